What follows belongs to an exercise in optimizing a design on an open flow for small area; a production flow would make more cautious choices.
At most, simulation tests tie the RTL to the original design; equivalence was not proved.
The runs stand in the order in which they began. Some may have run side by side, so a run need not build on the results above it, and the first need not be the original design.
Not every run is shown, and edits may drop behaviour that the tests do not exercise.
For run 1, only the layout was checked, not whether the RTL still works.
No driver is modelled on the clock port, so clocking that relies on it looks cheaper here than on a real chip.
Power figures rest on the tool's default switching activity, not on a simulated workload.

## design/flow/run.sh

```bash
#!/bin/bash
# synth_recipe.tcl (not shown) runs the flow's synth.tcl, then flattens the netlist and writes it again
# the make line also repeats each setting of config.mk as NAME=value (left out here)
make -C /OpenROAD-flow-scripts/flow DESIGN_CONFIG=/design/flow/config.mk WORK_HOME=/design/flow/orfs CLKGATE_MAP_FILE= SYNTH_SCRIPT=/design/flow/synth_recipe.tcl finish
```

## design/flow/constraint.sdc

```tcl
create_clock -name core_clock -period 8.0 [get_ports {i_Clk}]
set_input_delay 1.6000 -clock core_clock [delete_from_list [all_inputs] [get_ports {i_Clk}]]
set_output_delay 1.6000 -clock core_clock [all_outputs]
set_load 0.01 [all_outputs]
```

## design/flow/config.mk

```make
export PLATFORM = sky130hd
export DESIGN_NAME = Paddle_Top
export DESIGN_NICKNAME = Paddle_Top
export VERILOG_FILES = /design/flow/design.v
export SDC_FILE = /design/flow/constraint.sdc
export NUM_CORES = 4
export LEC_CHECK = 0
export ABC_AREA = 1
export CAP_MARGIN = 20
export CORE_MARGIN = 2
export CORE_UTILIZATION = 40
export CTS_BUF_LIST = sky130_fd_sc_hd__clkbuf_8
export CTS_CLUSTER_DIAMETER = 100
export CTS_CLUSTER_SIZE = 20
export PLACE_DENSITY = 0.6
export SLEW_MARGIN = 20
```

## design/flow/design.v

```verilog
module Paddle_Top
(input i_Clk,
input i_Rst,
input i_Switch_1,
input i_Switch_2,
input i_Switch_3,
input i_Switch_4,
input i_UART_RX,
output o_UART_TX,
output o_Segment1_A,
output o_Segment1_B,
output o_Segment1_C,
output o_Segment1_D,
output o_Segment1_E,
output o_Segment1_F,
output o_Segment1_G,
output o_Segment2_A,
output o_Segment2_B,
output o_Segment2_C,
output o_Segment2_D,
output o_Segment2_E,
output o_Segment2_F,
output o_Segment2_G,
output o_VGA_HSync,
output o_VGA_VSync,
output o_VGA_Red_0,
output o_VGA_Red_1,
output o_VGA_Red_2,
output o_VGA_Green_0,
output o_VGA_Green_1,
output o_VGA_Green_2,
output o_VGA_Blue_0,
output o_VGA_Blue_1,
output o_VGA_Blue_2);
    localparam [14:0] B_END = 1, B_MASK = 32767;
    localparam [14:0] B_KR = 31360, B_KWO = 29952, B_KS = 31330, B_KW = 29892;
    localparam [10:0] P_END = 913, P_MASK = 1499, P_W0 = 451;
    localparam [7:0] R_END = 72, R_MASK = 237, R_S0 = 84, R_SH = 142;
    localparam [7:0] T_END = 72, T_MASK = 237, T_S0 = 84, T_L = 213;
    reg [9:0] r_H;
    reg [9:0] r_V;
    wire w_H_end = r_H[9] & r_H[8] & (&r_H[4:0]);    
    wire w_V_end = r_V[9] & r_V[3] & r_V[2];         
    always @(posedge i_Clk) begin
        if (i_Rst) begin
            r_H <= 10'd799;
            r_V <= 10'd524;
        end else begin
            r_H <= w_H_end ? 10'd0 : r_H + 10'd1;
            r_V <= (w_H_end & w_V_end) ? 10'd0 : r_V + {9'd0, w_H_end};
        end
    end
    assign o_VGA_HSync = ~(r_H[9] & ~r_H[8] & r_H[7] & (r_H[6:4] != 3'd0) & (r_H[6:4] != 3'd7));
    assign o_VGA_VSync = ~(&r_V[8:5] & ~r_V[4] & r_V[3] & ~r_V[2] & r_V[1]);
    reg [3:0] r_rn;
    reg [7:0] r_ru;
    reg r_rbit;
    reg [7:0] r_Byte;        
    wire w_rev = ((r_ru ^ R_END) & R_MASK) == 8'd0;
    wire [7:0] w_ru_step = {r_ru[6:0], r_ru[7] ^ (r_ru[3] | r_ru[4])};
    wire w_RX_DV = w_rev & (r_rn == 4'd15);
    always @(posedge i_Clk) begin
        if (i_Rst)
            r_rn <= 4'd0;
        else case (r_rn)
            4'd0: r_rn <= i_UART_RX ? 4'd0 : 4'd1;
            4'd1: if (w_rev) r_rn <= i_UART_RX ? 4'd0 : 4'd2;
            4'd2: if (w_rev) r_rn <= 4'd8;
            4'd3: r_rn <= 4'd0;
            4'd15: if (w_rev) r_rn <= 4'd3;
            default: if (w_rev) r_rn <= r_rn + 4'd1;
        endcase
        if (r_rn == 4'd0)
            r_ru <= R_SH;
        else if (w_rev)
            r_ru <= R_S0;
        else
            r_ru <= w_ru_step;
        if (w_rev)
            r_rbit <= i_UART_RX;
        if (i_Rst)
            r_Byte <= 8'd0;
        else if (r_rn[3])
            r_Byte[r_rn[2:0]] <= r_rbit;
    end
    wire w_Ready = (r_Byte == 8'h0d);
    wire w_Quit = (r_Byte == 8'h71);
    reg r_Quit;
    always @(posedge i_Clk)
        r_Quit <= w_Quit;
    wire w_Reset = w_Quit & ~r_Quit;
    reg [3:0] r_tm;
    reg [7:0] r_tu;
    reg r_TX;
    wire w_tev = ((r_tu ^ T_END) & T_MASK) == 8'd0;
    wire [7:0] w_tu_step = {r_tu[6:0], r_tu[7] ^ (r_tu[3] | r_tu[4])};
    always @(posedge i_Clk) begin
        if (i_Rst) begin
            r_tm <= 4'd0;
            r_TX <= 1'b1;
        end else case (r_tm)
            4'd0: if (w_RX_DV) r_tm <= 4'd1;
            4'd1: begin r_tm <= 4'd8; r_TX <= 1'b0; end
            4'd2: if (w_tev) begin r_tm <= 4'd3; r_TX <= 1'b1; end
            4'd3: if (w_tev) r_tm <= 4'd0;
            4'd15: if (w_tev) begin r_tm <= 4'd2; r_TX <= r_Byte[7]; end
            default: if (w_tev) begin r_tm <= r_tm + 4'd1; r_TX <= r_Byte[r_tm[2:0]]; end
        endcase
        if (r_tm == 4'd0)
            r_tu <= T_L;
        else if (w_tev)
            r_tu <= T_S0;
        else
            r_tu <= w_tu_step;
    end
    assign o_UART_TX = r_TX;
    localparam [127:0] SEG_TAB = 128'h474f3d4e1f777b7f705f5b33796d307e;
    wire [6:0] w_Seg1 = ~SEG_TAB[{r_Byte[7:4], 3'b000} +: 7];
    wire [6:0] w_Seg2 = ~SEG_TAB[{r_Byte[3:0], 3'b000} +: 7];
    assign {o_Segment1_A, o_Segment1_B, o_Segment1_C, o_Segment1_D,
            o_Segment1_E, o_Segment1_F, o_Segment1_G} = w_Seg1;
    assign {o_Segment2_A, o_Segment2_B, o_Segment2_C, o_Segment2_D,
            o_Segment2_E, o_Segment2_F, o_Segment2_G} = w_Seg2;
    localparam G_RESET = 3'd0;    
    localparam G_RESP  = 3'd1;    
    localparam G_START = 3'd2;    
    localparam G_OUT   = 3'd3;    
    localparam G_MOVE  = 3'd4;    
    localparam G_WAIT  = 3'd5;    
    localparam G_MOVEO = 3'd6;    
    localparam G_WAITO = 3'd7;    
    reg [2:0] r_G;
    reg r_Done;                   
    reg [14:0] r_BC;
    wire w_bev = ((r_BC ^ B_END) & B_MASK) == 15'd0;
    wire [14:0] w_BC_step = {r_BC[13:0], r_BC[14] ^ r_BC[13]};
    wire w_Play = r_G[2] | (r_G[1] & r_G[0]);
    reg [5:0] r_BH;
    reg [4:0] r_BV;
    reg [1:0] r_Dir;
    reg [4:0] r_PL, r_PR;
    wire w_Out = (~r_BH[0] & ~r_BH[1] & r_BH[2] & ~r_BH[3] & ~r_BH[4]) |
                 (r_BH[0] & r_BH[1] & r_BH[5]);
    wire w_AtL = ~r_BH[1] & r_BH[2] & ~r_BH[3] & ~r_BH[4];               
    wire w_AtR = r_BH[1] & r_BH[5];                                       
    wire w_AtT = ~r_BH[0] & ~r_BH[1] & r_BH[2] & ~r_BH[3] & ~r_BV[2];     
    wire w_AtB = r_BH[0] & ~r_BH[3] & r_BH[4] & r_BV[2];                  
    wire w_FrontL = ~r_PL[4] & r_PL[3] & (r_PL[2:0] != 3'd0);             
    wire w_CornL = r_Dir[1] ? (r_PL == 5'd16) : (r_PL == 5'd8);
    wire w_FrontR = ~r_PR[4] & r_PR[3] & (r_PR[2:0] != 3'd7);             
    wire w_CornR = r_Dir[1] ? (r_PR == 5'd15) : (r_PR == 5'd7);
    wire w_FlipH = (w_AtL & (w_FrontL | w_CornL)) | (w_AtR & (w_FrontR | w_CornR));
    wire w_FlipV = w_AtT | w_AtB | (w_AtL & w_CornL) | (w_AtR & w_CornR);
    wire [1:0] w_NDir = r_Dir ^ {w_FlipV, w_FlipH};
    always @(posedge i_Clk) begin
        if (i_Rst | w_Reset)
            r_G <= G_RESET;
        else case (r_G)
            G_RESET: r_G <= w_Ready ? G_START : (r_Done ? G_RESP : G_RESET);
            G_RESP:  r_G <= w_Ready ? G_START : G_RESP;
            G_START: if (w_bev) r_G <= G_MOVE;
            G_OUT:   if (r_Done) r_G <= G_START;
            G_MOVE:  r_G <= w_Out ? G_WAITO : G_WAIT;
            G_WAIT:  if (w_bev) r_G <= G_MOVE;
            G_MOVEO: r_G <= G_OUT;
            default: if (w_bev) r_G <= G_MOVEO;
        endcase
        if (!i_Rst) begin
            if (!w_Play)
                r_Done <= 1'b0;
            else if (r_G == G_OUT && w_bev)
                r_Done <= 1'b1;
        end
        if (r_G == G_RESET || r_G == G_RESP || (r_G == G_OUT && w_bev))
            r_BC <= B_KR;
        else if (r_G == G_START && w_bev)
            r_BC <= B_KS;
        else if (r_G == G_WAIT && w_bev)
            r_BC <= B_KW;
        else if (r_G == G_WAITO && w_bev)
            r_BC <= B_KWO;
        else
            r_BC <= w_BC_step;
        if (!w_Play) begin
            r_BH <= 6'd6;
            r_BV <= 5'd14;
            r_Dir <= 2'b01;
        end else if (r_G == G_MOVE && !w_Out) begin
            r_Dir <= w_NDir;
            r_BH <= w_NDir[0] ? r_BH + 6'd1 : r_BH - 6'd1;
            r_BV <= w_NDir[1] ? r_BV + 5'd1 : r_BV - 5'd1;
        end
    end
    wire w_PInit = !w_Play || (r_G == G_OUT && r_Done);
    reg [1:0] r_LS, r_RS;         
    reg r_LUp, r_RUp;
    reg [10:0] r_LC, r_RC;
    wire w_Lev = ((r_LC ^ P_END) & P_MASK) == 11'd0;
    wire w_Rev = ((r_RC ^ P_END) & P_MASK) == 11'd0;
    always @(posedge i_Clk) begin
        if (i_Rst) r_LUp <= 1'b0;
        else if (i_Switch_1) r_LUp <= 1'b1;
        else if (i_Switch_2) r_LUp <= 1'b0;
        if (i_Rst) r_RUp <= 1'b0;
        else if (i_Switch_3) r_RUp <= 1'b1;
        else if (i_Switch_4) r_RUp <= 1'b0;
        if (!w_Play) r_LS <= 2'd0;
        else case (r_LS)
            2'd0: r_LS <= (i_Switch_1 ^ i_Switch_2) ? 2'd1 : 2'd0;
            2'd1: if (w_Lev) r_LS <= r_LUp ? 2'd2 : 2'd3;
            default: r_LS <= 2'd0;
        endcase
        if (!w_Play) r_RS <= 2'd0;
        else case (r_RS)
            2'd0: r_RS <= (i_Switch_3 ^ i_Switch_4) ? 2'd1 : 2'd0;
            2'd1: if (w_Rev) r_RS <= r_RUp ? 2'd2 : 2'd3;
            default: r_RS <= 2'd0;
        endcase
        r_LC <= (r_LS == 2'd1) ? {r_LC[9:0], r_LC[10] ^ r_LC[8]} : P_W0;
        r_RC <= (r_RS == 2'd1) ? {r_RC[9:0], r_RC[10] ^ r_RC[8]} : P_W0;
        if (w_PInit) r_PL <= 5'd11;
        else if (r_LS == 2'd2 && r_PL != 5'd0) r_PL <= r_PL - 5'd1;
        else if (r_LS == 2'd3 && r_PL != 5'd23) r_PL <= r_PL + 5'd1;
        if (w_PInit) r_PR <= 5'd11;
        else if (r_RS == 2'd2 && r_PR != 5'd0) r_PR <= r_PR - 5'd1;
        else if (r_RS == 2'd3 && r_PR != 5'd23) r_PR <= r_PR + 5'd1;
    end
    wire w_HSubLast = &r_H[3:0];
    wire w_BallPix = (r_G[2] | r_G[1]) &
                     (r_H[9:4] == r_BH) & ~w_HSubLast &
                     (r_V[9:4] == {1'b0, r_BV}) & (r_V[3:0] != 4'd0);
    wire w_PadCol = (r_H[8:4] == 5'd3) | ((r_H[8:4] == 5'd4) & ~w_HSubLast);
    wire [4:0] w_PadRow = r_H[9] ? r_PR : r_PL;
    wire [6:0] w_K = {1'b0, r_V[9:4]} - {2'b00, w_PadRow};
    wire w_PadPix = (r_G != G_RESET) & w_PadCol & (w_K[6:3] == 4'd0) & (w_K[2:0] != 3'd7) &
                    ~((w_K[2:0] == 3'd0) & (r_V[3:0] == 4'd0));
    reg r_Draw;
    always @(posedge i_Clk)
        r_Draw <= w_BallPix | w_PadPix;
    assign o_VGA_Red_0 = r_Draw;
    assign o_VGA_Red_1 = r_Draw;
    assign o_VGA_Red_2 = r_Draw;
    assign o_VGA_Green_0 = r_Draw;
    assign o_VGA_Green_1 = r_Draw;
    assign o_VGA_Green_2 = r_Draw;
    assign o_VGA_Blue_0 = r_Draw;
    assign o_VGA_Blue_1 = r_Draw;
    assign o_VGA_Blue_2 = r_Draw;
endmodule
```

==> flow_summary.yaml, run 1 <==
global_routing:
  grt_pass1_wl_um: 26400
  grt_usage: 0.178
  antenna_found_initial: 0
  grt_overflow: 0
  grt_pass1_vias: 5534
  grt_max_degree: 19
power_and_ir_drop:
  ir_drop_v: 0.000141
  p_total_mw: 1.75
  p_per_area_nw_per_um2: 226
  p_leak_nw: 3.36
critical_path:
  rrSetupSlack_ns: 5.10
  crit_path_start_kind: "flip-flop"
  cp.required_ns: 6.40
  cp_cell_sequence: "clkinv_1 > nor3_1 > inv_1 > o21ai_0 > clkdlybuf4s50_1"
  path_class: "flip-flop to output port"
  path_max_fanout: 9
  endpoint_kind: "output port"
  crit_path_max_incr_delay_ns: 0.56
  crit_family: "buffers and inverters"
  worst_r2r_endpoint: "r_V[6]$_SDFF_PP0_"
  cp.depth: 5
  r2r-start: "r_H[0]$_SDFF_PP1_"
  cp_slowest_cell: "clkdlybuf4s50_1"
  startpoint: "r_Byte[3]$_SDFFE_PP0P_"
  worstSetupEndpoint: "o_Segment2_F"
  reg2reg_depth: 15
  worst-path-buf-inv: 3
  critPathArrivalTime_ns: 2.23
timing:
  worst_pin_slew_ns: 0.632
  hold_ws_ns: 0.412
  max_freq_mhz: 261
  drv_slew: 0
  finalCritPeriodShare: 0.479
  fin_tns_setup_ns: 0
  finalClockSkew_ns: 0.00964
  slew_headroom: 0.575
  finalCriticalPeriod_ns: 3.83
  hold_viol: 0
  rsz0062_at_grt: "false"
  setup_viol: 0
  setup_slack_ns: 4.17
final_layout:
  finalInstanceArea_sq_um: 7740
  instances_no_fill: 1202
  syn2layout_area_growth_pct: 12.7
  seq_area_sq_um: 2540
  fill_cells: 1729
  multi_input_area_sq_um: 3620
  final_cell_mix: "inv_1 (147), nand2_1 (142), dfxtp_1 (124), nor2_1 (98), o21ai_0 (67)"
  final_common_cell: "inv_1"
  antenna_cells: 0
  utilization: 0.463
  fin_nets: 1024
  drive_gt1_frac: 0.0855
yosys:
  synth_flop_cell: "dfxtp_1"
  ys_seq_area_frac: 0.370
  synth.avg_cell_area_sq_um: 7.32
  synthesis.area_sq_um: 6870
  synth-edff-count: 2
  syn_inst: 938
  synth_nets: 992
  ys_async_sr_fraction: 0
  synthDistinctLibCells: 54
  yosysWarnings: 1
  synth-seq-cells: 126
drt:
  viasPerCell: 4.92
  wl_per_cell_um: 12.4
  vias: 5917
  ant_nets: 0
  drt_iter0_drc: 378
  drc: 0
  wirelength_um: 14900
  dr.pass1.iters: 5
floorplan:
  coreArea_sq_um: 16700
  dieWidth_um: 135
  fp.dieH_um: 135
  dieArea_sq_um: 18200
  rows: 47
  start_util: 0.411
  ioPinCount: 33
clock_tree:
  clock_latency_ns: 0.44
  cts.path.max_buffers: 2
  cts_inserted_buffers: 17
  hold_buffers: 0
  post_cts_resized: 0
  clk_pin_slew_worst_paths_ns: 0.08
  cts_setup_buffers: 0
  cts_sinks: 126
  htree_num_levels: 4
  cts_tree: "yes"
  clockRootBuffer: "clkbuf_8"
place:
  placed_area_sq_um: 7360
  io_buffers: 32
  dp.cells: 1171
  post-place-ws_ns: 4.64
  gp_congestion: 0.867
  hpwl_um: 11300
run_status:
  status: "complete, no violations"
job:
  max_cap_viol_count: 0
min_path:
  min_path_type: "flip-flop to flip-flop"
## cells in the mapped netlist (all sizes together), types with 2 or more instances
library cell / count / area [sq um]
a211oi: 6 / 45.0
a21oi: 62 / 310
a221oi: 2 / 17.5
a31oi: 7 / 43.8
a41oi: 2 / 17.5
buf: 10 / 76.3
clkbuf: 11 / 41.3
clkinv: 4 / 15.0
dfxtp: 124 / 2480
edfxtp: 2 / 60.1
fa: 4 / 80.1
ha: 43 / 538
inv: 153 / 574
nand2: 150 / 593
nand3: 58 / 320
nand3b: 2 / 18.8
nand4: 16 / 100
nor2: 104 / 405
nor3: 24 / 125
nor4: 9 / 62.6
o2111ai: 2 / 17.5
o211ai: 8 / 60.1
o21a: 2 / 15.0
o21ai: 75 / 387
o22ai: 5 / 31.3
o311ai: 3 / 33.8
o31ai: 2 / 15.0
or2: 18 / 113
xnor2: 5 / 43.8
xor2: 16 / 148
## worst min-delay path by stage
stage	startpoint	to	slack, ns	cells after the start
after detailed placement	r_tu[1]$_SDFF_PP0_	r_tu[2]$_SDFF_PP1_	0.40	1
after global placement	r_tu[1]$_SDFF_PP0_	r_tu[2]$_SDFF_PP1_	0.39	1
final	r_tu[1]$_SDFF_PP0_	r_tu[2]$_SDFF_PP1_	0.41	1
after CTS	r_tu[1]$_SDFF_PP0_	r_tu[2]$_SDFF_PP1_	0.42	1
after floorplan	r_LC[5]$_SDFF_PN0_	r_LC[6]$_SDFF_PN1_	0.39	1
after global routing	r_tu[1]$_SDFF_PP0_	r_tu[2]$_SDFF_PP1_	0.42	1
## where the power goes
group | total (mW) | switching [mW] | internal (mW)
logic | 0.423 | 0.264 | 0.159
registers | 0.787 | 0.0776 | 0.709
clock network | 0.536 | 0.276 | 0.260
total | 1.75 | 0.618 | 1.13
## registers in the layout, indices dropped and copies added (netlist names), 5 cells and up
name	flops
r_BC	15
r_BH	6
r_BV	5
r_Byte	8
r_H	10
r_LC	11
r_PL	5
r_PR	5
r_RC	11
r_V	10
r_ru	8
r_tu	8
## layer usage
metal / global-route usage / wire [um]
met2: 0.268 / 6410
met4: 0.0440 / 155
met5: 0 / 0
met3: 0.0424 / 625
met1: 0.256 / 7750
## kinds of logic after synthesis
group,after synthesis,share of synthesized area
muxes,1,0.00146
adders and majority gates,47,0.0900
buffers and inverters,178,0.103
DFF,126,0.370
AOI/OAI and AO/OA,182,0.152
xor gates and xnor gates,21,0.0279
and+or+nand+nor,383,0.256
## final cells by class
| class | instances | share of cell area |
|---|---|---|
| multi-input combinational | 634 | 0.467 |
| timing repair buffer | 34 | 0.0433 |
| clock buffer | 18 | 0.0320 |
| inverter | 157 | 0.0762 |
| tap | 220 | 0.0356 |
| clock inverter | 13 | 0.0170 |
| sequential | 126 | 0.329 |
==> run 2: changes to the inputs <==
--- a/design/flow/design.v
+++ b/design/flow/design.v
@@ -38,4 +38,71 @@
     localparam [7:0] R_END = 72, R_MASK = 237, R_S0 = 84, R_SH = 142;
     localparam [7:0] T_END = 72, T_MASK = 237, T_S0 = 84, T_L = 213;
+    function [9:0] inc10;
+        input [9:0] x;
+        input ci;
+        integer i;
+        reg c;
+        begin
+            c = ci;
+            for (i = 0; i < 10; i = i + 1) begin
+                inc10[i] = x[i] ^ c;
+                c = c & x[i];
+            end
+        end
+    endfunction
+    function [5:0] step6;      
+        input [5:0] x;
+        input up;
+        integer i;
+        reg c;
+        begin
+            c = 1'b1;
+            for (i = 0; i < 6; i = i + 1) begin
+                step6[i] = x[i] ^ c;
+                c = c & (x[i] ~^ up);
+            end
+        end
+    endfunction
+    function [4:0] step5;
+        input [4:0] x;
+        input up;
+        integer i;
+        reg c;
+        begin
+            c = 1'b1;
+            for (i = 0; i < 5; i = i + 1) begin
+                step5[i] = x[i] ^ c;
+                c = c & (x[i] ~^ up);
+            end
+        end
+    endfunction
+    function [3:0] inc4;
+        input [3:0] x;
+        integer i;
+        reg c;
+        begin
+            c = 1'b1;
+            for (i = 0; i < 4; i = i + 1) begin
+                inc4[i] = x[i] ^ c;
+                c = c & x[i];
+            end
+        end
+    endfunction
+    function [6:0] sub6;       
+        input [5:0] a;
+        input [4:0] b;
+        integer i;
+        reg c;
+        reg [5:0] nb;
+        begin
+            c = 1'b1;
+            nb = ~{1'b0, b};
+            for (i = 0; i < 6; i = i + 1) begin
+                sub6[i] = a[i] ^ nb[i] ^ c;
+                c = (a[i] & nb[i]) | (c & (a[i] ^ nb[i]));
+            end
+            sub6[6] = ~c;
+        end
+    endfunction
     reg [9:0] r_H;
     reg [9:0] r_V;
@@ -47,6 +114,6 @@
             r_V <= 10'd524;
         end else begin
-            r_H <= w_H_end ? 10'd0 : r_H + 10'd1;
-            r_V <= (w_H_end & w_V_end) ? 10'd0 : r_V + {9'd0, w_H_end};
+            r_H <= w_H_end ? 10'd0 : inc10(r_H, 1'b1);
+            r_V <= (w_H_end & w_V_end) ? 10'd0 : inc10(r_V, w_H_end);
         end
     end
@@ -69,5 +136,5 @@
             4'd3: r_rn <= 4'd0;
             4'd15: if (w_rev) r_rn <= 4'd3;
-            default: if (w_rev) r_rn <= r_rn + 4'd1;
+            default: if (w_rev) r_rn <= inc4(r_rn);
         endcase
         if (r_rn == 4'd0)
@@ -105,5 +172,5 @@
             4'd3: if (w_tev) r_tm <= 4'd0;
             4'd15: if (w_tev) begin r_tm <= 4'd2; r_TX <= r_Byte[7]; end
-            default: if (w_tev) begin r_tm <= r_tm + 4'd1; r_TX <= r_Byte[r_tm[2:0]]; end
+            default: if (w_tev) begin r_tm <= inc4(r_tm); r_TX <= r_Byte[r_tm[2:0]]; end
         endcase
         if (r_tm == 4'd0)
@@ -188,6 +255,6 @@
         end else if (r_G == G_MOVE && !w_Out) begin
             r_Dir <= w_NDir;
-            r_BH <= w_NDir[0] ? r_BH + 6'd1 : r_BH - 6'd1;
-            r_BV <= w_NDir[1] ? r_BV + 5'd1 : r_BV - 5'd1;
+            r_BH <= step6(r_BH, w_NDir[0]);
+            r_BV <= step5(r_BV, w_NDir[1]);
         end
     end
@@ -220,9 +287,9 @@
         r_RC <= (r_RS == 2'd1) ? {r_RC[9:0], r_RC[10] ^ r_RC[8]} : P_W0;
         if (w_PInit) r_PL <= 5'd11;
-        else if (r_LS == 2'd2 && r_PL != 5'd0) r_PL <= r_PL - 5'd1;
-        else if (r_LS == 2'd3 && r_PL != 5'd23) r_PL <= r_PL + 5'd1;
+        else if ((r_LS == 2'd2 && r_PL != 5'd0) || (r_LS == 2'd3 && r_PL != 5'd23))
+            r_PL <= step5(r_PL, r_LS[0]);
         if (w_PInit) r_PR <= 5'd11;
-        else if (r_RS == 2'd2 && r_PR != 5'd0) r_PR <= r_PR - 5'd1;
-        else if (r_RS == 2'd3 && r_PR != 5'd23) r_PR <= r_PR + 5'd1;
+        else if ((r_RS == 2'd2 && r_PR != 5'd0) || (r_RS == 2'd3 && r_PR != 5'd23))
+            r_PR <= step5(r_PR, r_RS[0]);
     end
     wire w_HSubLast = &r_H[3:0];
@@ -232,5 +299,5 @@
     wire w_PadCol = (r_H[8:4] == 5'd3) | ((r_H[8:4] == 5'd4) & ~w_HSubLast);
     wire [4:0] w_PadRow = r_H[9] ? r_PR : r_PL;
-    wire [6:0] w_K = {1'b0, r_V[9:4]} - {2'b00, w_PadRow};
+    wire [6:0] w_K = sub6(r_V[9:4], w_PadRow);
     wire w_PadPix = (r_G != G_RESET) & w_PadCol & (w_K[6:3] == 4'd0) & (w_K[2:0] != 3'd7) &
                     ~((w_K[2:0] == 3'd0) & (r_V[3:0] == 4'd0));
==> design/flow/config.mk (replaced) <==
export PLATFORM = sky130hd
export DESIGN_NAME = Paddle_Top
export DESIGN_NICKNAME = Paddle_Top
export VERILOG_FILES = /design/flow/design.v
export SDC_FILE = /design/flow/constraint.sdc
export NUM_CORES = 4
export LEC_CHECK = 0
export CAP_MARGIN = 20
export CORE_MARGIN = 2
export CORE_UTILIZATION = 40
export CTS_BUF_LIST = sky130_fd_sc_hd__clkbuf_4
export PLACE_DENSITY = 0.6
export SLEW_MARGIN = 20
==> run 2 against run 1 <==
Net effect: still clean on timing, DRC and antenna; cell area decreased by 4.5%; worst setup slack worse by 0.31 ns; core utilization shrank 1.6 points; maximum frequency shrank 7.4%; clock skew is 0.0077 ns higher; first-iteration DRC count shrank 8.2%; sequential power decreased by 2%; count of clock-buffer cells in the layout is 2 higher; final cell count down 18%.
==> flow_summary.yaml, run 2 <==
final_layout:
  syn2layout_area_growth_pct: 9.80
  final_common_cell: "dfxtp_1"
  fin_nets: 813
  largest_reg_flops: 15
  reg.largest.list: "r_BC: 15 flops, r_LC: 11 flops, r_RC: 11 flops"
  drive_gt1_frac: 0.0818
  final_cell_mix: "dfxtp_1 (124), nand2_1 (68), nor2_1 (56), ha_1 (45), clkdlybuf4s50_1 (32)"
  regMostFlops: "r_BC"
yosys:
  synth_area_leaders: "dfxtp_1 (37%), ha_1 (8.4%), nand2_1 (3.8%)"
  synth-seq-cells: 126
  synth_flop_cell: "dfxtp_1"
  synth-edff-count: 2
  synthesis.area_sq_um: 6730
  synthMostInstantiatedCell: "dfxtp_1"
  ys_seq_area_frac: 0.378
  netlist_top_cells_count: "dfxtp_1 (124), nand2_1 (68), nor2_1 (56)"
  synthDistinctLibCells: 78
  synth.avg_cell_area_sq_um: 8.92
  yosys.area.top_type_share: 0.369
  yosys.area.top_type: "dfxtp_1"
  synth_nets: 810
  syn_inst: 754
  ys_async_sr_fraction: 0
  yosysWarnings: 1
clock_tree:
  post_cts_resized: 0
  cts_sinks: 126
  cts_inserted_buffers: 17
  cts_setup_buffers: 0
  htree_num_levels: 4
  clk_pin_slew_worst_paths_ns: 0.11
  hold_buffers: 0
  clockRootBuffer: "clkbuf_4"
  cts.path.max_buffers: 2
  clock_latency_ns: 0.55
  cts_tree: "yes"
critical_path:
  endpoint_kind: "output port"
  critPathArrivalTime_ns: 2.54
  cp_cell_sequence: "inv_1 > ha_1 > nor2b_1 > or3b_2 > o21ai_0 > clkdlybuf4s50_1"
  worst-path-buf-inv: 2
  path_class: "flip-flop to output port"
  path_max_fanout: 7
  cp.required_ns: 6.40
  cp_slowest_cell: "clkdlybuf4s50_1"
  crit_path_start_kind: "flip-flop"
  crit_family: "buffers and inverters"
  crit_path_max_incr_delay_ns: 0.56
drt:
  ant_nets: 0
  drt_iter0_drc: 347
  wl_per_cell_um: 13.5
  vias: 5171
  dr.pass1.iters: 5
  wirelength_um: 13400
  drc: 0
  viasPerCell: 5.22
place:
  io_buffers: 32
  hpwl_um: 9870
  gp_congestion: 0.780
floorplan:
  dieArea_sq_um: 17900
  dieWidth_um: 134
  ioPinCount: 33
  rows: 47
  fp.dieH_um: 134
  coreArea_sq_um: 16500
  start_util: 0.407
min_path:
  min_path_type: "flip-flop to flip-flop"
power_and_ir_drop:
  p_int_mw: 1.07
  power.switching_mw: 0.483
  comb_power_share: 0.211
  p_leak_nw: 2.87
  clkPwrFrac: 0.295
  ir_drop_v: 0.000128
  seq_power_share: 0.494
  p_sw_frac: 0.311
  p_per_area_nw_per_um2: 210
timing:
  max_freq_mhz: 242
  fin_tns_setup_ns: 0
  slew_headroom: 0.440
  setup_viol: 0
  finalCritPeriodShare: 0.517
  worst_pin_slew_ns: 0.837
  drv_slew: 0
  rsz0062_at_grt: "false"
  finalCriticalPeriod_ns: 4.14
  hold_ws_ns: 0.417
  hold_viol: 0
  finalClockSkew_ns: 0.0174
global_routing:
  grt_max_degree: 23
  grt_pass1_wl_um: 23400
  grt_pass1_vias: 4862
  grt_usage: 0.161
  grt_overflow: 0
  antenna_found_initial: 1
run_status:
  status: "complete, no violations"
job:
  max_cap_viol_count: 0
==> run 2: final timing paths <==
check	from	end	slack, ns	cells after the start
worst min-delay path	r_tu[1]$_SDFF_PP0_	r_tu[2]$_SDFF_PP1_	0.42	1
worst max-delay path	r_Byte[1]$_SDFFE_PP0P_	o_Segment2_A	3.86	6
worst min register to register	r_tu[1]$_SDFF_PP0_	r_tu[2]$_SDFF_PP1_	0.42	1
worst max register to register	r_H[9]$_SDFF_PP1_	r_Draw$_DFF_P_	4.32	13
==> run 2: worst reg2reg max path: stages (launching register included) <==
cell and delay (ns):
dfxtp_1 0.59, mux2_2 0.40, ha_1 0.18, inv_1 0.06
fa_1 0.15, inv_1 0.05, fa_1 0.39, fa_1 0.39
fa_1 0.50, nand2_1 0.05, a2111oi_0 0.35, o311ai_0 0.22
nor3_1 0.21, a41o_1 0.11
==> run 2: cell families after synthesis <==
| kind of cell | after synthesis | share of synthesized area |
|---|---|---|
| buf+inv | 81 | 0.0536 |
| flops | 126 | 0.378 |
| xor+xnor | 34 | 0.0443 |
| compound gates | 119 | 0.115 |
| simple gates | 312 | 0.256 |
| fa+ha+maj | 49 | 0.0956 |
| mux | 33 | 0.0575 |
==> run 2: final cells by class <==
class | count | area (sq um)
fillers | 1576 | 9140
inverters | 32 | 120
clock inverters | 12 | 144
repair buffers | 33 | 328
flip-flops and latches | 126 | 2540
multi-input cells | 547 | 3820
well taps | 220 | 275
diodes | 1 | 2.50
clock buffers | 20 | 150
==> run 2: stage by stage <==
step / instances / total power, mW / worst slack (ns) / utilization / instance area, sq um
5_1_grt: 991 / 1.67 / 3.69 / 0.447 / 7390
3_5_place_dp: 958 / 1.11 / 4.28 / 0.429 / 7090
3_3_place_gp: 958 / 1.10 / 4.38 / 0.429 / 7090
4_1_cts: 990 / 1.57 / 3.80 / 0.447 / 7380
6_report: 991 / 1.55 / 3.86 / 0.447 / 7390
2_1_floorplan: 754 / 1.03 / 4.52 / - / 6730
==> run 2: power by group through the flow <==
stage | Clock (mW) | Sequential, mW | Combinational (mW)
after CTS | 0.472 | 0.770 | 0.331
after detailed placement | 0 | 0.784 | 0.329
final | 0.458 | 0.768 | 0.328
after global placement | 0 | 0.780 | 0.317
after floorplan | 0 | 0.756 | 0.273
after global routing | 0.503 | 0.782 | 0.385
==> run 2: per-layer routing <==
metal | up-vias | track usage | part of all wire
met2 | 77 | 0.256 | 0.46
li1 | 2651 | - | -
met5 | - | 0 | 0
met3 | 12 | 0.0396 | 0.030
met4 | 0 | 0.0597 | 0.014
met1 | 2431 | 0.213 | 0.49
--- run 3: outline of the changes from run 2 ---
design/flow/design.v: 316 -> 4284 lines; modules unchanged: 0
  Paddle_Top: edited, 316 -> 4284 lines, shown in part
==> module Paddle_Top as of run 3, first 66 of 4284 lines <==
module Paddle_Top(i_Clk, i_Rst, i_Switch_1, i_Switch_2, i_Switch_3, i_Switch_4, i_UART_RX, o_UART_TX, o_Segment1_A, o_Segment1_B, o_Segment1_C, o_Segment1_D, o_Segment1_E, o_Segment1_F, o_Segment1_G, o_Segment2_A, o_Segment2_B, o_Segment2_C, o_Segment2_D, o_Segment2_E, o_Segment2_F
, o_Segment2_G, o_VGA_HSync, o_VGA_VSync, o_VGA_Red_0, o_VGA_Red_1, o_VGA_Red_2, o_VGA_Green_0, o_VGA_Green_1, o_VGA_Green_2, o_VGA_Blue_0, o_VGA_Blue_1, o_VGA_Blue_2);
  input i_Clk;
  wire i_Clk;
  input i_Rst;
  wire i_Rst;
  input i_Switch_1;
  wire i_Switch_1;
  input i_Switch_2;
  wire i_Switch_2;
  input i_Switch_3;
  wire i_Switch_3;
  input i_Switch_4;
  wire i_Switch_4;
  input i_UART_RX;
  wire i_UART_RX;
  output o_UART_TX;
  reg o_UART_TX;
  output o_Segment1_A;
  wire o_Segment1_A;
  output o_Segment1_B;
  wire o_Segment1_B;
  output o_Segment1_C;
  wire o_Segment1_C;
  output o_Segment1_D;
  wire o_Segment1_D;
  output o_Segment1_E;
  wire o_Segment1_E;
  output o_Segment1_F;
  wire o_Segment1_F;
  output o_Segment1_G;
  wire o_Segment1_G;
  output o_Segment2_A;
  wire o_Segment2_A;
  output o_Segment2_B;
  wire o_Segment2_B;
  output o_Segment2_C;
  wire o_Segment2_C;
  output o_Segment2_D;
  wire o_Segment2_D;
  output o_Segment2_E;
  wire o_Segment2_E;
  output o_Segment2_F;
  wire o_Segment2_F;
  output o_Segment2_G;
  wire o_Segment2_G;
  output o_VGA_HSync;
  wire o_VGA_HSync;
  output o_VGA_VSync;
  wire o_VGA_VSync;
  output o_VGA_Red_0;
  wire o_VGA_Red_0;
  output o_VGA_Red_1;
  wire o_VGA_Red_1;
  output o_VGA_Red_2;
  wire o_VGA_Red_2;
  output o_VGA_Green_0;
  wire o_VGA_Green_0;
  output o_VGA_Green_1;
  wire o_VGA_Green_1;
  output o_VGA_Green_2;
  wire o_VGA_Green_2;
  output o_VGA_Blue_0;
  reg o_VGA_Blue_0;
  output o_VGA_Blue_1;
  wire o_VGA_Blue_1;
--- a/design/flow/config.mk
+++ b/design/flow/config.mk
@@ -6,4 +6,5 @@
 export NUM_CORES = 4
 export LEC_CHECK = 0
+export ABC_AREA = 1
 export CAP_MARGIN = 20
 export CORE_MARGIN = 2
==> run 3 against run 2 <==
Net effect: still clean on timing, DRC and antenna; worst hold slack worse by 0.0086 ns; global-route usage is 0.25 points higher; clock skew is 0.0035 ns lower; sequential share of layout area is 4.0 points higher; core utilization is 0.85 points higher; first-iteration DRC count is 25% lower; maximum frequency is 2.9% higher; critical endpoint is now o_Segment1_C; largest power group unchanged; highest routed layer unchanged.
==> flow_summary.yaml, run 3 <==
timing:
  finalCriticalPeriod_ns: 4.02
  setup_viol: 0
  slew_headroom: 0.513
  fin_tns_setup_ns: 0
  max_freq_mhz: 249
  finalCritPeriodShare: 0.502
  finalClockSkew_ns: 0.0139
  rsz0062_at_grt: "false"
  hold_viol: 0
  drv_slew: 0
  worst_pin_slew_ns: 0.726
yosys:
  synthDistinctLibCells: 47
  ys_async_sr_fraction: 0
  synth-seq-cells: 126
  synth_nets: 837
  synth_flop_cell: "dfxtp_1"
  synth.avg_cell_area_sq_um: 7.23
  ys_seq_area_frac: 0.430
  yosys.area.top_type_share: 0.425
  synthMostInstantiatedCell: "nand2_1"
  synth-edff-count: 1
  netlist_top_cells_count: "nand2_1 (149), dfxtp_1 (125), inv_1 (121)"
  synth_area_leaders: "dfxtp_1 (42%), nand2_1 (9.5%), inv_1 (7.7%)"
  yosysWarnings: 1
  synthesis.area_sq_um: 5890
  yosys.area.top_type: "dfxtp_1"
  syn_inst: 814
drt:
  drc: 0
  met3_length_um: 458
  drt_iter0_drc: 261
  wl_met2_um: 5520
  wl_per_cell_um: 11.8
  vias: 5038
  met1_length_um: 6210
  ant_nets: 0
  viasPerCell: 4.82
  wirelength_um: 12300
  dr.pass1.iters: 5
  top_layer: "met4"
global_routing:
  antenna_found_initial: 1
  grt_pass1_wl_um: 21200
  grt_max_degree: 29
  grt_pass1_vias: 4596
  grt_usage: 0.164
  grt_overflow: 0
final_layout:
  regMostFlops: "r_BC"
  reg.largest.list: "r_BC: 15 flops, r_LC: 11 flops, r_RC: 11 flops"
  instances_no_fill: 1045
  finalInstanceArea_sq_um: 6600
  final_cell_mix: "nand2_1 (149), dfxtp_1 (125), inv_1 (121), nor2_1 (104)"
  largest_reg_flops: 15
  fin_nets: 871
  drive_gt1_frac: 0.0721
  fill_cells: 1471
  syn2layout_area_growth_pct: 12.0
  final_common_cell: "nand2_1"
clock_tree:
  clk_pin_slew_worst_paths_ns: 0.10
  cts_inserted_buffers: 17
  cts_tree: "yes"
  post_cts_resized: 0
  cts.path.max_buffers: 2
  cts_setup_buffers: 0
  clockRootBuffer: "clkbuf_4"
  hold_buffers: 0
  htree_num_levels: 4
  clock_latency_ns: 0.51
  cts_sinks: 126
place:
  io_buffers: 32
  gp_congestion: 0.827
  placed_area_sq_um: 6340
  hpwl_um: 9050
  dp.cells: 1013
run_status:
  status: "complete, no violations"
critical_path:
  path_max_fanout: 8
  endpoint_kind: "output port"
  cp.required_ns: 6.40
  crit_path_start_kind: "flip-flop"
  rrSetupSlack_ns: 5.40
  path_class: "flip-flop to output port"
  critPathArrivalTime_ns: 2.42
floorplan:
  rows: 44
  dieWidth_um: 125
  start_util: 0.407
  ioPinCount: 33
  coreArea_sq_um: 14500
  dieArea_sq_um: 15700
  fp.dieH_um: 125
min_path:
  min_path_type: "flip-flop to flip-flop"
power_and_ir_drop:
  p_leak_nw: 2.97
  p_per_area_nw_per_um2: 178
  p_total_mw: 1.18
  ir_drop_v: 0.000104
job:
  max_cap_viol_count: 0
-- run 3: changes by cell type after synthesis, sizes merged, moves of 13 or more --
cell,delta
and3,-16
mux2i,-24
o21ai,+22
xor2,-13
nand2b,-22
nand3,+34
nand2,+84
inv,+98
nor2,+53
xnor2,-14
and2,-26
clkbuf,-25
ha,-29
a21oi,+15
-- run 3: cell type report --
class | count | area (sq um) | share of cell area
diodes | 1 | 2.50 | 0.000379
clock buffers | 20 | 150 | 0.0228
clock inverters | 11 | 100 | 0.0152
inverters | 132 | 497 | 0.0753
multi-input cells | 539 | 2760 | 0.419
flip-flops and latches | 126 | 2530 | 0.384
well taps | 184 | 230 | 0.0349
repair buffers | 32 | 320 | 0.0486
-- run 3: path summary, 6_finish.rpt --
check,start,to,cells past startpoint
worst max-delay path,r_Byte[4]$_DFF_P_,o_Segment1_C,7
worst min-delay path,r_H[0]$_DFF_P_,r_H[0]$_DFF_P_,1
worst max register to register,r_BH[1]$_DFF_P_,r_BH[5]$_DFF_P_,15
worst min register to register,r_H[0]$_DFF_P_,r_H[0]$_DFF_P_,1
-- run 3: cell families (layout without fill, tap and decap cells) --
kind of cell,after synthesis,count (layout),share of synthesized area
other,0,1,0
xor gates and xnor gates,7,7,0.0104
adders and majority gates,16,16,0.0340
and+or+nand+nor,377,377,0.290
buffers and inverters,149,195,0.101
AOI/OAI and AO/OA,139,139,0.135
DFF,126,126,0.430
-- run 3: stage by stage --
stage | utilization | setup WS [ns] | hold slack (ns)
finish | 0.456 | 3.98 | 0.408
global route | 0.456 | 3.81 | 0.428
CTS | 0.455 | 3.93 | 0.412
detailed placement | 0.438 | 4.52 | 0.387
global placement | 0.438 | 4.54 | 0.380
floorplan | - | 5.10 | 0.371
-- run 3: critical path, cell delays in order, from the launching register on --
cell and delay [ns]:
dfxtp_1 0.49, inv_1 0.13, ha_1 0.30, or2_1 0.23
nand2_1 0.10, o22ai_1 0.07, o21a_1 0.12, clkdlybuf4s50_1 0.47
-- run 3: where the power goes --
| part | leakage [nW] | switching [mW] | internal (mW) |
|---|---|---|---|
| Clock | 0.138 | 0.221 | 0.187 |
| Combinational | 1.81 | 0.0535 | 0.0359 |
| Sequential | 1.02 | 0.0257 | 0.653 |
-- run 3: layer usage --
| metal | vias up | track usage |
|---|---|---|
| met5 | - | 0 |
| met4 | 0 | 0.0608 |
| met3 | 8 | 0.0496 |
| met2 | 80 | 0.250 |
| met1 | 2236 | 0.219 |
| li1 | 2714 | - |
==> run 4: changes to the inputs <==
--- a/design/flow/config.mk
+++ b/design/flow/config.mk
@@ -9,6 +9,6 @@
 export CAP_MARGIN = 20
 export CORE_MARGIN = 2
-export CORE_UTILIZATION = 40
+export CORE_UTILIZATION = 65
 export CTS_BUF_LIST = sky130_fd_sc_hd__clkbuf_4
-export PLACE_DENSITY = 0.6
+export PLACE_DENSITY = 0.85
 export SLEW_MARGIN = 20
==> run 4 against run 3 <==
Net effect: still clean; routed wire length increased by 2.6%; sequential share of layout area increased by 0.43 points; clock skew increased by 0.0040 ns; first-iteration DRC count increased by 10%; flip-flop and latch count unchanged; core utilization increased by 29 points; power increased by 2.0%; clock power increased by 5.4%; synthesized cell count unchanged; global-route usage increased by 9.9 points; via count increased by 5.7%; area after synthesis unchanged; largest power group unchanged.
==> flow_summary.yaml, run 4 <==
place:
  hpwl_um: 9390
  dp.cells: 937
  gp_congestion: 0.993
  placed_area_sq_um: 6250
  io_buffers: 32
  post-place-ws_ns: 4.51
final_layout:
  largest_reg_flops: 15
  final_cell_mix: "nand2_1 (149), dfxtp_1 (125), inv_1 (121), nor2_1 (104)"
  instances_no_fill: 969
  finalInstanceArea_sq_um: 6520
  syn2layout_area_growth_pct: 10.8
  antenna_cells: 0
  regMostFlops: "r_BC"
  fill_cells: 685
  fin_nets: 871
  final_common_cell: "nand2_1"
  drive_gt1_frac: 0.0778
  reg.largest.list: "r_BC: 15 flops, r_LC: 11 flops, r_RC: 11 flops"
drt:
  wirelength_um: 12700
  wl_per_cell_um: 13.1
  viasPerCell: 5.50
  drt_iter0_drc: 288
  drc: 0
  dr.pass1.iters: 5
  ant_nets: 0
  vias: 5327
global_routing:
  grt_pass1_wl_um: 21200
  grt_usage: 0.263
  antenna_found_initial: 0
  grt_max_degree: 29
  grt_pass1_vias: 5000
  grt_overflow: 0
clock_tree:
  cts_sinks: 126
  htree_num_levels: 4
  post_cts_resized: 0
  clockRootBuffer: "clkbuf_4"
  cts_tree: "yes"
  clk_pin_slew_worst_paths_ns: 0.12
  cts_inserted_buffers: 17
  clock_latency_ns: 0.51
  hold_buffers: 0
  cts.path.max_buffers: 2
  cts_setup_buffers: 0
yosys:
  synth-seq-cells: 126
  synth_flop_cell: "dfxtp_1"
  yosys.area.top_type_share: 0.425
  yosysWarnings: 1
  netlist_top_cells_count: "nand2_1 (149), dfxtp_1 (125), inv_1 (121)"
  ys_async_sr_fraction: 0
  synth_area_leaders: "dfxtp_1 (42%), nand2_1 (9.5%), inv_1 (7.7%)"
  synth.avg_cell_area_sq_um: 7.23
  synthMostInstantiatedCell: "nand2_1"
  synth-edff-count: 1
  synth_nets: 837
  ys_seq_area_frac: 0.430
  yosys.area.top_type: "dfxtp_1"
  synthesis.area_sq_um: 5890
  syn_inst: 814
  synthDistinctLibCells: 47
timing:
  rsz0062_at_grt: "false"
  drv_slew: 0
  worst_pin_slew_ns: 0.695
  finalCriticalPeriod_ns: 4.08
  finalClockSkew_ns: 0.0179
  hold_viol: 0
  max_freq_mhz: 245
  finalCritPeriodShare: 0.510
  setup_viol: 0
  setup_slack_ns: 3.92
  fin_tns_setup_ns: 0
  hold_ws_ns: 0.409
  slew_headroom: 0.533
power_and_ir_drop:
  p_sw_frac: 0.272
  p_int_mw: 0.873
  power.switching_mw: 0.326
  seq_power_share: 0.567
  clkPwrFrac: 0.358
  p_per_area_nw_per_um2: 184
  comb_power_share: 0.075
  p_leak_nw: 2.98
  ir_drop_v: 0.000121
job:
  max_cap_viol_count: 0
floorplan:
  fp.dieH_um: 99.2
  start_util: 0.672
  rows: 34
  coreArea_sq_um: 8760
  dieArea_sq_um: 9840
  dieWidth_um: 99.2
  ioPinCount: 33
critical_path:
  worst_r2r_endpoint: "r_BH[5]$_DFF_P_"
  r2r-start: "r_BH[1]$_DFF_P_"
  worstSetupEndpoint: "o_Segment1_C"
  critPathArrivalTime_ns: 2.48
  startpoint: "r_Byte[4]$_DFF_P_"
  path_class: "flip-flop to output port"
  rrSetupSlack_ns: 5.48
  reg2reg_depth: 15
  crit_path_start_kind: "flip-flop"
  endpoint_kind: "output port"
  cp.required_ns: 6.40
  path_max_fanout: 8
min_path:
  min_path_type: "flip-flop to flip-flop"
run_status:
  status: "complete, no violations"
-- run 4: changes by cell type in the layout (fill, tap and decap cells not counted) --
cell / delta
clkbuf_4: -3
clkinv_2: +2
clkinv_1: -4
clkinv_4: +3
inv_6: +2
diode_2: -1
clkinvlp_4: +1
-- run 4: power groups by stage --
| stage | sequential [mW] | combinational, mW | clock, mW |
|---|---|---|---|
| after floorplan | 0.685 | 0.0720 | 0 |
| after global placement | 0.692 | 0.0843 | 0 |
| after detailed placement | 0.694 | 0.0885 | 0 |
| after CTS | 0.680 | 0.0899 | 0.435 |
| after global routing | 0.685 | 0.104 | 0.464 |
| final | 0.680 | 0.0895 | 0.430 |
-- run 4: kinds of logic after synthesis --
group	count (synthesis)	share of synthesized area
AOI/OAI and AO/OA	139	0.135
xor gates and xnor gates	7	0.0104
adders and majority gates	16	0.0340
buffers and inverters	149	0.101
DFF	126	0.430
and+or+nand+nor	377	0.290
-- run 4: stage by stage --
| step | power [mW] | util |
|---|---|---|
| 3_5_place_dp | 0.782 | 0.713 |
| 5_1_grt | 1.25 | 0.744 |
| 6_report | 1.20 | 0.744 |
| 2_1_floorplan | 0.757 | - |
| 3_3_place_gp | 0.776 | 0.713 |
| 4_1_cts | 1.20 | 0.744 |
-- run 4: worst max-delay path, stage by stage (launching register included) --
cell and delay, ns:
dfxtp_1 0.50, inv_1 0.12, ha_1 0.31, or2_1 0.25, nand2_1 0.12, o22ai_1 0.08, o21a_1 0.12, clkdlybuf4s50_1 0.47
-- run 4: routing by layer --
| layer | GRT usage | vias to the layer above | wire length, um |
|---|---|---|---|
| met5 | 0 | - | 0 |
| met2 | 0.455 | 152 | 6260 |
| met3 | 0.0583 | 30 | 600 |
| met1 | 0.312 | 2428 | 5560 |
| met4 | 0.118 | 0 | 238 |
| li1 | - | 2717 | - |
-- run 4: worst min-delay path by stage --
stage | from | to | slack (ns) | cells past startpoint
CTS | r_H[0]$_DFF_P_ | r_H[0]$_DFF_P_ | 0.41 | 1
detailed placement | r_H[0]$_DFF_P_ | r_H[0]$_DFF_P_ | 0.38 | 1
floorplan | r_H[0]$_DFF_P_ | r_H[0]$_DFF_P_ | 0.37 | 1
global placement | r_H[0]$_DFF_P_ | r_H[0]$_DFF_P_ | 0.38 | 1
global route | r_H[0]$_DFF_P_ | r_H[0]$_DFF_P_ | 0.42 | 1
finish | r_H[0]$_DFF_P_ | r_H[0]$_DFF_P_ | 0.41 | 1
-- run 4: layout make-up --
type	instances	area [sq um]	area share
Clock buffer	17	128	0.0196
Sequential cell	126	2530	0.388
Clock inverter	15	146	0.0224
Tap cell	108	135	0.0207
Inverter	132	497	0.0762
Timing Repair Buffer	32	320	0.0491
Multi-Input combinational cell	539	2760	0.424
==> run 5: changes to the inputs <==
==> design/flow/flow/run.sh (new file) <==
#!/bin/bash
# Own layout flow: the standard flow (standard.sh), with two changes:
#  - ports are buffered with the smallest buffer (sky130_fd_sc_hd__buf_1);
#  - clock tree synthesis uses clkbuf_4 buffers and inserts no dummy loads.
# Every tool's full output goes to the ORFS logs under orfs/logs/ and the
# make output to flow_make.log in this folder.
set -euo pipefail
export BUFFER_PORTS_ARGS="-buffer_cell sky130_fd_sc_hd__buf_1"
export CTS_ARGS="-sink_clustering_enable -repair_clock_nets -buf_list sky130_fd_sc_hd__clkbuf_4 -dont_use_dummy_load"
bash standard.sh finish > flow_make.log 2>&1
==> design/flow/standard.sh (new file) <==
#!/bin/bash
# synth_recipe.tcl (not shown) runs the flow's synth.tcl, then flattens the netlist and writes it again
# the make line also repeats each setting of config.mk as NAME=value (left out here)
make -C /OpenROAD-flow-scripts/flow DESIGN_CONFIG=/design/flow/config.mk WORK_HOME=/design/flow/orfs CLKGATE_MAP_FILE= SYNTH_SCRIPT=/design/flow/synth_recipe.tcl "${@:-finish}"
--- a/design/flow/config.mk
+++ b/design/flow/config.mk
@@ -9,6 +9,6 @@
 export CAP_MARGIN = 20
 export CORE_MARGIN = 2
-export CORE_UTILIZATION = 65
+export CORE_UTILIZATION = 40
 export CTS_BUF_LIST = sky130_fd_sc_hd__clkbuf_4
-export PLACE_DENSITY = 0.85
+export PLACE_DENSITY = 0.6
 export SLEW_MARGIN = 20
removed: design/flow/run.sh
==> run 5 against run 4 <==
Net effect: non-clock buffer count unchanged; register-to-register slack improved by 0.03 ns; critical path depth unchanged; critical path type unchanged; critical endpoint unchanged; largest cell class unchanged; highest routed layer unchanged.
==> flow_summary.yaml, run 5 <==
drt:
  ant_nets: 0
  wirelength_um: 12200
  drc: 0
  dr.pass1.iters: 5
  viasPerCell: 4.93
  wl_per_cell_um: 11.9
  vias: 5079
  drt_iter0_drc: 239
yosys:
  synth_flop_cell: "dfxtp_1"
  yosys.area.top_type: "dfxtp_1"
  synthMostInstantiatedCell: "nand2_1"
  synth-adder-area-share: 0.0340
  ys_async_sr_fraction: 0
  synth-seq-cells: 126
  synth-xor-area-share: 0.0104
  synth_top_family_by_area: "simple AND/OR/NAND/NOR gates"
  yosys.area_share.simple: 0.290
  synthesis.area_sq_um: 5890
  synth_compound_area_frac: 0.135
  ys_seq_area_frac: 0.430
  syn_inst: 814
  synthDistinctLibCells: 47
  synthMuxAreaShare: 0
  yosysWarnings: 1
  yosys.area.top_type_share: 0.425
  synth.avg_cell_area_sq_um: 7.23
  synth_nets: 837
  netlist_top_cells_count: "nand2_1 (149), dfxtp_1 (125), inv_1 (121)"
  synth-edff-count: 1
  synth_area_leaders: "dfxtp_1 (42%), nand2_1 (9.5%), inv_1 (7.7%)"
min_path:
  min_path_type: "flip-flop to flip-flop"
clock_tree:
  clock_latency_ns: 0.52
  clk_pin_slew_worst_paths_ns: 0.09
  cts_inserted_buffers: 17
  htree_num_levels: 4
  post_cts_resized: 0
  cts_tree: "yes"
  cts_setup_buffers: 0
  hold_buffers: 0
  cts.path.max_buffers: 2
  clockRootBuffer: "clkbuf_4"
  cts_sinks: 126
critical_path:
  cp_slowest_cell: "dfxtp_1"
  worst_r2r_endpoint: "r_BH[5]$_DFF_P_"
  crit_path_start_kind: "flip-flop"
  critPathArrivalTime_ns: 2.05
  path_max_fanout: 8
  cp.depth: 7
  cp.required_ns: 6.40
  crit_family: "flip-flops"
  reg2reg_depth: 15
  endpoint_kind: "output port"
  crit_path_max_incr_delay_ns: 0.49
  worstSetupEndpoint: "o_Segment1_C"
  rrSetupSlack_ns: 5.51
  cp_cell_sequence: "inv_1 > ha_1 > or2_1 > nand2_1 > o22ai_1 > o21a_1 > buf_1"
  path_class: "flip-flop to output port"
  r2r-start: "r_BH[1]$_DFF_P_"
  startpoint: "r_Byte[4]$_DFF_P_"
  worst-path-buf-inv: 2
final_layout:
  largest_reg_flops: 15
  drive_gt1_frac: 0.0638
  fill_cells: 1518
  finalInstanceArea_sq_um: 6270
  final_common_cell: "nand2_1"
  final_cell_mix: "nand2_1 (149), dfxtp_1 (125), inv_1 (121), nor2_1 (104)"
  reg.largest.list: "r_BC: 15 flops, r_LC: 11 flops, r_RC: 11 flops"
  regMostFlops: "r_BC"
  fin_nets: 871
  syn2layout_area_growth_pct: 6.54
floorplan:
  ioPinCount: 33
  start_util: 0.407
  dieWidth_um: 125
  coreArea_sq_um: 14500
  fp.dieH_um: 125
  rows: 44
  dieArea_sq_um: 15700
timing:
  drv_slew: 0
  slew_headroom: 0.516
  finalCriticalPeriod_ns: 3.65
  hold_viol: 0
  finalCritPeriodShare: 0.456
  finalClockSkew_ns: 0.0284
  rsz0062_at_grt: "false"
  max_freq_mhz: 274
  setup_viol: 0
  worst_pin_slew_ns: 0.721
  fin_tns_setup_ns: 0
run_status:
  status: "complete, no violations"
place:
  hpwl_um: 9210
  io_buffers: 32
  gp_congestion: 0.833
  placed_area_sq_um: 6140
global_routing:
  grt_overflow: 0
  grt_max_degree: 29
  grt_pass1_wl_um: 21500
  antenna_found_initial: 1
  grt_pass1_vias: 4673
  grt_usage: 0.166
power_and_ir_drop:
  p_leak_nw: 2.84
  p_sw_frac: 0.257
  p_int_mw: 0.784
  seq_power_share: 0.644
  clkPwrFrac: 0.274
  comb_power_share: 0.082
  power.switching_mw: 0.272
  ir_drop_v: 0.000149
  p_per_area_nw_per_um2: 168
job:
  max_cap_viol_count: 0
run 5: kinds of logic after synthesis:
logic type / after synthesis
buffers and inverters: 149
xor gates and xnor gates: 7
AOI/OAI and AO/OA: 139
adders and majority gates: 16
DFF: 126
and+or+nand+nor: 377
run 5: worst min-delay path by stage:
stage          slack, ns               end       startpoint  cells past startpoint
6_report            0.41  r_LC[10]$_DFF_P_  r_LC[9]$_DFF_P_                      2
5_1_grt             0.42  r_LC[10]$_DFF_P_  r_LC[9]$_DFF_P_                      2
4_1_cts             0.41  r_LC[10]$_DFF_P_  r_LC[9]$_DFF_P_                      2
3_5_place_dp        0.39    r_H[0]$_DFF_P_   r_H[0]$_DFF_P_                      1
3_3_place_gp        0.38    r_H[0]$_DFF_P_   r_H[0]$_DFF_P_                      1
2_1_floorplan       0.37    r_H[0]$_DFF_P_   r_H[0]$_DFF_P_                      1
run 5: tightest hold or removal path, cell delays in order (launching register included):
cell     delay [ns]
dfxtp_1        0.31
inv_1          0.04
nor2_1         0.03
run 5: layout make-up:
cell class | count | area [sq um] | share of cell area
Antenna cell | 1 | 2.50 | 0.000399
Clock buffer | 17 | 128 | 0.0203
Inverter | 132 | 497 | 0.0792
Multi-Input combinational cell | 539 | 2760 | 0.441
Sequential cell | 126 | 2530 | 0.404
Tap cell | 184 | 230 | 0.0367
Timing Repair Buffer | 32 | 120 | 0.0191
run 5: metrics by stage:
step,hold WS (ns),util,cells,power (mW),setup slack (ns)
after global placement,0.385,0.424,1013,0.781,4.91
after detailed placement,0.394,0.424,1013,0.781,4.87
after global routing,0.420,0.433,1031,1.12,4.15
after floorplan,0.371,-,814,0.757,5.10
after CTS,0.410,0.433,1030,1.07,4.29
final,0.410,0.433,1031,1.06,4.35
run 5: power by group through the flow:
stage | registers [mW] | clock network [mW] | logic [mW]
2_1_floorplan | 0.685 | 0 | 0.0720
3_3_place_gp | 0.694 | 0 | 0.0866
3_5_place_dp | 0.694 | 0 | 0.0874
4_1_cts | 0.679 | 0.307 | 0.0881
5_1_grt | 0.683 | 0.332 | 0.102
6_report | 0.680 | 0.289 | 0.0867
run 5: routing by layer:
metal	track usage	vias to the layer above	part of all wire
li1	-	2704	-
met1	0.224	2261	0.50
met2	0.257	95	0.43
met3	0.0458	19	0.039
met4	0.0562	0	0.022
met5	0	-	0
==> run 6: changes to the inputs <==
==> design/flow/flow/run.sh (replaced) <==
#!/bin/bash
# Own layout flow: the standard flow (standard.sh) with three changes:
#  - after the standard synthesis, its combinational logic is mapped again
#    for area (flow/remap.ys); registers keep their cells and names;
#  - ports are buffered with the smallest buffer (sky130_fd_sc_hd__buf_1);
#  - clock tree synthesis uses clkbuf_4 buffers and inserts no dummy loads.
# Tool output: ORFS logs under orfs/logs/, make output in flow_synth.log and
# flow_make.log, the re-mapping in remap.log.
set -euo pipefail
R=orfs/results/$FLOW_PLATFORM/Paddle_Top/base
LIB=$FLOW_HOME/platforms/sky130hd/lib/sky130_fd_sc_hd__tt_025C_1v80.lib
DONTUSE="-dont_use *probe* -dont_use *lpflow*"
bash standard.sh synth > flow_synth.log 2>&1
cp $R/1_2_yosys.v $R/1_2_yosys_standard.v
sed -e "s#@LIB@#$LIB#g" -e "s#@IN@#$R/1_2_yosys_standard.v#" -e "s#@OUT@#$R/1_2_yosys_remap.v#" \
    -e "s#@TOP@#$FLOW_TOP#" -e "s#@DONTUSE@#$DONTUSE -dont_use *clkbuf* -dont_use *clkinv* -dont_use *dly*#" \
    flow/remap.ys > remap_run.ys
yosys -l remap.log remap_run.ys > /dev/null
cp $R/1_2_yosys_remap.v $R/1_2_yosys.v
export BUFFER_PORTS_ARGS="-buffer_cell sky130_fd_sc_hd__buf_1"
export CTS_ARGS="-sink_clustering_enable -repair_clock_nets -buf_list sky130_fd_sc_hd__clkbuf_4 -dont_use_dummy_load"
bash standard.sh finish > flow_make.log 2>&1
==> design/flow/flow/remap.ys (new file) <==
# Re-map the combinational logic of the standard synthesis for area.
# Registers (dfxtp/edfxtp) and tie cells are kept as they are, with their
# names; every other cell is replaced by its function and mapped again by
# ABC with an area-only script (no buffering or upsizing), then the
# standard synthesis's closing steps are repeated.
read_liberty -ignore_miss_func @LIB@
read_verilog @IN@
hierarchy -top @TOP@
blackbox sky130_fd_sc_hd__dfxtp_1 sky130_fd_sc_hd__edfxtp_1 sky130_fd_sc_hd__conb_1
flatten
rename -hide w:*.*
opt_clean -purge
abc -liberty @LIB@ @DONTUSE@ -script "+strash;dch;map -a;topo"
opt_clean -purge
read_liberty -lib -ignore_redef @LIB@
hilomap -singleton -hicell sky130_fd_sc_hd__conb_1 HI -locell sky130_fd_sc_hd__conb_1 LO
insbuf -buf sky130_fd_sc_hd__buf_4 A X
opt_clean -purge
tee -o remap_stat.txt stat -liberty @LIB@
check -assert
write_verilog -noattr -nohex -nodec @OUT@
==> run 6 against run 5 <==
Net effect: area after synthesis is 5.1% lower; flip-flop and latch count stayed put; first-iteration DRC count is 80% higher; maximum frequency is 0.13% higher; core utilization is 0.39 points higher; final cell count is 1.6% lower; still clean; combinational power is 9.7% lower; critical path type unchanged.
==> flow_summary.yaml, run 6 <==
global_routing:
  grt_max_degree: 30
  grt_pass1_wl_um: 21100
  grt_overflow: 0
  grt_pass1_vias: 4565
  grt_usage: 0.178
  antenna_found_initial: 1
timing:
  fin_tns_setup_ns: 0
  max_freq_mhz: 274
  setup_viol: 0
  finalCritPeriodShare: 0.456
  finalCriticalPeriod_ns: 3.65
  finalClockSkew_ns: 0.0273
  hold_viol: 0
  rsz0062_at_grt: "false"
  slew_headroom: 0.546
  setup_slack_ns: 4.35
  hold_ws_ns: 0.407
  worst_pin_slew_ns: 0.678
  drv_slew: 0
final_layout:
  final_cell_mix: "inv_1 (151), nor2_1 (143), dfxtp_1 (125), nand2_1 (85), o21ai_0 (77)"
  fill_cells: 1514
  fin_nets: 843
  final_common_cell: "inv_1"
  reg.largest.list: "r_BC: 15 flops, r_LC: 11 flops, r_RC: 11 flops"
  utilization: 0.437
  largest_reg_flops: 15
  drive_gt1_frac: 0.0384
  finalInstanceArea_sq_um: 6020
  instances_no_fill: 1015
  syn2layout_area_growth_pct: 7.70
  regMostFlops: "r_BC"
yosys:
  synth_nets: 798
  synthesis.area_sq_um: 5590
  syn_inst: 791
  synth.avg_cell_area_sq_um: 7.07
  yosysWarnings: 1
drt:
  ant_nets: 0
  drc: 0
  drt_iter0_drc: 430
  viasPerCell: 4.93
  wl_per_cell_um: 12.1
  wirelength_um: 12300
  dr.pass1.iters: 5
  vias: 5003
power_and_ir_drop:
  ir_drop_v: 0.0000777
  p_total_mw: 1.04
  p_per_area_nw_per_um2: 174
  p_leak_nw: 2.59
clock_tree:
  cts_tree: "yes"
  cts_sinks: 126
  hold_buffers: 0
  cts_inserted_buffers: 17
  clk_pin_slew_worst_paths_ns: 0.10
  clockRootBuffer: "clkbuf_4"
  cts_setup_buffers: 0
  htree_num_levels: 4
  cts.path.max_buffers: 2
  clock_latency_ns: 0.53
  post_cts_resized: 0
run_status:
  status: "complete, no violations"
place:
  placed_area_sq_um: 5890
  hpwl_um: 9140
  post-place-ws_ns: 4.90
  dp.cells: 997
  gp_congestion: 0.813
  io_buffers: 32
critical_path:
  endpoint_kind: "output port"
  crit_path_start_kind: "flip-flop"
  crit_top_cell: "inv_1"
  cp_slowest_cell: "dfxtp_1"
  crit_path_max_incr_delay_ns: 0.48
  reg2reg_depth: 18
  path_class: "flip-flop to output port"
  rrSetupSlack_ns: 5.32
  cp.required_ns: 6.40
  path_max_fanout: 8
  worst_r2r_endpoint: "r_V[9]$_DFF_P_"
  startpoint: "r_Byte[4]$_DFF_P_"
  r2r-start: "r_H[0]$_DFF_P_"
  critPathArrivalTime_ns: 2.05
  cp_cell_sequence: "inv_1 > nor2_1 > inv_1 > nor3_1 > a21oi_1 > inv_1 > nor2_1 > o22a_2 > buf_1"
job:
  max_cap_viol_count: 0
min_path:
  whs_path_depth: 2
  whs_endpoint: "r_RC[4]$_DFF_P_"
  min_from: "r_RC[3]$_DFF_P_"
  min_path_type: "flip-flop to flip-flop"
floorplan:
  start_util: 0.406
  dieArea_sq_um: 14900
  ioPinCount: 33
  dieWidth_um: 122
  rows: 43
  coreArea_sq_um: 13800
  fp.dieH_um: 122
run 6: how the worst max path moves through the flow:
| stage | endpoint | slack, ns | depth (start not counted) |
|---|---|---|---|
| after global placement | o_Segment1_C | 4.94 | 9 |
| after floorplan | o_Segment1_C | 5.21 | 8 |
| after CTS | o_Segment1_C | 4.30 | 9 |
| after detailed placement | o_Segment1_C | 4.90 | 9 |
| final | o_Segment1_C | 4.35 | 9 |
| after global routing | o_Segment1_C | 4.17 | 9 |
run 6: per-layer routing:
layer / global-route usage / part of all wire / vias up
met5: 0 / 0 / -
met1: 0.242 / 0.51 / 2213
met3: 0.0474 / 0.040 / 14
li1: - / - / 2672
met2: 0.275 / 0.44 / 104
met4: 0.0603 / 0.011 / 0
run 6: report_power, final:
part / leakage (nW) / total (mW) / switching (mW) / internal [mW]
clock network: 0.0782 / 0.295 / 0.198 / 0.0969
registers: 1.02 / 0.671 / 0.0198 / 0.651
logic: 1.49 / 0.0783 / 0.0498 / 0.0286
total: 2.59 / 1.04 / 0.268 / 0.777
run 6: critical path: cells and delay by family, from the launching register on:
kind	cells	cell delay, ns
DFF	1	0.48
and+or+nand+nor	3	0.42
buffers and inverters	4	0.38
AOI/OAI and AO/OA	2	0.26
run 6: area by class of cell:
type / count / area, sq um / share of cell area
multi-input combinational: 506 / 2430 / 0.404
sequential: 126 / 2530 / 0.421
timing repair buffer: 34 / 135 / 0.0224
clock buffer: 17 / 128 / 0.0212
tap: 180 / 225 / 0.0374
inverter: 151 / 567 / 0.0941
antenna: 1 / 2.50 / 0.000416
==> run 7: changes to the inputs <==
--- a/design/flow/flow/run.sh
+++ b/design/flow/flow/run.sh
@@ -19,4 +19,4 @@
 cp $R/1_2_yosys_remap.v $R/1_2_yosys.v
 export BUFFER_PORTS_ARGS="-buffer_cell sky130_fd_sc_hd__buf_1"
-export CTS_ARGS="-sink_clustering_enable -repair_clock_nets -buf_list sky130_fd_sc_hd__clkbuf_4 -dont_use_dummy_load"
+export CTS_ARGS="-sink_clustering_enable -repair_clock_nets -buf_list sky130_fd_sc_hd__clkbuf_8 -sink_clustering_size 25 -sink_clustering_max_diameter 150 -dont_use_dummy_load"
 bash standard.sh finish > flow_make.log 2>&1
==> run 7 against run 6 <==
Net effect: critical endpoint unchanged; flip-flop and latch count did not move; routed wire length about the same; combinational power about the same; register-to-register slack improved by 0.03 ns; sequential share of layout area shrank 0.71 points; synthesized cell count unchanged.
==> flow_summary.yaml, run 7 <==
run_status:
  status: "complete, no violations"
global_routing:
  grt_pass1_wl_um: 21100
  busiest_layer: "met2"
  grt_usage: 0.179
  grt_pass1_vias: 4530
  grt_overflow: 0
  antenna_found_initial: 0
  grt_max_degree: 30
  met1_usage: 0.242
  gr-usage-met2: 0.277
  grt_use_met3: 0.0418
final_layout:
  largest_reg_flops: 15
  seq_area_sq_um: 2530
  multi_input_area_sq_um: 2430
  final_cell_mix: "inv_1 (151), nor2_1 (143), dfxtp_1 (125), nand2_1 (85), o21ai_0 (77)"
  regMostFlops: "r_BC"
  reg.largest.list: "r_BC: 15 flops, r_LC: 11 flops, r_RC: 11 flops"
  fin_nets: 843
  syn2layout_area_growth_pct: 9.56
  instances_no_fill: 1014
  drive_gt1_frac: 0.0384
  fill_cells: 1497
  final_common_cell: "inv_1"
  antenna_cells: 0
job:
  max_cap_viol_count: 0
timing:
  hold_viol: 0
  drv_slew: 0
  max_freq_mhz: 281
  worst_pin_slew_ns: 0.697
  finalCritPeriodShare: 0.444
  finalCriticalPeriod_ns: 3.55
  rsz0062_at_grt: "false"
  slew_headroom: 0.534
  fin_tns_setup_ns: 0
  setup_viol: 0
  hold_ws_ns: 0.405
  finalClockSkew_ns: 0.0181
yosys:
  syn_inst: 791
  synth.avg_cell_area_sq_um: 7.07
  synth_nets: 798
  yosysWarnings: 1
  synthesis.area_sq_um: 5590
place:
  gp_congestion: 0.813
  hpwl_um: 9140
  dp.cells: 997
  io_buffers: 32
min_path:
  whs_path_depth: 2
  whs_endpoint: "r_tu[2]$_DFF_P_"
  min_path_type: "flip-flop to flip-flop"
  min_from: "r_tu[1]$_DFF_P_"
critical_path:
  startpoint: "r_Byte[4]$_DFF_P_"
  crit_path_max_incr_delay_ns: 0.47
  path_max_fanout: 8
  cp_slowest_cell: "dfxtp_1"
  crit_path_start_kind: "flip-flop"
  rrSetupSlack_ns: 5.35
  r2r-start: "r_H[0]$_DFF_P_"
  cp_cell_sequence: "inv_1 > nor2_1 > inv_1 > nor3_1 > a21oi_1 > inv_1 > nor2_1 > o22a_2 > buf_1"
  critPathArrivalTime_ns: 1.95
  endpoint_kind: "output port"
  worst-path-buf-inv: 4
  path_class: "flip-flop to output port"
  worst_r2r_endpoint: "r_V[9]$_DFF_P_"
  cp.required_ns: 6.40
  reg2reg_depth: 18
  crit_family: "flip-flops"
  crit_top_cell: "inv_1"
floorplan:
  dieWidth_um: 122
  ioPinCount: 33
  rows: 43
  coreArea_sq_um: 13800
  start_util: 0.406
  dieArea_sq_um: 14900
  fp.dieH_um: 122
drt:
  wirelength_um: 12300
  wl_per_cell_um: 12.1
  vias: 5015
  dr.pass1.iters: 5
  drc: 0
  viasPerCell: 4.95
  ant_nets: 0
  drt_iter0_drc: 348
clock_tree:
  post_cts_resized: 0
  htree_num_levels: 4
  cts.path.max_buffers: 2
  cts_inserted_buffers: 17
  cts_setup_buffers: 0
  clk_pin_slew_worst_paths_ns: 0.06
  cts_sinks: 126
  hold_buffers: 0
  clock_latency_ns: 0.44
  clockRootBuffer: "clkbuf_8"
  cts_tree: "yes"
power_and_ir_drop:
  p_per_area_nw_per_um2: 187
  p_leak_nw: 2.64
  ir_drop_v: 0.0000940
## run 7: per-stage QoR
step | utilization | power [mW] | area, sq um | setup slack [ns]
floorplan | - | 0.739 | 5590 | 5.21
global placement | 0.428 | 0.764 | 5890 | 4.94
detailed placement | 0.428 | 0.764 | 5890 | 4.90
CTS | 0.445 | 1.17 | 6120 | 4.40
global route | 0.445 | 1.21 | 6120 | 4.29
finish | 0.445 | 1.15 | 6120 | 4.45
## run 7: area by class of cell
class                      count  share of cell area
sequential                   126               0.413
tap                          180              0.0368
timing repair buffer          34              0.0221
clock buffer                  17              0.0382
inverter                     151              0.0925
multi-input combinational    506               0.397
## run 7: where the power goes
group	leakage, nW	switching [mW]	internal, mW
clock	0.122	0.210	0.186
sequential	1.02	0.0198	0.652
combinational	1.49	0.0497	0.0286
total	2.64	0.279	0.867
## run 7: worst register-to-register path, cell delays in order, from the launching register on
cell and delay (ns):
dfxtp_1 0.35, nand2_1 0.05, inv_1 0.08, nand2_1 0.05
inv_1 0.09, nand2_1 0.10, nor2_1 0.21, inv_1 0.09
nor3_1 0.24, nand2_1 0.11, nor2_1 0.17, nand2_1 0.09
nor2_1 0.20, nand2_1 0.10, nor2_1 0.17, nand2_1 0.11
nor3_1 0.22, o21ai_0 0.12, nand2_1 0.06
## run 7: worst max path at each step
stage,end,slack (ns),cells after the start
3_5_place_dp,o_Segment1_C,4.90,9
5_1_grt,o_Segment1_C,4.29,9
2_1_floorplan,o_Segment1_C,5.21,8
3_3_place_gp,o_Segment1_C,4.94,9
4_1_cts,o_Segment1_C,4.40,9
6_report,o_Segment1_C,4.45,9
## run 7: layer usage
| layer | wire [um] | vias to the layer above |
|---|---|---|
| met5 | 0 | - |
| met4 | 218 | 0 |
| met1 | 6100 | 2226 |
| met2 | 5420 | 109 |
| li1 | - | 2663 |
| met3 | 560 | 17 |
==> run 8: changes to the inputs <==
--- a/design/flow/flow/run.sh
+++ b/design/flow/flow/run.sh
@@ -19,4 +19,4 @@
 cp $R/1_2_yosys_remap.v $R/1_2_yosys.v
 export BUFFER_PORTS_ARGS="-buffer_cell sky130_fd_sc_hd__buf_1"
-export CTS_ARGS="-sink_clustering_enable -repair_clock_nets -buf_list sky130_fd_sc_hd__clkbuf_8 -sink_clustering_size 25 -sink_clustering_max_diameter 150 -dont_use_dummy_load"
+export CTS_ARGS="-sink_clustering_enable -repair_clock_nets -buf_list sky130_fd_sc_hd__clkbuf_4 -dont_use_dummy_load"
 bash standard.sh finish > flow_make.log 2>&1
--- a/design/flow/config.mk
+++ b/design/flow/config.mk
@@ -9,6 +9,5 @@
 export CAP_MARGIN = 20
 export CORE_MARGIN = 2
-export CORE_UTILIZATION = 40
-export CTS_BUF_LIST = sky130_fd_sc_hd__clkbuf_4
-export PLACE_DENSITY = 0.6
+export CORE_UTILIZATION = 60
+export PLACE_DENSITY = 0.8
 export SLEW_MARGIN = 20
==> run 8 against run 7 <==
Net effect: flip-flop and latch count did not move; cell area down 3.3%; worst setup slack got worse by 0.061 ns; still clean; highest routed layer unchanged; clock power fell by 28%; sequential power hardly changed; maximum frequency decreased by 1.7%; first-iteration DRC count shrank 32%; clock skew up 0.024 ns; critical path type unchanged.
==> flow_summary.yaml, run 8 <==
clock_tree:
  clk_pin_slew_worst_paths_ns: 0.09
  clock_latency_ns: 0.48
  clockRootBuffer: "clkbuf_4"
  post_cts_resized: 0
  cts.path.max_buffers: 2
  cts_sinks: 126
  cts_setup_buffers: 0
  cts_inserted_buffers: 17
  hold_buffers: 0
  htree_num_levels: 4
  cts_tree: "yes"
drt:
  wirelength_um: 12200
  viasPerCell: 5.59
  ant_nets: 0
  drc: 0
  wl_per_cell_um: 12.9
  drt_iter0_drc: 236
  vias: 5280
  dr.pass1.iters: 5
floorplan:
  dieWidth_um: 101
  fp.dieH_um: 101
  dieArea_sq_um: 10100
  ioPinCount: 33
  rows: 35
  start_util: 0.611
  coreArea_sq_um: 9150
global_routing:
  grt_max_degree: 30
  grt_overflow: 0
  antenna_found_initial: 0
  grt_pass1_wl_um: 20500
  grt_pass1_vias: 4757
  grt_usage: 0.250
final_layout:
  final_cell_mix: "inv_1 (151), nor2_1 (143), dfxtp_1 (125), nand2_1 (85), o21ai_0 (77)"
  reg.largest.list: "r_BC: 15 flops, r_LC: 11 flops, r_RC: 11 flops"
  fill_cells: 813
  utilization: 0.647
  regMostFlops: "r_BC"
  antenna_cells: 0
  largest_reg_flops: 15
  syn2layout_area_growth_pct: 5.98
  fin_nets: 842
  finalInstanceArea_sq_um: 5920
  drive_gt1_frac: 0.0372
  final_common_cell: "inv_1"
yosys:
  synth.avg_cell_area_sq_um: 7.07
  synthesis.area_sq_um: 5590
  syn_inst: 791
  synth_nets: 798
  yosysWarnings: 1
critical_path:
  worst-path-buf-inv: 4
  path_class: "flip-flop to output port"
  crit_path_max_incr_delay_ns: 0.47
  cp_cell_sequence: "inv_1 > nor2_1 > inv_1 > nor3_1 > a21oi_1 > inv_1 > nor2_1 > o22a_2 > buf_1"
  rrSetupSlack_ns: 4.96
  crit_top_cell: "inv_1"
  crit_path_start_kind: "flip-flop"
  endpoint_kind: "output port"
  reg2reg_depth: 18
  worst_r2r_endpoint: "r_V[9]$_DFF_P_"
  r2r-start: "r_H[0]$_DFF_P_"
  cp_slowest_cell: "dfxtp_1"
  cp.required_ns: 6.40
  path_max_fanout: 8
  critPathArrivalTime_ns: 2.02
  crit_family: "flip-flops"
timing:
  finalCritPeriodShare: 0.452
  rsz0062_at_grt: "false"
  hold_viol: 0
  worst_pin_slew_ns: 0.845
  max_freq_mhz: 277
  setup_viol: 0
  slew_headroom: 0.436
  finalClockSkew_ns: 0.0423
  drv_slew: 0
  fin_tns_setup_ns: 0
  hold_ws_ns: 0.406
  finalCriticalPeriod_ns: 3.62
min_path:
  whs_path_depth: 1
  min_from: "r_H[0]$_DFF_P_"
  whs_endpoint: "r_H[0]$_DFF_P_"
  min_path_type: "flip-flop to flip-flop"
place:
  io_buffers: 32
  placed_area_sq_um: 5800
  hpwl_um: 9260
  gp_congestion: 0.918
power_and_ir_drop:
  p_leak_nw: 2.59
  p_sw_frac: 0.250
  seq_power_share: 0.650
  p_per_area_nw_per_um2: 175
  ir_drop_v: 0.000145
  power.switching_mw: 0.258
  comb_power_share: 0.076
  clkPwrFrac: 0.274
  p_int_mw: 0.776
  p_total_mw: 1.03
run_status:
  status: "complete, no violations"
job:
  max_cap_viol_count: 0
## run 8: worst max path at each step
stage,end,depth (start not counted),startpoint,slack (ns)
floorplan,o_Segment1_C,8,r_Byte[4]$_DFF_P_,5.21
global placement,r_rn[1]$_DFF_P_,8,i_Rst,4.85
detailed placement,r_rn[1]$_DFF_P_,8,i_Rst,4.73
CTS,o_Segment1_C,9,r_Byte[4]$_DFF_P_,4.37
global route,o_Segment1_C,9,r_Byte[4]$_DFF_P_,4.19
finish,o_Segment1_C,9,r_Byte[4]$_DFF_P_,4.38
## run 8: final cells by class
type	instances	area, sq um	share of cell area
inverter	151	567	0.0957
multi-input combinational	506	2430	0.410
clock buffer	17	128	0.0215
timing repair buffer	33	128	0.0215
sequential	126	2530	0.427
tap	111	139	0.0234
## run 8: worst reg2reg max path, delay by kind of cell (launching register included)
family | cells | cell delay, ns
DFF | 1 | 0.35
and+or+nand+nor | 14 | 2.23
AOI/OAI and AO/OA | 1 | 0.16
buffers and inverters | 3 | 0.24
## run 8: layer usage
| metal | GRT usage | up-vias | share of wire |
|---|---|---|---|
| li1 | - | 2670 | - |
| met4 | 0.0811 | 0 | 0.015 |
| met5 | 0 | - | 0 |
| met1 | 0.301 | 2414 | 0.44 |
| met2 | 0.442 | 175 | 0.50 |
| met3 | 0.0569 | 21 | 0.050 |
## run 8: stage by stage
step,instances,worst slack (ns)
after global routing,944,4.19
after detailed placement,927,4.73
after CTS,944,4.37
after global placement,927,4.85
final,944,4.38
after floorplan,791,5.21
## run 8: power by group through the flow
stage	clock [mW]	sequential, mW	combinational, mW
2_1_floorplan	0	0.680	0.0590
3_3_place_gp	0	0.684	0.0736
3_5_place_dp	0	0.686	0.0772
4_1_cts	0.291	0.671	0.0781
5_1_grt	0.317	0.675	0.0897
6_report	0.284	0.672	0.0783
==> run 9: changes to the inputs <==
--- a/design/flow/config.mk
+++ b/design/flow/config.mk
@@ -9,5 +9,5 @@
 export CAP_MARGIN = 20
 export CORE_MARGIN = 2
-export CORE_UTILIZATION = 60
-export PLACE_DENSITY = 0.8
+export CORE_UTILIZATION = 40
+export PLACE_DENSITY = 0.6
 export SLEW_MARGIN = 20
==> run 9 against run 8 <==
Net effect: final cell count is 7.5% higher; die area is 48% higher; power is 1.0% higher; highest routed layer unchanged; area after synthesis stayed put; sequential power hardly changed; clock skew is 0.015 ns lower; register-to-register slack better by 0.36 ns; via count is 5.2% lower; largest cell class unchanged; count of clock-buffer cells in the layout stayed put; worst hold slack better by 0.0014 ns; combinational power hardly changed.
==> flow_summary.yaml, run 9 <==
run_status:
  status: "complete, no violations"
final_layout:
  reg.largest.list: "r_BC: 15 flops, r_LC: 11 flops, r_RC: 11 flops"
  drive_gt1_frac: 0.0384
  largest_reg_flops: 15
  multi_input_area_sq_um: 2430
  seq_area_sq_um: 2530
  regMostFlops: "r_BC"
  syn2layout_area_growth_pct: 7.70
  final_common_cell: "inv_1"
  fin_nets: 843
  fill_cells: 1514
  final_cell_mix: "inv_1 (151), nor2_1 (143), dfxtp_1 (125), nand2_1 (85), o21ai_0 (77)"
global_routing:
  grt_overflow: 0
  grt_pass1_vias: 4565
  grt_usage: 0.178
  antenna_found_initial: 1
  grt_max_degree: 30
  grt_pass1_wl_um: 21100
drt:
  dr.pass1.iters: 5
  wirelength_um: 12300
  ant_nets: 0
  wl_per_cell_um: 12.1
  drt_iter0_drc: 430
  drc: 0
  viasPerCell: 4.93
  vias: 5003
floorplan:
  rows: 43
  dieArea_sq_um: 14900
  fp.dieH_um: 122
  start_util: 0.406
  ioPinCount: 33
  coreArea_sq_um: 13800
  dieWidth_um: 122
clock_tree:
  hold_buffers: 0
  post_cts_resized: 0
  cts.path.max_buffers: 2
  cts_tree: "yes"
  cts_sinks: 126
  clk_pin_slew_worst_paths_ns: 0.10
  clockRootBuffer: "clkbuf_4"
  cts_inserted_buffers: 17
  clock_latency_ns: 0.53
  htree_num_levels: 4
  cts_setup_buffers: 0
place:
  hpwl_um: 9140
  io_buffers: 32
  gp_congestion: 0.813
critical_path:
  startpoint: "r_Byte[4]$_DFF_P_"
  rrSetupSlack_ns: 5.32
  reg2reg_depth: 18
  crit_path_start_kind: "flip-flop"
  path_max_fanout: 8
  path_class: "flip-flop to output port"
  worstSetupEndpoint: "o_Segment1_C"
  r2r-start: "r_H[0]$_DFF_P_"
  cp.required_ns: 6.40
  worst_r2r_endpoint: "r_V[9]$_DFF_P_"
  endpoint_kind: "output port"
  critPathArrivalTime_ns: 2.05
timing:
  hold_viol: 0
  hold_ws_ns: 0.407
  setup_viol: 0
  slew_headroom: 0.546
  worst_pin_slew_ns: 0.678
  finalCriticalPeriod_ns: 3.65
  rsz0062_at_grt: "false"
  drv_slew: 0
  finalCritPeriodShare: 0.456
  max_freq_mhz: 274
  fin_tns_setup_ns: 0
  finalClockSkew_ns: 0.0273
power_and_ir_drop:
  ir_drop_v: 0.0000777
  p_per_area_nw_per_um2: 174
  p_leak_nw: 2.59
yosys:
  yosysWarnings: 1
  syn_inst: 791
  synth_nets: 798
  synth.avg_cell_area_sq_um: 7.07
  synthesis.area_sq_um: 5590
job:
  max_cap_viol_count: 0
min_path:
  min_path_type: "flip-flop to flip-flop"
[run 9: critical path: stages (launching register included)]
cell and delay [ns]:
dfxtp_1 0.48, inv_1 0.12, nor2_1 0.15, inv_1 0.07
nor3_1 0.23, a21oi_1 0.09, inv_1 0.07, nor2_1 0.04
o22a_2 0.17, buf_1 0.12
[run 9: per-layer routing]
metal | GRT usage | wire, um
met4 | 0.0603 | 140
met1 | 0.242 | 6230
met2 | 0.275 | 5440
met3 | 0.0474 | 496
met5 | 0 | 0
[run 9: stage by stage]
| step | power [mW] | util | instances | area (sq um) | worst slack, ns |
|---|---|---|---|---|---|
| floorplan | 0.739 | - | 791 | 5590 | 5.21 |
| global placement | 0.764 | 0.428 | 997 | 5890 | 4.94 |
| detailed placement | 0.764 | 0.428 | 997 | 5890 | 4.90 |
| CTS | 1.06 | 0.437 | 1014 | 6020 | 4.30 |
| global route | 1.10 | 0.437 | 1015 | 6020 | 4.17 |
| finish | 1.04 | 0.437 | 1015 | 6020 | 4.35 |
[run 9: worst min-delay path by stage]
stage                          from         endpoint  slack (ns)  cells after the start
floorplan            r_H[0]$_DFF_P_   r_H[0]$_DFF_P_        0.38                      1
global placement    r_tu[1]$_DFF_P_  r_tu[2]$_DFF_P_        0.39                      2
detailed placement  r_tu[1]$_DFF_P_  r_tu[2]$_DFF_P_        0.39                      2
CTS                 r_RC[3]$_DFF_P_  r_RC[4]$_DFF_P_        0.41                      2
global route        r_tu[1]$_DFF_P_  r_tu[2]$_DFF_P_        0.42                      2
finish              r_RC[3]$_DFF_P_  r_RC[4]$_DFF_P_        0.41                      2
[run 9: report_power, final]
| part | internal (mW) | switching [mW] | total, mW | leakage [nW] |
|---|---|---|---|---|
| Clock | 0.0969 | 0.198 | 0.295 | 0.0782 |
| Combinational | 0.0286 | 0.0498 | 0.0783 | 1.49 |
| Sequential | 0.651 | 0.0198 | 0.671 | 1.02 |
| Total | 0.777 | 0.268 | 1.04 | 2.59 |
[run 9: cell type report]
| cell class | count | area share |
|---|---|---|
| flip-flops and latches | 126 | 0.421 |
| multi-input cells | 506 | 0.404 |
| inverters | 151 | 0.0941 |
| well taps | 180 | 0.0374 |
| repair buffers | 34 | 0.0224 |
| clock buffers | 17 | 0.0212 |
| diodes | 1 | 0.000416 |
==> run 10: too many edits to list; what changed since run 9 <==
design/flow/design.v: 4284 -> 4202 lines; modules unchanged: 0
  Paddle_Top: edited, 4284 -> 4202 lines, shown in part
==> module Paddle_Top, changes in run 10, first 110 of 4794 lines <==
@@ -67,4 +67,28 @@
   output o_VGA_Blue_2;
   wire o_VGA_Blue_2;
+  wire _0616_;
+  wire _0617_;
+  wire _0618_;
+  wire _0619_;
+  wire _0620_;
+  wire _0621_;
+  wire _0622_;
+  wire _0623_;
+  wire _0624_;
+  wire _0625_;
+  wire _0626_;
+  wire _0627_;
+  wire _0628_;
+  wire _0629_;
+  wire _0630_;
+  wire _0631_;
+  wire _0632_;
+  wire _0633_;
+  wire _0634_;
+  wire _0635_;
+  wire _0636_;
+  wire _0637_;
+  wire _0638_;
+  wire _0639_;
   wire _0640_;
   wire _0641_;
@@ -1472,54 +1496,4 @@
   wire _2043_;
   wire _2044_;
-  wire _2045_;
-  wire _2046_;
-  wire _2047_;
-  wire _2048_;
-  wire _2049_;
-  wire _2050_;
-  wire _2051_;
-  wire _2052_;
-  wire _2053_;
-  wire _2054_;
-  wire _2055_;
-  wire _2056_;
-  wire _2057_;
-  wire _2058_;
-  wire _2059_;
-  wire _2060_;
-  wire _2061_;
-  wire _2062_;
-  wire _2063_;
-  wire _2064_;
-  wire _2065_;
-  wire _2066_;
-  wire _2067_;
-  wire _2068_;
-  wire _2069_;
-  wire _2070_;
-  wire _2071_;
-  wire _2072_;
-  wire _2073_;
-  wire _2074_;
-  wire _2075_;
-  wire _2076_;
-  wire _2077_;
-  wire _2078_;
-  wire _2079_;
-  wire _2080_;
-  wire _2081_;
-  wire _2082_;
-  wire _2083_;
-  wire _2084_;
-  wire _2085_;
-  wire _2086_;
-  wire _2087_;
-  wire _2088_;
-  wire _2089_;
-  wire _2090_;
-  wire _2091_;
-  wire _2092_;
-  wire _2093_;
-  wire _2094_;
   wire _0000_;
   wire _0001_;
@@ -1647,58 +1621,66 @@
   wire _0123_;
   wire _0124_;
-  wire _0126_;
+  wire _0128_;
   wire _0130_;
   wire _0131_;
   wire _0133_;
-  wire _0135_;
+  wire _0134_;
   wire _0136_;
   wire _0137_;
-  wire _0138_;
   wire _0139_;
   wire _0140_;
+  wire _0141_;
   wire _0142_;
   wire _0143_;
   wire _0144_;
   wire _0146_;
-  wire _0147_;
-  wire _0149_;
+  wire _0148_;
   wire _0150_;
-  wire _0151_;
-  wire _0153_;
==> run 10 against run 9 <==
Net effect: first-iteration DRC count decreased by 30%; worst setup slack got worse by 0.18 ns; still clean; core utilization increased by 0.69 points; clock power decreased by 3%; highest routed layer unchanged; clock skew increased by 0.0092 ns; synthesized cell count decreased by 3.7%; sequential share of layout area increased by 0.67 points; flip-flop and latch count unchanged; critical path type unchanged; global-route usage increased by 1.0 points; cell area decreased by 1.6%; routed wire length increased by 4.9%.
==> flow_summary.yaml, run 10 <==
yosys:
  synth_nets: 769
  synth.avg_cell_area_sq_um: 7.24
  synthesis.area_sq_um: 5520
  syn_inst: 762
  yosysWarnings: 1
clock_tree:
  cts.path.max_buffers: 2
  post_cts_resized: 0
  cts_sinks: 126
  cts_setup_buffers: 0
  cts_tree: "yes"
  hold_buffers: 0
  clock_latency_ns: 0.54
  htree_num_levels: 4
  cts_inserted_buffers: 17
  clockRootBuffer: "clkbuf_4"
  clk_pin_slew_worst_paths_ns: 0.10
drt:
  vias: 5118
  ant_nets: 0
  wl_met2_um: 6080
  drc: 0
  met1_length_um: 5980
  drt_iter0_drc: 301
  wl_per_cell_um: 13.2
  top_layer: "met4"
  met3_length_um: 670
  viasPerCell: 5.23
  dr.pass1.iters: 5
  wirelength_um: 12900
final_layout:
  regMostFlops: "r_BC"
  fill_cells: 1442
  syn2layout_area_growth_pct: 7.39
  reg.largest.list: "r_BC: 15 flops, r_LC: 11 flops, r_RC: 11 flops"
  drive_gt1_frac: 0.0411
  multi_input_area_sq_um: 2420
  seq_area_sq_um: 2530
  fin_nets: 812
  final_common_cell: "inv_1"
  final_cell_mix: "inv_1 (136), dfxtp_1 (125), nor2_1 (120), nand2_1 (88), o21ai_0 (73)"
  largest_reg_flops: 15
  antenna_cells: 0
floorplan:
  rows: 42
  ioPinCount: 33
  fp.dieH_um: 121
  dieWidth_um: 121
  coreArea_sq_um: 13300
  dieArea_sq_um: 14800
  start_util: 0.413
min_path:
  min_path_type: "flip-flop to flip-flop"
critical_path:
  worst-path-buf-inv: 5
  path_class: "flip-flop to output port"
  crit_family: "buffers and inverters"
  critPathArrivalTime_ns: 2.23
  crit_path_max_incr_delay_ns: 0.48
  path_max_fanout: 8
  cp_slowest_cell: "dfxtp_1"
  cp.required_ns: 6.40
  endpoint_kind: "output port"
  crit_top_cell: "inv_1"
  crit_path_start_kind: "flip-flop"
  cp_cell_sequence: "inv_1 > nor2_1 > inv_1 > nor2_1 > inv_1 > nor2_1 > inv_1 > nand3_1 > nand3_1 > o21ai_0 > buf_1"
global_routing:
  grt_pass1_wl_um: 22200
  grt_usage: 0.189
  grt_max_degree: 26
  grt_pass1_vias: 4978
  grt_overflow: 0
  antenna_found_initial: 0
timing:
  fin_tns_setup_ns: 0
  hold_viol: 0
  slew_headroom: 0.343
  worst_pin_slew_ns: 0.986
  drv_slew: 0
  setup_viol: 0
  finalCritPeriodShare: 0.478
  finalClockSkew_ns: 0.0365
  rsz0062_at_grt: "false"
  finalCriticalPeriod_ns: 3.83
  max_freq_mhz: 261
power_and_ir_drop:
  ir_drop_v: 0.000105
  p_total_mw: 1.03
  p_per_area_nw_per_um2: 173
  p_leak_nw: 2.49
job:
  max_cap_viol_count: 0
place:
  gp_congestion: 0.891
  io_buffers: 32
  hpwl_um: 9780
run_status:
  status: "complete, no violations"
run 10: cell count changes in the layout (fill, tap and decap cells not counted), sizes merged, moves of 4 or more:
cell   before  now
nor2      143  120
inv       151  136
o22ai       4   15
a21oi      52   43
nor4       14    6
a31oi       6   12
or2        10   15
nand3      28   32
o21ai      77   73
run 10: final cells by class:
cell class | count | area share
Clock buffer | 17 | 0.0215
Inverter | 136 | 0.0861
Multi-Input combinational cell | 492 | 0.408
Sequential cell | 126 | 0.427
Tap cell | 176 | 0.0372
Timing Repair Buffer | 32 | 0.0203
run 10: worst paths after layout:
kind                            slack (ns)               from  cells past startpoint        endpoint
worst max register to register        5.21     r_H[0]$_DFF_P_                     16  r_V[8]$_DFF_P_
worst min register to register        0.41     r_H[0]$_DFF_P_                      1  r_H[0]$_DFF_P_
worst min-delay path                  0.41     r_H[0]$_DFF_P_                      1  r_H[0]$_DFF_P_
worst max-delay path                  4.17  r_Byte[2]$_DFF_P_                     11    o_Segment2_F
run 10: per-layer routing:
layer | GRT usage | up-vias
met2 | 0.315 | 121
met5 | 0 | -
met1 | 0.230 | 2393
met4 | 0.0718 | 0
li1 | - | 2588
met3 | 0.0526 | 16
run 10: where the power goes:
part / internal (mW) / leakage [nW] / total [mW] / switching, mW
clock network: 0.0968 / 0.0782 / 0.287 / 0.190
logic: 0.0242 / 1.39 / 0.0700 / 0.0458
registers: 0.650 / 1.02 / 0.669 / 0.0189
run 10: worst register-to-register path: cells and delay by family (launching register included):
kind,cells,cell delay [ns]
xor+xnor,1,0.18
simple gates,10,1.64
flops,1,0.35
buf+inv,5,0.54
run 10: metrics by stage:
stage	instances	util	cell area [sq um]	hold slack, ns	setup slack (ns)
after floorplan	762	-	5520	0.380	4.87
after global placement	962	0.434	5800	0.389	4.82
after detailed placement	962	0.434	5800	0.396	4.77
after CTS	979	0.444	5930	0.411	4.14
after global routing	979	0.444	5930	0.427	3.91
final	979	0.444	5930	0.411	4.17
==> run 11: too many edits to list; what changed since run 10 <==
design/flow/design.v: 4202 -> 4224 lines; modules unchanged: 0
  Paddle_Top: edited, 4202 -> 4224 lines, shown in part
==> module Paddle_Top, changes in run 11, first 110 of 4417 lines <==
@@ -67,4 +67,89 @@
   output o_VGA_Blue_2;
   wire o_VGA_Blue_2;
+  wire _0531_;
+  wire _0532_;
+  wire _0533_;
+  wire _0534_;
+  wire _0535_;
+  wire _0536_;
+  wire _0537_;
+  wire _0538_;
+  wire _0539_;
+  wire _0540_;
+  wire _0541_;
+  wire _0542_;
+  wire _0543_;
+  wire _0544_;
+  wire _0545_;
+  wire _0546_;
+  wire _0547_;
+  wire _0548_;
+  wire _0549_;
+  wire _0550_;
+  wire _0551_;
+  wire _0552_;
+  wire _0553_;
+  wire _0554_;
+  wire _0555_;
+  wire _0556_;
+  wire _0557_;
+  wire _0558_;
+  wire _0559_;
+  wire _0560_;
+  wire _0561_;
+  wire _0562_;
+  wire _0563_;
+  wire _0564_;
+  wire _0565_;
+  wire _0566_;
+  wire _0567_;
+  wire _0568_;
+  wire _0569_;
+  wire _0570_;
+  wire _0571_;
+  wire _0572_;
+  wire _0573_;
+  wire _0574_;
+  wire _0575_;
+  wire _0576_;
+  wire _0577_;
+  wire _0578_;
+  wire _0579_;
+  wire _0580_;
+  wire _0581_;
+  wire _0582_;
+  wire _0583_;
+  wire _0584_;
+  wire _0585_;
+  wire _0586_;
+  wire _0587_;
+  wire _0588_;
+  wire _0589_;
+  wire _0590_;
+  wire _0591_;
+  wire _0592_;
+  wire _0593_;
+  wire _0594_;
+  wire _0595_;
+  wire _0596_;
+  wire _0597_;
+  wire _0598_;
+  wire _0599_;
+  wire _0600_;
+  wire _0601_;
+  wire _0602_;
+  wire _0603_;
+  wire _0604_;
+  wire _0605_;
+  wire _0606_;
+  wire _0607_;
+  wire _0608_;
+  wire _0609_;
+  wire _0610_;
+  wire _0611_;
+  wire _0612_;
+  wire _0613_;
+  wire _0614_;
+  wire _0615_;
   wire _0616_;
   wire _0617_;
@@ -1459,41 +1544,4 @@
   wire _2006_;
   wire _2007_;
-  wire _2008_;
-  wire _2009_;
-  wire _2010_;
-  wire _2011_;
-  wire _2012_;
-  wire _2013_;
-  wire _2014_;
-  wire _2015_;
-  wire _2016_;
-  wire _2017_;
-  wire _2018_;
-  wire _2019_;
-  wire _2020_;
-  wire _2021_;
-  wire _2022_;
-  wire _2023_;
-  wire _2024_;
--- a/design/flow/flow/run.sh
+++ b/design/flow/flow/run.sh
@@ -2,5 +2,6 @@
 # Own layout flow: the standard flow (standard.sh) with three changes:
 #  - after the standard synthesis, its combinational logic is mapped again
-#    for area (flow/remap.ys); registers keep their cells and names;
+#    for area with ABC's amap (flow/remap.ys); registers keep their cells
+#    and names;
 #  - ports are buffered with the smallest buffer (sky130_fd_sc_hd__buf_1);
 #  - clock tree synthesis uses clkbuf_4 buffers and inserts no dummy loads.
--- a/design/flow/flow/remap.ys
+++ b/design/flow/flow/remap.ys
@@ -11,5 +11,5 @@
 rename -hide w:*.*
 opt_clean -purge
-abc -liberty @LIB@ @DONTUSE@ -script "+strash;dch;map -a;topo"
+abc -liberty @LIB@ @DONTUSE@ -script "+strash;dch -f;amap -F 200 -A 200;topo"
 opt_clean -purge
 read_liberty -lib -ignore_redef @LIB@
==> run 11 against run 10 <==
Net effect: combinational power is 76% higher; cell area fell by 2.2%; sequential power grew 4.9%; count of clock-buffer cells in the layout stayed put; global-route usage decreased by 1.1 points; highest routed layer unchanged; routed wire length is 5.9% lower; critical path depth did not move; clock skew increased by 0.0081 ns; still clean; synthesized cell count down 13%; worst hold slack worse by 0.0018 ns.
==> flow_summary.yaml, run 11 <==
run_status:
  status: "complete, no violations"
final_layout:
  fill_cells: 1333
  regMostFlops: "r_BC"
  finalInstanceArea_sq_um: 5800
  syn2layout_area_growth_pct: 7.92
  instances_no_fill: 882
  fin_nets: 714
  drive_gt1_frac: 0.0270
  final_cell_mix: "dfxtp_1 (125), inv_1 (101), nor2_1 (88), o21ai_0 (66)"
  reg.largest.list: "r_BC: 15 flops, r_LC: 11 flops, r_RC: 11 flops"
  largest_reg_flops: 15
  final_common_cell: "dfxtp_1"
critical_path:
  cp_slowest_cell: "dfxtp_1"
  path_max_fanout: 6
  crit_path_max_incr_delay_ns: 0.43
  endpoint_kind: "output port"
  worst-path-buf-inv: 3
  crit_family: "compound AO/OA/AOI/OAI gates"
  path_class: "flip-flop to output port"
  crit_top_cell: "o21ai_0"
  crit_path_start_kind: "flip-flop"
  cp_cell_sequence: "inv_1 > nor3_1 > inv_1 > nand3_1 > o21ai_0 > a21oi_1 > o21ai_0 > o21ai_0 > o21ai_0 > o32ai_1 > buf_1"
  cp.required_ns: 6.40
  critPathArrivalTime_ns: 2.71
global_routing:
  grt_usage: 0.178
  grt_pass1_vias: 4592
  grt_max_degree: 19
  antenna_found_initial: 1
  grt_overflow: 0
  grt_pass1_wl_um: 20700
power_and_ir_drop:
  p_leak_nw: 2.19
  p_per_area_nw_per_um2: 191
  p_total_mw: 1.11
  ir_drop_v: 0.000149
place:
  dp.cells: 864
  placed_area_sq_um: 5670
  io_buffers: 32
  gp_congestion: 0.841
  hpwl_um: 9070
drt:
  drc: 0
  drt_iter0_drc: 370
  vias: 4768
  viasPerCell: 5.41
  wl_per_cell_um: 13.8
  dr.pass1.iters: 5
  wirelength_um: 12200
  ant_nets: 0
yosys:
  syn_inst: 662
  synth_nets: 669
  yosysWarnings: 1
  synthesis.area_sq_um: 5370
  synth.avg_cell_area_sq_um: 8.12
timing:
  hold_viol: 0
  finalClockSkew_ns: 0.0447
  drv_slew: 0
  setup_viol: 0
  worst_pin_slew_ns: 0.806
  rsz0062_at_grt: "false"
  slew_headroom: 0.459
  finalCriticalPeriod_ns: 4.31
  fin_tns_setup_ns: 0
  finalCritPeriodShare: 0.539
  max_freq_mhz: 232
floorplan:
  dieWidth_um: 120
  fp.dieH_um: 120
  coreArea_sq_um: 13200
  start_util: 0.407
  rows: 42
  ioPinCount: 33
  dieArea_sq_um: 14400
clock_tree:
  cts.path.max_buffers: 2
  cts_setup_buffers: 0
  clockRootBuffer: "clkbuf_4"
  cts_sinks: 126
  cts_inserted_buffers: 17
  post_cts_resized: 0
  htree_num_levels: 4
  clk_pin_slew_worst_paths_ns: 0.11
  clock_latency_ns: 0.53
  hold_buffers: 0
  cts_tree: "yes"
job:
  max_cap_viol_count: 0
min_path:
  min_path_type: "flip-flop to flip-flop"
[run 11: final cells by class]
cell class / count / area [sq um] / area share
Timing Repair Buffer: 34 / 135 / 0.0233
Clock buffer: 17 / 128 / 0.0220
Antenna cell: 1 / 2.50 / 0.000432
Inverter: 101 / 379 / 0.0654
Sequential cell: 126 / 2530 / 0.437
Tap cell: 176 / 220 / 0.0380
Multi-Input combinational cell: 427 / 2400 / 0.414
[run 11: worst reg2reg max path, stage by stage, from the launching register on]
cell and delay, ns:
dfxtp_1 0.35, inv_1 0.17, nor4_1 0.12, inv_1 0.10, a21oi_1 0.11, nor3_1 0.37
inv_1 0.22, a211oi_1 0.45, inv_1 0.11, nor4_1 0.35, a41oi_1 0.12, nor2_1 0.19
o21ai_0 0.11, o311a_1 0.12
[run 11: path summary, 6_finish.rpt]
kind / startpoint / to / slack [ns] / depth (start not counted)
worst max-delay path: r_Byte[6]$_DFF_P_ / o_Segment1_B / 3.69 / 11
worst min-delay path: r_LC[5]$_DFF_P_ / r_LC[6]$_DFF_P_ / 0.41 / 1
worst max register to register: r_BH[2]$_DFF_P_ / r_BH[5]$_DFF_P_ / 5.03 / 13
worst min register to register: r_LC[5]$_DFF_P_ / r_LC[6]$_DFF_P_ / 0.41 / 1
[run 11: per-stage QoR]
| stage | hold WS [ns] | setup slack, ns | util |
|---|---|---|---|
| floorplan | 0.384 | 4.37 | - |
| finish | 0.410 | 3.69 | 0.440 |
| global placement | 0.391 | 4.41 | 0.430 |
| global route | 0.421 | 3.35 | 0.440 |
| detailed placement | 0.391 | 4.26 | 0.430 |
| CTS | 0.413 | 3.64 | 0.439 |
[run 11: where the power goes]
group | total (mW) | switching, mW | internal (mW)
registers | 0.702 | 0.0333 | 0.669
clock network | 0.284 | 0.187 | 0.0970
logic | 0.123 | 0.0760 | 0.0471
[run 11: routing by layer]
layer / share of wire / global-route usage / vias to the layer above
met5: 0 / 0 / -
met4: 0.0088 / 0.0507 / 0
met3: 0.040 / 0.0528 / 9
met2: 0.48 / 0.301 / 84
met1: 0.47 / 0.219 / 2211
li1: - / - / 2464
==> run 12: changes to the inputs <==
--- a/design/flow/flow/run.sh
+++ b/design/flow/flow/run.sh
@@ -20,4 +20,4 @@
 cp $R/1_2_yosys_remap.v $R/1_2_yosys.v
 export BUFFER_PORTS_ARGS="-buffer_cell sky130_fd_sc_hd__buf_1"
-export CTS_ARGS="-sink_clustering_enable -repair_clock_nets -buf_list sky130_fd_sc_hd__clkbuf_4 -dont_use_dummy_load"
+export CTS_ARGS="-sink_clustering_enable -repair_clock_nets -buf_list sky130_fd_sc_hd__clkbuf_4 -sink_clustering_max_diameter 40 -dont_use_dummy_load"
 bash standard.sh finish > flow_make.log 2>&1
==> run 12 against run 11 <==
Net effect: still clean on timing, DRC and antenna; first-iteration DRC count is the same; sequential power is essentially flat; sequential share of layout area is the same; global-route usage is the same; area after synthesis is the same; power is the same; register-to-register slack is essentially flat; worst setup slack is the same; critical endpoint unchanged.
==> flow_summary.yaml, run 12 <==
run_status:
  status: "complete, no violations"
floorplan:
  ioPinCount: 33
  rows: 42
  fp.dieH_um: 120
  dieWidth_um: 120
  coreArea_sq_um: 13200
  dieArea_sq_um: 14400
  start_util: 0.407
global_routing:
  grt_pass1_vias: 4592
  antenna_found_initial: 1
  grt_max_degree: 19
  grt_usage: 0.178
  grt_pass1_wl_um: 20700
  grt_overflow: 0
job:
  max_cap_viol_count: 0
place:
  gp_congestion: 0.841
  hpwl_um: 9070
  io_buffers: 32
  post-place-ws_ns: 4.26
  dp.cells: 864
  placed_area_sq_um: 5670
final_layout:
  largest_reg_flops: 15
  finalInstanceArea_sq_um: 5800
  fin_nets: 714
  final_common_cell: "dfxtp_1"
  final_cell_mix: "dfxtp_1 (125), inv_1 (101), nor2_1 (88), o21ai_0 (66)"
  instances_no_fill: 882
  syn2layout_area_growth_pct: 7.92
  reg.largest.list: "r_BC: 15 flops, r_LC: 11 flops, r_RC: 11 flops"
  regMostFlops: "r_BC"
  drive_gt1_frac: 0.0270
  utilization: 0.440
critical_path:
  cp.required_ns: 6.40
  crit_path_max_incr_delay_ns: 0.43
  rrSetupSlack_ns: 5.03
  worst_r2r_endpoint: "r_BH[5]$_DFF_P_"
  critPathArrivalTime_ns: 2.71
  r2r-start: "r_BH[2]$_DFF_P_"
  cp_cell_sequence: "inv_1 > nor3_1 > inv_1 > nand3_1 > o21ai_0 > a21oi_1 > o21ai_0 > o21ai_0 > o21ai_0 > o32ai_1 > buf_1"
  endpoint_kind: "output port"
  crit_family: "compound AO/OA/AOI/OAI gates"
  crit_top_cell: "o21ai_0"
  path_max_fanout: 6
  worst-path-buf-inv: 3
  crit_path_start_kind: "flip-flop"
  reg2reg_depth: 13
  cp_slowest_cell: "dfxtp_1"
  path_class: "flip-flop to output port"
drt:
  drt_iter0_drc: 370
  dr.pass1.iters: 5
  drc: 0
  ant_nets: 0
  vias: 4768
  wl_per_cell_um: 13.8
  viasPerCell: 5.41
  wirelength_um: 12200
timing:
  rsz0062_at_grt: "false"
  finalCriticalPeriod_ns: 4.31
  setup_viol: 0
  setup_slack_ns: 3.69
  drv_slew: 0
  slew_headroom: 0.459
  finalClockSkew_ns: 0.0447
  max_freq_mhz: 232
  hold_viol: 0
  finalCritPeriodShare: 0.539
  fin_tns_setup_ns: 0
  worst_pin_slew_ns: 0.806
min_path:
  whs_path_depth: 1
  min_from: "r_LC[5]$_DFF_P_"
  whs_endpoint: "r_LC[6]$_DFF_P_"
  min_path_type: "flip-flop to flip-flop"
yosys:
  synthesis.area_sq_um: 5370
  syn_inst: 662
  synth.avg_cell_area_sq_um: 8.12
  yosysWarnings: 1
  synth_nets: 669
clock_tree:
  hold_buffers: 0
  cts.path.max_buffers: 2
  cts_sinks: 126
  post_cts_resized: 0
  cts_tree: "yes"
  htree_num_levels: 4
  clk_pin_slew_worst_paths_ns: 0.11
  clock_latency_ns: 0.53
  cts_setup_buffers: 0
  cts_inserted_buffers: 17
  clockRootBuffer: "clkbuf_4"
power_and_ir_drop:
  ir_drop_v: 0.000149
  p_leak_nw: 2.19
  p_per_area_nw_per_um2: 191
==> run 12: cell counts in the layout (fill, tap and decap cells not counted) <==
No cell type changed its count.
==> run 12: layout make-up <==
class	instances	area (sq um)
Clock buffer	17	128
Fill cell	1333	7390
Sequential cell	126	2530
Antenna cell	1	2.50
Multi-Input combinational cell	427	2400
Timing Repair Buffer	34	135
Tap cell	176	220
Inverter	101	379
==> run 12: worst max-delay path by stage <==
stage,from,end,slack (ns),depth (start not counted)
4_1_cts,r_Byte[6]$_DFF_P_,o_Segment1_B,3.64,11
2_1_floorplan,r_Byte[6]$_DFF_P_,o_Segment1_B,4.37,10
3_5_place_dp,r_Byte[6]$_DFF_P_,o_Segment1_B,4.26,11
6_report,r_Byte[6]$_DFF_P_,o_Segment1_B,3.69,11
5_1_grt,r_Byte[4]$_DFF_P_,o_Segment1_B,3.35,11
3_3_place_gp,r_Byte[6]$_DFF_P_,o_Segment1_B,4.41,11
==> run 12: stage by stage <==
| stage | hold WS (ns) | power, mW |
|---|---|---|
| after floorplan | 0.384 | 0.801 |
| after global placement | 0.391 | 0.835 |
| after detailed placement | 0.391 | 0.839 |
| after CTS | 0.413 | 1.13 |
| after global routing | 0.421 | 1.18 |
| final | 0.410 | 1.11 |
==> run 12: power breakdown <==
part	switching [mW]	total (mW)	leakage, nW	internal [mW]
Sequential	0.0333	0.702	1.02	0.669
Clock	0.187	0.284	0.0782	0.0970
Combinational	0.0760	0.123	1.09	0.0471
Total	0.296	1.11	2.19	0.813
==> run 12: routing by layer <==
layer,vias to the layer above,share of wire,GRT usage
met3,9,0.040,0.0528
met2,84,0.48,0.301
li1,2464,-,-
met4,0,0.0088,0.0507
met1,2211,0.47,0.219
met5,-,0,0
==> run 13: changes to the inputs <==
--- a/design/flow/flow/run.sh
+++ b/design/flow/flow/run.sh
@@ -20,4 +20,4 @@
 cp $R/1_2_yosys_remap.v $R/1_2_yosys.v
 export BUFFER_PORTS_ARGS="-buffer_cell sky130_fd_sc_hd__buf_1"
-export CTS_ARGS="-sink_clustering_enable -repair_clock_nets -buf_list sky130_fd_sc_hd__clkbuf_4 -sink_clustering_max_diameter 40 -dont_use_dummy_load"
+export CTS_ARGS="-sink_clustering_enable -repair_clock_nets -buf_list sky130_fd_sc_hd__clkbuf_4 -root_buf sky130_fd_sc_hd__clkbuf_8 -dont_use_dummy_load"
 bash standard.sh finish > flow_make.log 2>&1
==> run 13 against run 12 <==
Net effect: final cell count shrank 0.11%; die area is the same; worst hold slack is essentially flat; synthesized cell count is the same; clock power grew 2%; core utilization is essentially flat; cell area is essentially flat; register-to-register slack is essentially flat; flip-flop and latch count is the same; combinational power is essentially flat; non-clock buffer count is the same; first-iteration DRC count shrank 4.1%; largest power group unchanged.
==> flow_summary.yaml, run 13 <==
global_routing:
  antenna_found_initial: 0
  grt_pass1_wl_um: 20700
  grt_usage: 0.178
  grt_pass1_vias: 4592
  grt_max_degree: 19
  grt_overflow: 0
timing:
  hold_viol: 0
  finalCriticalPeriod_ns: 4.20
  setup_viol: 0
  finalClockSkew_ns: 0.0441
  worst_pin_slew_ns: 0.801
  finalCritPeriodShare: 0.525
  slew_headroom: 0.462
  max_freq_mhz: 238
  rsz0062_at_grt: "false"
  fin_tns_setup_ns: 0
  drv_slew: 0
  hold_ws_ns: 0.409
critical_path:
  endpoint_kind: "output port"
  crit_path_start_kind: "flip-flop"
  crit_family: "compound AO/OA/AOI/OAI gates"
  r2r-start: "r_BH[2]$_DFF_P_"
  crit_path_max_incr_delay_ns: 0.47
  crit_top_cell: "o21ai_0"
  cp_cell_sequence: "inv_1 > nor3_1 > inv_1 > nand3_1 > o21ai_0 > a21oi_1 > o21ai_0 > o21ai_0 > o21ai_0 > o32ai_1 > buf_1"
  cp_slowest_cell: "dfxtp_1"
  critPathArrivalTime_ns: 2.60
  path_max_fanout: 8
  worst-path-buf-inv: 3
  startpoint: "r_Byte[4]$_DFF_P_"
  cp.required_ns: 6.40
  path_class: "flip-flop to output port"
final_layout:
  final_common_cell: "dfxtp_1"
  antenna_cells: 0
  fin_nets: 714
  reg.largest.list: "r_BC: 15 flops, r_LC: 11 flops, r_RC: 11 flops"
  final_cell_mix: "dfxtp_1 (125), inv_1 (101), nor2_1 (88), o21ai_0 (66)"
  syn2layout_area_growth_pct: 7.99
  largest_reg_flops: 15
  utilization: 0.440
  regMostFlops: "r_BC"
  drive_gt1_frac: 0.0270
clock_tree:
  clockRootBuffer: "clkbuf_8"
  cts.path.max_buffers: 2
  cts_sinks: 126
  cts_tree: "yes"
  cts_inserted_buffers: 17
  cts_setup_buffers: 0
  clk_pin_slew_worst_paths_ns: 0.11
  clock_latency_ns: 0.43
  hold_buffers: 0
  htree_num_levels: 4
  post_cts_resized: 0
yosys:
  synthesis.area_sq_um: 5370
  synth.avg_cell_area_sq_um: 8.12
  syn_inst: 662
  yosysWarnings: 1
  synth_nets: 669
job:
  max_cap_viol_count: 0
power_and_ir_drop:
  p_leak_nw: 2.20
  p_total_mw: 1.12
  p_per_area_nw_per_um2: 192
  ir_drop_v: 0.000149
drt:
  drc: 0
  wirelength_um: 12200
  viasPerCell: 5.41
  drt_iter0_drc: 355
  vias: 4765
  ant_nets: 0
  wl_per_cell_um: 13.8
  dr.pass1.iters: 5
floorplan:
  dieWidth_um: 120
  coreArea_sq_um: 13200
  dieArea_sq_um: 14400
  fp.dieH_um: 120
  ioPinCount: 33
  start_util: 0.407
  rows: 42
place:
  gp_congestion: 0.841
  hpwl_um: 9070
  io_buffers: 32
min_path:
  min_from: "r_LC[5]$_DFF_P_"
  min_path_type: "flip-flop to flip-flop"
run_status:
  status: "complete, no violations"
run 13: changes by cell type in the layout (fill, tap and decap cells not counted):
cell      previous run  this run
diode_2              1         0
clkbuf_4            17        16
clkbuf_8             0         1
run 13: per-layer routing:
metal / GRT usage / up-vias / routed length [um]
met5: 0 / - / 0
met4: 0.0507 / 0 / 114
met3: 0.0528 / 10 / 520
met2: 0.301 / 93 / 5860
met1: 0.219 / 2201 / 5680
li1: - / 2461 / -
run 13: power breakdown:
part | internal [mW] | switching, mW | leakage (nW) | total (mW)
Clock | 0.104 | 0.187 | 0.0808 | 0.291
Sequential | 0.669 | 0.0336 | 1.02 | 0.703
Combinational | 0.0471 | 0.0757 | 1.09 | 0.123
run 13: final timing paths:
check	to	slack (ns)	cells past startpoint
hold reg to reg	r_LC[6]$_DFF_P_	0.41	1
setup / recovery	o_Segment1_B	3.80	11
hold / removal	r_LC[6]$_DFF_P_	0.41	1
setup reg to reg	r_BH[5]$_DFF_P_	5.03	13
run 13: cell type report:
type	instances	area, sq um
clock buffer	17	134
multi-input combinational	427	2400
inverter	101	379
sequential	126	2530
timing repair buffer	34	135
tap	176	220
fill	1330	7390
run 13: through the flow:
stage / setup WS, ns / std cells / cell area, sq um
2_1_floorplan: 4.37 / 662 / 5370
3_3_place_gp: 4.41 / 864 / 5670
3_5_place_dp: 4.26 / 864 / 5670
4_1_cts: 3.77 / 881 / 5800
5_1_grt: 3.48 / 881 / 5800
6_report: 3.80 / 881 / 5800
==> run 14: changes to the inputs <==
--- a/design/flow/flow/run.sh
+++ b/design/flow/flow/run.sh
@@ -20,4 +20,4 @@
 cp $R/1_2_yosys_remap.v $R/1_2_yosys.v
 export BUFFER_PORTS_ARGS="-buffer_cell sky130_fd_sc_hd__buf_1"
-export CTS_ARGS="-sink_clustering_enable -repair_clock_nets -buf_list sky130_fd_sc_hd__clkbuf_4 -root_buf sky130_fd_sc_hd__clkbuf_8 -dont_use_dummy_load"
+export CTS_ARGS="-sink_clustering_enable -repair_clock_nets -buf_list sky130_fd_sc_hd__clkbuf_4 -sink_buffer_max_cap_derate 0.7 -dont_use_dummy_load"
 bash standard.sh finish > flow_make.log 2>&1
==> run 14 against run 13 <==
Net effect: still clean on timing, DRC and antenna; sequential power about the same; clock skew is 0.00054 ns higher; final cell count grew 0.11%; cell area barely moved; via count barely moved; flip-flop and latch count unchanged; non-clock buffer count unchanged.
==> flow_summary.yaml, run 14 <==
floorplan:
  ioPinCount: 33
  rows: 42
  fp.dieH_um: 120
  coreArea_sq_um: 13200
  dieWidth_um: 120
  dieArea_sq_um: 14400
  start_util: 0.407
min_path:
  min_from: "r_LC[5]$_DFF_P_"
  min_path_type: "flip-flop to flip-flop"
  whs_path_depth: 1
yosys:
  synth_nets: 669
  synth.avg_cell_area_sq_um: 8.12
  syn_inst: 662
  synthesis.area_sq_um: 5370
  yosysWarnings: 1
clock_tree:
  htree_num_levels: 4
  cts_inserted_buffers: 17
  cts_tree: "yes"
  cts_setup_buffers: 0
  hold_buffers: 0
  cts.path.max_buffers: 2
  clock_latency_ns: 0.53
  clk_pin_slew_worst_paths_ns: 0.11
  post_cts_resized: 0
  cts_sinks: 126
  clockRootBuffer: "clkbuf_4"
timing:
  fin_tns_setup_ns: 0
  hold_viol: 0
  worst_pin_slew_ns: 0.806
  drv_slew: 0
  finalCritPeriodShare: 0.539
  finalClockSkew_ns: 0.0447
  finalCriticalPeriod_ns: 4.31
  setup_viol: 0
  slew_headroom: 0.459
  max_freq_mhz: 232
  rsz0062_at_grt: "false"
final_layout:
  fill_cells: 1333
  drive_gt1_frac: 0.0270
  regMostFlops: "r_BC"
  reg.largest.list: "r_BC: 15 flops, r_LC: 11 flops, r_RC: 11 flops"
  finalInstanceArea_sq_um: 5800
  final_cell_mix: "dfxtp_1 (125), inv_1 (101), nor2_1 (88), o21ai_0 (66)"
  syn2layout_area_growth_pct: 7.92
  fin_nets: 714
  final_common_cell: "dfxtp_1"
  largest_reg_flops: 15
critical_path:
  startpoint: "r_Byte[6]$_DFF_P_"
  critPathArrivalTime_ns: 2.71
  cp.depth: 11
  rrSetupSlack_ns: 5.03
  worst-path-buf-inv: 3
  r2r-start: "r_BH[2]$_DFF_P_"
  cp.required_ns: 6.40
  worst_r2r_endpoint: "r_BH[5]$_DFF_P_"
  path_class: "flip-flop to output port"
  crit_path_start_kind: "flip-flop"
  crit_path_max_incr_delay_ns: 0.43
  endpoint_kind: "output port"
  worstSetupEndpoint: "o_Segment1_B"
  reg2reg_depth: 13
  crit_family: "compound AO/OA/AOI/OAI gates"
  cp_cell_sequence: "inv_1 > nor3_1 > inv_1 > nand3_1 > o21ai_0 > a21oi_1 > o21ai_0 > o21ai_0 > o21ai_0 > o32ai_1 > buf_1"
  cp_slowest_cell: "dfxtp_1"
  crit_top_cell: "o21ai_0"
  path_max_fanout: 6
power_and_ir_drop:
  p_per_area_nw_per_um2: 191
  p_leak_nw: 2.19
  ir_drop_v: 0.000149
global_routing:
  grt_max_degree: 19
  antenna_found_initial: 1
  grt_pass1_wl_um: 20700
  grt_pass1_vias: 4592
  grt_overflow: 0
  grt_usage: 0.178
job:
  max_cap_viol_count: 0
drt:
  ant_nets: 0
  vias: 4768
  drt_iter0_drc: 370
  drc: 0
  wirelength_um: 12200
  wl_per_cell_um: 13.8
  viasPerCell: 5.41
  dr.pass1.iters: 5
place:
  placed_area_sq_um: 5670
  gp_congestion: 0.841
  hpwl_um: 9070
  io_buffers: 32
run_status:
  status: "complete, no violations"
## run 14: per-stage QoR
stage	setup WS, ns	hold slack (ns)	std cells	power [mW]	utilization
after floorplan	4.37	0.384	662	0.801	-
after global placement	4.41	0.391	864	0.835	0.430
after detailed placement	4.26	0.391	864	0.839	0.430
after CTS	3.64	0.413	881	1.13	0.439
after global routing	3.35	0.421	882	1.18	0.440
final	3.69	0.410	882	1.11	0.440
## run 14: layout make-up
type / instances / area (sq um) / area share
Antenna cell: 1 / 2.50 / 0.000432
Sequential cell: 126 / 2530 / 0.437
Timing Repair Buffer: 34 / 135 / 0.0233
Clock buffer: 17 / 128 / 0.0220
Multi-Input combinational cell: 427 / 2400 / 0.414
Inverter: 101 / 379 / 0.0654
Tap cell: 176 / 220 / 0.0380
## run 14: how the worst min path moves through the flow
stage | to
floorplan | r_LC[6]$_DFF_P_
global placement | r_tu[2]$_DFF_P_
detailed placement | r_tu[2]$_DFF_P_
CTS | r_LC[6]$_DFF_P_
global route | r_LC[6]$_DFF_P_
finish | r_LC[6]$_DFF_P_
## run 14: layer usage
metal | up-vias | wire length (um) | share of wire | GRT usage
met5 | - | 0 | 0 | 0
met4 | 0 | 107 | 0.0088 | 0.0507
met1 | 2211 | 5690 | 0.47 | 0.219
met2 | 84 | 5860 | 0.48 | 0.301
met3 | 9 | 486 | 0.040 | 0.0528
li1 | 2464 | - | - | -
## run 14: power by group
part           switching, mW  internal (mW)  total [mW]
clock network          0.187         0.0970       0.284
registers             0.0333          0.669       0.702
logic                 0.0760         0.0471       0.123
total                  0.296          0.813        1.11
## run 14: worst register-to-register path, delay by kind of cell (launching register included)
kind / cells / cell delay (ns)
flip-flops: 1 / 0.35
AND/OR/NAND/NOR: 4 / 1.03
AO/OA/AOI/OAI: 5 / 0.91
buffers and inverters: 4 / 0.60
==> run 15: too many edits to list; what changed since run 14 <==
design/flow/design.v: 4224 -> 4128 lines; modules unchanged: 0
  Paddle_Top: edited, 4224 -> 4128 lines, shown in part
==> module Paddle_Top, changes in run 15, first 110 of 4243 lines <==
@@ -67,4 +67,11 @@
   output o_VGA_Blue_2;
   wire o_VGA_Blue_2;
+  wire _0524_;
+  wire _0525_;
+  wire _0526_;
+  wire _0527_;
+  wire _0528_;
+  wire _0529_;
+  wire _0530_;
   wire _0531_;
   wire _0532_;
@@ -1496,52 +1503,4 @@
   wire _1958_;
   wire _1959_;
-  wire _1960_;
-  wire _1961_;
-  wire _1962_;
-  wire _1963_;
-  wire _1964_;
-  wire _1965_;
-  wire _1966_;
-  wire _1967_;
-  wire _1968_;
-  wire _1969_;
-  wire _1970_;
-  wire _1971_;
-  wire _1972_;
-  wire _1973_;
-  wire _1974_;
-  wire _1975_;
-  wire _1976_;
-  wire _1977_;
-  wire _1978_;
-  wire _1979_;
-  wire _1980_;
-  wire _1981_;
-  wire _1982_;
-  wire _1983_;
-  wire _1984_;
-  wire _1985_;
-  wire _1986_;
-  wire _1987_;
-  wire _1988_;
-  wire _1989_;
-  wire _1990_;
-  wire _1991_;
-  wire _1992_;
-  wire _1993_;
-  wire _1994_;
-  wire _1995_;
-  wire _1996_;
-  wire _1997_;
-  wire _1998_;
-  wire _1999_;
-  wire _2000_;
-  wire _2001_;
-  wire _2002_;
-  wire _2003_;
-  wire _2004_;
-  wire _2005_;
-  wire _2006_;
-  wire _2007_;
   wire _0000_;
   wire _0001_;
@@ -1669,47 +1628,44 @@
   wire _0123_;
   wire _0124_;
-  wire _0126_;
+  wire _0125_;
+  wire _0127_;
   wire _0128_;
   wire _0129_;
   wire _0130_;
   wire _0131_;
+  wire _0132_;
   wire _0133_;
   wire _0134_;
-  wire _0135_;
-  wire _0137_;
   wire _0138_;
   wire _0139_;
+  wire _0140_;
   wire _0141_;
   wire _0142_;
-  wire _0143_;
   wire _0144_;
   wire _0145_;
-  wire _0146_;
   wire _0147_;
-  wire _0148_;
   wire _0150_;
   wire _0151_;
   wire _0152_;
+  wire _0153_;
+  wire _0154_;
   wire _0155_;
-  wire _0156_;
   wire _0157_;
   wire _0158_;
   wire _0159_;
-  wire _0160_;
   wire _0161_;
-  wire _0162_;
   wire _0163_;
   wire _0164_;
-  wire _0165_;
-  wire _0166_;
+  wire _0167_;
+  wire _0168_;
--- a/design/flow/flow/run.sh
+++ b/design/flow/flow/run.sh
@@ -5,7 +5,10 @@
 #    and names;
 #  - ports are buffered with the smallest buffer (sky130_fd_sc_hd__buf_1);
-#  - clock tree synthesis uses clkbuf_4 buffers and inserts no dummy loads.
-# Tool output: ORFS logs under orfs/logs/, make output in flow_synth.log and
-# flow_make.log, the re-mapping in remap.log.
+#  - clock tree synthesis uses clkbuf_4 buffers and inserts no dummy loads;
+#    afterwards any leaf clock buffer whose flip-flops would see a clock slew
+#    over 100 ps (placement estimate) becomes a clkbuf_8 (flow/clkfix.tcl).
+# Tool output: ORFS logs under orfs/logs/, make output in flow_synth.log,
+# flow_cts.log and flow_make.log, the re-mapping in remap.log, the clock
+# buffer sizing in clkfix.log.
 set -euo pipefail
 R=orfs/results/$FLOW_PLATFORM/Paddle_Top/base
@@ -20,4 +23,8 @@
 cp $R/1_2_yosys_remap.v $R/1_2_yosys.v
 export BUFFER_PORTS_ARGS="-buffer_cell sky130_fd_sc_hd__buf_1"
-export CTS_ARGS="-sink_clustering_enable -repair_clock_nets -buf_list sky130_fd_sc_hd__clkbuf_4 -sink_buffer_max_cap_derate 0.7 -dont_use_dummy_load"
+export CTS_ARGS="-sink_clustering_enable -repair_clock_nets -buf_list sky130_fd_sc_hd__clkbuf_4 -dont_use_dummy_load"
+bash standard.sh cts > flow_cts.log 2>&1
+CK_LIB=$LIB CK_IN=$R/4_cts.odb CK_SDC=$R/4_cts.sdc CK_OUT=$R/4_cts.odb \
+CK_RC=$FLOW_HOME/platforms/sky130hd/setRC.tcl CK_LIMIT_PS=100 \
+    openroad -no_init -exit flow/clkfix.tcl > clkfix.log 2>&1
 bash standard.sh finish > flow_make.log 2>&1
==> design/flow/flow/clkfix.tcl (new file) <==
# After clock tree synthesis: leaf clock buffers whose flip-flop clock pins
# would see a slow clock edge are swapped for the next larger clock buffer,
# then placement is legalised again. Reads and rewrites the CTS database.
# Environment: CK_LIB (liberty), CK_IN, CK_SDC, CK_OUT, CK_RC (setRC.tcl), CK_LIMIT_PS.
read_liberty $::env(CK_LIB)
read_db $::env(CK_IN)
read_sdc $::env(CK_SDC)
source $::env(CK_RC)
set_propagated_clock [all_clocks]
estimate_parasitics -placement
set limit $::env(CK_LIMIT_PS)
set swapped 0
foreach inst [get_cells *] {
  if {[get_property $inst ref_name] ne "sky130_fd_sc_hd__clkbuf_4"} { continue }
  set out [get_pins -of_objects $inst -filter "direction == output"]
  set net [get_nets -of_objects $out]
  set worst 0
  set flops 0
  foreach p [get_pins -of_objects $net -filter "direction == input"] {
    foreach e {rise fall} {
      foreach a {min max} {
        set s [sta::time_ui_sta [get_property $p slew_${a}_$e]]
        set worst [expr {max($worst, $s * 1e12)}]
      }
    }
  }
  puts "leaf [get_property $inst name] worst [format %.1f $worst] ps"
  if {$worst > $limit} {
    replace_cell $inst sky130_fd_sc_hd__clkbuf_8
    incr swapped
    puts "  swapped to sky130_fd_sc_hd__clkbuf_8"
  }
}
puts "swapped $swapped leaf clock buffers"
if {$swapped > 0} {
  detailed_placement
  check_placement -verbose
}
write_db $::env(CK_OUT)
==> run 15 against run 14 <==
Net effect: still clean on timing, DRC and antenna; synthesized cell count rose by 1.4%; final cell count rose by 0.79%; non-clock buffer count fell by 1; routed wire length rose by 0.60%; worst hold slack improved by 0.0047 ns; power rose by 14%; critical path type unchanged; largest cell class unchanged; highest routed layer unchanged.
==> flow_summary.yaml, run 15 <==
clock_tree:
  hold_buffers: 0
  cts_tree: "yes"
  clock_latency_ns: 0.42
  clk_pin_slew_worst_paths_ns: 0.07
  cts_setup_buffers: 0
  htree_num_levels: 4
  cts.path.max_buffers: 2
  cts_inserted_buffers: 17
  clockRootBuffer: "clkbuf_4"
  cts_sinks: 126
  post_cts_resized: 0
power_and_ir_drop:
  seq_power_share: 0.581
  clkPwrFrac: 0.253
  p_per_area_nw_per_um2: 219
  p_leak_nw: 2.22
  ir_drop_v: 0.000147
  p_int_mw: 0.888
  power.switching_mw: 0.372
  p_sw_frac: 0.296
  comb_power_share: 0.166
floorplan:
  ioPinCount: 33
  start_util: 0.405
  fp.dieH_um: 119
  dieWidth_um: 119
  dieArea_sq_um: 14200
  coreArea_sq_um: 13100
  rows: 42
place:
  gp_congestion: 0.938
  placed_area_sq_um: 5610
  dp.cells: 872
  io_buffers: 32
  hpwl_um: 9010
  post-place-ws_ns: 4.78
critical_path:
  cp_cell_sequence: "inv_1 > o311ai_0 > nand2_1 > a21oi_1 > a21oi_1 > o21ai_0 > buf_1"
  crit_top_cell: "a21oi_1"
  cp_slowest_cell: "o311ai_0"
  crit_path_max_incr_delay_ns: 0.44
  path_max_fanout: 6
  crit_path_start_kind: "flip-flop"
  endpoint_kind: "output port"
  cp.required_ns: 6.40
  path_class: "flip-flop to output port"
  critPathArrivalTime_ns: 2.06
timing:
  worst_pin_slew_ns: 0.844
  hold_viol: 0
  fin_tns_setup_ns: 0
  setup_viol: 0
  setup_slack_ns: 4.34
  slew_headroom: 0.433
  finalCriticalPeriod_ns: 3.66
  finalCritPeriodShare: 0.457
  drv_slew: 0
  finalClockSkew_ns: 0.0308
  rsz0062_at_grt: "false"
  max_freq_mhz: 273
run_status:
  status: "complete, no violations"
drt:
  wl_per_cell_um: 13.8
  vias: 4843
  dr.pass1.iters: 5
  drt_iter0_drc: 514
  drc: 0
  wirelength_um: 12200
  viasPerCell: 5.45
  ant_nets: 0
yosys:
  syn_inst: 671
  synthesis.area_sq_um: 5320
  synth.avg_cell_area_sq_um: 7.92
  yosysWarnings: 1
  synth_nets: 678
final_layout:
  seq_area_sq_um: 2530
  regMostFlops: "r_BC"
  final_cell_mix: "dfxtp_1 (125), inv_1 (95), nor2_1 (77), o21ai_0 (71), nand2_1 (48)"
  largest_reg_flops: 15
  final_common_cell: "dfxtp_1"
  instances_no_fill: 889
  antenna_cells: 0
  syn2layout_area_growth_pct: 8.40
  fill_cells: 1339
  finalInstanceArea_sq_um: 5760
  drive_gt1_frac: 0.0252
  reg.largest.list: "r_BC: 15 flops, r_LC: 11 flops, r_RC: 11 flops"
  multi_input_area_sq_um: 2370
  fin_nets: 722
global_routing:
  grt_usage: 0.181
  grt_max_degree: 25
  grt_pass1_vias: 4342
  grt_overflow: 0
  grt_pass1_wl_um: 20800
  antenna_found_initial: 0
job:
  max_cap_viol_count: 0
min_path:
  min_path_type: "flip-flop to flip-flop"
==> run 15: layer usage <==
metal	share of wire	track usage	vias up
met5	0	0	-
met4	0.016	0.0610	0
met3	0.055	0.0532	19
met2	0.44	0.272	134
met1	0.49	0.249	2243
li1	-	-	2447
==> run 15: power by group through the flow <==
stage | registers [mW] | clock network [mW] | logic, mW
floorplan | 0.733 | 0 | 0.161
global placement | 0.745 | 0 | 0.205
detailed placement | 0.746 | 0 | 0.209
CTS | 0.732 | 0.297 | 0.210
global route | 0.742 | 0.356 | 0.243
finish | 0.733 | 0.319 | 0.209
==> run 15: final timing paths <==
kind | from | to | slack [ns] | cells past startpoint
worst max-delay path | r_Byte[2]$_DFF_P_ | o_Segment2_F | 4.34 | 7
worst min-delay path | r_tu[1]$_DFF_P_ | r_tu[2]$_DFF_P_ | 0.41 | 1
worst max register to register | r_H[0]$_DFF_P_ | r_V[9]$_DFF_P_ | 5.11 | 15
worst min register to register | r_tu[1]$_DFF_P_ | r_tu[2]$_DFF_P_ | 0.41 | 1
==> run 15: layout make-up <==
type / instances / share of cell area
inverter: 95 / 0.0619
clock buffer: 17 / 0.0276
multi-input combinational: 442 / 0.411
tap: 176 / 0.0382
sequential: 126 / 0.439
timing repair buffer: 33 / 0.0221
==> run 15: critical path, delay by kind of cell (launching register included) <==
family	cells	cell delay (ns)
flip-flops	1	0.43
AND/OR/NAND/NOR	1	0.09
buffers and inverters	2	0.30
AO/OA/AOI/OAI	4	0.83
==> run 15: stage by stage <==
step / hold slack (ns) / total power, mW / utilization
after global routing: 0.442 / 1.34 / 0.439
final: 0.414 / 1.26 / 0.439
after detailed placement: 0.394 / 0.955 / 0.427
after floorplan: 0.384 / 0.894 / -
after global placement: 0.391 / 0.950 / 0.427
after CTS: 0.425 / 1.24 / 0.436
==> run 16: changes to the inputs <==
--- a/design/flow/flow/clkfix.tcl
+++ b/design/flow/flow/clkfix.tcl
@@ -1,3 +1,4 @@
-# After clock tree synthesis: leaf clock buffers whose flip-flop clock pins
+# After clock tree synthesis: leaf clock buffers (those driving flip-flops)
+# whose flip-flop clock pins
 # would see a slow clock edge are swapped for the next larger clock buffer,
 # then placement is legalised again. Reads and rewrites the CTS database.
@@ -18,4 +19,5 @@
   set flops 0
   foreach p [get_pins -of_objects $net -filter "direction == input"] {
+    if {[string match "*dfxtp*" [get_property [get_cells -of_objects $p] ref_name]]} { incr flops }
     foreach e {rise fall} {
       foreach a {min max} {
@@ -26,5 +28,5 @@
   }
   puts "leaf [get_property $inst name] worst [format %.1f $worst] ps"
-  if {$worst > $limit} {
+  if {$flops > 0 && $worst > $limit} {
     replace_cell $inst sky130_fd_sc_hd__clkbuf_8
     incr swapped
==> run 16 against run 15 <==
Net effect: register-to-register slack barely moved; worst setup slack got worse by 0.11 ns; synthesized cell count did not move; sequential share of layout area barely moved; final cell count rose by 0.11%; via count barely moved; die area did not move; sequential power barely moved; combinational power barely moved; critical path depth rose by 1; critical endpoint is now o_Segment1_F.
==> flow_summary.yaml, run 16 <==
place:
  hpwl_um: 9010
  gp_congestion: 0.938
  io_buffers: 32
yosys:
  yosysWarnings: 1
  syn_inst: 671
  synthesis.area_sq_um: 5320
  synth_nets: 678
  synth.avg_cell_area_sq_um: 7.92
critical_path:
  cp.required_ns: 6.40
  critPathArrivalTime_ns: 2.17
  path_class: "flip-flop to output port"
  crit_path_start_kind: "flip-flop"
  endpoint_kind: "output port"
  path_max_fanout: 10
power_and_ir_drop:
  comb_power_share: 0.168
  seq_power_share: 0.585
  p_sw_frac: 0.297
  p_int_mw: 0.881
  p_per_area_nw_per_um2: 217
  clkPwrFrac: 0.248
  p_leak_nw: 2.21
  ir_drop_v: 0.000147
  p_total_mw: 1.25
  power.switching_mw: 0.372
global_routing:
  grt_max_degree: 25
  grt_pass1_vias: 4342
  grt_pass1_wl_um: 20800
  antenna_found_initial: 1
  grt_overflow: 0
  grt_usage: 0.181
drt:
  ant_nets: 0
  dr.pass1.iters: 5
  met3_length_um: 634
  vias: 4846
  top_layer: "met4"
  drt_iter0_drc: 480
  wl_per_cell_um: 13.8
  viasPerCell: 5.44
  met1_length_um: 6000
  wirelength_um: 12300
  drc: 0
  wl_met2_um: 5390
floorplan:
  dieWidth_um: 119
  coreArea_sq_um: 13100
  ioPinCount: 33
  start_util: 0.405
  rows: 42
  fp.dieH_um: 119
  dieArea_sq_um: 14200
final_layout:
  largest_reg_flops: 15
  regMostFlops: "r_BC"
  reg.largest.list: "r_BC: 15 flops, r_LC: 11 flops, r_RC: 11 flops"
  final_cell_mix: "dfxtp_1 (125), inv_1 (95), nor2_1 (77), o21ai_0 (71), nand2_1 (48)"
  fin_nets: 722
  drive_gt1_frac: 0.0252
  utilization: 0.438
  syn2layout_area_growth_pct: 8.33
  final_common_cell: "dfxtp_1"
  fill_cells: 1342
clock_tree:
  post_cts_resized: 0
  cts_inserted_buffers: 17
  clockRootBuffer: "clkbuf_4"
  cts_setup_buffers: 0
  cts_tree: "yes"
  cts_sinks: 126
  htree_num_levels: 4
  clock_latency_ns: 0.54
  cts.path.max_buffers: 2
  hold_buffers: 0
  clk_pin_slew_worst_paths_ns: 0.09
timing:
  max_freq_mhz: 265
  fin_tns_setup_ns: 0
  rsz0062_at_grt: "false"
  worst_pin_slew_ns: 0.842
  finalCriticalPeriod_ns: 3.77
  slew_headroom: 0.435
  finalClockSkew_ns: 0.0313
  setup_viol: 0
  finalCritPeriodShare: 0.471
  drv_slew: 0
  hold_viol: 0
job:
  max_cap_viol_count: 0
min_path:
  min_path_type: "flip-flop to flip-flop"
run_status:
  status: "complete, no violations"
run 16: worst paths after layout:
path,slack [ns],endpoint,from,cells after the start
setup / recovery,4.23,o_Segment1_F,r_Byte[6]$_DFF_P_,8
hold / removal,0.41,r_tu[2]$_DFF_P_,r_tu[1]$_DFF_P_,1
setup reg to reg,5.11,r_V[9]$_DFF_P_,r_H[0]$_DFF_P_,15
hold reg to reg,0.41,r_tu[2]$_DFF_P_,r_tu[1]$_DFF_P_,1
run 16: cell type report:
cell class / instances / area [sq um] / share of cell area
diodes: 1 / 2.50 / 0.000434
clock buffers: 17 / 153 / 0.0265
inverters: 95 / 357 / 0.0619
multi-input cells: 442 / 2370 / 0.411
flip-flops and latches: 126 / 2530 / 0.440
well taps: 176 / 220 / 0.0382
repair buffers: 33 / 128 / 0.0222
run 16: per-layer routing:
layer	GRT usage	vias to the layer above
met5	0	-
met4	0.0610	0
met3	0.0532	22
met2	0.272	139
met1	0.249	2238
li1	-	2447
run 16: power groups by stage:
stage	Clock, mW	Combinational, mW	Sequential, mW
floorplan	0	0.161	0.733
global placement	0	0.205	0.745
detailed placement	0	0.209	0.746
CTS	0.297	0.210	0.732
global route	0.350	0.243	0.742
finish	0.310	0.210	0.732
run 16: worst max-delay path: stages (launching register included):
cell	delay [ns]
dfxtp_1	0.41
inv_1	0.21
nor3_1	0.11
nor2_1	0.14
inv_1	0.09
o31ai_1	0.29
nor2_1	0.08
a21oi_1	0.13
buf_1	0.17
run 16: stage by stage:
step | hold slack [ns] | instances | worst slack, ns | cell area (sq um)
finish | 0.414 | 890 | 4.23 | 5760
global route | 0.440 | 890 | 3.92 | 5760
CTS | 0.425 | 889 | 4.18 | 5730
detailed placement | 0.394 | 872 | 4.78 | 5610
global placement | 0.391 | 872 | 4.86 | 5610
floorplan | 0.384 | 671 | 4.86 | 5320
==> run 17: changes to the inputs <==
--- a/design/flow/flow/run.sh
+++ b/design/flow/flow/run.sh
@@ -1,4 +1,4 @@
 #!/bin/bash
-# Own layout flow: the standard flow (standard.sh) with three changes:
+# Own layout flow: the standard flow (standard.sh) with these changes:
 #  - after the standard synthesis, its combinational logic is mapped again
 #    for area with ABC's amap (flow/remap.ys); registers keep their cells
@@ -7,5 +7,5 @@
 #  - clock tree synthesis uses clkbuf_4 buffers and inserts no dummy loads;
 #    afterwards any leaf clock buffer whose flip-flops would see a clock slew
-#    over 100 ps (placement estimate) becomes a clkbuf_8 (flow/clkfix.tcl).
+#    over 105 ps (placement estimate) becomes a clkbuf_8 (flow/clkfix.tcl).
 # Tool output: ORFS logs under orfs/logs/, make output in flow_synth.log,
 # flow_cts.log and flow_make.log, the re-mapping in remap.log, the clock
@@ -26,5 +26,5 @@
 bash standard.sh cts > flow_cts.log 2>&1
 CK_LIB=$LIB CK_IN=$R/4_cts.odb CK_SDC=$R/4_cts.sdc CK_OUT=$R/4_cts.odb \
-CK_RC=$FLOW_HOME/platforms/sky130hd/setRC.tcl CK_LIMIT_PS=100 \
+CK_RC=$FLOW_HOME/platforms/sky130hd/setRC.tcl CK_LIMIT_PS=105 \
     openroad -no_init -exit flow/clkfix.tcl > clkfix.log 2>&1
 bash standard.sh finish > flow_make.log 2>&1
==> run 17 against run 16 <==
Net effect: combinational power barely moved; clock power fell by 6%; clock skew fell by 0.00070 ns; core utilization fell by 0.14 points; largest cell class unchanged; first-iteration DRC count fell by 1.7%; critical path depth fell by 1; highest routed layer unchanged; area after synthesis did not move; critical path type unchanged; final cell count did not move; sequential share of layout area rose by 0.14 points; die area did not move.
==> flow_summary.yaml, run 17 <==
run_status:
  status: "complete, no violations"
drt:
  vias: 4852
  drt_iter0_drc: 472
  viasPerCell: 5.45
  ant_nets: 0
  wl_per_cell_um: 13.8
  dr.pass1.iters: 5
  drc: 0
  wirelength_um: 12300
critical_path:
  path_max_fanout: 6
  endpoint_kind: "output port"
  crit_path_max_incr_delay_ns: 0.45
  cp_cell_sequence: "inv_1 > o311ai_0 > nand2_1 > a21oi_1 > a21oi_1 > o21ai_0 > buf_1"
  path_class: "flip-flop to output port"
  reg2reg_depth: 15
  cp.required_ns: 6.40
  crit_top_cell: "a21oi_1"
  crit_path_start_kind: "flip-flop"
  cp_slowest_cell: "o311ai_0"
  rrSetupSlack_ns: 5.11
  critPathArrivalTime_ns: 2.21
place:
  gp_congestion: 0.938
  post-place-ws_ns: 4.78
  io_buffers: 32
  hpwl_um: 9010
clock_tree:
  cts_setup_buffers: 0
  cts_tree: "yes"
  cts.path.max_buffers: 2
  cts_sinks: 126
  clock_latency_ns: 0.52
  hold_buffers: 0
  clockRootBuffer: "clkbuf_4"
  post_cts_resized: 0
  cts_inserted_buffers: 17
  htree_num_levels: 4
  clk_pin_slew_worst_paths_ns: 0.10
floorplan:
  coreArea_sq_um: 13100
  dieArea_sq_um: 14200
  ioPinCount: 33
  start_util: 0.405
  dieWidth_um: 119
  rows: 42
  fp.dieH_um: 119
final_layout:
  seq_area_sq_um: 2530
  drive_gt1_frac: 0.0252
  fill_cells: 1342
  final_common_cell: "dfxtp_1"
  final_cell_mix: "dfxtp_1 (125), inv_1 (95), nor2_1 (77), o21ai_0 (71), nand2_1 (48)"
  regMostFlops: "r_BC"
  fin_nets: 722
  multi_input_area_sq_um: 2370
  reg.largest.list: "r_BC: 15 flops, r_LC: 11 flops, r_RC: 11 flops"
  largest_reg_flops: 15
  syn2layout_area_growth_pct: 7.98
timing:
  hold_viol: 0
  finalCriticalPeriod_ns: 3.81
  finalCritPeriodShare: 0.476
  setup_slack_ns: 4.19
  finalClockSkew_ns: 0.0306
  slew_headroom: 0.433
  fin_tns_setup_ns: 0
  drv_slew: 0
  max_freq_mhz: 263
  rsz0062_at_grt: "false"
  worst_pin_slew_ns: 0.843
  setup_viol: 0
power_and_ir_drop:
  p_leak_nw: 2.20
  p_per_area_nw_per_um2: 215
  ir_drop_v: 0.000142
  p_total_mw: 1.23
yosys:
  synth.avg_cell_area_sq_um: 7.92
  yosysWarnings: 1
  synthesis.area_sq_um: 5320
  syn_inst: 671
  synth_nets: 678
job:
  max_cap_viol_count: 0
global_routing:
  grt_pass1_vias: 4347
  antenna_found_initial: 1
  grt_max_degree: 25
  grt_usage: 0.182
  grt_pass1_wl_um: 20900
  grt_overflow: 0
min_path:
  whs_path_depth: 1
  min_path_type: "flip-flop to flip-flop"
## run 17: worst paths after layout
kind | start | end
setup / recovery | r_Byte[2]$_DFF_P_ | o_Segment2_F
hold / removal | r_ru[1]$_DFF_P_ | r_ru[2]$_DFF_P_
setup reg to reg | r_H[0]$_DFF_P_ | r_V[9]$_DFF_P_
hold reg to reg | r_ru[1]$_DFF_P_ | r_ru[2]$_DFF_P_
## run 17: layout make-up
type | count | area share
clock buffer | 17 | 0.0233
antenna | 1 | 0.000436
sequential | 126 | 0.441
inverter | 95 | 0.0621
multi-input combinational | 442 | 0.413
timing repair buffer | 33 | 0.0222
tap | 176 | 0.0384
## run 17: stage by stage
stage	utilization	hold WS [ns]	std cells	area, sq um
after floorplan	-	0.384	671	5320
after global placement	0.427	0.391	872	5610
after detailed placement	0.427	0.394	872	5610
after CTS	0.436	0.425	889	5730
after global routing	0.437	0.445	890	5740
final	0.437	0.420	890	5740
## run 17: layer usage
| layer | wire length [um] | global-route usage | vias to the layer above |
|---|---|---|---|
| met5 | 0 | 0 | - |
| met4 | 204 | 0.0610 | 0 |
| met2 | 5410 | 0.272 | 144 |
| met1 | 5980 | 0.249 | 2235 |
| met3 | 659 | 0.0575 | 21 |
| li1 | - | - | 2452 |
## run 17: report_power, final
part / internal (mW) / total, mW / switching [mW]
clock network: 0.102 / 0.292 / 0.190
registers: 0.685 / 0.732 / 0.0471
logic: 0.0776 / 0.210 / 0.132
total: 0.865 / 1.23 / 0.369
## run 17: critical path: cells and delay by family (launching register included)
kind / cells / cell delay, ns
AO/OA/AOI/OAI: 4 / 0.84
buffers and inverters: 2 / 0.30
flip-flops: 1 / 0.44
AND/OR/NAND/NOR: 1 / 0.09

==> port drivers added, routing unchanged <==
The flow's constraints put no driver on any port. The routed layouts listed below were extracted and timed again, unchanged, in two steps.
Step 1 sets driving cells, clkbuf_16 on the clock port and buf_2 on the other inputs (assumed; they add their load-dependent delay and slew).
Step 2 times the ports against the registers' clock, not the clock port: input delays grow and output delays shrink by t, the midpoint of the rising clock arrivals with the driver on.
Slacks: ideal / step 1 / step 2; pairs: ideal / step 1.
| run | shift t [ns] | setup slack, ns | worst hold slack (ns) | clock arrival spread, ns | slew at the worst register clock pin (ns) |
|---|---|---|---|---|---|
| run 1 | 0.469 | 4.172 / 4.136 / 4.605 | 0.412 / 0.412 / 0.412 | 0.014 / 0.014 | 0.09 / 0.09 |
| run 2 | 0.570 | 3.863 / 3.830 / 4.321 | 0.417 / 0.417 / 0.417 | 0.022 / 0.023 | 0.12 / 0.12 |
| run 3 | 0.540 | 3.981 / 3.946 / 4.486 | 0.408 / 0.408 / 0.408 | 0.014 / 0.014 | 0.11 / 0.11 |
| run 4 | 0.531 | 3.923 / 3.894 / 4.425 | 0.409 / 0.409 / 0.409 | 0.019 / 0.018 | 0.12 / 0.12 |
| run 5 | 0.540 | 4.350 / 4.313 / 4.853 | 0.410 / 0.410 / 0.410 | 0.038 / 0.037 | 0.11 / 0.11 |
| run 6 | 0.554 | 4.355 / 4.317 / 4.871 | 0.407 / 0.407 / 0.407 | 0.031 / 0.031 | 0.11 / 0.11 |
| run 7 | 0.469 | 4.446 / 4.409 / 4.878 | 0.405 / 0.405 / 0.405 | 0.023 / 0.023 | 0.07 / 0.07 |
| run 8 | 0.498 | 4.384 / 4.354 / 4.668 | 0.406 / 0.406 / 0.406 | 0.054 / 0.054 | 0.11 / 0.11 |
| run 9 | 0.554 | 4.355 / 4.317 / 4.871 | 0.407 / 0.407 / 0.407 | 0.031 / 0.031 | 0.11 / 0.11 |
| run 10 | 0.549 | 4.173 / 4.136 / 4.685 | 0.411 / 0.411 / 0.411 | 0.048 / 0.049 | 0.12 / 0.12 |
| run 11 | 0.544 | 3.691 / 3.653 / 4.198 | 0.410 / 0.410 / 0.410 | 0.050 / 0.049 | 0.13 / 0.13 |
| run 12 | 0.544 | 3.691 / 3.653 / 4.198 | 0.410 / 0.410 / 0.410 | 0.050 / 0.049 | 0.13 / 0.13 |
| run 13 | 0.442 | 3.796 / 3.757 / 4.199 | 0.409 / 0.409 / 0.409 | 0.049 / 0.049 | 0.12 / 0.12 |
| run 14 | 0.544 | 3.691 / 3.653 / 4.198 | 0.410 / 0.410 / 0.410 | 0.050 / 0.049 | 0.13 / 0.13 |
| run 15 | 0.441 | 4.343 / 4.307 / 4.747 | 0.414 / 0.414 / 0.414 | 0.031 / 0.031 | 0.09 / 0.09 |
| run 16 | 0.558 | 4.228 / 4.190 / 4.748 | 0.414 / 0.414 / 0.414 | 0.032 / 0.032 | 0.09 / 0.09 |
| run 17 | 0.545 | 4.193 / 4.156 / 4.701 | 0.420 / 0.420 / 0.420 | 0.039 / 0.039 | 0.10 / 0.10 |
After both steps setup and hold are still met in every run listed.
